What follows belongs to an exercise in optimizing a design on an open flow for small area, a short achievable clock period and few clock cycles; a production flow would make more cautious choices.
At most, simulation tests tie the RTL to the original design; equivalence was not proved.
Runs are listed by start time; runs that overlapped did not see each other's results, and the first one shown may already differ from the original design.
Not every run is shown, and edits may drop behaviour that the tests do not exercise.
For runs 3 and 5, only the layout was checked, not whether the RTL still works.
Power and IR drop assume default switching activity.

==> flow/design.v <==
`timescale 1ns / 1ps
module Translate (
    input             CLK,
    input             RSTn,        
    output     [15:0] MADDR,       
    output            M_W,         
    output     [15:0] MDATAOUT,    
    input      [15:0] MDATAIN,     
    output reg        HALTED
);
    parameter word_size = 16;
    reg [1:0]            stage;    
    reg [word_size-1:0]  PC;
    reg [word_size-1:0]  I_IN;
    reg [word_size-1:0]  regdata1;
    reg                  equal;
    reg [word_size-1:0]  REG [15:0];
    wire [3:0] op      = I_IN[15:12];
    wire [3:0] regaddr1 = I_IN[11:8];
    wire [3:0] regaddr2 = I_IN[7:4];
    wire [3:0] regaddr3 = I_IN[3:0];
    wire [7:0] im      = I_IN[7:0];
    wire [3:0] offset  = I_IN[3:0];
    wire [7:0] target  = I_IN[11:4];
    wire [word_size-1:0] r1 = REG[regaddr1];
    wire [word_size-1:0] r2 = REG[regaddr2];
    wire [word_size-1:0] r3 = REG[regaddr3];
    wire mem_op = (op == 4'b0001) || (op == 4'b0011);
    assign MADDR    = (stage == 2'd2 && mem_op) ? {8'b0, im} : PC;
    assign M_W      = (stage == 2'd2 && op == 4'b0011);
    assign MDATAOUT = r1;
    wire [word_size-1:0] sum  = r2 + r3;
    wire [word_size-1:0] diff = r2 - r3;
    wire add_overflow = (r2[16-1] & r3[16-1] & ~sum[16-1]) |
                        (~r2[16-1] & ~r3[16-1] & sum[16-1]);
    wire sub_overflow = (r2[16-1] & ~r3[16-1] & ~diff[16-1]) |
                        (~r2[16-1] & r3[16-1] & diff[16-1]);
    always @(posedge CLK) begin
        if (!RSTn) begin
            stage  <= 2'd0;
            PC     <= 16'd0;
            HALTED <= 1'b0;
        end else if (!HALTED) begin
            stage <= stage + 2'd1;
            case (stage)
            2'd1: I_IN <= MDATAIN;
            2'd2: begin
                equal <= (r1 == r2);
                case (op)
                4'b0111: begin
                    regdata1 <= sum;
                    REG[4'b0111] <= {15'b0, add_overflow};
                end
                4'b1000: begin
                    regdata1 <= diff;
                    REG[4'b0111] <= {15'b0, sub_overflow};
                end
                4'b0110:   regdata1 <= r2 | r3;
                4'b0101:  regdata1 <= r2 & r3;
                4'b1001:  regdata1 <= (r2 < r3) ? 16'd1 : 16'd0;
                default: ;
                endcase
            end
            2'd3: begin
                case (op)
                4'b0001: begin
                    REG[regaddr1] <= MDATAIN;
                    PC <= PC + 16'd1;
                end
                4'b0011: PC <= PC + 16'd1;
                4'b0111, 4'b1000, 4'b0110, 4'b0101, 4'b1001: begin
                    REG[regaddr1] <= regdata1;
                    PC <= PC + 16'd1;
                end
                4'b1100: begin
                    REG[regaddr1] <= {8'b0, im};
                    PC <= PC + 16'd1;
                end
                4'b1010: PC <= equal ? PC + {12'b0, offset} : PC + 16'd1;
                4'b1011: PC <= {8'b0, target};
                default: HALTED <= 1'b1;
                endcase
            end
            default: ;
            endcase
        end
    end
endmodule
==> flow/run.sh <==
#!/bin/bash
# synth_recipe.tcl (not shown) runs the flow's synth.tcl, then flattens the netlist and writes it again
# the make line also repeats each setting of config.mk as NAME=value (left out here)
make -C /OpenROAD-flow-scripts/flow DESIGN_CONFIG=/design/flow/config.mk WORK_HOME=/design/flow/orfs CLKGATE_MAP_FILE= SYNTH_SCRIPT=/design/flow/synth_recipe.tcl finish
==> flow/config.mk <==
export PLATFORM = sky130hd
export DESIGN_NAME = Translate
export DESIGN_NICKNAME = Translate
export VERILOG_FILES = /design/flow/design.v
export SDC_FILE = /design/flow/constraint.sdc
export NUM_CORES = 4
export LEC_CHECK = 0
export CAP_MARGIN = 20
export CORE_MARGIN = 2
export CORE_UTILIZATION = 40
export SLEW_MARGIN = 20
==> flow/constraint.sdc <==
create_clock -name core_clock -period 6.0 [get_ports {CLK}]
set_input_delay 1.2000 -clock core_clock [delete_from_list [all_inputs] [get_ports {CLK}]]
set_output_delay 1.2000 -clock core_clock [all_outputs]
set_load 0.01 [all_outputs]
==> impl_metrics.ini, run 1 <==
[yosys]
seq_area_frac_synth = 0.480
synth-seq-cells = 320
synth.top_cell.area_share = 0.448
yosys.cell_types.count = 69
synth_top_area_cell = edfxtp_1
async_reset_ff_frac = 0
syn-num-nets = 1373
synthFlopType = edfxtp_1
yosys-top-cells-area = edfxtp_1 (45%), mux4_2 (28%), ha_1 (3.7%), dfxtp_1 (3.2%), nor2_1 (1.9%)
synth_edf_count = 289
yosys_warnings = 1
synth_area_sq_um = 19400
synth.avg_cell_area_sq_um = 15.0
syn_inst = 1294

[place]
dp_hpwl_mm = 37.7
gp_congestion = 0.934
detailedPlace.worstSlack_ns = 1.15
io_buffers = 51

[clock_network]
post_cts_resized = 0
clkSlewWorstSetupHoldPaths_ns = 0.06
cts_setup_buffers = 0
clkLatencyLatePin_ns = 0.56
cts_buffers = 38
cts_root_buffer = clkbuf_16
cts.path.max_buffers = 3
htree_num_levels = 2
hold_buffers = 0
clkSinkCount = 320
cts_tree = yes

[critical_path]
cp-start-kind = register
crit_family = compound AO/OA/AOI/OAI gates
cp-end-kind = register
cpMaxStageDelayCell = dfxtp_2
crit_chain = buf_4 -> mux4_2 -> mux4_2 -> inv_1 -> ha_1 -> inv_1 -> o221ai_1 -> a21oi_1 -> a221oi_1 -> nor4_1 -> a211o_1 -> a31oi_1 -> o21ai_0 -> buf_4
critPathBufInv = 4
cp_max_fo = 25
worst-setup-path-type = reg2reg
critPathRequiredTime_ns = 6.30
slowest_delay_ns = 0.85
arrival_ns = 5.17

[power]
power_density_nw_per_um2 = 247
seq_power_share = 0.465
switching_share = 0.256
peakVddDrop_uv = 156
p_leak_uw = 0.00653
power.total_uw = 5440
p_clk_frac = 0.412
power.switching_uw = 1390
p_comb_frac = 0.123
p_int_uw = 4050

[detailed_routing]
viasPerCell = 6.46
vias = 12800
post-route-drc-count = 0
routed_wl_mm = 58.2
first_pass_iters = 7
antenna_left = 0
drt_iter0_markers = 1529
wl_per_cell_um = 29.3

[floorplan]
initial_utilization = 0.406
ios = 52
die_height_um = 224
dieArea_sq_um = 50200
rows = 80
coreArea_sq_um = 47700
die_w_um = 224

[timing]
setup_slack_ns = 1.13
drv_slew = 0
setup_viol = 0
min_period_ns = 4.87
finalCritPeriodShare = 0.812
worst_pin_slew_ns = 1.07
rsz0062_at_grt = no
relSlewSlack = 0.283
skew_ns = 0.0254
hold_viol_final = 0
setup_tns_ns = 0
fmax_mhz = 205

[global_routing]
grt_pass1_vias = 12800
antenna_found_initial = 0
overflow = 0
grt_pass1_wl_mm = 85.6
grt_max_degree = 37
grt.total_usage = 0.235

[final_layout]
multi_input_area_sq_um = 9600
fin_util = 0.462
fin_nets = 1423
fill_cells = 4125
drive_gt1_frac = 0.296
insertedDiodeCount = 0
seqCellArea_sq_um = 9320
area_growth_pct = 13.7

[min_path]
hp-class = reg2reg

[run]
cap_violations = 0

[outcome]
outcome = complete, no violations
==> logic make-up after synthesis <==
logic type,share of synthesized area
and+or+nand+nor,0.0573
muxes,0.302
xor gates and xnor gates,0.0136
DFF,0.480
buffers and inverters,0.0318
adders and majority gates,0.0405
AOI/OAI and AO/OA,0.0754
==> layout make-up <==
cell class / count / area share
clock buffer: 48 / 0.0449
clock inverter: 19 / 0.00840
inverter: 58 / 0.00988
multi-input combinational: 823 / 0.436
sequential: 320 / 0.423
tap: 615 / 0.0349
timing repair buffer: 103 / 0.0437
==> metrics by stage <==
| stage | hold slack (ns) | instances | instance area, sq um |
|---|---|---|---|
| 6_report | 0.538 | 1986 | 22000 |
| 5_1_grt | 0.572 | 1986 | 22000 |
| 3_3_place_gp | 0.517 | 1918 | 20800 |
| 2_1_floorplan | 0.479 | 1294 | 19400 |
| 4_1_cts | 0.539 | 1985 | 22000 |
| 3_5_place_dp | 0.532 | 1918 | 20800 |
==> synth_stat cells (all sizes together), types with 27 or more instances <==
cell type  number
edfxtp        289
mux4          240
nor2           97
ha             58
inv            57
a21oi          53
clkbuf         53
o21ai          44
nand2          43
buf            40
dfxtp          31
xnor2          27
==> worst min-delay path, stage by stage, from the launching register on <==
cell,delay [ns]
dfxtp_1,0.36
nand2_1,0.08
a21oi_1,0.05
==> power groups by stage <==
stage | sequential (uW) | clock [uW] | combinational (uW)
floorplan | 2490 | 0 | 514
global placement | 2580 | 0 | 656
detailed placement | 2580 | 0 | 659
CTS | 2530 | 2270 | 662
global route | 2540 | 2360 | 708
finish | 2530 | 2240 | 666
==> state kept, by name, summed over array words and instances, names as in the netlist, named ones only <==
signal    cells
PC           16
I_IN         16
regdata1     16
stage         2
HALTED        1
REG         256
equal         1
==> path summary, 6_finish.rpt <==
| path | end | cells after the start | slack, ns | startpoint |
|---|---|---|---|---|
| setup / recovery | REG[1][0] | 14 | 1.13 | register |
| hold / removal | PC[10] | 2 | 0.54 | PC[10] |
| hold reg to reg | PC[10] | 2 | 0.54 | PC[10] |
| setup reg to reg | REG[1][0] | 14 | 1.13 | register |
==> layout by cell type, fill, tap and decap left out, types with 5 or more instances in the layout <==
cell,instances
a221o_1,16
clkbuf_1,10
nand4_1,7
o21ai_0,44
nand2_1,43
a21oi_1,52
clkinv_2,7
nor4_1,5
clkinv_1,6
dfxtp_1,24
buf_4,47
o21bai_1,6
a211o_1,6
clkbuf_16,38
a31oi_1,6
mux4_2,240
a211oi_1,10
ha_1,58
buf_12,5
nor3_2,5
inv_1,57
nand2b_1,12
a221oi_1,5
nor3_1,10
clkdlybuf4s50_1,51
o221ai_1,13
nor2_1,83
and2_1,5
mux2_2,20
edfxtp_1,289
nand3_1,18
xnor2_1,27
nor2b_1,12
a21o_1,6
nor2_2,14
mux2i_1,22
==> layer usage <==
metal | track usage | up-vias | routed length (um)
met1 | 0.317 | 6633 | 23100
met2 | 0.380 | 656 | 27600
met4 | 0.0991 | 0 | 2730
met5 | 0 | - | 0
met3 | 0.0359 | 122 | 4680
li1 | - | 5412 | -
==> inputs of run 2 (changes only) <==
==> flow/design.v (replaced) <==
`timescale 1ns / 1ps
module Translate (
    input             CLK,
    input             RSTn,        
    output     [15:0] MADDR,       
    output            M_W,         
    output     [15:0] MDATAOUT,    
    input      [15:0] MDATAIN,     
    output            HALTED
);
    localparam [3:0] OP_LW = 4'b0001, OP_SW = 4'b0011, OP_AND = 4'b0101,
                     OP_OR = 4'b0110, OP_ADD = 4'b0111, OP_SUB = 4'b1000,
                     OP_SLT = 4'b1001, OP_BEQ = 4'b1010, OP_J = 4'b1011,
                     OP_ADDI = 4'b1100;
    reg  [255:0] RF;       
    reg  [15:0]  NPC;      
    reg          AV;       
    reg  [15:0]  IR;       
    reg          IV;       
    reg  [3:0]   RB;       
    reg  [15:0]  BT;       
    reg          H;        
    reg          LWP;      
    reg  [3:0]   LWD;      
    wire [3:0] op = IR[15:12];
    wire [3:0] wa = IR[11:8];
    wire [3:0] ra = IR[7:4];
    wire [7:0] im = IR[7:0];
    wire is_lw   = (op == OP_LW);
    wire is_sw   = (op == OP_SW);
    wire is_and  = (op == OP_AND);
    wire is_or   = (op == OP_OR);
    wire is_add  = (op == OP_ADD);
    wire is_sub  = (op == OP_SUB);
    wire is_slt  = (op == OP_SLT);
    wire is_beq  = (op == OP_BEQ);
    wire is_addi = (op == OP_ADDI);
    wire is_halt = (op == 4'b0000) || (op == 4'b0010) || (op == 4'b0100) ||
                   (op == 4'b1101) || (op == 4'b1110) || (op == 4'b1111);
    wire ex = IV & ~LWP & ~H;
    wire [15:0] A = RF[{ra, 4'b0} +: 16];
    wire [15:0] B = RF[{RB, 4'b0} +: 16];
    wire        inv = is_sub | is_slt;
    wire [15:0] Bx  = inv ? ~B : B;
    wire [16:0] S   = {1'b0, A} + {1'b0, Bx} + {16'b0, inv};
    wire        ovf = (A[15] == Bx[15]) & (S[15] != A[15]);
    reg [15:0] res;
    always @(*) begin
        case (op)
        OP_AND:  res = A & B;
        OP_OR:   res = A | B;
        OP_SLT:  res = {15'b0, ~S[16]};
        OP_ADDI: res = {8'b0, im};
        default: res = S[15:0];
        endcase
    end
    wire eq    = (A == B);
    wire taken = ex & is_beq & eq;
    wire we    = ex & (is_and | is_or | is_add | is_sub | is_slt | is_addi);
    wire ovw   = ex & (is_add | is_sub);
    wire mem_e = ex & (is_lw | is_sw);
    wire hit   = ex & is_sw & AV & (({8'b0, im} + 16'd1) == NPC);
    wire in_j  = AV & (MDATAIN[15:12] == OP_J);
    wire [15:0] jt = {8'b0, MDATAIN[11:4]};
    wire [15:0] fa = in_j ? jt : NPC;
    wire jf    = in_j & ~taken & ~hit;     
    assign MADDR    = mem_e ? {8'b0, im} : fa;
    assign M_W      = ex & is_sw;
    assign MDATAOUT = B;
    assign HALTED   = H | (IV & ~LWP & is_halt);
    wire [15:0] wd = LWP ? MDATAIN : res;
    integer k;
    always @(posedge CLK) begin
        for (k = 0; k < 16; k = k + 1) begin
            if (LWP ? (LWD == k) : (we & (wa == k)))
                RF[16*k +: 16] <= wd;
            else if (k == 7 && ovw)
                RF[16*k +: 16] <= {15'b0, ovf};
        end
    end
    wire [3:0] in_op = MDATAIN[15:12];
    wire [4:0] zm1   = {1'b0, MDATAIN[3:0]} - 5'd1;
    always @(posedge CLK) begin
        if (AV) begin
            IR <= MDATAIN;
            RB <= (in_op == OP_SW || in_op == OP_BEQ) ? MDATAIN[11:8] : MDATAIN[3:0];
            BT <= NPC + {{11{zm1[4]}}, zm1};
        end
        LWD <= wa;
        if (!RSTn) begin
            NPC <= 16'd0;
            AV  <= 1'b0;
            IV  <= 1'b0;
            H   <= 1'b0;
            LWP <= 1'b0;
        end else begin
            LWP <= ex & is_lw;
            if (ex & is_halt) H <= 1'b1;
            AV  <= ~mem_e & ~taken;
            IV  <= (AV & ~in_j & ~taken & ~hit) | (IV & ~ex);
            if (taken)      NPC <= BT;
            else if (hit)   NPC <= {8'b0, im};
            else if (!mem_e) NPC <= fa + 16'd1;
            else if (jf)    NPC <= jt;
        end
    end
endmodule
==> run 2 against run 1 <==
- combinational power rose by 71%
- first-iteration DRC count fell by 18%
- clock skew down 0.0046 ns
- flip-flop and latch count down 4
- critical endpoint is now RF[112]
- core utilization is 0.20 points higher
- highest routed layer unchanged
==> impl_metrics.ini, run 2 <==
[detailed_routing]
post-route-drc-count = 0
viasPerCell = 6.08
wl_per_cell_um = 26.3
routed_wl_mm = 50.2
drt_iter0_markers = 1255
vias = 11600
antenna_left = 0
first_pass_iters = 5

[yosys]
synth.avg_cell_area_sq_um = 14.4
synth.top_cell.area_share = 0.495
synthFlopType = edfxtp_1
synth-seq-cells = 316
synthMostInstantiatedCell = edfxtp_1
synth_top_area_cell = edfxtp_1
syn-num-nets = 1311
seq_area_frac_synth = 0.522
yosys.cell_types.count = 72
syn_inst = 1226
yosys-top-cells-area = edfxtp_1 (50%), mux4_2 (20%), ha_1 (4.6%), dfxtp_1 (2.7%), nand2_1 (1.7%)
yosys_warnings = 1
async_reset_ff_frac = 0
ys_top_cells_by_count = edfxtp_1 (292), mux4_2 (158), nand2_1 (79), ha_1 (65), inv_1 (55)
synth_area_sq_um = 17700
synth_edf_count = 292

[critical_path]
critPathBufInv = 1
cp-end-kind = register
arrival_ns = 5.59
crit_top_cell = mux4_2
crit_family = compound AO/OA/AOI/OAI gates
cp_max_fo = 25
cp_num_cells = 13
cpMaxStageDelayCell = mux4_2
rr_worst_depth = 13
critPathRequiredTime_ns = 6.43
worst-setup-path-type = reg2reg
crit_chain = buf_4 -> mux4_2 -> mux4_2 -> fa_1 -> a21oi_1 -> o21bai_1 -> a211oi_1 -> o31a_1 -> o21ai_0 -> o311a_1 -> nor3_1 -> o21a_1 -> a221o_1
cp-start-kind = register
slowest_delay_ns = 0.57

[clock_network]
cts_tree = yes
cts_buffers = 36
clkSlewWorstSetupHoldPaths_ns = 0.06
htree_num_levels = 2
cts.path.max_buffers = 3
clkSinkCount = 316
hold_buffers = 0
cts_setup_buffers = 0
cts_root_buffer = clkbuf_16
post_cts_resized = 0
clkLatencyLatePin_ns = 0.56

[floorplan]
rows = 77
dieArea_sq_um = 46000
ios = 52
initial_utilization = 0.403
die_height_um = 214
coreArea_sq_um = 43900
die_w_um = 214

[timing]
rsz0062_at_grt = no
relSlewSlack = 0.265
fmax_mhz = 194
min_period_ns = 5.16
hold_viol_final = 0
drv_slew = 0
setup_viol = 0
setup_slack_ns = 0.839
worst_pin_slew_ns = 1.10
setup_tns_ns = 0
finalCritPeriodShare = 0.860
skew_ns = 0.0208

[outcome]
outcome = complete, no violations

[power]
p_comb_frac = 0.189
switching_share = 0.270
p_leak_uw = 0.00709
seq_power_share = 0.448
power_density_nw_per_um2 = 297
power.switching_uw = 1640
p_clk_frac = 0.363
p_int_uw = 4410
peakVddDrop_uv = 145

[place]
placed_area_sq_um = 19200
detailedPlace.worstSlack_ns = 0.857
gp_congestion = 0.885
dpl.cell_count = 1842
dp_hpwl_mm = 32.3
io_buffers = 51

[global_routing]
grt_pass1_wl_mm = 74.6
antenna_found_initial = 0
overflow = 0
grt.total_usage = 0.220
grt_max_degree = 48
grt_pass1_vias = 11400

[final_layout]
largest_reg_flops = 256
seqCellArea_sq_um = 9250
layout_commonest_cell = edfxtp_1
fill_cells = 3874
area_growth_pct = 15.0
insertedDiodeCount = 0
final_area_sq_um = 20400
fin_nets = 1374
drive_gt1_frac = 0.223
multi_input_area_sq_um = 8160
top_register = RF
final_cells = 1908
final_cell_mix = edfxtp_1 (292), mux4_2 (158), nand2_1 (79)

[min_path]
min_path_cells = 0
hp-class = reg2reg

[run]
cap_violations = 0
run 2: cell types whose count changed after synthesis, sizes merged, moves of 12 or more:
cell   previous run  this run
xor2              3        32
and3              4        16
mux4            240       159
and2              5        18
o22ai             2        17
nor2             97        50
mux2             20         5
nand2            43        79
a221o            16         3
buf              40        20
run 2: layer usage:
layer,wire [um],vias to the layer above,track usage
li1,-,5064,-
met1,21300,5969,0.306
met2,23800,479,0.355
met3,3650,81,0.0342
met4,1430,0,0.0757
met5,0,-,0
run 2: power by group through the flow:
| stage | clock, uW | sequential [uW] | combinational, uW |
|---|---|---|---|
| after floorplan | 0 | 2730 | 760 |
| after global placement | 0 | 2750 | 1110 |
| after detailed placement | 0 | 2760 | 1130 |
| after CTS | 2240 | 2710 | 1140 |
| after global routing | 2320 | 2710 | 1240 |
| final | 2200 | 2710 | 1140 |
run 2: final timing paths:
path          start  endpoint  slack, ns
min reg2reg  IR[11]    LWD[3]       0.45
max           IR[4]   RF[112]       0.84
min          IR[11]    LWD[3]       0.45
max reg2reg   IR[4]   RF[112]       0.84
run 2: cell type report:
type	instances	area share
clock inverter	23	0.0104
tap	592	0.0364
clock buffer	42	0.0464
sequential	316	0.454
multi-input combinational	785	0.401
timing repair buffer	95	0.0419
inverter	55	0.0101
run 2: stage by stage:
| step | hold slack [ns] | util | total power [uW] |
|---|---|---|---|
| 4_1_cts | 0.439 | 0.463 | 6080 |
| 5_1_grt | 0.473 | 0.464 | 6280 |
| 3_3_place_gp | 0.424 | 0.437 | 3860 |
| 2_1_floorplan | 0.398 | - | 3490 |
| 6_report | 0.447 | 0.464 | 6050 |
| 3_5_place_dp | 0.427 | 0.437 | 3890 |
run 2: worst register-to-register path: stages, from the launching register on:
cell      delay [ns]
edfxtp_1        0.52
buf_4           0.51
mux4_2          0.58
mux4_2          0.55
fa_1            0.49
a21oi_1         0.15
o21bai_1        0.13
a211oi_1        0.41
o31a_1          0.27
o21ai_0         0.19
o311a_1         0.35
nor3_1          0.15
o21a_1          0.48
a221o_1         0.24
run 2: logic make-up after synthesis:
group,synth area share
flip-flops,0.522
AND/OR/NAND/NOR,0.0781
multiplexers,0.215
AO/OA/AOI/OAI,0.0827
adder cells (fa/ha/maj),0.0482
buffers and inverters,0.0271
XOR/XNOR,0.0267
Testbench counts for the RTL of run 2, summed over its fixed seeds: cycles 191,203.
==> inputs of run 3 (changes only) <==
==> flow/design.v (replaced) <==
`timescale 1ns / 1ps
module Translate (
    input             CLK,
    input             RSTn,        
    output     [15:0] MADDR,       
    output            M_W,         
    output     [15:0] MDATAOUT,    
    input      [15:0] MDATAIN,     
    output            HALTED
);
    localparam [3:0] OP_LW = 4'b0001, OP_SW = 4'b0011, OP_AND = 4'b0101,
                     OP_OR = 4'b0110, OP_ADD = 4'b0111, OP_SUB = 4'b1000,
                     OP_SLT = 4'b1001, OP_BEQ = 4'b1010, OP_J = 4'b1011,
                     OP_ADDI = 4'b1100;
    function is_halt_op(input [3:0] o);
        is_halt_op = (o == 4'b0000) || (o == 4'b0010) || (o == 4'b0100) ||
                     (o == 4'b1101) || (o == 4'b1110) || (o == 4'b1111);
    endfunction
    reg  [255:0] RF;       
    reg  [15:0] MA;        
    reg         MF;        
    reg         MWR;       
    reg  [15:0] P;         
    reg         AV;        
    reg  [15:0] IR;
    reg         IV;
    reg  [15:0] IPC1;      
    reg  [3:0]  RB;        
    reg  [15:0] EI;
    reg         EV;
    reg  [15:0] OA, OB;    
    reg         PA, PB;    
    reg  [15:0] BTE;       
    reg         LWP;       
    reg  [3:0]  LWD;       
    reg         H;         
    wire [3:0] eop = EI[15:12];
    wire [3:0] ewa = EI[11:8];
    wire [7:0] eim = EI[7:0];
    wire e_lw   = (eop == OP_LW);
    wire e_sw   = (eop == OP_SW);
    wire e_sub  = (eop == OP_SUB);
    wire e_slt  = (eop == OP_SLT);
    wire e_add  = (eop == OP_ADD);
    wire e_beq  = (eop == OP_BEQ);
    wire e_halt = is_halt_op(eop);
    wire e_wr   = (eop == OP_AND) | (eop == OP_OR) | e_add | e_sub | e_slt | (eop == OP_ADDI);
    wire ex = EV & ~LWP & ~H;
    wire        inv = e_sub | e_slt;
    wire [15:0] Bx  = inv ? ~OB : OB;
    wire [16:0] S   = {1'b0, OA} + {1'b0, Bx} + {16'b0, inv};
    wire        ovf = (OA[15] == Bx[15]) & (S[15] != OA[15]);
    reg [15:0] res;
    always @(*) begin
        case (eop)
        OP_AND:  res = OA & OB;
        OP_OR:   res = OA | OB;
        OP_SLT:  res = {15'b0, ~S[16]};
        OP_ADDI: res = {8'b0, eim};
        default: res = S[15:0];
        endcase
    end
    wire we    = ex & e_wr;
    wire ovw   = ex & (e_add | e_sub);
    wire taken = ex & e_beq & (OA == OB);
    wire [8:0] eim1 = {1'b0, eim} + 9'd1;
    wire hitR  = IV & (IPC1 == {7'b0, eim1});
    wire hitA  = AV & (P == {7'b0, eim1});
    wire hit   = ex & e_sw & (hitR | hitA);
    wire [3:0] rop = IR[15:12];
    wire [3:0] ra  = IR[7:4];
    wire r_j  = (rop == OP_J);
    wire r_sw = (rop == OP_SW);
    wire radv = ~LWP;                         
    wire rsq  = taken | (hit & hitR);         
    wire rfold = IV & r_j & radv & ~rsq;
    wire [15:0] rfa = RF[{ra, 4'b0} +: 16];
    wire [15:0] rfb = RF[{RB, 4'b0} +: 16];
    wire [15:0] ovword = {15'b0, ovf};
    wire [15:0] fa = (we & (ewa == ra)) ? res : (ovw & (ra == 4'd7)) ? ovword : rfa;
    wire [15:0] fb = (we & (ewa == RB)) ? res : (ovw & (RB == 4'd7)) ? ovword : rfb;
    wire [3:0] aop = MDATAIN[15:12];
    wire asq   = taken | hit | rfold;
    wire afold = AV & (aop == OP_J) & ~(IV & r_sw) & ~asq;
    wire acap  = AV & ~asq & ~afold;
    wire ev_n   = radv ? (IV & ~rsq & ~r_j) : EV;
    wire [15:0] ni = radv ? IR : EI;
    wire lwp_n  = ex & e_lw;
    wire h_n    = H | (ex & e_halt);
    wire nex    = ev_n & ~lwp_n & ~h_n;
    wire nlw    = nex & (ni[15:12] == OP_LW);
    wire nsw    = nex & (ni[15:12] == OP_SW);
    wire dnext  = nlw | nsw;
    wire [15:0] seq  = MF ? MA + 16'd1 : P;
    wire [15:0] cand = taken ? BTE :
                       hit   ? {8'b0, eim} :
                       rfold ? {8'b0, IR[11:4]} :
                       afold ? {8'b0, MDATAIN[11:4]} : seq;
    assign MADDR    = MA;
    assign M_W      = MWR;
    assign MDATAOUT = OB;
    assign HALTED   = H | (EV & ~LWP & e_halt);
    wire [15:0] wd = LWP ? MDATAIN : res;
    integer k;
    always @(posedge CLK) begin
        for (k = 0; k < 16; k = k + 1) begin
            if (LWP ? (LWD == k) : (we & (ewa == k)))
                RF[16*k +: 16] <= wd;
            else if (k == 7 && ovw)
                RF[16*k +: 16] <= ovword;
        end
    end
    wire [4:0] zm1 = {1'b0, IR[3:0]} - 5'd1;
    always @(posedge CLK) begin
        LWD <= ewa;
        if (acap) begin
            IR   <= MDATAIN;
            IPC1 <= P;
            RB   <= (aop == OP_SW || aop == OP_BEQ) ? MDATAIN[11:8] : MDATAIN[3:0];
        end
        if (radv) begin
            EI  <= IR;
            OA  <= fa;
            OB  <= fb;
            PA  <= ex & e_lw & (ewa == ra);
            PB  <= ex & e_lw & (ewa == RB);
            BTE <= IPC1 + {{11{zm1[4]}}, zm1};
        end else begin
            if (PA) OA <= MDATAIN;
            if (PB) OB <= MDATAIN;
        end
        MA <= dnext ? {8'b0, ni[7:0]} : cand;
        P  <= dnext ? cand : seq;
        if (!RSTn) begin
            MA  <= 16'd0;
            MF  <= 1'b1;
            MWR <= 1'b0;
            AV  <= 1'b0;
            IV  <= 1'b0;
            EV  <= 1'b0;
            LWP <= 1'b0;
            H   <= 1'b0;
        end else begin
            MF  <= ~dnext;
            MWR <= nsw;
            AV  <= MF & ~asq & ~afold;
            IV  <= acap | (IV & ~radv & ~rsq);
            EV  <= ev_n;
            LWP <= lwp_n;
            H   <= h_n;
        end
    end
endmodule
==> run 3 against run 2 <==
- global-route usage down 0.18 points
- register-to-register slack better by 0.40 ns
- fmax up 8.4%
- largest power group unchanged
==> impl_metrics.ini, run 3 <==
[min_path]
min_to = IPC1[11]
hold_start = P[11]
hp-class = reg2reg
min_path_cells = 0

[power]
switching_share = 0.285
p_clk_frac = 0.338
power_density_nw_per_um2 = 316
peakVddDrop_uv = 161
power.switching_uw = 2160
p_leak_uw = 0.00829
seq_power_share = 0.466
p_comb_frac = 0.196
p_int_uw = 5420

[global_routing]
grt_max_degree = 65
overflow = 0
grt_pass1_wl_mm = 88.4
grt_pass1_vias = 13700
antenna_found_initial = 0
grt.total_usage = 0.219

[timing]
finalCritPeriodShare = 0.794
worst_pin_slew_ns = 1.14
setup_viol = 0
rsz0062_at_grt = no
min_period_ns = 4.76
relSlewSlack = 0.242
setup_tns_ns = 0
skew_ns = 0.0464
fmax_mhz = 210
hold_viol_final = 0
drv_slew = 0

[critical_path]
crit_top_cell = nor2_1
critPathRequiredTime_ns = 6.22
rr_worst_depth = 13
rrSetupSlack_ns = 1.24
arrival_ns = 4.98
cp-start-kind = register
r2r_end = RF[254]
slowest_delay_ns = 0.92
cp_max_fo = 16
cp-end-kind = register
crit_chain = nand2b_1 -> nor2_1 -> buf_4 -> xnor2_1 -> ha_1 -> o21ai_0 -> nor2_1 -> o311ai_0 -> nand3_1 -> and3_1 -> nor3_1 -> a211oi_1 -> a21oi_1
r2r-start = EI[14]
worst-setup-path-type = reg2reg
cpMaxStageDelayCell = a21oi_1

[floorplan]
die_w_um = 234
dieArea_sq_um = 54900
ios = 52
die_height_um = 234
coreArea_sq_um = 52600
initial_utilization = 0.404
rows = 84

[final_layout]
layout_commonest_cell = edfxtp_1
seqCellArea_sq_um = 11500
fin_nets = 1644
top_register = RF
multi_input_area_sq_um = 9260
insertedDiodeCount = 0
fill_cells = 4548
area_growth_pct = 13.2
drive_gt1_frac = 0.204
fin_util = 0.457
final_cell_mix = edfxtp_1 (346), mux4_2 (160), nor2_1 (93)
largest_reg_flops = 256

[clock_network]
cts_tree = yes
clkSlewWorstSetupHoldPaths_ns = 0.06
cts.path.max_buffers = 3
hold_buffers = 0
cts_root_buffer = clkbuf_16
htree_num_levels = 2
post_cts_resized = 0
cts_setup_buffers = 0
cts_buffers = 42
clkLatencyLatePin_ns = 0.59
clkSinkCount = 401

[yosys]
synthFlopType = edfxtp_1
synth-seq-cells = 401
synth_top_area_cell = edfxtp_1
yosys-top-cells-area = edfxtp_1 (49%), mux4_2 (17%), dfxtp_1 (5.2%), ha_1 (3.8%), xnor2_1 (2.1%)
synth.top_cell.area_share = 0.489
async_reset_ff_frac = 0
synthAdderAreaFrac = 0.0402
syn_inst = 1508
ys_top_cells_by_count = edfxtp_1 (346), mux4_2 (160), nor2_1 (94), inv_1 (76), nand2_1 (76)
synth_edf_count = 346
synth.mux.area_fraction = 0.183
synth-xor-area-share = 0.0333
synth_area_sq_um = 21200
synth_top_family_by_area = multiplexers
syn-num-nets = 1593
yosys.cell_types.count = 78
synth.avg_cell_area_sq_um = 14.1
synth_compound_area_frac = 0.0879
yosys_warnings = 1
synthMostInstantiatedCell = edfxtp_1
synthSimpleGateAreaFrac = 0.0846
seq_area_frac_synth = 0.541

[detailed_routing]
antenna_left = 0
vias = 14000
first_pass_iters = 5
drt_iter0_markers = 1499
wl_per_cell_um = 26.0
routed_wl_mm = 59.2
viasPerCell = 6.13
post-route-drc-count = 0

[place]
dp_hpwl_mm = 39.6
gp_congestion = 0.896
io_buffers = 51

[run]
cap_violations = 0

[outcome]
outcome = complete, no violations
run 3: through the flow:
step / setup WS, ns / hold slack (ns) / instances / instance area (sq um) / power, uW
after CTS: 1.35 / 0.456 / 2279 / 24000 / 7600
after global routing: 0.942 / 0.481 / 2279 / 24000 / 7880
after global placement: 1.48 / 0.447 / 2203 / 22700 / 5020
after detailed placement: 1.37 / 0.457 / 2203 / 22700 / 5050
after floorplan: 1.74 / 0.428 / 1508 / 21200 / 4500
final: 1.24 / 0.457 / 2279 / 24000 / 7580
run 3: area by class of cell:
cell class              count  area share
flip-flops and latches    401       0.478
multi-input cells         949       0.385
clock buffers              57      0.0465
well taps                 688      0.0358
repair buffers             87      0.0330
inverters                  78      0.0122
clock inverters            19     0.00885
run 3: worst max-delay path by stage:
stage,startpoint,end,slack [ns],depth (start not counted)
3_3_place_gp,EI[14],RF[126],1.48,14
4_1_cts,EI[14],RF[15],1.35,13
6_report,EI[14],RF[254],1.24,13
2_1_floorplan,EI[14],RF[125],1.74,14
3_5_place_dp,EI[14],RF[207],1.37,13
5_1_grt,EI[14],RF[126],0.94,14
run 3: power by group through the flow:
stage               Sequential [uW]  Combinational [uW]  Clock (uW)
finish                         3530                1490        2560
global route                   3550                1620        2710
CTS                            3530                1470        2600
detailed placement             3590                1460           0
global placement               3590                1430           0
floorplan                      3530                 968           0
run 3: cells by family after synthesis:
kind of cell,count (synthesis)
buf+inv,158
fa+ha+maj,67
mux,183
compound gates,263
flops,401
simple gates,357
xor+xnor,79
run 3: per-layer routing:
metal / part of all wire / GRT usage / up-vias
li1: - / - / 6096
met1: 0.41 / 0.304 / 7154
met2: 0.48 / 0.349 / 614
met3: 0.080 / 0.0407 / 101
met4: 0.030 / 0.0694 / 0
met5: 0 / 0 / -
run 3: worst max-delay path, delay by kind of cell, from the launching register on:
kind                       cells  cell delay [ns]
and+or+nand+nor                6             1.50
AOI/OAI and AO/OA              4             1.75
buffers and inverters          1             0.33
adders and majority gates      1             0.28
xor gates and xnor gates       1             0.14
DFF                            1             0.39
==> inputs of run 4 (changes only) <==
==> flow/design.v: back to that of run 2 <==
--- a/flow/config.mk
+++ b/flow/config.mk
@@ -8,4 +8,5 @@
 export CAP_MARGIN = 20
 export CORE_MARGIN = 2
 export CORE_UTILIZATION = 40
+export SETUP_SLACK_MARGIN = 2.5
 export SLEW_MARGIN = 20
==> run 4 against run 3 <==
- global-route usage rose by 1.6 points
- clock-buffer cell count down 13
- largest cell class unchanged
- non-clock buffer count up 175
- hold slack worse by 0.015 ns
- clock skew down 0.021 ns
- fmax rose by 8.2%
- still clean on timing, DRC and antenna
- setup slack better by 0.36 ns
- final area fell by 3.2%
- combinational power rose by 24%
- flip-flop and latch count decreased by 85
- power shrank 11%
- clock power decreased by 14%
==> impl_metrics.ini, run 4 <==
[outcome]
outcome = complete, no violations

[power]
peakVddDrop_uv = 194
power_density_nw_per_um2 = 291
power.total_uw = 6770
p_leak_uw = 0.00852

[final_layout]
top_register = RF
layout_commonest_cell = edfxtp_1
fin_nets = 1543
final_cells = 2078
final_cell_mix = edfxtp_1 (292), mux4_2 (158), buf_4 (120)
fin_util = 0.530
drive_gt1_frac = 0.420
fill_cells = 3628
largest_reg_flops = 256
area_growth_pct = 31.4

[floorplan]
die_height_um = 214
initial_utilization = 0.403
coreArea_sq_um = 43900
die_w_um = 214
rows = 77
ios = 52
dieArea_sq_um = 46000

[clock_network]
clkLatencyLatePin_ns = 0.56
clkSinkCount = 316
cts_root_buffer = clkbuf_16
cts_buffers = 37
hold_buffers = 0
cts_tree = yes
clkSlewWorstSetupHoldPaths_ns = 0.06
cts.path.max_buffers = 3
htree_num_levels = 2

[yosys]
synth.top_cell.area_share = 0.495
synth.avg_cell_area_sq_um = 14.4
synth-seq-cells = 316
synth_top_area_cell = edfxtp_1
yosys-top-cells-area = edfxtp_1 (50%), mux4_2 (20%), ha_1 (4.6%), dfxtp_1 (2.7%), nand2_1 (1.7%)
synth_edf_count = 292
ys_top_cells_by_count = edfxtp_1 (292), mux4_2 (158), nand2_1 (79), ha_1 (65), inv_1 (55)
seq_area_frac_synth = 0.522
yosys_warnings = 1
async_reset_ff_frac = 0
synthMostInstantiatedCell = edfxtp_1
syn_inst = 1226
yosys.cell_types.count = 72
synthFlopType = edfxtp_1
syn-num-nets = 1311
synth_area_sq_um = 17700

[place]
dpl.cell_count = 1835
io_buffers = 51
gp_congestion = 0.890
detailedPlace.worstSlack_ns = 1.07
dp_hpwl_mm = 32.3

[global_routing]
grt_max_degree = 64
grt_pass1_wl_mm = 79.3
antenna_found_initial = 2
grt.total_usage = 0.234
grt_pass1_vias = 12500
overflow = 0

[critical_path]
critPathRequiredTime_ns = 6.41
crit_family = compound AO/OA/AOI/OAI gates
slowest_delay_ns = 0.54
r2r-start = RB[0]
worst-setup-path-type = reg2reg
rr_worst_depth = 16
rrSetupSlack_ns = 1.60
cp-start-kind = register
r2r_end = RF[62]
crit_top_cell = buf_12
crit_chain = buf_12 -> buf_12 -> buf_16 -> mux4_2 -> mux4_2 -> xor2_2 -> fa_2 -> a21oi_4 -> o21bai_4 -> a211oi_2 -> o31a_1 -> o21ai_2 -> o311a_1 -> a211o_1 -> a2bb2oi_4 -> buf_12
cp-end-kind = register
critPathBufInv = 4
cp_max_fo = 14
arrival_ns = 4.81
cpMaxStageDelayCell = mux4_2

[timing]
fmax_mhz = 227
drv_slew = 0
setup_tns_ns = 0
hold_viol_final = 0
setup_slack_ns = 1.60
skew_ns = 0.0252
setup_viol = 0
rsz0062_at_grt = yes
finalCritPeriodShare = 0.734
relSlewSlack = 0.255
min_period_ns = 4.40
worst_pin_slew_ns = 1.12

[min_path]
min_to = LWD[1]
hp-class = reg2reg
min_path_cells = 0
hold_start = IR[9]

[detailed_routing]
post-route-drc-count = 0
vias = 12600
first_pass_iters = 7
viasPerCell = 6.06
drt_iter0_markers = 1447
routed_wl_mm = 54.8
antenna_left = 0
wl_per_cell_um = 26.3

[run]
cap_violations = 0
-- run 4: cell types whose count changed after synthesis, sizes merged, moves of 18 or more --
cell / before / now
edfxtp: 346 / 292
a22oi: 21 / 2
inv: 77 / 55
xnor2: 52 / 22
dfxtp: 55 / 24
a21oi: 65 / 42
nor2: 94 / 50
nand3: 38 / 20
-- run 4: routing by layer --
layer,share of wire,vias up,global-route usage
li1,-,5409,-
met1,0.41,6451,0.322
met2,0.47,590,0.373
met3,0.077,135,0.0423
met4,0.036,2,0.0919
met5,0.00018,-,0
-- run 4: report_power, final --
group          switching [uW]  internal, uW
logic                     924           926
clock network             914          1300
registers                43.6          2660
total                    1880          4890
-- run 4: cell type report --
type / instances / area (sq um) / share of cell area
sequential: 316 / 9250 / 0.398
multi-input combinational: 786 / 8960 / 0.385
timing repair buffer: 262 / 2920 / 0.125
clock buffer: 44 / 983 / 0.0423
tap: 592 / 741 / 0.0318
inverter: 55 / 213 / 0.00914
clock inverter: 22 / 193 / 0.00828
antenna: 1 / 2.50 / 0.000108
-- run 4: worst max-delay path by stage --
stage,startpoint,to,slack (ns),cells after the start
after global placement,MDATAIN[13],MADDR[5],1.13,6
after floorplan,RB[0],RF[126],1.91,15
after global routing,RB[0],RF[28],1.51,18
after CTS,RB[0],RF[62],1.67,16
final,RB[0],RF[62],1.60,16
after detailed placement,MDATAIN[14],MADDR[5],1.07,6
-- run 4: kinds of logic after synthesis --
logic type | Yosys count | synth area share
buffers and inverters | 125 | 0.0271
AO/OA/AOI/OAI | 213 | 0.0827
AND/OR/NAND/NOR | 272 | 0.0781
multiplexers | 179 | 0.215
flip-flops | 316 | 0.522
adder cells (fa/ha/maj) | 67 | 0.0482
XOR/XNOR | 54 | 0.0267
-- run 4: per-stage QoR --
| stage | hold slack, ns | cell area [sq um] |
|---|---|---|
| floorplan | 0.398 | 18200 |
| global route | 0.480 | 23300 |
| CTS | 0.440 | 22400 |
| finish | 0.442 | 23300 |
| global placement | 0.428 | 19300 |
| detailed placement | 0.427 | 19300 |
-- run 4: repair_timing --
action                                  CTS  global route
pin swaps                                27            47
buffers inserted                        111            48
endpoints found under the setup margin  315           311
gates cloned                             16             1
gates resized for setup                 270           119
Testbench counts for the RTL of run 4, summed over its fixed seeds: cycles 191,203.
==> inputs of run 5 (changes only) <==
==> flow/design.v: back to that of run 3 <==
--- a/flow/config.mk
+++ b/flow/config.mk
@@ -8,5 +8,5 @@
 export CAP_MARGIN = 20
 export CORE_MARGIN = 2
 export CORE_UTILIZATION = 40
-export SETUP_SLACK_MARGIN = 2.5
+export SETUP_SLACK_MARGIN = 3.0
 export SLEW_MARGIN = 20
==> run 5 against run 4 <==
- largest power group unchanged
- via count increased by 18%
- sequential power increased by 31%
- still clean on timing, DRC and antenna
- register-to-register slack improved by 1.1 ns
- largest cell class unchanged
- fmax increased by 33%
- highest routed layer is now met4
- final cell count increased by 16%
- sequential share of layout area increased by 3.2 points
- critical path type unchanged
- combinational power increased by 31%
- clock power increased by 16%
- non-clock buffer count decreased by 46
==> impl_metrics.ini, run 5 <==
[outcome]
outcome = complete, no violations

[yosys]
ys_top_cells_by_count = edfxtp_1 (346), mux4_2 (160), nor2_1 (94), inv_1 (76), nand2_1 (76)
seq_area_frac_synth = 0.541
synthFlopType = edfxtp_1
synth_area_sq_um = 21200
synth_top_area_cell = edfxtp_1
synth-seq-cells = 401
synth.top_cell.area_share = 0.489
async_reset_ff_frac = 0
syn_inst = 1508
synth_edf_count = 346
yosys.cell_types.count = 78
synth.avg_cell_area_sq_um = 14.1
yosys_warnings = 1
synthMostInstantiatedCell = edfxtp_1
yosys-top-cells-area = edfxtp_1 (49%), mux4_2 (17%), dfxtp_1 (5.2%), ha_1 (3.8%), xnor2_1 (2.1%)
syn-num-nets = 1593

[power]
p_leak_uw = 0.00934
p_comb_frac = 0.285
p_int_uw = 5990
switching_share = 0.298
seq_power_share = 0.414
peakVddDrop_uv = 191
power_density_nw_per_um2 = 318
power.switching_uw = 2540
p_clk_frac = 0.301

[clock_network]
hold_buffers = 0
clkSinkCount = 401
clkLatencyLatePin_ns = 0.59
cts_buffers = 43
cts_tree = yes
cts_root_buffer = clkbuf_16
htree_num_levels = 2
clkSlewWorstSetupHoldPaths_ns = 0.07
cts.path.max_buffers = 3

[final_layout]
fill_cells = 4306
area_growth_pct = 26.3
largest_reg_flops = 256
final_cells = 2415
top_register = RF
final_area_sq_um = 26800
insertedDiodeCount = 0
fin_nets = 1780
final_cell_mix = edfxtp_1 (346), mux4_2 (160), buf_4 (106)
layout_commonest_cell = edfxtp_1
seqCellArea_sq_um = 11500
multi_input_area_sq_um = 10500
drive_gt1_frac = 0.369

[place]
dpl.cell_count = 2192
dp_hpwl_mm = 40.4
detailedPlace.worstSlack_ns = 1.92
placed_area_sq_um = 22800
io_buffers = 51
gp_congestion = 0.935

[global_routing]
antenna_found_initial = 0
grt_max_degree = 65
grt_pass1_vias = 14700
grt_pass1_wl_mm = 93.3
overflow = 0
grt.total_usage = 0.232

[critical_path]
cpMaxStageDelayCell = or4b_4
arrival_ns = 3.66
cp_max_fo = 4
crit_top_cell = buf_4
worst-setup-path-type = reg2reg
cp-end-kind = register
critPathBufInv = 4
slowest_delay_ns = 0.54
crit_family = simple AND/OR/NAND/NOR gates
crit_chain = buf_4 -> buf_6 -> or4b_4 -> o21ai_4 -> fa_2 -> a211oi_4 -> buf_4 -> nor2_4 -> o311ai_4 -> nand3_2 -> and3_4 -> buf_4 -> o21ai_4 -> a21boi_4 -> a21oi_4 -> mux2_4
cp-start-kind = register
critPathRequiredTime_ns = 6.34

[timing]
setup_slack_ns = 2.68
relSlewSlack = 0.256
setup_viol = 0
setup_tns_ns = 0
worst_pin_slew_ns = 1.11
finalCritPeriodShare = 0.553
min_period_ns = 3.32
hold_viol_final = 0
skew_ns = 0.0234
drv_slew = 0
rsz0062_at_grt = yes
fmax_mhz = 301

[detailed_routing]
routed_wl_mm = 65.3
antenna_left = 0
first_pass_iters = 7
wl_per_cell_um = 27.0
post-route-drc-count = 0
viasPerCell = 6.16
vias = 14900
drt_iter0_markers = 1610

[floorplan]
rows = 84
initial_utilization = 0.404
die_w_um = 234
ios = 52
die_height_um = 234
coreArea_sq_um = 52600
dieArea_sq_um = 54900

[run]
cap_violations = 0

[min_path]
hp-class = reg2reg
[run 5: power groups by stage]
stage | registers (uW) | logic (uW) | clock network [uW]
floorplan | 3530 | 1010 | 0
finish | 3530 | 2430 | 2570
global placement | 3590 | 1460 | 0
detailed placement | 3590 | 1490 | 0
global route | 3540 | 2570 | 2700
CTS | 3530 | 1980 | 2600
[run 5: logic make-up (layout without fill, tap and decap cells)]
family	after synthesis	after routing	share of synthesized area
simple gates	357	362	0.0846
xor+xnor	79	79	0.0333
mux	183	183	0.183
buf+inv	158	372	0.0296
fa+ha+maj	67	67	0.0402
flops	401	401	0.541
compound gates	263	263	0.0879
[run 5: metrics by stage]
step / hold WS (ns) / utilization / power [uW]
after floorplan: 0.428 / - / 4540
after global placement: 0.462 / 0.433 / 5060
after detailed placement: 0.448 / 0.433 / 5090
after CTS: 0.458 / 0.487 / 8100
after global routing: 0.479 / 0.510 / 8810
final: 0.460 / 0.510 / 8530
[run 5: worst register-to-register path: stages (launching register included)]
cell	delay (ns)
dfxtp_4	0.35
buf_4	0.13
buf_6	0.11
or4b_4	0.54
o21ai_4	0.10
fa_2	0.26
a211oi_4	0.08
buf_4	0.15
nor2_4	0.14
o311ai_4	0.11
nand3_2	0.10
and3_4	0.21
buf_4	0.13
o21ai_4	0.06
a21boi_4	0.23
a21oi_4	0.10
mux2_4	0.29
[run 5: cell type report]
cell class | count | area share
inverter | 78 | 0.0114
timing repair buffer | 216 | 0.0841
sequential | 401 | 0.430
multi-input combinational | 954 | 0.393
clock buffer | 57 | 0.0426
clock inverter | 20 | 0.00704
timing repair inverter | 1 | 0.000280
tap | 688 | 0.0321
[run 5: timing repair]
item,4_1_cts,5_1_grt
setup buffers,85,51
setup endpoints to repair,424,380
gates cloned,6,4
pin swaps,74,62
resized for setup,161,121
[run 5: metal layers]
metal | part of all wire | track usage | vias up
li1 | - | - | 6378
met1 | 0.40 | 0.311 | 7631
met2 | 0.47 | 0.362 | 732
met3 | 0.094 | 0.0581 | 135
met4 | 0.036 | 0.0934 | 0
met5 | 0 | 0 | -
[run 5: final timing paths]
path	startpoint	endpoint	slack (ns)	cells past startpoint
worst max-delay path	EI[14]	RF[112]	2.68	16
worst min-delay path	IR[10]	EI[10]	0.46	0
worst max register to register	EI[14]	RF[112]	2.68	16
worst min register to register	IR[10]	EI[10]	0.46	0
==> inputs of run 6 (changes only) <==
==> flow/design.v (replaced) <==
`timescale 1ns / 1ps
module Translate (
    input             CLK,
    input             RSTn,        
    output     [15:0] MADDR,       
    output            M_W,         
    output     [15:0] MDATAOUT,    
    input      [15:0] MDATAIN,     
    output            HALTED
);
    localparam [3:0] OP_LW = 4'b0001, OP_SW = 4'b0011, OP_AND = 4'b0101,
                     OP_OR = 4'b0110, OP_ADD = 4'b0111, OP_SUB = 4'b1000,
                     OP_SLT = 4'b1001, OP_BEQ = 4'b1010, OP_J = 4'b1011,
                     OP_ADDI = 4'b1100;
    function is_halt_op(input [3:0] o);
        is_halt_op = (o == 4'b0000) || (o == 4'b0010) || (o == 4'b0100) ||
                     (o == 4'b1101) || (o == 4'b1110) || (o == 4'b1111);
    endfunction
    reg  [255:0] RF;       
    reg  [15:0] MA;        
    reg         MF;        
    reg         MWR;       
    reg  [15:0] P;         
    reg         AV;        
    reg  [15:0] IR;
    reg         IV;
    reg  [15:0] IPC1;      
    reg  [3:0]  RB;        
    reg  [11:0] EI;        
    reg         EV;
    reg         f_inv, f_and, f_or, f_sum, f_slt, f_addi, f_wr, f_as;
    reg         f_lw, f_sw, f_beq, f_halt;
    reg  [15:0] OA, OB;    
    reg         PA, PB;    
    reg  [15:0] BTE;       
    reg         LWP;       
    reg  [3:0]  LWD;       
    reg         H;         
    reg         MAA, MAB;  
    reg         SVA, SVB;  
    reg         HR;        
    wire [3:0] ewa = EI[11:8];
    wire [7:0] eim = EI[7:0];
    wire ex = EV & ~LWP & ~H;
    wire [15:0] Bx  = f_inv ? ~OB : OB;
    wire [16:0] S   = {1'b0, OA} + {1'b0, Bx} + {16'b0, f_inv};
    wire        ovf = (OA[15] == Bx[15]) & (S[15] != OA[15]);
    wire [15:0] res = ({16{f_and}} & (OA & OB)) |
                      ({16{f_or}}  & (OA | OB)) |
                      ({16{f_sum}} & S[15:0]) |
                      {15'b0, f_slt & ~S[16]} |
                      ({16{f_addi}} & {8'b0, eim});
    wire we    = ex & f_wr;
    wire ovw   = ex & f_as;
    wire taken = ex & f_beq & (OA == OB);
    wire [8:0] eim1 = {1'b0, eim} + 9'd1;
    wire hitR  = IV & HR;
    wire hitA  = AV & (P == {7'b0, eim1});
    wire hit   = ex & f_sw & (hitR | hitA);
    wire [3:0] rop = IR[15:12];
    wire [3:0] ra  = IR[7:4];
    wire r_j  = (rop == OP_J);
    wire r_sw = (rop == OP_SW);
    wire radv = ~LWP;                         
    wire rsq  = taken | (hit & hitR);         
    wire rfold = IV & r_j & radv & ~rsq;
    wire [15:0] rfa = RF[{ra, 4'b0} +: 16];
    wire [15:0] rfb = RF[{RB, 4'b0} +: 16];
    wire [15:0] ovword = {15'b0, ovf};
    wire [15:0] fa = (we & MAA) ? res : (ovw & SVA) ? ovword : rfa;
    wire [15:0] fb = (we & MAB) ? res : (ovw & SVB) ? ovword : rfb;
    wire r_wr = (rop == OP_AND) | (rop == OP_OR) | (rop == OP_ADD) | (rop == OP_SUB) |
                (rop == OP_SLT) | (rop == OP_ADDI);
    wire [3:0] aop = MDATAIN[15:12];
    wire asq   = taken | hit | rfold;
    wire aj    = AV & (aop == OP_J) & ~(IV & r_sw);
    wire afold = aj & ~asq;
    wire [3:0] axa = MDATAIN[7:4];
    wire [3:0] axb = (aop == OP_SW || aop == OP_BEQ) ? MDATAIN[11:8] : MDATAIN[3:0];
    wire acap  = AV & ~asq & ~afold;
    wire ev_n   = radv ? (IV & ~rsq & ~r_j) : EV;
    wire [3:0] niop = radv ? IR[15:12] : (f_lw ? OP_LW : f_sw ? OP_SW : 4'b0);
    wire [7:0] niim = radv ? IR[7:0] : eim;
    wire lwp_n  = ex & f_lw;
    wire h_n    = H | (ex & f_halt);
    wire nex    = ev_n & ~lwp_n & ~h_n;
    wire nlw    = nex & (niop == OP_LW);
    wire nsw    = nex & (niop == OP_SW);
    wire dnext  = nlw | nsw;
    wire [15:0] seq  = MF ? MA + 16'd1 : P;
    wire [15:0] cand = taken ? BTE :
                       hit   ? {8'b0, eim} :
                       rfold ? {8'b0, IR[11:4]} :
                       aj    ? {8'b0, MDATAIN[11:4]} : seq;
    assign MADDR    = MA;
    assign M_W      = MWR;
    assign MDATAOUT = OB;
    assign HALTED   = H | (EV & ~LWP & f_halt);
    wire [15:0] wd = LWP ? MDATAIN : res;
    integer k;
    always @(posedge CLK) begin
        for (k = 0; k < 16; k = k + 1) begin
            if (LWP ? (LWD == k) : (we & (ewa == k)))
                RF[16*k +: 16] <= wd;
            else if (k == 7 && ovw)
                RF[16*k +: 16] <= ovword;
        end
    end
    wire [4:0] zm1 = {1'b0, IR[3:0]} - 5'd1;
    always @(posedge CLK) begin
        LWD <= ewa;
        if (acap) begin
            IR   <= MDATAIN;
            IPC1 <= P;
            RB   <= axb;
            MAA  <= (IR[11:8] == axa);
            MAB  <= (IR[11:8] == axb);
            SVA  <= (axa == 4'd7);
            SVB  <= (axb == 4'd7);
            HR   <= r_sw & (P == {7'b0, {1'b0, IR[7:0]} + 9'd1});
        end
        if (radv) begin
            EI  <= IR[11:0];
            f_inv  <= (rop == OP_SUB) | (rop == OP_SLT);
            f_and  <= (rop == OP_AND);
            f_or   <= (rop == OP_OR);
            f_sum  <= (rop == OP_ADD) | (rop == OP_SUB);
            f_slt  <= (rop == OP_SLT);
            f_addi <= (rop == OP_ADDI);
            f_wr   <= r_wr;
            f_as   <= (rop == OP_ADD) | (rop == OP_SUB);
            f_lw   <= (rop == OP_LW);
            f_sw   <= (rop == OP_SW);
            f_beq  <= (rop == OP_BEQ);
            f_halt <= is_halt_op(rop);
            OA  <= fa;
            OB  <= fb;
            PA  <= ex & f_lw & MAA;
            PB  <= ex & f_lw & MAB;
            BTE <= IPC1 + {{11{zm1[4]}}, zm1};
        end else begin
            if (PA) OA <= MDATAIN;
            if (PB) OB <= MDATAIN;
        end
        MA <= dnext ? {8'b0, niim} : cand;
        P  <= dnext ? cand : seq;
        if (!RSTn) begin
            MA  <= 16'd0;
            MF  <= 1'b1;
            MWR <= 1'b0;
            AV  <= 1'b0;
            IV  <= 1'b0;
            EV  <= 1'b0;
            LWP <= 1'b0;
            H   <= 1'b0;
        end else begin
            MF  <= ~dnext;
            MWR <= nsw;
            AV  <= MF & ~asq & ~afold;
            IV  <= acap | (IV & ~radv & ~rsq);
            EV  <= ev_n;
            LWP <= lwp_n;
            H   <= h_n;
        end
    end
endmodule
==> run 6 against run 5 <==
- non-clock buffer count down 60
- first-iteration DRC count grew 9.6%
- fmax increased by 6.4%
- wire length is 2.4% lower
- final area fell by 2.7%
- area after synthesis rose by 2.5%
- via count is 1.5% lower
- global-route usage decreased by 0.96 points
- flip-flop and latch count is 12 higher
- sequential power decreased by 3%
==> impl_metrics.ini, run 6 <==
[timing]
min_period_ns = 3.12
fmax_mhz = 320
setup_tns_ns = 0
worst_pin_slew_ns = 1.03
relSlewSlack = 0.315
hold_viol_final = 0
setup_viol = 0
hold_ws_ns = 0.452
skew_ns = 0.0590
rsz0062_at_grt = yes
finalCritPeriodShare = 0.520
drv_slew = 0

[yosys]
synth_top_area_cell = edfxtp_1
synth_area_sq_um = 21800
synth.top_cell.area_share = 0.511
syn_inst = 1547
yosys_warnings = 1
synth.avg_cell_area_sq_um = 14.1
synth_edf_count = 370
synth-seq-cells = 413
ys_top_cells_by_count = edfxtp_1 (370), mux4_2 (144), nand2_1 (83), nor2_1 (81), a21oi_1 (73)
synthMostInstantiatedCell = edfxtp_1
seq_area_frac_synth = 0.550
yosys.cell_types.count = 83
async_reset_ff_frac = 0
syn-num-nets = 1633
synthFlopType = edfxtp_1
yosys-top-cells-area = edfxtp_1 (51%), mux4_2 (15%), dfxtp_1 (4.0%), ha_1 (3.8%), xor2_1 (1.9%)

[critical_path]
r2r-start = f_inv
cp_max_fo = 8
rr_worst_depth = 14
cp-start-kind = register
crit_chain = buf_6 -> buf_6 -> buf_8 -> buf_4 -> xor2_1 -> ha_2 -> nand2_1 -> nor2_2 -> nand2_1 -> o21ai_2 -> a21oi_2 -> nand4_1 -> or3b_4 -> o21a_4
r2r_end = RF[79]
critPathRequiredTime_ns = 6.35
critPathBufInv = 4
worst-setup-path-type = reg2reg
arrival_ns = 3.48
rrSetupSlack_ns = 2.88
crit_family = simple AND/OR/NAND/NOR gates
cpMaxStageDelayCell = or3b_4
cp-end-kind = register
slowest_delay_ns = 0.46

[min_path]
hold_start = EI[11]
min_to = LWD[3]
min_path_cells = 0
hp-class = reg2reg

[global_routing]
grt_pass1_wl_mm = 93.1
grt_max_degree = 71
grt_pass1_vias = 14500
overflow = 0
grt.total_usage = 0.223
antenna_found_initial = 0

[power]
p_leak_uw = 0.00926
peakVddDrop_uv = 227
power_density_nw_per_um2 = 289
power.total_uw = 7550

[final_layout]
top_register = RF
final_cell_mix = edfxtp_1 (370), mux4_2 (144), buf_4 (84)
area_growth_pct = 19.9
final_cells = 2402
insertedDiodeCount = 0
layout_commonest_cell = edfxtp_1
largest_reg_flops = 256
drive_gt1_frac = 0.274
fin_util = 0.485
fin_nets = 1757

[clock_network]
cts.path.max_buffers = 3
hold_buffers = 0
htree_num_levels = 2
cts_buffers = 45
cts_tree = yes
clkLatencyLatePin_ns = 0.62
clkSlewWorstSetupHoldPaths_ns = 0.07
clkSinkCount = 413
cts_root_buffer = clkbuf_16

[place]
gp_congestion = 0.868
io_buffers = 51
dpl.cell_count = 2232
dp_hpwl_mm = 39.6

[detailed_routing]
routed_wl_mm = 63.7
post-route-drc-count = 0
drt_iter0_markers = 1765
antenna_left = 0
viasPerCell = 6.10
first_pass_iters = 5
wl_per_cell_um = 26.5
vias = 14700

[outcome]
outcome = complete, no violations

[floorplan]
dieArea_sq_um = 56300
die_height_um = 237
die_w_um = 237
rows = 85
ios = 52
coreArea_sq_um = 53800
initial_utilization = 0.404

[run]
cap_violations = 0
run 6: changes by cell type after synthesis, sizes merged, moves of 13 or more:
cell / previous run / this run
o221ai: 20 / 7
inv: 77 / 58
mux2i: 3 / 34
xnor2: 52 / 36
xor2: 26 / 46
edfxtp: 346 / 370
mux4: 160 / 144
a22oi: 21 / 6
run 6: worst max path at each step:
stage / slack, ns / end / cells past startpoint / from
floorplan: 2.92 / RF[108] / 11 / f_inv
global placement: 1.59 / IPC1[1] / 8 / MDATAIN[13]
detailed placement: 1.49 / IPC1[1] / 8 / MDATAIN[13]
CTS: 2.91 / RF[15] / 11 / f_inv
global route: 2.79 / RF[44] / 11 / OB[0]
finish: 2.88 / RF[79] / 14 / f_inv
run 6: cells by family after synthesis:
logic type	share of synthesized area
multiplexers	0.173
buffers and inverters	0.0267
flip-flops	0.550
XOR/XNOR	0.0330
adder cells (fa/ha/maj)	0.0398
AND/OR/NAND/NOR	0.0849
AO/OA/AOI/OAI	0.0919
run 6: layout make-up:
class,count,area (sq um)
fillers,4552,27700
flip-flops and latches,413,12000
multi-input cells,993,10000
repair buffers,156,1560
clock buffers,61,1230
well taps,696,871
inverters,58,221
clock inverters,21,160
repair inverters,4,30.0
run 6: power breakdown:
group | switching [uW] | internal, uW
Combinational | 817 | 660
Clock | 1200 | 1450
Sequential | 109 | 3320
run 6: per-stage QoR:
stage	worst slack, ns	instance area [sq um]
floorplan	2.92	21800
global placement	1.59	23200
detailed placement	1.49	23200
CTS	2.91	25600
global route	2.79	26100
finish	2.88	26100
run 6: timing repair:
action / 4_1_cts / 5_1_grt
cloned: 9 / 2
pin swaps: 32 / 30
endpoints found under the setup margin: 345 / 282
buffers inserted: 48 / 29
gates resized for setup: 98 / 61
run 6: routing by layer:
metal / up-vias / GRT usage / routed length [um]
li1: 6369 / - / -
met1: 7470 / 0.301 / 26000
met2: 672 / 0.361 / 30300
met3: 139 / 0.0435 / 5250
met4: 0 / 0.0736 / 2190
met5: - / 0 / 0
Testbench counts for the RTL of run 6, summed over its fixed seeds: cycles 206,549.
==> inputs of run 7 (changes only) <==
--- a/flow/design.v
+++ b/flow/design.v
@@ -38,11 +38,13 @@
     reg         H;         
     reg         MAA, MAB;  
     reg         SVA, SVB;  
+    reg         FAR, FBR;  
+    reg         FAO, FBO;  
     reg         HR;        
     wire [3:0] ewa = EI[11:8];
     wire [7:0] eim = EI[7:0];
     wire ex = EV & ~LWP & ~H;
-    wire [15:0] Bx  = f_inv ? ~OB : OB;
+    wire [15:0] Bx  = OB;      
     wire [16:0] S   = {1'b0, OA} + {1'b0, Bx} + {16'b0, f_inv};
     wire        ovf = (OA[15] == Bx[15]) & (S[15] != OA[15]);
     wire [15:0] res = ({16{f_and}} & (OA & OB)) |
@@ -67,8 +69,9 @@
     wire [15:0] rfa = RF[{ra, 4'b0} +: 16];
     wire [15:0] rfb = RF[{RB, 4'b0} +: 16];
     wire [15:0] ovword = {15'b0, ovf};
-    wire [15:0] fa = (we & MAA) ? res : (ovw & SVA) ? ovword : rfa;
-    wire [15:0] fb = (we & MAB) ? res : (ovw & SVB) ? ovword : rfb;
+    wire [15:0] fa = FAR ? res : FAO ? ovword : rfa;
+    wire [15:0] fb = FBR ? res : FBO ? ovword : rfb;
+    wire r_inv = (rop == OP_SUB) | (rop == OP_SLT);
     wire r_wr = (rop == OP_AND) | (rop == OP_OR) | (rop == OP_ADD) | (rop == OP_SUB) |
                 (rop == OP_SLT) | (rop == OP_ADDI);
     wire [3:0] aop = MDATAIN[15:12];
@@ -87,6 +90,12 @@
     wire nlw    = nex & (niop == OP_LW);
     wire nsw    = nex & (niop == OP_SW);
     wire dnext  = nlw | nsw;
+    wire nwr    = nex & (radv ? r_wr : f_wr);
+    wire nas    = nex & (radv ? ((rop == OP_ADD) | (rop == OP_SUB)) : f_as);
+    wire maa_n  = acap ? (IR[11:8] == axa) : MAA;
+    wire mab_n  = acap ? (IR[11:8] == axb) : MAB;
+    wire sva_n  = acap ? (axa == 4'd7) : SVA;
+    wire svb_n  = acap ? (axb == 4'd7) : SVB;
     wire [15:0] seq  = MF ? MA + 16'd1 : P;
     wire [15:0] cand = taken ? BTE :
                        hit   ? {8'b0, eim} :
@@ -113,10 +122,6 @@
             IR   <= MDATAIN;
             IPC1 <= P;
             RB   <= axb;
-            MAA  <= (IR[11:8] == axa);
-            MAB  <= (IR[11:8] == axb);
-            SVA  <= (axa == 4'd7);
-            SVB  <= (axb == 4'd7);
             HR   <= r_sw & (P == {7'b0, {1'b0, IR[7:0]} + 9'd1});
         end
         if (radv) begin
@@ -134,14 +139,22 @@
             f_beq  <= (rop == OP_BEQ);
             f_halt <= is_halt_op(rop);
             OA  <= fa;
-            OB  <= fb;
+            OB  <= fb ^ {16{r_inv}};
             PA  <= ex & f_lw & MAA;
             PB  <= ex & f_lw & MAB;
             BTE <= IPC1 + {{11{zm1[4]}}, zm1};
         end else begin
             if (PA) OA <= MDATAIN;
-            if (PB) OB <= MDATAIN;
+            if (PB) OB <= MDATAIN ^ {16{f_inv}};
         end
+        MAA <= maa_n;
+        MAB <= mab_n;
+        SVA <= sva_n;
+        SVB <= svb_n;
+        FAR <= nwr & maa_n;
+        FBR <= nwr & mab_n;
+        FAO <= nas & sva_n;
+        FBO <= nas & svb_n;
         MA <= dnext ? {8'b0, niim} : cand;
         P  <= dnext ? cand : seq;
         if (!RSTn) begin
==> run 7 against run 6 <==
- flip-flop and latch count increased by 5
- critical path type unchanged
- clock power increased by 3%
- critical endpoint is now RF[124]
- sequential power about the same
- clock-buffer cell count decreased by 9
- wire length increased by 3.0%
- synthesized cell count increased by 0.78%
- largest cell class unchanged
==> impl_metrics.ini, run 7 <==
[outcome]
outcome = complete, no violations

[final_layout]
largest_reg_flops = 256
insertedDiodeCount = 0
fin_nets = 1778
seqCellArea_sq_um = 12000
final_area_sq_um = 26600
drive_gt1_frac = 0.306
fin_util = 0.493
fill_cells = 4580
area_growth_pct = 21.7
layout_commonest_cell = edfxtp_1
multi_input_area_sq_um = 10100
final_cells = 2439
final_cell_mix = edfxtp_1 (365), mux4_2 (159), buf_4 (105)
top_register = RF

[global_routing]
grt_pass1_wl_mm = 97.0
grt_max_degree = 66
grt.total_usage = 0.233
overflow = 0
antenna_found_initial = 2
grt_pass1_vias = 15000

[timing]
fmax_mhz = 326
setup_tns_ns = 0
skew_ns = 0.0379
hold_viol_final = 0
setup_slack_ns = 2.93
worst_pin_slew_ns = 1.05
setup_viol = 0
finalCritPeriodShare = 0.511
relSlewSlack = 0.297
drv_slew = 0
min_period_ns = 3.07
rsz0062_at_grt = yes

[yosys]
synthFlopType = edfxtp_1
synth.top_cell.area_share = 0.502
async_reset_ff_frac = 0
synth_top_area_cell = edfxtp_1
syn_inst = 1559
seq_area_frac_synth = 0.551
synth-seq-cells = 418
yosys.cell_types.count = 83
synth.avg_cell_area_sq_um = 14.0
yosys-top-cells-area = edfxtp_1 (50%), mux4_2 (16%), dfxtp_1 (4.9%), ha_1 (2.9%), xnor2_1 (2.0%)
synth_edf_count = 365
yosys_warnings = 1
syn-num-nets = 1631
synthMostInstantiatedCell = edfxtp_1
ys_top_cells_by_count = edfxtp_1 (365), mux4_2 (159), nor2_1 (94), nand2_1 (87), a21oi_1 (85)
synth_area_sq_um = 21800

[floorplan]
ios = 52
rows = 85
die_w_um = 238
coreArea_sq_um = 53900
dieArea_sq_um = 56500
die_height_um = 238
initial_utilization = 0.405

[detailed_routing]
post-route-drc-count = 0
vias = 14800
first_pass_iters = 5
viasPerCell = 6.07
wl_per_cell_um = 26.9
antenna_left = 0
routed_wl_mm = 65.6
drt_iter0_markers = 1518

[clock_network]
cts_tree = yes
cts_root_buffer = clkbuf_16
cts.path.max_buffers = 3
clkSinkCount = 418
hold_buffers = 0
htree_num_levels = 2
cts_buffers = 45
clkSlewWorstSetupHoldPaths_ns = 0.06
clkLatencyLatePin_ns = 0.60

[place]
dp_hpwl_mm = 40.2
io_buffers = 51
placed_area_sq_um = 23400
dpl.cell_count = 2251
detailedPlace.worstSlack_ns = 1.57
gp_congestion = 0.932

[power]
peakVddDrop_uv = 218
p_leak_uw = 0.00936
power_density_nw_per_um2 = 291

[min_path]
hp-class = reg2reg
hold_start = EI[9]

[run]
cap_violations = 0

[critical_path]
cp_max_fo = 8
critPathRequiredTime_ns = 6.34
r2r-start = f_inv
crit_chain = fa_2 -> inv_2 -> fa_2 -> nor2b_4 -> o31ai_4 -> buf_6 -> a211oi_4 -> nor2_1 -> xnor2_1 -> a21o_1 -> mux2_4 -> and2_4
slowest_delay_ns = 0.42
startpoint = f_inv
crit_top_cell = fa_2
cp-start-kind = register
worst-setup-path-type = reg2reg
cp-end-kind = register
arrival_ns = 3.41
cpMaxStageDelayCell = edfxtp_1
-- run 7: worst paths after layout --
| check | to | slack [ns] | depth (start not counted) |
|---|---|---|---|
| worst min-delay path | LWD[1] | 0.42 | 0 |
| worst max-delay path | RF[124] | 2.93 | 12 |
| worst min register to register | LWD[1] | 0.42 | 0 |
| worst max register to register | RF[124] | 2.93 | 12 |
-- run 7: final cells by class --
cell class              instances  area share
multi-input cells             977       0.381
inverters                      75      0.0109
clock inverters                32     0.00961
well taps                     696      0.0328
repair buffers                187      0.0683
clock buffers                  52      0.0437
flip-flops and latches        418       0.453
repair inverters                2    0.000565
-- run 7: report_power, final --
group | switching, uW | leakage, uW | internal (uW)
clock network | 1200 | 0.000686 | 1530
logic | 837 | 0.00473 | 732
registers | 106 | 0.00394 | 3340
total | 2140 | 0.00936 | 5600
-- run 7: repair_timing --
item,4_1_cts,5_1_grt
resized for setup,104,58
buffers inserted,55,44
gates cloned,2,2
pin swaps,29,28
endpoints found under the setup margin,315,248
-- run 7: kinds of logic after synthesis --
kind of cell | after synthesis | synth area share
compound gates | 291 | 0.0875
xor+xnor | 88 | 0.0353
fa+ha+maj | 54 | 0.0320
buf+inv | 164 | 0.0316
flops | 418 | 0.551
mux | 203 | 0.185
simple gates | 341 | 0.0778
-- run 7: metal layers --
metal,global-route usage,vias up,wire [um]
met3,0.0359,164,4590
met1,0.303,7557,26300
met2,0.387,685,31700
li1,-,6403,-
met4,0.101,2,2960
met5,0,-,14
-- run 7: per-stage QoR --
| stage | power, uW | hold slack, ns |
|---|---|---|
| CTS | 7620 | 0.433 |
| global route | 8010 | 0.451 |
| finish | 7740 | 0.424 |
| detailed placement | 4710 | 0.419 |
| floorplan | 4300 | 0.398 |
| global placement | 4700 | 0.412 |
-- run 7: critical path: cells and delay by family, from the launching register on --
family / cells / cell delay, ns
flip-flops: 1 / 0.42
XOR/XNOR: 1 / 0.15
AND/OR/NAND/NOR: 3 / 0.42
buffers and inverters: 2 / 0.19
adder cells (fa/ha/maj): 2 / 0.69
multiplexers: 1 / 0.37
AO/OA/AOI/OAI: 3 / 0.55
Testbench counts for the RTL of run 7, summed over its fixed seeds: cycles 206,549.
==> inputs of run 8 (changes only) <==
--- a/flow/config.mk
+++ b/flow/config.mk
@@ -8,5 +8,5 @@
 export CAP_MARGIN = 20
 export CORE_MARGIN = 2
 export CORE_UTILIZATION = 40
-export SETUP_SLACK_MARGIN = 3.0
+export SETUP_SLACK_MARGIN = 2.6
 export SLEW_MARGIN = 20
==> run 8 against run 7 <==
- setup slack got worse by 0.21 ns
- flip-flop and latch count did not move
- die area unchanged
- combinational power shrank about 20%
- clock power increased by 6%
- clock skew decreased by 0.0052 ns
- clock-buffer cell count rose by 5
- hold slack gained 0.028 ns
- non-clock buffer count is 82 lower
- core utilization down 2.6 points
- fmax fell by 6.4%
- largest cell class unchanged
- synthesized cell count stayed put
==> impl_metrics.ini, run 8 <==
[clock_network]
cts_buffers = 45
cts_root_buffer = clkbuf_16
cts_tree = yes
htree_num_levels = 2
clkSlewWorstSetupHoldPaths_ns = 0.06
cts.path.max_buffers = 3
hold_buffers = 0
clkSinkCount = 418
clkLatencyLatePin_ns = 0.60

[detailed_routing]
antenna_left = 0
first_pass_iters = 5
vias = 14200
post-route-drc-count = 0
wl_per_cell_um = 26.5
viasPerCell = 6.04
routed_wl_mm = 62.5
drt_iter0_markers = 1502

[yosys]
syn-num-nets = 1631
synthMostInstantiatedCell = edfxtp_1
async_reset_ff_frac = 0
yosys.cell_types.count = 83
syn_inst = 1559
synth_edf_count = 365
ys_top_cells_by_count = edfxtp_1 (365), mux4_2 (159), nor2_1 (94), nand2_1 (87), a21oi_1 (85)
synthFlopType = edfxtp_1
synth_area_sq_um = 21800
synth-seq-cells = 418
synth.top_cell.area_share = 0.502
yosys_warnings = 1
synth.avg_cell_area_sq_um = 14.0
yosys-top-cells-area = edfxtp_1 (50%), mux4_2 (16%), dfxtp_1 (4.9%), ha_1 (2.9%), xnor2_1 (2.0%)
synth_top_area_cell = edfxtp_1
seq_area_frac_synth = 0.551

[floorplan]
ios = 52
dieArea_sq_um = 56500
rows = 85
die_w_um = 238
die_height_um = 238
coreArea_sq_um = 53900
initial_utilization = 0.405

[place]
gp_congestion = 0.894
io_buffers = 51
dpl.cell_count = 2248
dp_hpwl_mm = 40.0

[critical_path]
r2r-start = OB[3]
arrival_ns = 2.08
r2r_end = MA[2]
critPathRequiredTime_ns = 4.80
rrSetupSlack_ns = 2.72
cp_max_fo = 74
rr_worst_depth = 11
startpoint = LWP
endpoint = HALTED
cp-end-kind = output pin
worst-setup-path-type = reg2out
cp-start-kind = register

[outcome]
outcome = complete, no violations

[power]
switching_share = 0.268
p_clk_frac = 0.380
p_int_uw = 5550
peakVddDrop_uv = 195
seq_power_share = 0.456
p_comb_frac = 0.164
p_leak_uw = 0.00883
power_density_nw_per_um2 = 301
power.switching_uw = 2040

[global_routing]
antenna_found_initial = 2
grt_max_degree = 75
grt.total_usage = 0.222
grt_pass1_vias = 14200
overflow = 0
grt_pass1_wl_mm = 93.0

[final_layout]
largest_reg_flops = 256
drive_gt1_frac = 0.214
top_register = RF
final_cell_mix = edfxtp_1 (365), mux4_2 (159), nor2_1 (93)
insertedDiodeCount = 0
layout_commonest_cell = edfxtp_1
fin_nets = 1696
area_growth_pct = 15.3
final_cells = 2357
fill_cells = 4652

[min_path]
hp-class = reg2reg

[timing]
setup_tns_ns = 0
hold_viol_final = 0
worst_pin_slew_ns = 1.08
finalCritPeriodShare = 0.546
min_period_ns = 3.28
relSlewSlack = 0.279
drv_slew = 0
rsz0062_at_grt = no
skew_ns = 0.0327
setup_viol = 0
fmax_mhz = 305

[run]
cap_violations = 0
-- run 8: changes by cell type in the layout (fill, tap and decap cells not counted), sizes merged, moves of 2 or more --
cell,delta
clkdlybuf4s50,+5
buf,-81
clkinv,-3
clkbuf,+5
clkinvlp,-2
dlygate4sd2,-2
dlymetal6s2s,-3
bufinv,+2
inv,-2
-- run 8: per-layer routing --
metal	track usage	share of wire
met5	0	0.00053
met4	0.0675	0.031
met3	0.0368	0.068
met2	0.365	0.48
met1	0.304	0.42
-- run 8: cell type report --
| type | instances | area (sq um) | share of cell area |
|---|---|---|---|
| inverter | 75 | 285 | 0.0113 |
| timing repair buffer | 105 | 1000 | 0.0398 |
| clock buffer | 57 | 1220 | 0.0485 |
| timing repair inverter | 2 | 15.0 | 0.000596 |
| tap | 696 | 871 | 0.0346 |
| clock inverter | 27 | 308 | 0.0122 |
| sequential | 418 | 12000 | 0.477 |
| multi-input combinational | 977 | 9460 | 0.375 |
-- run 8: worst max-delay path: stages (launching register included) --
cell	delay (ns)
dfxtp_2	0.37
buf_12	0.32
nor2b_1	0.12
a21o_1	0.20
clkdlybuf4s50_1	0.48
-- run 8: worst min-delay path by stage --
stage | startpoint | cells after the start | end | slack [ns]
after floorplan | EI[9] | 0 | LWD[1] | 0.40
after global placement | EI[9] | 0 | LWD[1] | 0.43
after detailed placement | EI[8] | 0 | LWD[0] | 0.43
after CTS | EI[8] | 0 | LWD[0] | 0.45
after global routing | EI[8] | 0 | LWD[0] | 0.49
final | EI[8] | 0 | LWD[0] | 0.45
-- run 8: power groups by stage --
stage | Clock (uW) | Combinational, uW | Sequential (uW)
floorplan | 0 | 796 | 3470
global placement | 0 | 1150 | 3520
finish | 2880 | 1250 | 3460
CTS | 2910 | 1190 | 3460
global route | 3030 | 1340 | 3470
detailed placement | 0 | 1160 | 3520
-- run 8: kinds of logic (layout without fill, tap and decap cells) --
kind of cell | after synthesis | count (layout) | share of synthesized area
adder cells (fa/ha/maj) | 54 | 54 | 0.0320
XOR/XNOR | 88 | 88 | 0.0353
AO/OA/AOI/OAI | 291 | 291 | 0.0875
buffers and inverters | 164 | 266 | 0.0316
AND/OR/NAND/NOR | 341 | 341 | 0.0778
flip-flops | 418 | 418 | 0.551
multiplexers | 203 | 203 | 0.185
-- run 8: per-stage QoR --
stage / cell area, sq um / utilization / hold WS [ns] / power, uW / setup WS, ns
3_5_place_dp: 23200 / 0.431 / 0.428 / 4680 / 1.65
6_report: 25200 / 0.467 / 0.453 / 7580 / 2.72
5_1_grt: 25200 / 0.467 / 0.488 / 7850 / 2.61
3_3_place_gp: 23200 / 0.431 / 0.425 / 4670 / 1.78
2_1_floorplan: 21800 / - / 0.398 / 4270 / 2.66
4_1_cts: 25000 / 0.463 / 0.453 / 7570 / 2.60
-- run 8: what timing repair did --
action / in CTS / in global routing
endpoints found under the setup margin: 180 / 155
pin swaps: 1 / 7
gates cloned: 1 / 1
buffers inserted: 9 / 14
gates resized for setup: 18 / 19
==> inputs of run 9 (changes only) <==
--- a/flow/config.mk
+++ b/flow/config.mk
@@ -8,5 +8,5 @@
 export CAP_MARGIN = 20
 export CORE_MARGIN = 2
 export CORE_UTILIZATION = 40
-export SETUP_SLACK_MARGIN = 2.6
+export SETUP_SLACK_MARGIN = 3.4
 export SLEW_MARGIN = 20
==> run 9 against run 8 <==
- global-route usage rose by 2.1 points
- critical path depth rose by 9
- final area rose by 15%
- clock power fell by 5%
- fmax is 2.2% higher
- area after synthesis unchanged
- setup slack gained 0.070 ns
- sequential power about the same
- largest power group unchanged
- highest routed layer is now met4
==> impl_metrics.ini, run 9 <==
[power]
peakVddDrop_uv = 212
seq_power_share = 0.426
p_leak_uw = 0.0103
p_int_uw = 5840
p_clk_frac = 0.339
p_comb_frac = 0.235
power_density_nw_per_um2 = 281
switching_share = 0.280
power.switching_uw = 2270

[place]
dpl.cell_count = 2242
dp_hpwl_mm = 40.2
io_buffers = 51
gp_congestion = 0.900

[detailed_routing]
vias = 15600
drt_iter0_markers = 1623
first_pass_iters = 6
post-route-drc-count = 0
viasPerCell = 6.17
antenna_left = 0
wl_per_cell_um = 28.0
routed_wl_mm = 70.5

[clock_network]
clkSlewWorstSetupHoldPaths_ns = 0.06
htree_num_levels = 2
clkSinkCount = 418
hold_buffers = 0
cts.path.max_buffers = 3
cts_buffers = 44
cts_tree = yes
cts_root_buffer = clkbuf_16
clkLatencyLatePin_ns = 0.60

[yosys]
synthMostInstantiatedCell = edfxtp_1
syn-num-nets = 1631
synth_area_sq_um = 21800
async_reset_ff_frac = 0
yosys-top-cells-area = edfxtp_1 (50%), mux4_2 (16%), dfxtp_1 (4.9%), ha_1 (2.9%), xnor2_1 (2.0%)
synth-seq-cells = 418
synth.top_cell.area_share = 0.502
seq_area_frac_synth = 0.551
synth.avg_cell_area_sq_um = 14.0
syn_inst = 1559
synthFlopType = edfxtp_1
synth_edf_count = 365
synth_top_area_cell = edfxtp_1
yosys.cell_types.count = 83
yosys_warnings = 1
ys_top_cells_by_count = edfxtp_1 (365), mux4_2 (159), nor2_1 (94), nand2_1 (87), a21oi_1 (85)

[global_routing]
antenna_found_initial = 0
overflow = 0
grt.total_usage = 0.243
grt_pass1_wl_mm = 101
grt_pass1_vias = 15300
grt_max_degree = 64

[timing]
setup_viol = 0
min_period_ns = 3.21
rsz0062_at_grt = yes
hold_viol_final = 0
finalCritPeriodShare = 0.535
relSlewSlack = 0.255
worst_pin_slew_ns = 1.12
drv_slew = 0
skew_ns = 0.0352
hold_ws_ns = 0.440
setup_tns_ns = 0
fmax_mhz = 312

[critical_path]
cp_max_fo = 4
cp-end-kind = register
crit_top_cell = fa_2
worst-setup-path-type = reg2reg
crit_chain = buf_12 -> fa_2 -> inv_2 -> fa_2 -> nor2b_4 -> o31ai_4 -> buf_4 -> a211oi_4 -> o21ai_2 -> nand2_2 -> a21oi_4 -> mux2i_1 -> and4b_1
arrival_ns = 3.55
critPathRequiredTime_ns = 6.34
slowest_delay_ns = 0.41
cp-start-kind = register
cpMaxStageDelayCell = edfxtp_1

[outcome]
outcome = complete, no violations

[final_layout]
top_register = RF
final_cells = 2519
fin_nets = 1864
insertedDiodeCount = 0
area_growth_pct = 32.2
final_cell_mix = edfxtp_1 (365), mux4_2 (159), buf_4 (97)
largest_reg_flops = 256
layout_commonest_cell = edfxtp_1
drive_gt1_frac = 0.399

[floorplan]
die_w_um = 238
ios = 52
dieArea_sq_um = 56500
rows = 85
die_height_um = 238
initial_utilization = 0.405
coreArea_sq_um = 53900

[run]
cap_violations = 0

[min_path]
hp-class = reg2reg
[run 9: cell counts after synthesis]
Identical to the previous run, type by type.
[run 9: logic make-up after synthesis]
kind of cell / count (synthesis) / share of synthesized area
adders and majority gates: 54 / 0.0320
DFF: 418 / 0.551
xor gates and xnor gates: 88 / 0.0353
buffers and inverters: 164 / 0.0316
AOI/OAI and AO/OA: 291 / 0.0875
and+or+nand+nor: 341 / 0.0778
muxes: 203 / 0.185
[run 9: what timing repair did]
item / in CTS / in global routing
gates cloned: 18 / 9
setup buffers: 103 / 70
gates resized for setup: 248 / 141
endpoints found under the setup margin: 493 / 426
pin swaps: 77 / 99
[run 9: final timing paths]
kind | startpoint | end | slack [ns] | cells past startpoint
worst max-delay path | f_inv | OB[0] | 2.79 | 13
worst min-delay path | P[14] | IPC1[14] | 0.44 | 0
worst max register to register | f_inv | OB[0] | 2.79 | 13
worst min register to register | P[14] | IPC1[14] | 0.44 | 0
[run 9: per-layer routing]
metal / GRT usage / vias up / routed length, um
met2: 0.398 / 810 / 33300
met4: 0.0983 / 0 / 3440
li1: - / 6582 / -
met1: 0.323 / 7961 / 27700
met3: 0.0423 / 198 / 6040
met5: 0 / - / 0
[run 9: layout make-up]
cell class / instances / area (sq um)
repair inverters: 3 / 26.3
inverters: 75 / 298
flip-flops and latches: 418 / 12000
clock buffers: 55 / 1160
multi-input cells: 980 / 10900
clock inverters: 22 / 260
fillers: 4238 / 25100
well taps: 696 / 871
repair buffers: 270 / 3340
[run 9: worst max-delay path, delay by kind of cell, from the launching register on]
| family | cells | cell delay (ns) |
|---|---|---|
| AOI/OAI and AO/OA | 4 | 0.87 |
| adders and majority gates | 2 | 0.64 |
| buffers and inverters | 3 | 0.41 |
| DFF | 1 | 0.41 |
| muxes | 1 | 0.19 |
| and+or+nand+nor | 3 | 0.43 |
[run 9: power groups by stage]
stage               Sequential [uW]  Clock (uW)  Combinational [uW]
floorplan                      3470           0                 877
global placement               3520           0                1230
detailed placement             3520           0                1240
CTS                            3450        2790                1590
global route                   3470        2900                2010
finish                         3450        2750                1910
[run 9: metrics by stage]
stage                     instance area, sq um  power (uW)  utilization  setup slack, ns
after floorplan                          22300        4350            -             2.92
after global placement                   23600        4750        0.437             1.82
after detailed placement                 23600        4760        0.437             1.75
after CTS                                27400        7840        0.508             2.86
after global routing                     28900        8380        0.535             2.74
final                                    28900        8110        0.535             2.79
==> inputs of run 10 (changes only) <==
--- a/flow/config.mk
+++ b/flow/config.mk
@@ -8,5 +8,6 @@
 export CAP_MARGIN = 20
 export CORE_MARGIN = 2
 export CORE_UTILIZATION = 40
-export SETUP_SLACK_MARGIN = 3.4
+export CTS_BUF_LIST = sky130_fd_sc_hd__clkbuf_4 sky130_fd_sc_hd__clkbuf_8
+export SETUP_SLACK_MARGIN = 3.0
 export SLEW_MARGIN = 20
==> run 10 against run 9 <==
- core utilization down 4.0 points
- area after synthesis unchanged
- flip-flop and latch count unchanged
- largest power group unchanged
- sequential power about the same
- still clean
- synthesized cell count unchanged
- critical endpoint unchanged
==> impl_metrics.ini, run 10 <==
[final_layout]
drive_gt1_frac = 0.331
fin_nets = 1812
layout_commonest_cell = edfxtp_1
fill_cells = 4562
area_growth_pct = 22.4
fin_util = 0.496
largest_reg_flops = 256
final_cell_mix = edfxtp_1 (365), mux4_2 (159), buf_4 (110)
insertedDiodeCount = 0
top_register = RF
final_cells = 2492

[power]
power_density_nw_per_um2 = 289
peakVddDrop_uv = 156
p_leak_uw = 0.00952

[clock_network]
cts_buffers = 72
cts_tree = yes
clkSlewWorstSetupHoldPaths_ns = 0.06
clkSinkCount = 418
clkLatencyLatePin_ns = 0.70
cts_root_buffer = clkbuf_8
htree_num_levels = 3
cts.path.max_buffers = 3
hold_buffers = 0

[place]
dpl.cell_count = 2251
detailedPlace.worstSlack_ns = 1.57
dp_hpwl_mm = 40.2
io_buffers = 51
gp_congestion = 0.932

[yosys]
synth.avg_cell_area_sq_um = 14.0
synth_area_sq_um = 21800
yosys-top-cells-area = edfxtp_1 (50%), mux4_2 (16%), dfxtp_1 (4.9%), ha_1 (2.9%), xnor2_1 (2.0%)
seq_area_frac_synth = 0.551
synth_top_area_cell = edfxtp_1
synthFlopType = edfxtp_1
synth.top_cell.area_share = 0.502
ys_top_cells_by_count = edfxtp_1 (365), mux4_2 (159), nor2_1 (94), nand2_1 (87), a21oi_1 (85)
async_reset_ff_frac = 0
synth_edf_count = 365
synthMostInstantiatedCell = edfxtp_1
syn_inst = 1559
synth-seq-cells = 418
yosys.cell_types.count = 83
yosys_warnings = 1
syn-num-nets = 1631

[critical_path]
cp-start-kind = register
cp-end-kind = register
cpMaxStageDelayCell = fa_2
critPathBufInv = 0
crit_family = simple AND/OR/NAND/NOR gates
critPathRequiredTime_ns = 6.41
r2r_end = OB[0]
crit_chain = fa_2 -> a211oi_2 -> o211a_1 -> or3_4 -> a41oi_4 -> xnor2_2 -> o31ai_1 -> or4_1 -> and4b_1
worst-setup-path-type = reg2reg
cp_max_fo = 4
r2r-start = f_inv
rrSetupSlack_ns = 2.97
arrival_ns = 3.43
rr_worst_depth = 9
slowest_delay_ns = 0.48

[detailed_routing]
vias = 15000
antenna_left = 0
routed_wl_mm = 66.2
first_pass_iters = 6
drt_iter0_markers = 1501
wl_per_cell_um = 26.6
viasPerCell = 6.03
post-route-drc-count = 0

[global_routing]
antenna_found_initial = 0
grt.total_usage = 0.234
grt_max_degree = 66
grt_pass1_vias = 15000
grt_pass1_wl_mm = 96.9
overflow = 0

[timing]
setup_viol = 0
setup_tns_ns = 0
rsz0062_at_grt = yes
finalCritPeriodShare = 0.505
relSlewSlack = 0.290
fmax_mhz = 330
skew_ns = 0.0760
hold_viol_final = 0
worst_pin_slew_ns = 1.07
setup_slack_ns = 2.97
drv_slew = 0
min_period_ns = 3.03

[run]
cap_violations = 0

[min_path]
hold_start = EI[9]
min_to = LWD[1]
min_path_cells = 0
hp-class = reg2reg

[floorplan]
die_w_um = 238
ios = 52
coreArea_sq_um = 53900
rows = 85
dieArea_sq_um = 56500
die_height_um = 238
initial_utilization = 0.405

[outcome]
outcome = complete, no violations
-- run 10: logic make-up after synthesis --
group,Yosys count,synth area share
DFF,418,0.551
and+or+nand+nor,341,0.0778
AOI/OAI and AO/OA,291,0.0875
xor gates and xnor gates,88,0.0353
buffers and inverters,164,0.0316
adders and majority gates,54,0.0320
muxes,203,0.185
-- run 10: layout make-up --
cell class              instances  area, sq um  share of cell area
clock buffers                 100         1220              0.0456
flip-flops and latches        418        12000               0.450
repair inverters                1         7.51            0.000281
repair buffers                194         1890              0.0707
multi-input cells             978        10200               0.380
inverters                      75          288              0.0108
clock inverters                30          280              0.0105
well taps                     696          871              0.0326
-- run 10: worst max path at each step --
stage	from	to	slack (ns)	cells past startpoint
2_1_floorplan	IR[0]	BTE[15]	2.92	11
3_3_place_gp	MDATAIN[13]	IPC1[0]	1.61	9
3_5_place_dp	MDATAIN[13]	IPC1[2]	1.57	9
4_1_cts	OB[2]	RF[125]	2.82	10
5_1_grt	IR[0]	BTE[15]	2.89	12
6_report	f_inv	OB[0]	2.97	9
-- run 10: metrics by stage --
stage / hold slack (ns) / total power [uW] / cell area [sq um]
after global placement: 0.412 / 4700 / 23400
after CTS: 0.414 / 7620 / 26000
after global routing: 0.451 / 8010 / 26700
after detailed placement: 0.419 / 4710 / 23400
final: 0.403 / 7740 / 26700
after floorplan: 0.398 / 4300 / 22100
-- run 10: per-layer routing --
| layer | part of all wire | GRT usage |
|---|---|---|
| met1 | 0.40 | 0.306 |
| met2 | 0.49 | 0.389 |
| met3 | 0.076 | 0.0387 |
| met4 | 0.036 | 0.0987 |
| met5 | 0 | 0 |
-- run 10: power by group --
part           switching [uW]  total [uW]  internal, uW  leakage [uW]
Clock                    1250        2750          1500      0.000788
Combinational             820        1530           711       0.00479
Sequential                106        3450          3340       0.00394
-- run 10: timing repair --
item / 4_1_cts / 5_1_grt
pin swaps: 28 / 33
buffers inserted: 55 / 49
setup endpoints to repair: 319 / 264
gates cloned: 3 / 3
gates resized for setup: 96 / 66
==> inputs of run 11 (changes only) <==
==> flow/config.mk (replaced) <==
export PLATFORM = sky130hd
export DESIGN_NAME = Translate
export DESIGN_NICKNAME = Translate
export VERILOG_FILES = /design/flow/design.v
export SDC_FILE = /design/flow/constraint.sdc
export NUM_CORES = 4
export LEC_CHECK = 0
export ABC_AREA = 1
export CAP_MARGIN = 20
export CORE_MARGIN = 2
export CORE_UTILIZATION = 40
export SETUP_SLACK_MARGIN = 3.0
export SLEW_MARGIN = 20
==> run 11 against run 10 <==
- global-route usage rose by 2.2 points
- synthesized cell count rose by 76%
- clock skew fell by 0.038 ns
- final cell count rose by 44%
- non-clock buffer count fell by 77
- area after synthesis rose by 6.1%
- die area rose by 6.0%
- clock power rose by 11%
- critical path depth did not move
- clock-buffer cell count fell by 35
- flip-flop and latch count did not move
- via count rose by 36%
==> impl_metrics.ini, run 11 <==
[outcome]
outcome = complete, no violations

[power]
p_leak_uw = 0.0106
p_int_uw = 5540
peakVddDrop_uv = 186
p_comb_frac = 0.174
power_density_nw_per_um2 = 296
power.switching_uw = 2310
seq_power_share = 0.439
p_clk_frac = 0.387
switching_share = 0.294

[final_layout]
fin_nets = 2848
top_register = RF
seqCellArea_sq_um = 12000
drive_gt1_frac = 0.0753
layout_commonest_cell = nand2_1
area_growth_pct = 14.4
largest_reg_flops = 256
final_cells = 3581
final_cell_mix = nand2_1 (540), o21ai_0 (366), edfxtp_1 (365)
insertedDiodeCount = 0
multi_input_area_sq_um = 9660
fill_cells = 5559

[critical_path]
critPathRequiredTime_ns = 6.32
cp-end-kind = register
cpMaxStageDelayCell = clkbuf_8
slowest_delay_ns = 0.55
cp_max_fo = 86
cp-start-kind = register
crit_chain = buf_6 -> clkbuf_8 -> a21oi_1 -> o21ai_0 -> o21ai_0 -> o21ai_0 -> a31oi_1 -> o21ai_0 -> o211ai_1
worst-setup-path-type = reg2reg
crit_top_cell = o21ai_0
arrival_ns = 3.24

[yosys]
yosys.cell_types.count = 45
yosys_warnings = 1
synth_area_sq_um = 23200
seq_area_frac_synth = 0.519
async_reset_ff_frac = 0
synthFlopType = edfxtp_1
yosys-top-cells-area = edfxtp_1 (47%), nand2_1 (8.8%), o21ai_0 (8.1%), nand3_1 (5.8%), a21oi_1 (5.3%)
syn_inst = 2750
ys_top_cells_by_count = nand2_1 (546), o21ai_0 (377), edfxtp_1 (365), inv_1 (292), nand3_1 (269)
synth-seq-cells = 418
synth_edf_count = 365
syn-num-nets = 2822
synth.avg_cell_area_sq_um = 8.42
synth_top_area_cell = edfxtp_1
synthMostInstantiatedCell = nand2_1
synth.top_cell.area_share = 0.473

[clock_network]
htree_num_levels = 2
clkLatencyLatePin_ns = 0.61
clkSinkCount = 418
cts_root_buffer = clkbuf_16
hold_buffers = 0
cts_buffers = 48
cts_tree = yes
cts.path.max_buffers = 3
clkSlewWorstSetupHoldPaths_ns = 0.06

[place]
gp_congestion = 0.900
dp_hpwl_mm = 50.7
dpl.cell_count = 3460
detailedPlace.worstSlack_ns = 1.27
io_buffers = 51

[min_path]
hp-class = reg2reg

[floorplan]
dieArea_sq_um = 59800
initial_utilization = 0.403
die_height_um = 245
rows = 88
die_w_um = 245
coreArea_sq_um = 57500
ios = 52

[detailed_routing]
post-route-drc-count = 0
vias = 20400
antenna_left = 0
drt_iter0_markers = 2435
routed_wl_mm = 78.3
first_pass_iters = 6
viasPerCell = 5.70
wl_per_cell_um = 21.9

[global_routing]
overflow = 0
grt_use_met1 = 0.355
antenna_found_initial = 1
grt_pass1_wl_mm = 117
use_met2 = 0.399
busiest_layer = met2
grt_use_met3 = 0.0446
grt_pass1_vias = 19100
grt.total_usage = 0.256
grt_max_degree = 205

[timing]
min_period_ns = 2.92
finalCritPeriodShare = 0.487
skew_ns = 0.0380
rsz0062_at_grt = yes
setup_tns_ns = 0
worst_pin_slew_ns = 1.10
drv_slew = 0
setup_slack_ns = 3.08
hold_viol_final = 0
relSlewSlack = 0.264
setup_viol = 0
fmax_mhz = 343

[run]
cap_violations = 0
-- run 11: changes by cell type in the layout (fill, tap and decap cells not counted), sizes merged, moves of 50 or more --
cell / delta
a21oi: +159
buf: -75
inv: +215
mux4: -159
nand2: +461
nand3: +242
nor2: +92
o211ai: +50
o21ai: +334
-- run 11: logic make-up (layout without fill, tap and decap cells) --
logic type      after synthesis  after routing  share of synthesized area
compound gates              728            728                      0.168
xor+xnor                     37             37                     0.0140
buf+inv                     446            512                     0.0736
simple gates               1067           1067                      0.195
flops                       418            418                      0.519
fa+ha+maj                    54             54                     0.0301
-- run 11: critical path: cells and delay by family, from the launching register on --
| family | cells | cell delay [ns] |
|---|---|---|
| buf+inv | 2 | 0.95 |
| compound gates | 7 | 1.31 |
| flops | 1 | 0.33 |
-- run 11: final cells by class --
cell class / count / area share
timing repair inverter: 2 / 0.000519
multi-input combinational: 1886 / 0.365
timing repair buffer: 117 / 0.0398
sequential: 418 / 0.454
clock buffer: 65 / 0.0489
tap: 765 / 0.0361
clock inverter: 25 / 0.0120
inverter: 303 / 0.0442
-- run 11: per-layer routing --
| layer | vias up | routed length (um) |
|---|---|---|
| met3 | 166 | 7240 |
| met5 | - | 10 |
| met1 | 9683 | 33200 |
| li1 | 9535 | - |
| met4 | 2 | 2990 |
| met2 | 1016 | 34900 |
-- run 11: worst paths after layout --
kind / cells past startpoint / endpoint / start / slack (ns)
setup reg to reg: 9 / OA[11] / IR[4] / 3.08
hold / removal: 0 / IPC1[9] / P[9] / 0.43
setup / recovery: 9 / OA[11] / IR[4] / 3.08
hold reg to reg: 0 / IPC1[9] / P[9] / 0.43
-- run 11: power by group through the flow --
stage / clock [uW] / sequential, uW / combinational [uW]
2_1_floorplan: 0 / 3470 / 846
3_3_place_gp: 0 / 3510 / 1280
3_5_place_dp: 0 / 3510 / 1300
4_1_cts: 3080 / 3450 / 1320
5_1_grt: 3190 / 3460 / 1500
6_report: 3040 / 3440 / 1370
-- run 11: timing repair --
| action | in CTS | in global routing |
|---|---|---|
| pin swaps | 1 | 3 |
| cloned | 2 | 0 |
| endpoints found under the setup margin | 357 | 223 |
| endpoints found under the hold margin | 0 | 0 |
| setup buffers | 9 | 20 |
| resized for setup | 29 | 33 |
-- run 11: stage by stage --
stage | util | power, uW | hold WS, ns | area (sq um)
6_report | 0.461 | 7850 | 0.431 | 26500
5_1_grt | 0.461 | 8150 | 0.443 | 26500
4_1_cts | 0.457 | 7850 | 0.433 | 26200
3_5_place_dp | 0.425 | 4810 | 0.418 | 24400
3_3_place_gp | 0.425 | 4790 | 0.412 | 24400
2_1_floorplan | - | 4320 | 0.393 | 23200
==> inputs of run 12 (changes only) <==
--- a/flow/config.mk
+++ b/flow/config.mk
@@ -9,5 +9,7 @@
 export CAP_MARGIN = 20
 export CORE_MARGIN = 2
 export CORE_UTILIZATION = 40
+export CTS_CLUSTER_DIAMETER = 100
+export CTS_CLUSTER_SIZE = 30
 export SETUP_SLACK_MARGIN = 3.0
 export SLEW_MARGIN = 20
==> run 12 against run 11 <==
- hold slack improved by 0.014 ns
- die area did not move
- sequential share of layout area is 1.6 points higher
- final area is 3.5% lower
- critical endpoint is now OA[9]
- sequential power about the same
- flip-flop and latch count unchanged
- global-route usage fell by 0.37 points
- setup slack got worse by 0.098 ns
- final cell count down 1.5%
- largest cell class unchanged
- fmax decreased by 3.3%
- clock-buffer cell count fell by 43
==> impl_metrics.ini, run 12 <==
[floorplan]
die_w_um = 245
dieArea_sq_um = 59800
rows = 88
coreArea_sq_um = 57500
initial_utilization = 0.403
die_height_um = 245
ios = 52

[timing]
rsz0062_at_grt = yes
setup_tns_ns = 0
hold_viol_final = 0
relSlewSlack = 0.279
min_period_ns = 3.02
setup_viol = 0
drv_slew = 0
worst_pin_slew_ns = 1.08
skew_ns = 0.0465
finalCritPeriodShare = 0.503
fmax_mhz = 331

[critical_path]
cp-end-kind = register
startpoint = IR[4]
cp-start-kind = register
critPathRequiredTime_ns = 6.29
worst-setup-path-type = reg2reg
r2r-start = IR[4]
arrival_ns = 3.31
cp_max_fo = 63

[clock_network]
htree_num_levels = 1
cts_tree = yes
cts.path.max_buffers = 3
clkLatencyLatePin_ns = 0.60
cts_root_buffer = clkbuf_16
clkSlewWorstSetupHoldPaths_ns = 0.12
cts_buffers = 21
clkSinkCount = 418

[global_routing]
grt.total_usage = 0.252
overflow = 0
grt_pass1_vias = 18800
antenna_found_initial = 1
grt_pass1_wl_mm = 115
grt_max_degree = 205

[final_layout]
final_cell_mix = nand2_1 (540), o21ai_0 (366), edfxtp_1 (365)
area_growth_pct = 10.4
layout_commonest_cell = nand2_1
final_area_sq_um = 25600
drive_gt1_frac = 0.0619
final_cells = 3526
insertedDiodeCount = 0
top_register = RF
fin_nets = 2821
largest_reg_flops = 256

[yosys]
synth-seq-cells = 418
syn_inst = 2750
yosys.cell_types.count = 45
synth.avg_cell_area_sq_um = 8.42
ys_top_cells_by_count = nand2_1 (546), o21ai_0 (377), edfxtp_1 (365), inv_1 (292), nand3_1 (269)
async_reset_ff_frac = 0
syn-num-nets = 2822
synthMostInstantiatedCell = nand2_1
synth_top_area_cell = edfxtp_1
seq_area_frac_synth = 0.519
yosys_warnings = 1
synth_area_sq_um = 23200
synth.top_cell.area_share = 0.473
yosys-top-cells-area = edfxtp_1 (47%), nand2_1 (8.8%), o21ai_0 (8.1%), nand3_1 (5.8%), a21oi_1 (5.3%)
synthFlopType = edfxtp_1
synth_edf_count = 365

[detailed_routing]
wl_per_cell_um = 22.0
vias = 20200
antenna_left = 0
viasPerCell = 5.73
routed_wl_mm = 77.4
drt_iter0_markers = 2451
post-route-drc-count = 0
first_pass_iters = 7

[place]
dp_hpwl_mm = 50.7
dpl.cell_count = 3460
io_buffers = 51
gp_congestion = 0.900
placed_area_sq_um = 24400

[power]
peakVddDrop_uv = 211
power_density_nw_per_um2 = 257
p_leak_uw = 0.0101

[outcome]
outcome = complete, no violations

[min_path]
hp-class = reg2reg
hold_start = P[9]

[run]
cap_violations = 0
run 12: cell counts after synthesis:
No cell type changed its count.
run 12: layer usage:
metal,track usage,routed length (um),vias up
li1,-,-,9452
met1,0.354,33100,9624
met2,0.400,35000,992
met3,0.0337,6730,148
met4,0.0898,2690,2
met5,0,13,-
run 12: power by group:
| group | internal, uW | total, uW | switching (uW) |
|---|---|---|---|
| logic | 419 | 1380 | 956 |
| clock network | 697 | 1750 | 1050 |
| registers | 3340 | 3440 | 101 |
| total | 4450 | 6560 | 2110 |
run 12: logic make-up after synthesis:
logic type               synth area share
AND/OR/NAND/NOR                     0.195
AO/OA/AOI/OAI                       0.168
buffers and inverters              0.0736
flip-flops                          0.519
adder cells (fa/ha/maj)            0.0301
XOR/XNOR                           0.0140
run 12: cell type report:
cell class                      count  area [sq um]
Timing Repair Buffer              117          1070
Clock inverter                     13           158
Inverter                          303          1170
Clock buffer                       22           529
Sequential cell                   418         12000
Timing Repair inverter              2          13.8
Multi-Input combinational cell   1886          9650
Tap cell                          765           957
Fill cell                        5622         31900
run 12: worst max-delay path, stage by stage (launching register included):
cell and delay (ns):
edfxtp_1 0.35, buf_6 0.41, clkbuf_8 0.46, a21oi_1 0.11, o21ai_0 0.10, o21ai_0 0.11, o21ai_0 0.30, nor2_1 0.06
o21ai_0 0.46, o221ai_1 0.27
run 12: final timing paths:
check | endpoint | slack [ns] | depth (start not counted)
worst max register to register | OA[9] | 2.98 | 9
worst min register to register | IPC1[9] | 0.45 | 0
worst min-delay path | IPC1[9] | 0.45 | 0
worst max-delay path | OA[9] | 2.98 | 9
run 12: metrics by stage:
step | hold WS [ns] | power (uW) | util | worst slack [ns]
after floorplan | 0.393 | 4320 | - | 3.13
final | 0.445 | 6560 | 0.445 | 2.98
after global routing | 0.455 | 6830 | 0.445 | 2.90
after global placement | 0.412 | 4790 | 0.425 | 1.37
after CTS | 0.448 | 6550 | 0.441 | 2.57
after detailed placement | 0.418 | 4810 | 0.425 | 1.27
run 12: repair_timing:
item,4_1_cts,5_1_grt
setup buffers,9,20
pin swaps,1,1
setup endpoints to repair,365,236
cloned,2,0
hold buffers,0,0
resized for setup,29,31
==> inputs of run 13 (changes only) <==
--- a/flow/config.mk
+++ b/flow/config.mk
@@ -9,7 +9,5 @@
 export CAP_MARGIN = 20
 export CORE_MARGIN = 2
 export CORE_UTILIZATION = 40
-export CTS_CLUSTER_DIAMETER = 100
-export CTS_CLUSTER_SIZE = 30
-export SETUP_SLACK_MARGIN = 3.0
+export SETUP_SLACK_MARGIN = 3.2
 export SLEW_MARGIN = 20
==> run 13 against run 12 <==
- via count increased by 2.1%
- combinational power about the same
- final area increased by 5.0%
- largest cell class unchanged
- highest routed layer is now met4
- clock-buffer cell count increased by 42
- critical path depth decreased by 5
- hold slack got worse by 0.0060 ns
- largest power group unchanged
- fmax increased by 3.3%
- critical endpoint is now HALTED
- power increased by 21%
- first-iteration DRC count decreased by 7.0%
- final cell count increased by 2.0%
- critical path type is now reg2out
==> impl_metrics.ini, run 13 <==
[yosys]
syn_inst = 2750
seq_area_frac_synth = 0.519
synthMostInstantiatedCell = nand2_1
synth-seq-cells = 418
yosys_warnings = 1
synthFlopType = edfxtp_1
syn-num-nets = 2822
ys_top_cells_by_count = nand2_1 (546), o21ai_0 (377), edfxtp_1 (365), inv_1 (292), nand3_1 (269)
synthSimpleGateAreaFrac = 0.195
synth_edf_count = 365
synth_area_sq_um = 23200
yosys.cell_types.count = 45
synth_compound_area_frac = 0.168
async_reset_ff_frac = 0
synth.avg_cell_area_sq_um = 8.42
synth.top_cell.area_share = 0.473
yosys-top-cells-area = edfxtp_1 (47%), nand2_1 (8.8%), o21ai_0 (8.1%), nand3_1 (5.8%), a21oi_1 (5.3%)
synthAdderAreaFrac = 0.0301
synth_top_family_by_area = simple AND/OR/NAND/NOR gates
synth.mux.area_fraction = 0
synth-xor-area-share = 0.0140
synth_top_area_cell = edfxtp_1

[critical_path]
cp_max_fo = 6
cp_num_cells = 4
rrSetupSlack_ns = 3.24
arrival_ns = 1.72
cp-start-kind = register
cp-end-kind = output pin
r2r_end = RF[33]
crit_family = flip-flops
startpoint = LWP
critPathBufInv = 2
slowest_delay_ns = 0.41
rr_worst_depth = 9
critPathRequiredTime_ns = 4.80
worst-setup-path-type = reg2out
r2r-start = OA[0]
crit_chain = inv_8 -> nand3_4 -> o21ai_4 -> clkdlybuf4s15_2
cpMaxStageDelayCell = dfxtp_2

[final_layout]
fin_nets = 2862
final_cell_mix = nand2_1 (531), edfxtp_1 (365), o21ai_0 (357)
layout_commonest_cell = nand2_1
top_register = RF
area_growth_pct = 15.9
fill_cells = 5509
drive_gt1_frac = 0.0911
final_cells = 3596
insertedDiodeCount = 0
largest_reg_flops = 256

[place]
gp_congestion = 0.899
dp_hpwl_mm = 50.2
dpl.cell_count = 3461
io_buffers = 51

[global_routing]
overflow = 0
grt_max_degree = 204
grt_pass1_wl_mm = 117
antenna_found_initial = 0
grt.total_usage = 0.257
grt_pass1_vias = 19400

[clock_network]
clkLatencyLatePin_ns = 0.64
clkSinkCount = 418
cts_buffers = 49
htree_num_levels = 2
hold_buffers = 0
cts_tree = yes
cts_root_buffer = clkbuf_16
cts.path.max_buffers = 3
clkSlewWorstSetupHoldPaths_ns = 0.06

[run]
cap_violations = 0

[floorplan]
coreArea_sq_um = 57500
ios = 52
die_w_um = 245
die_height_um = 245
initial_utilization = 0.403
rows = 88
dieArea_sq_um = 59800

[timing]
worst_pin_slew_ns = 1.06
min_period_ns = 2.92
setup_tns_ns = 0
setup_viol = 0
drv_slew = 0
finalCritPeriodShare = 0.487
relSlewSlack = 0.288
hold_ws_ns = 0.439
fmax_mhz = 342
rsz0062_at_grt = yes
hold_viol_final = 0
skew_ns = 0.0658

[min_path]
min_path_cells = 0
hp-class = reg2reg
min_to = IPC1[9]
hold_start = P[9]

[detailed_routing]
drt_iter0_markers = 2279
post-route-drc-count = 0
viasPerCell = 5.74
wl_per_cell_um = 21.9
antenna_left = 0
vias = 20600
routed_wl_mm = 78.8
first_pass_iters = 5

[power]
power_density_nw_per_um2 = 296
p_leak_uw = 0.0108
peakVddDrop_uv = 186

[outcome]
outcome = complete, no violations
-- run 13: logic make-up after synthesis --
family,count (synthesis)
XOR/XNOR,37
flip-flops,418
AO/OA/AOI/OAI,728
buffers and inverters,446
adder cells (fa/ha/maj),54
AND/OR/NAND/NOR,1067
-- run 13: worst reg2reg max path, stage by stage (launching register included) --
cell	delay [ns]
edfxtp_1	0.46
fa_2	0.25
inv_1	0.05
fa_1	0.47
o21ai_0	0.10
a21oi_1	0.31
nor2_1	0.09
a21oi_2	0.37
clkinvlp_4	0.14
buf_4	0.20
-- run 13: timing repair --
item,CTS,global route
cloned,2,2
setup endpoints to repair,590,290
buffers inserted,24,15
pin swaps,2,4
resized for setup,67,67
-- run 13: worst max path at each step --
stage                    end  slack, ns
global route          HALTED       3.03
finish                HALTED       3.08
floorplan                 HR       3.22
global placement    IPC1[14]       1.40
CTS                   HALTED       3.05
detailed placement  IPC1[14]       1.37
-- run 13: per-layer routing --
layer	share of wire	GRT usage
met1	0.43	0.357
met3	0.085	0.0403
met4	0.030	0.0843
met2	0.46	0.409
met5	0	0
-- run 13: layout make-up --
class	count	area (sq um)	area share
multi-input cells	1886	9770	0.364
well taps	765	957	0.0357
clock buffers	64	1310	0.0489
clock inverters	28	353	0.0131
flip-flops and latches	418	12000	0.448
inverters	303	1180	0.0439
repair buffers	129	1230	0.0460
repair inverters	3	21.3	0.000792
-- run 13: where the power goes --
part	leakage [uW]	switching, uW	internal [uW]
Combinational	0.00604	959	432
Sequential	0.00395	102	3340
Clock	0.000808	1290	1820
Total	0.0108	2350	5590
-- run 13: through the flow --
stage / worst slack (ns) / utilization / power (uW) / area [sq um]
detailed placement: 1.37 / 0.426 / 4800 / 24500
floorplan: 3.22 / - / 4320 / 23200
global route: 3.03 / 0.467 / 8260 / 26800
CTS: 3.05 / 0.461 / 7920 / 26500
global placement: 1.40 / 0.426 / 4780 / 24500
finish: 3.08 / 0.467 / 7940 / 26800
==> inputs of run 14 (changes only) <==
--- a/flow/design.v
+++ b/flow/design.v
@@ -25,7 +25,8 @@
     reg  [15:0] IR;
     reg         IV;
     reg  [15:0] IPC1;      
-    reg  [3:0]  RB;        
+    reg  [15:0] OHA;       
+    reg  [15:0] OHB;       
     reg  [11:0] EI;        
     reg         EV;
     reg         f_inv, f_and, f_or, f_sum, f_slt, f_addi, f_wr, f_as;
@@ -66,8 +67,16 @@
     wire radv = ~LWP;                         
     wire rsq  = taken | (hit & hitR);         
     wire rfold = IV & r_j & radv & ~rsq;
-    wire [15:0] rfa = RF[{ra, 4'b0} +: 16];
-    wire [15:0] rfb = RF[{RB, 4'b0} +: 16];
+    reg  [15:0] rfa, rfb;
+    integer j;
+    always @(*) begin
+        rfa = 16'b0;
+        rfb = 16'b0;
+        for (j = 0; j < 16; j = j + 1) begin
+            rfa = rfa | ({16{OHA[j]}} & RF[16*j +: 16]);
+            rfb = rfb | ({16{OHB[j]}} & RF[16*j +: 16]);
+        end
+    end
     wire [15:0] ovword = {15'b0, ovf};
     wire [15:0] fa = FAR ? res : FAO ? ovword : rfa;
     wire [15:0] fb = FBR ? res : FBO ? ovword : rfb;
@@ -121,7 +130,8 @@
         if (acap) begin
             IR   <= MDATAIN;
             IPC1 <= P;
-            RB   <= axb;
+            OHA  <= 16'b1 << axa;
+            OHB  <= 16'b1 << axb;
             HR   <= r_sw & (P == {7'b0, {1'b0, IR[7:0]} + 9'd1});
         end
         if (radv) begin
--- a/flow/config.mk
+++ b/flow/config.mk
@@ -9,5 +9,5 @@
 export CAP_MARGIN = 20
 export CORE_MARGIN = 2
 export CORE_UTILIZATION = 40
-export SETUP_SLACK_MARGIN = 3.2
+export SETUP_SLACK_MARGIN = 3.0
 export SLEW_MARGIN = 20
==> run 14 against run 13 <==
- register-to-register slack lost 0.30 ns
- via count shrank 6.5%
- clock skew shrank 0.014 ns
- clock-buffer cell count shrank 6
- largest power group unchanged
- core utilization shrank 0.13 points
- final cell count shrank 9.2%
- hold slack lost 0.027 ns
- fmax shrank 4.5%
==> impl_metrics.ini, run 14 <==
[outcome]
outcome = complete, no violations

[clock_network]
clkLatencyLatePin_ns = 0.64
cts_root_buffer = clkbuf_16
clkSlewWorstSetupHoldPaths_ns = 0.06
cts_tree = yes
cts_buffers = 48
htree_num_levels = 2
clkSinkCount = 446
cts.path.max_buffers = 3

[critical_path]
cp-start-kind = register
worst-setup-path-type = reg2reg
cp-end-kind = register
critPathRequiredTime_ns = 6.39
arrival_ns = 3.45
cp_max_fo = 58

[final_layout]
fill_cells = 5261
seqCellArea_sq_um = 12900
top_register = RF
multi_input_area_sq_um = 9000
area_growth_pct = 15.5
layout_commonest_cell = nand2_1
drive_gt1_frac = 0.0897
largest_reg_flops = 256
final_cell_mix = nand2_1 (780), edfxtp_1 (393), inv_1 (188)
fin_nets = 2540

[detailed_routing]
drt_iter0_markers = 2914
wl_per_cell_um = 25.4
vias = 19300
first_pass_iters = 7
viasPerCell = 5.91
routed_wl_mm = 82.8
post-route-drc-count = 0
antenna_left = 0

[yosys]
synth_edf_count = 393
yosys-top-cells-area = edfxtp_1 (52%), nand2_1 (13%), dfxtp_1 (4.7%), inv_1 (3.2%), nand3_1 (2.9%)
synth_top_area_cell = edfxtp_1
synth_area_sq_um = 22700
async_reset_ff_frac = 0
yosys.cell_types.count = 60
synth.avg_cell_area_sq_um = 9.38
synth.top_cell.area_share = 0.521
syn_inst = 2416
seq_area_frac_synth = 0.568
syn-num-nets = 2488
yosys_warnings = 1
ys_top_cells_by_count = nand2_1 (789), edfxtp_1 (393), inv_1 (192), nand3_1 (131), nor2_1 (131)
synthMostInstantiatedCell = nand2_1
synth-seq-cells = 446
synthFlopType = edfxtp_1

[floorplan]
rows = 87
die_height_um = 242
dieArea_sq_um = 58600
die_w_um = 242
coreArea_sq_um = 56200
initial_utilization = 0.403
ios = 52

[timing]
finalCritPeriodShare = 0.510
worst_pin_slew_ns = 1.26
skew_ns = 0.0520
relSlewSlack = 0.162
drv_slew = 0
setup_tns_ns = 0
setup_viol = 0
fmax_mhz = 327
hold_ws_ns = 0.412
rsz0062_at_grt = yes
min_period_ns = 3.06
hold_viol_final = 0

[global_routing]
grt.total_usage = 0.275
grt_pass1_vias = 17900
overflow = 0
grt_max_degree = 59
grt_pass1_wl_mm = 119
antenna_found_initial = 1

[place]
io_buffers = 51
gp_congestion = 0.960
dp_hpwl_mm = 52.4

[power]
p_leak_uw = 0.0104
power_density_nw_per_um2 = 295
peakVddDrop_uv = 235

[min_path]
hp-class = reg2reg

[run]
cap_violations = 0
[run 14: cell families (layout without fill, tap and decap cells)]
kind of cell,count (synthesis),after routing,synth area share
XOR/XNOR,43,43,0.0172
other,0,1,0
buffers and inverters,306,398,0.0522
flip-flops,446,446,0.568
AO/OA/AOI/OAI,366,366,0.105
adder cells (fa/ha/maj),54,54,0.0308
AND/OR/NAND/NOR,1201,1201,0.227
[run 14: layout make-up]
class                   count  share of cell area
flip-flops and latches    446               0.492
multi-input cells        1664               0.344
clock buffers              58              0.0485
well taps                 756              0.0361
repair buffers             96              0.0332
inverters                 208              0.0314
clock inverters            32              0.0134
repair inverters            4             0.00134
diodes                      1           0.0000956
[run 14: power breakdown]
group | total, uW | internal, uW | leakage [uW] | switching, uW
Combinational | 925 | 291 | 0.00545 | 633
Sequential | 3690 | 3530 | 0.00416 | 160
Clock | 3090 | 1740 | 0.000789 | 1350
Total | 7710 | 5570 | 0.0104 | 2140
[run 14: worst paths after layout]
check | start | to | slack (ns) | cells after the start
worst min register to register | P[13] | IPC1[13] | 0.41 | 0
worst max-delay path | LWP | OA[9] | 2.94 | 6
worst min-delay path | P[13] | IPC1[13] | 0.41 | 0
worst max register to register | LWP | OA[9] | 2.94 | 6
[run 14: what timing repair did]
item | in CTS | in global routing
resized for setup | 24 | 29
setup endpoints to repair | 491 | 249
cloned | 4 | 0
pin swaps | 0 | 3
setup buffers | 3 | 12
hold buffers | 0 | 0
[run 14: per-layer routing]
layer	global-route usage	wire length (um)	part of all wire
met5	0	0	0
met4	0.0955	3240	0.039
met3	0.0772	10500	0.13
met2	0.418	35700	0.43
met1	0.377	33300	0.40
[run 14: per-stage QoR]
stage | utilization | setup slack [ns] | power (uW) | cell area [sq um] | cells
finish | 0.466 | 2.94 | 7710 | 26200 | 3265
global route | 0.466 | 2.98 | 7920 | 26200 | 3264
CTS | 0.462 | 3.00 | 7650 | 25900 | 3252
detailed placement | 0.430 | 1.73 | 4610 | 24200 | 3155
global placement | 0.430 | 1.72 | 4600 | 24200 | 3155
floorplan | - | 3.00 | 4220 | 22700 | 2416
[run 14: critical path, stage by stage, from the launching register on]
cell,delay (ns)
dfxtp_4,0.42
buf_4,0.37
nor2_1,0.55
nand2_1,0.72
a41oi_1,0.44
a21oi_1,0.07
o21ai_1,0.23
Testbench counts for the RTL of run 14, summed over its fixed seeds: cycles 206,549.
==> inputs of run 15 (changes only) <==
--- a/flow/design.v
+++ b/flow/design.v
@@ -25,8 +25,7 @@
     reg  [15:0] IR;
     reg         IV;
     reg  [15:0] IPC1;      
-    reg  [15:0] OHA;       
-    reg  [15:0] OHB;       
+    reg  [3:0]  RB;        
     reg  [11:0] EI;        
     reg         EV;
     reg         f_inv, f_and, f_or, f_sum, f_slt, f_addi, f_wr, f_as;
@@ -67,16 +66,8 @@
     wire radv = ~LWP;                         
     wire rsq  = taken | (hit & hitR);         
     wire rfold = IV & r_j & radv & ~rsq;
-    reg  [15:0] rfa, rfb;
-    integer j;
-    always @(*) begin
-        rfa = 16'b0;
-        rfb = 16'b0;
-        for (j = 0; j < 16; j = j + 1) begin
-            rfa = rfa | ({16{OHA[j]}} & RF[16*j +: 16]);
-            rfb = rfb | ({16{OHB[j]}} & RF[16*j +: 16]);
-        end
-    end
+    wire [15:0] rfa = RF[{ra, 4'b0} +: 16];
+    wire [15:0] rfb = RF[{RB, 4'b0} +: 16];
     wire [15:0] ovword = {15'b0, ovf};
     wire [15:0] fa = FAR ? res : FAO ? ovword : rfa;
     wire [15:0] fb = FBR ? res : FBO ? ovword : rfb;
@@ -130,8 +121,7 @@
         if (acap) begin
             IR   <= MDATAIN;
             IPC1 <= P;
-            OHA  <= 16'b1 << axa;
-            OHB  <= 16'b1 << axb;
+            RB   <= axb;
             HR   <= r_sw & (P == {7'b0, {1'b0, IR[7:0]} + 9'd1});
         end
         if (radv) begin
--- a/flow/config.mk
+++ b/flow/config.mk
@@ -9,5 +9,5 @@
 export CAP_MARGIN = 20
 export CORE_MARGIN = 2
 export CORE_UTILIZATION = 40
-export SETUP_SLACK_MARGIN = 3.0
+export SETUP_SLACK_MARGIN = 3.4
 export SLEW_MARGIN = 20
==> run 15 against run 14 <==
- register-to-register slack better by 0.39 ns
- fmax grew 14%
- synthesized cell count is 14% higher
- hold slack better by 0.023 ns
- core utilization grew 2.2 points
- power increased by 4.8%
- clock-buffer cell count unchanged
- critical path depth is 4 lower
- first-iteration DRC count shrank 16%
- combinational power is 75% higher
- final area up 7.1%
- die area is 2.2% higher
- critical endpoint is now MDATAOUT[1]
- largest cell class unchanged
==> impl_metrics.ini, run 15 <==
[clock_network]
htree_num_levels = 2
clkSinkCount = 418
hold_buffers = 0
clkLatencyLatePin_ns = 0.64
cts_buffers = 47
cts_root_buffer = clkbuf_16
clkSlewWorstSetupHoldPaths_ns = 0.06
cts_tree = yes
cts.path.max_buffers = 3

[place]
dp_hpwl_mm = 50.1
gp_congestion = 0.912
io_buffers = 51
detailedPlace.worstSlack_ns = 1.55

[detailed_routing]
wl_met1_mm = 34.1
dr_wl_met2_mm = 37.8
drt_iter0_markers = 2451
wl_per_cell_um = 22.5
routed_wl_mm = 82.0
highest_layer = met4
antenna_left = 0
viasPerCell = 5.74
vias = 20900
dr_wl_met3_mm = 7.34
post-route-drc-count = 0
first_pass_iters = 6

[critical_path]
arrival_ns = 1.49
cp-end-kind = output pin
cp_max_fo = 2
worst-setup-path-type = reg2out
cp-start-kind = register
critPathRequiredTime_ns = 4.80

[final_layout]
largest_reg_flops = 256
final_cell_mix = nand2_1 (499), edfxtp_1 (365), o21ai_0 (342)
fin_nets = 2918
top_register = RF
insertedDiodeCount = 0
drive_gt1_frac = 0.154
layout_commonest_cell = nand2_1
area_growth_pct = 21.0
fill_cells = 5356

[power]
seq_power_share = 0.426
p_int_uw = 5630
p_clk_frac = 0.373
power_density_nw_per_um2 = 288
power.total_uw = 8080
switching_share = 0.303
p_leak_uw = 0.0112
power.switching_uw = 2450
p_comb_frac = 0.201
peakVddDrop_uv = 233

[global_routing]
grt_pass1_vias = 19700
grt_max_degree = 103
grt_pass1_wl_mm = 120
overflow = 0
antenna_found_initial = 0
grt.total_usage = 0.263

[outcome]
outcome = complete, no violations

[yosys]
async_reset_ff_frac = 0
ys_top_cells_by_count = nand2_1 (546), o21ai_0 (377), edfxtp_1 (365), inv_1 (292), nand3_1 (269)
synth.top_cell.area_share = 0.473
seq_area_frac_synth = 0.519
syn-num-nets = 2822
synthMostInstantiatedCell = nand2_1
synth-seq-cells = 418
synth.avg_cell_area_sq_um = 8.42
syn_inst = 2750
synth_area_sq_um = 23200
yosys-top-cells-area = edfxtp_1 (47%), nand2_1 (8.8%), o21ai_0 (8.1%), nand3_1 (5.8%), a21oi_1 (5.3%)
yosys.cell_types.count = 45
yosys_warnings = 1
synth_edf_count = 365
synth_top_area_cell = edfxtp_1
synthFlopType = edfxtp_1

[timing]
setup_slack_ns = 3.31
rsz0062_at_grt = yes
setup_viol = 0
finalCritPeriodShare = 0.448
skew_ns = 0.0625
setup_tns_ns = 0
min_period_ns = 2.69
hold_viol_final = 0
drv_slew = 0
fmax_mhz = 372
worst_pin_slew_ns = 1.18
relSlewSlack = 0.213

[floorplan]
die_w_um = 245
dieArea_sq_um = 59800
coreArea_sq_um = 57500
ios = 52
initial_utilization = 0.403
die_height_um = 245
rows = 88

[run]
cap_violations = 0

[min_path]
hp-class = reg2reg
[run 15: cell types whose count changed after synthesis, sizes merged, moves of 49 or more]
cell	delta
o21ai	+275
a21oi	+148
inv	+89
nand3	+133
a221oi	-70
nand4	-61
nand2	-245
nor2	+50
o211ai	+49
[run 15: path summary, 6_finish.rpt]
check,start,to,slack (ns),cells after the start
setup / recovery,OB[1],MDATAOUT[1],3.31,2
hold / removal,P[9],IPC1[9],0.44,0
hold reg to reg,P[9],IPC1[9],0.44,0
setup reg to reg,OB[0],RF[54],3.33,15
[run 15: stage by stage]
step           cell area [sq um]  cells  hold WS [ns]   util
2_1_floorplan              23200   2750         0.393      -
3_3_place_gp               24500   3461         0.417  0.426
3_5_place_dp               24500   3461         0.418  0.426
4_1_cts                    27000   3608         0.439  0.471
5_1_grt                    28000   3650         0.454  0.488
6_report                   28000   3650         0.436  0.488
[run 15: what timing repair did]
action                     4_1_cts  5_1_grt
setup endpoints to repair      670      375
buffers inserted                52       38
gates cloned                     7        4
resized for setup              171      187
pin swaps                       12       32
[run 15: cell type report]
class	instances	area [sq um]	area share
clock buffer	58	1230	0.0438
clock inverter	30	359	0.0128
inverter	303	1220	0.0434
multi-input combinational	1886	10400	0.369
sequential	418	12000	0.430
tap	765	957	0.0342
timing repair buffer	186	1840	0.0658
timing repair inverter	4	28.8	0.00103
[run 15: kinds of logic (layout without fill, tap and decap cells)]
kind of cell,count (synthesis),in the layout,share of synthesized area
simple gates,1067,1067,0.195
compound gates,728,728,0.168
fa+ha+maj,54,54,0.0301
xor+xnor,37,37,0.0140
buf+inv,446,581,0.0736
flops,418,418,0.519
[run 15: layer usage]
layer / GRT usage / vias up
met4: 0.0924 / 0
li1: - / 9681
met3: 0.0409 / 175
met5: 0 / -
met1: 0.361 / 10000
met2: 0.422 / 1031
[run 15: worst max-delay path, cell delays in order, from the launching register on]
cell	delay [ns]
edfxtp_1	0.44
buf_4	0.16
dlygate4sd2_1	0.27
[run 15: power groups by stage]
stage               Combinational (uW)  Clock [uW]  Sequential, uW
global placement                  1270           0            3510
CTS                               1420        3050            3440
floorplan                          848           0            3470
global route                      1760        3150            3450
detailed placement                1280           0            3510
finish                            1620        3020            3440
Testbench counts for the RTL of run 15, summed over its fixed seeds: cycles 206,549.
==> inputs of run 16 (changes only) <==
--- a/flow/design.v
+++ b/flow/design.v
@@ -25,7 +25,8 @@
     reg  [15:0] IR;
     reg         IV;
     reg  [15:0] IPC1;      
-    reg  [3:0]  RB;        
+    reg  [15:0] OHA;       
+    reg  [15:0] OHB;       
     reg  [11:0] EI;        
     reg         EV;
     reg         f_inv, f_and, f_or, f_sum, f_slt, f_addi, f_wr, f_as;
@@ -66,8 +67,16 @@
     wire radv = ~LWP;                         
     wire rsq  = taken | (hit & hitR);         
     wire rfold = IV & r_j & radv & ~rsq;
-    wire [15:0] rfa = RF[{ra, 4'b0} +: 16];
-    wire [15:0] rfb = RF[{RB, 4'b0} +: 16];
+    reg  [15:0] rfa, rfb;
+    integer j;
+    always @(*) begin
+        rfa = 16'b0;
+        rfb = 16'b0;
+        for (j = 0; j < 16; j = j + 1) begin
+            rfa = rfa | ({16{OHA[j]}} & RF[16*j +: 16]);
+            rfb = rfb | ({16{OHB[j]}} & RF[16*j +: 16]);
+        end
+    end
     wire [15:0] ovword = {15'b0, ovf};
     wire [15:0] fa = FAR ? res : FAO ? ovword : rfa;
     wire [15:0] fb = FBR ? res : FBO ? ovword : rfb;
@@ -121,7 +130,8 @@
         if (acap) begin
             IR   <= MDATAIN;
             IPC1 <= P;
-            RB   <= axb;
+            OHA  <= 16'b1 << axa;
+            OHB  <= 16'b1 << axb;
             HR   <= r_sw & (P == {7'b0, {1'b0, IR[7:0]} + 9'd1});
         end
         if (radv) begin
--- a/flow/config.mk
+++ b/flow/config.mk
@@ -9,5 +9,5 @@
 export CAP_MARGIN = 20
 export CORE_MARGIN = 2
 export CORE_UTILIZATION = 40
-export SETUP_SLACK_MARGIN = 3.4
+export SETUP_SLACK_MARGIN = 3.3
 export SLEW_MARGIN = 20
==> run 16 against run 15 <==
- still clean
- register-to-register slack lost 0.11 ns
- synthesized cell count shrank 12%
- first-iteration DRC count grew 7.5%
- flip-flop and latch count grew 28
- final cell count shrank 8.5%
- final area shrank 2.9%
- power shrank 1.9%
- via count shrank 6.1%
- critical endpoint is now BTE[15]
- largest cell class unchanged
==> impl_metrics.ini, run 16 <==
[outcome]
outcome = complete, no violations

[floorplan]
ios = 52
dieArea_sq_um = 58600
initial_utilization = 0.403
coreArea_sq_um = 56200
die_w_um = 242
die_height_um = 242
rows = 87

[yosys]
ys_top_cells_by_count = nand2_1 (789), edfxtp_1 (393), inv_1 (192), nand3_1 (131), nor2_1 (131)
yosys_warnings = 1
synth_edf_count = 393
yosys.cell_types.count = 60
synth_area_sq_um = 22700
synth_top_area_cell = edfxtp_1
synthMostInstantiatedCell = nand2_1
yosys-top-cells-area = edfxtp_1 (52%), nand2_1 (13%), dfxtp_1 (4.7%), inv_1 (3.2%), nand3_1 (2.9%)
syn_inst = 2416
synth.avg_cell_area_sq_um = 9.38
synthFlopType = edfxtp_1
syn-num-nets = 2488
seq_area_frac_synth = 0.568
synth.top_cell.area_share = 0.521
async_reset_ff_frac = 0
synth-seq-cells = 446

[place]
dpl.cell_count = 3157
gp_congestion = 0.949
dp_hpwl_mm = 52.1
io_buffers = 51

[timing]
skew_ns = 0.0549
setup_tns_ns = 0
setup_viol = 0
worst_pin_slew_ns = 1.28
fmax_mhz = 359
min_period_ns = 2.78
rsz0062_at_grt = yes
hold_viol_final = 0
finalCritPeriodShare = 0.464
drv_slew = 0
relSlewSlack = 0.144

[clock_network]
cts_tree = yes
cts_root_buffer = clkbuf_16
clkLatencyLatePin_ns = 0.64
hold_buffers = 0
cts_buffers = 48
clkSlewWorstSetupHoldPaths_ns = 0.06
cts.path.max_buffers = 3
htree_num_levels = 2
clkSinkCount = 446

[critical_path]
cp-end-kind = register
critPathRequiredTime_ns = 6.34
arrival_ns = 3.12
cp-start-kind = register
worst-setup-path-type = reg2reg
cp_max_fo = 6

[final_layout]
final_cell_mix = nand2_1 (763), edfxtp_1 (393), inv_1 (176)
area_growth_pct = 20.1
top_register = RF
layout_commonest_cell = nand2_1
drive_gt1_frac = 0.144
fin_nets = 2612
final_cells = 3339
largest_reg_flops = 256

[global_routing]
grt.total_usage = 0.276
overflow = 0
antenna_found_initial = 3
grt_pass1_vias = 18300
grt_pass1_wl_mm = 120
grt_max_degree = 59

[detailed_routing]
viasPerCell = 5.89
antenna_left = 0
wl_per_cell_um = 25.1
vias = 19700
routed_wl_mm = 83.7
post-route-drc-count = 0
first_pass_iters = 8
drt_iter0_markers = 2636

[power]
power_density_nw_per_um2 = 291
power.total_uw = 7920
p_leak_uw = 0.0109
peakVddDrop_uv = 225

[min_path]
hp-class = reg2reg

[run]
cap_violations = 0
run 16: cells by family (layout without fill, tap and decap cells):
family	after synthesis	count (layout)	synth area share
and+or+nand+nor	1201	1201	0.227
adders and majority gates	54	54	0.0308
xor gates and xnor gates	43	43	0.0172
other	0	4	0
AOI/OAI and AO/OA	366	366	0.105
buffers and inverters	306	469	0.0522
DFF	446	446	0.568
run 16: worst paths after layout:
kind,slack [ns],cells after the start,start,endpoint
worst min-delay path,0.44,0,P[15],IPC1[15]
worst min register to register,0.44,0,P[15],IPC1[15]
worst max register to register,3.22,16,IR[1],BTE[15]
worst max-delay path,3.22,16,IR[1],BTE[15]
run 16: stage by stage:
stage               worst slack (ns)  utilization  cell area, sq um  hold WS (ns)
floorplan                       3.31            -             22700         0.393
global placement                2.16        0.430             24200         0.420
detailed placement              2.14        0.430             24200         0.426
CTS                             3.15        0.472             26500         0.446
global route                    3.04        0.484             27200         0.470
finish                          3.22        0.485             27200         0.440
run 16: area by class of cell:
type	instances	area (sq um)
antenna	4	10.0
clock buffer	67	1370
clock inverter	22	333
fill	5187	29000
inverter	208	833
multi-input combinational	1664	9340
sequential	446	12900
tap	756	946
timing repair buffer	168	1450
timing repair inverter	4	45.0
run 16: timing repair:
| action | in CTS | in global routing |
|---|---|---|
| setup endpoints to repair | 703 | 412 |
| gates resized for setup | 130 | 82 |
| cloned | 4 | 1 |
| pin swaps | 11 | 29 |
| buffers inserted | 32 | 52 |
| endpoints found under the hold margin | 0 | 0 |
run 16: routing by layer:
metal,wire length (um),GRT usage,vias to the layer above
li1,-,-,8692
met2,36300,0.425,1299
met3,9920,0.0658,311
met4,4570,0.129,2
met1,32800,0.370,9353
met5,11,0,-
run 16: power by group:
part	total (uW)	internal, uW	switching, uW
sequential	3680	3540	148
clock	3210	1910	1300
combinational	1030	343	683
run 16: worst max-delay path: stages (launching register included):
cell	delay (ns)
edfxtp_1	0.41
inv_2	0.08
ha_4	0.18
nand3_4	0.12
clkinvlp_4	0.16
buf_6	0.15
buf_4	0.13
buf_8	0.13
ha_4	0.24
a21oi_4	0.14
nor2_2	0.05
a211oi_2	0.25
o31ai_4	0.14
a21oi_2	0.16
inv_1	0.05
nand2_1	0.05
nand2_1	0.05
Testbench counts for the RTL of run 16, summed over its fixed seeds: cycles 206,549.
==> inputs of run 17 (changes only) <==
--- a/flow/design.v
+++ b/flow/design.v
@@ -24,7 +24,7 @@
     reg         AV;        
     reg  [15:0] IR;
     reg         IV;
-    reg  [15:0] IPC1;      
+    reg  [15:0] IPC;       
     reg  [15:0] OHA;       
     reg  [15:0] OHB;       
     reg  [11:0] EI;        
@@ -33,7 +33,6 @@
     reg         f_lw, f_sw, f_beq, f_halt;
     reg  [15:0] OA, OB;    
     reg         PA, PB;    
-    reg  [15:0] BTE;       
     reg         LWP;       
     reg  [3:0]  LWD;       
     reg         H;         
@@ -63,6 +62,7 @@
     wire [3:0] rop = IR[15:12];
     wire [3:0] ra  = IR[7:4];
     wire r_j  = (rop == OP_J);
+    wire r_beq = (rop == OP_BEQ);
     wire r_sw = (rop == OP_SW);
     wire radv = ~LWP;                         
     wire rsq  = taken | (hit & hitR);         
@@ -89,7 +89,10 @@
     wire afold = aj & ~asq;
     wire [3:0] axa = MDATAIN[7:4];
     wire [3:0] axb = (aop == OP_SW || aop == OP_BEQ) ? MDATAIN[11:8] : MDATAIN[3:0];
-    wire acap  = AV & ~asq & ~afold;
+    wire abq   = AV & (aop == OP_BEQ) & IV & r_beq;
+    wire abnc  = abq & ~asq;
+    wire acap  = AV & ~asq & ~afold & ~abnc;
+    wire [15:0] pm1 = P - 16'd1;          
     wire ev_n   = radv ? (IV & ~rsq & ~r_j) : EV;
     wire [3:0] niop = radv ? IR[15:12] : (f_lw ? OP_LW : f_sw ? OP_SW : 4'b0);
     wire [7:0] niim = radv ? IR[7:0] : eim;
@@ -106,10 +109,12 @@
     wire sva_n  = acap ? (axa == 4'd7) : SVA;
     wire svb_n  = acap ? (axb == 4'd7) : SVB;
     wire [15:0] seq  = MF ? MA + 16'd1 : P;
-    wire [15:0] cand = taken ? BTE :
+    wire [15:0] bt   = IPC + {12'b0, eim[3:0]};
+    wire [15:0] cand = taken ? bt :
                        hit   ? {8'b0, eim} :
                        rfold ? {8'b0, IR[11:4]} :
-                       aj    ? {8'b0, MDATAIN[11:4]} : seq;
+                       aj    ? {8'b0, MDATAIN[11:4]} :
+                       abq   ? pm1 : seq;
     assign MADDR    = MA;
     assign M_W      = MWR;
     assign MDATAOUT = OB;
@@ -124,12 +129,11 @@
                 RF[16*k +: 16] <= ovword;
         end
     end
-    wire [4:0] zm1 = {1'b0, IR[3:0]} - 5'd1;
     always @(posedge CLK) begin
         LWD <= ewa;
         if (acap) begin
             IR   <= MDATAIN;
-            IPC1 <= P;
+            if (aop == OP_BEQ) IPC <= pm1;
             OHA  <= 16'b1 << axa;
             OHB  <= 16'b1 << axb;
             HR   <= r_sw & (P == {7'b0, {1'b0, IR[7:0]} + 9'd1});
@@ -152,7 +156,6 @@
             OB  <= fb ^ {16{r_inv}};
             PA  <= ex & f_lw & MAA;
             PB  <= ex & f_lw & MAB;
-            BTE <= IPC1 + {{11{zm1[4]}}, zm1};
         end else begin
             if (PA) OA <= MDATAIN;
             if (PB) OB <= MDATAIN ^ {16{f_inv}};
@@ -179,7 +182,7 @@
         end else begin
             MF  <= ~dnext;
             MWR <= nsw;
-            AV  <= MF & ~asq & ~afold;
+            AV  <= MF & ~asq & ~afold & ~abnc;
             IV  <= acap | (IV & ~radv & ~rsq);
             EV  <= ev_n;
             LWP <= lwp_n;
--- a/flow/config.mk
+++ b/flow/config.mk
@@ -9,5 +9,5 @@
 export CAP_MARGIN = 20
 export CORE_MARGIN = 2
 export CORE_UTILIZATION = 40
-export SETUP_SLACK_MARGIN = 3.3
+export SETUP_SLACK_MARGIN = 3.5
 export SLEW_MARGIN = 20
==> run 17 against run 16 <==
- power decreased by 3.7%
- flip-flop and latch count decreased by 16
- non-clock buffer count grew 64
- final cell count is 4.7% higher
- synthesized cell count rose by 4.4%
- sequential share of layout area decreased by 3.7 points
- setup slack improved by 0.082 ns
- highest routed layer unchanged
==> impl_metrics.ini, run 17 <==
[outcome]
outcome = complete, no violations

[yosys]
syn-num-nets = 2584
synth.avg_cell_area_sq_um = 8.91
synth-xor-area-share = 0.0125
synthSimpleGateAreaFrac = 0.243
synth.mux.area_fraction = 0
yosys_warnings = 1
synth_compound_area_frac = 0.114
synth-seq-cells = 430
ys_top_cells_by_count = nand2_1 (825), edfxtp_1 (377), inv_1 (213), nand3_1 (182), nor2_1 (169)
synth.top_cell.area_share = 0.504
yosys-top-cells-area = edfxtp_1 (50%), nand2_1 (14%), dfxtp_1 (4.7%), nand3_1 (4.1%), inv_1 (3.6%)
synthMostInstantiatedCell = nand2_1
seq_area_frac_synth = 0.551
synthAdderAreaFrac = 0.0249
yosys.cell_types.count = 52
synth_top_family_by_area = simple AND/OR/NAND/NOR gates
synth_edf_count = 377
syn_inst = 2523
async_reset_ff_frac = 0
synthFlopType = edfxtp_1
synth_top_area_cell = edfxtp_1
synth_area_sq_um = 22500

[critical_path]
cpMaxStageDelayCell = edfxtp_1
crit_chain = fa_2 -> inv_2 -> fa_2 -> o21ai_2 -> buf_4 -> nand2_1 -> nand2_1 -> o21ai_4 -> nand2_2 -> o211ai_1
rrSetupSlack_ns = 3.30
cp-end-kind = register
slowest_delay_ns = 0.49
startpoint = f_inv
cp-start-kind = register
cp_max_fo = 3
endpoint = OA[4]
arrival_ns = 3.08
rr_worst_depth = 10
r2r_end = OA[4]
cp_num_cells = 10
worst-setup-path-type = reg2reg
critPathBufInv = 2
crit_family = compound AO/OA/AOI/OAI gates
r2r-start = f_inv
critPathRequiredTime_ns = 6.38

[clock_network]
clkLatencyLatePin_ns = 0.61
cts_buffers = 48
clkSlewWorstSetupHoldPaths_ns = 0.06
clkSinkCount = 430
cts_root_buffer = clkbuf_16
cts.path.max_buffers = 3
htree_num_levels = 2
cts_tree = yes

[run]
cap_violations = 0

[global_routing]
grt_pass1_wl_mm = 125
overflow = 0
antenna_found_initial = 6
grt.total_usage = 0.296
grt_max_degree = 69
grt_pass1_vias = 19000

[timing]
min_period_ns = 2.70
hold_viol_final = 0
rsz0062_at_grt = yes
relSlewSlack = 0.228
drv_slew = 0
setup_tns_ns = 0
fmax_mhz = 370
setup_viol = 0
worst_pin_slew_ns = 1.16
skew_ns = 0.0376
finalCritPeriodShare = 0.450

[floorplan]
rows = 86
ios = 52
dieArea_sq_um = 58100
initial_utilization = 0.406
die_w_um = 241
die_height_um = 241
coreArea_sq_um = 55300

[final_layout]
final_area_sq_um = 28400
fin_nets = 2772
area_growth_pct = 26.6
drive_gt1_frac = 0.204
layout_commonest_cell = nand2_1
largest_reg_flops = 256
final_cell_mix = nand2_1 (758), edfxtp_1 (377), inv_1 (191)
top_register = RF

[min_path]
hp-class = reg2reg

[power]
p_comb_frac = 0.161
power_density_nw_per_um2 = 268
seq_power_share = 0.459
power.switching_uw = 2180
switching_share = 0.286
p_leak_uw = 0.0115
peakVddDrop_uv = 227
p_int_uw = 5450
p_clk_frac = 0.381

[detailed_routing]
routed_wl_mm = 88.9
post-route-drc-count = 0
viasPerCell = 5.93
wl_per_cell_um = 25.4
drt_iter0_markers = 2557
antenna_left = 0
vias = 20700
first_pass_iters = 6

[place]
io_buffers = 51
dp_hpwl_mm = 56.3
gp_congestion = 0.961
placed_area_sq_um = 24100
run 17: changes by cell type after synthesis, moves of 16 or more:
cell	previous run	this run
nand3_1	131	182
nor2_1	131	169
nand2_1	789	825
inv_1	192	213
edfxtp_1	393	377
nand4_1	75	59
run 17: cell families (layout without fill, tap and decap cells):
kind of cell,count (synthesis),after routing
buf+inv,322,540
xor+xnor,32,32
fa+ha+maj,43,43
flops,430,430
other cells,0,1
compound gates,394,394
simple gates,1302,1308
run 17: worst min path at each step:
stage                 from      to  slack, ns  depth (start not counted)
detailed placement  EI[10]  LWD[2]       0.43                          0
global route        EI[10]  LWD[2]       0.49                          0
finish              EI[10]  LWD[2]       0.46                          0
floorplan           EI[10]  LWD[2]       0.39                          0
global placement    EI[10]  LWD[2]       0.42                          0
CTS                 EI[10]  LWD[2]       0.46                          0
run 17: stage by stage:
step                hold WS, ns  power [uW]  cells   util  worst slack [ns]
finish                    0.459        7630   3496  0.514              3.30
global route              0.489        7840   3495  0.514              3.22
CTS                       0.458        7440   3414  0.486              3.28
detailed placement        0.428        4460   3256  0.435              1.84
global placement          0.420        4450   3256  0.435              1.87
floorplan                 0.393        4070   2523      -              3.05
run 17: power groups by stage:
stage	sequential, uW	combinational, uW	clock, uW
CTS	3510	1010	2920
floorplan	3500	568	0
global route	3500	1300	3040
detailed placement	3580	881	0
finish	3500	1220	2900
global placement	3580	873	0
run 17: final cells by class:
type | instances | area [sq um]
fill | 5039 | 26900
multi-input combinational | 1777 | 10300
clock inverter | 23 | 218
inverter | 220 | 891
tap | 748 | 936
timing repair buffer | 232 | 2300
antenna | 1 | 2.50
timing repair inverter | 2 | 22.5
sequential | 430 | 12400
clock buffer | 63 | 1310
run 17: layer usage:
| metal | GRT usage | share of wire | vias up |
|---|---|---|---|
| met3 | 0.0700 | 0.12 | 276 |
| met4 | 0.112 | 0.044 | 10 |
| li1 | - | - | 9157 |
| met1 | 0.407 | 0.40 | 9919 |
| met2 | 0.453 | 0.44 | 1361 |
| met5 | 0 | 0.00079 | - |
run 17: repair_timing:
item,CTS,global route
buffers inserted,68,69
gates resized for setup,255,241
hold buffers,0,0
gates cloned,4,12
endpoints found under the setup margin,640,506
pin swaps,31,83
Testbench counts for the RTL of run 17, summed over its fixed seeds: cycles 206,583.
==> inputs of run 18 (changes only) <==
--- a/flow/config.mk
+++ b/flow/config.mk
@@ -9,5 +9,5 @@
 export CAP_MARGIN = 20
 export CORE_MARGIN = 2
 export CORE_UTILIZATION = 40
-export SETUP_SLACK_MARGIN = 3.5
+export SETUP_SLACK_MARGIN = 3.8
 export SLEW_MARGIN = 20
==> run 18 against run 17 <==
- global-route usage grew 0.94 points
- critical endpoint is now RF[226]
- via count up 3.5%
- first-iteration DRC count rose by 13%
- still clean on timing, DRC and antenna
==> impl_metrics.ini, run 18 <==
[outcome]
outcome = complete, no violations

[yosys]
synth_top_area_cell = edfxtp_1
syn-num-nets = 2584
synth_edf_count = 377
synthFlopType = edfxtp_1
synth.avg_cell_area_sq_um = 8.91
yosys_warnings = 1
ys_top_cells_by_count = nand2_1 (825), edfxtp_1 (377), inv_1 (213), nand3_1 (182), nor2_1 (169)
synth-seq-cells = 430
yosys-top-cells-area = edfxtp_1 (50%), nand2_1 (14%), dfxtp_1 (4.7%), nand3_1 (4.1%), inv_1 (3.6%)
async_reset_ff_frac = 0
seq_area_frac_synth = 0.551
synth.top_cell.area_share = 0.504
syn_inst = 2523
synth_area_sq_um = 22500
yosys.cell_types.count = 52
synthMostInstantiatedCell = nand2_1

[detailed_routing]
viasPerCell = 6.00
drt_iter0_markers = 2896
wl_per_cell_um = 25.6
post-route-drc-count = 0
first_pass_iters = 6
routed_wl_mm = 91.5
antenna_left = 0
vias = 21500

[timing]
worst_pin_slew_ns = 1.24
hold_viol_final = 0
drv_slew = 0
finalCritPeriodShare = 0.438
setup_tns_ns = 0
relSlewSlack = 0.175
skew_ns = 0.0627
fmax_mhz = 381
setup_viol = 0
rsz0062_at_grt = yes
min_period_ns = 2.63

[power]
p_leak_uw = 0.0122
peakVddDrop_uv = 222
power_density_nw_per_um2 = 270
power.total_uw = 8160

[floorplan]
ios = 52
die_height_um = 241
dieArea_sq_um = 58100
rows = 86
coreArea_sq_um = 55300
initial_utilization = 0.406
die_w_um = 241

[critical_path]
crit_chain = fa_2 -> inv_2 -> fa_2 -> buf_4 -> buf_6 -> a21oi_2 -> nor3_4 -> or2_4 -> buf_6 -> buf_12 -> nand2_8
r2r_end = RF[226]
startpoint = OA[0]
rr_worst_depth = 11
critPathRequiredTime_ns = 6.30
slowest_delay_ns = 0.46
cp_max_fo = 8
r2r-start = OA[0]
rrSetupSlack_ns = 3.37
worst-setup-path-type = reg2reg
cpMaxStageDelayCell = edfxtp_1
cp-end-kind = register
cp-start-kind = register
arrival_ns = 2.93

[final_layout]
final_cell_mix = nand2_1 (713), edfxtp_1 (377), inv_1 (173)
multi_input_area_sq_um = 11100
fill_cells = 4794
final_cells = 3574
drive_gt1_frac = 0.278
layout_commonest_cell = nand2_1
top_register = RF
fin_nets = 2846
seqCellArea_sq_um = 12400
largest_reg_flops = 256
area_growth_pct = 34.7

[place]
dpl.cell_count = 3261
gp_congestion = 0.963
io_buffers = 51
dp_hpwl_mm = 55.7

[min_path]
hp-class = reg2reg
min_path_cells = 0
min_to = LWD[2]
hold_start = EI[10]

[global_routing]
grt_pass1_wl_mm = 129
grt_max_degree = 67
overflow = 0
grt.total_usage = 0.305
antenna_found_initial = 1
grt_pass1_vias = 19800

[clock_network]
clkLatencyLatePin_ns = 0.63
clkSinkCount = 430
htree_num_levels = 2
clkSlewWorstSetupHoldPaths_ns = 0.06
cts_tree = yes
cts_root_buffer = clkbuf_16
cts.path.max_buffers = 3
cts_buffers = 47

[run]
cap_violations = 0
[run 18: final cells by class]
| type | count | share of cell area |
|---|---|---|
| timing repair inverter | 1 | 0.000289 |
| antenna | 2 | 0.000165 |
| inverter | 220 | 0.0300 |
| clock inverter | 36 | 0.0175 |
| tap | 748 | 0.0309 |
| multi-input combinational | 1782 | 0.367 |
| sequential | 430 | 0.411 |
| timing repair buffer | 303 | 0.104 |
| clock buffer | 52 | 0.0395 |
[run 18: metrics by stage]
step           hold WS (ns)  area (sq um)  utilization  setup WS (ns)
3_3_place_gp          0.433         24100        0.437           2.03
4_1_cts               0.452         28500        0.516           3.40
3_5_place_dp          0.419         24200        0.437           1.96
6_report              0.454         30300        0.547           3.37
2_1_floorplan         0.393         22700            -           3.05
5_1_grt               0.503         30300        0.547           3.30
[run 18: repair_timing]
action,4_1_cts,5_1_grt
buffers inserted,130,74
gates cloned,12,7
resized for setup,536,270
endpoints found under the setup margin,751,474
pin swaps,84,123
hold buffers,0,0
[run 18: routing by layer]
layer	vias to the layer above	track usage	wire length, um
li1	9297	-	-
met1	10200	0.417	35300
met2	1582	0.462	39400
met3	359	0.0732	11800
met4	0	0.132	5040
met5	-	0	0
[run 18: cell families (layout without fill, tap and decap cells)]
family                     count (synthesis)  count (layout)  share of synthesized area
adders and majority gates                 43              43                     0.0249
buffers and inverters                    322             612                     0.0542
xor gates and xnor gates                  32              32                     0.0125
other                                      0               2                          0
and+or+nand+nor                         1302            1313                      0.243
DFF                                      430             430                      0.551
AOI/OAI and AO/OA                        394             394                      0.114
[run 18: worst max-delay path by stage]
stage	endpoint	depth (start not counted)
after floorplan	HR	10
after global placement	OHB[4]	10
after detailed placement	OHB[5]	10
after CTS	HALTED	4
after global routing	OA[2]	9
final	RF[226]	11
[run 18: worst max-delay path: cells and delay by family (launching register included)]
kind                     cells  cell delay (ns)
AO/OA/AOI/OAI                1             0.05
adder cells (fa/ha/maj)      2             0.73
flip-flops                   1             0.46
buffers and inverters        5             0.50
AND/OR/NAND/NOR              3             0.57
[run 18: power by group]
part / internal (uW) / switching [uW] / total [uW] / leakage [uW]
registers: 3380 / 105 / 3480 / 0.00398
logic: 551 / 896 / 1450 / 0.00738
clock network: 1900 / 1330 / 3230 / 0.000820
==> inputs of run 19 (changes only) <==
==> flow/design.v: back to that of run 7 <==
==> run 19 against run 18 <==
- area after synthesis grew 3.1%
- global-route usage down 1.4 points
- final area rose by 2.4%
- synthesized cell count rose by 9.0%
- setup slack better by 0.074 ns
- critical path type is now reg2out
- largest cell class unchanged
- highest routed layer unchanged
==> impl_metrics.ini, run 19 <==
[clock_network]
clkSinkCount = 418
htree_num_levels = 2
cts_root_buffer = clkbuf_16
cts_tree = yes
clkSlewWorstSetupHoldPaths_ns = 0.06
cts_buffers = 48
cts.path.max_buffers = 3
clkLatencyLatePin_ns = 0.64

[final_layout]
fill_cells = 5051
top_register = RF
area_growth_pct = 33.9
final_cell_mix = nand2_1 (436), edfxtp_1 (365), o21ai_0 (317)
drive_gt1_frac = 0.266
fin_nets = 3034
layout_commonest_cell = nand2_1
largest_reg_flops = 256
fin_util = 0.540
insertedDiodeCount = 0

[power]
p_leak_uw = 0.0123
power_density_nw_per_um2 = 278
peakVddDrop_uv = 238

[timing]
relSlewSlack = 0.140
rsz0062_at_grt = yes
setup_slack_ns = 3.45
finalCritPeriodShare = 0.426
skew_ns = 0.0683
worst_pin_slew_ns = 1.28
hold_viol_final = 0
drv_slew = 0
fmax_mhz = 392
setup_tns_ns = 0
setup_viol = 0
min_period_ns = 2.55

[critical_path]
rrSetupSlack_ns = 3.45
worst-setup-path-type = reg2out
crit_chain = inv_8 -> nand3_4 -> o21ai_4 -> buf_6
arrival_ns = 1.35
r2r_end = OA[14]
rr_worst_depth = 14
r2r-start = OA[0]
crit_family = flip-flops
cp-end-kind = output pin
startpoint = LWP
cpMaxStageDelayCell = dfxtp_4
critPathRequiredTime_ns = 4.80
endpoint = HALTED
slowest_delay_ns = 0.37
cp-start-kind = register
critPathBufInv = 2
cp_max_fo = 3
cp_num_cells = 4

[detailed_routing]
vias = 22200
post-route-drc-count = 0
viasPerCell = 5.90
drt_iter0_markers = 2590
wl_per_cell_um = 23.6
routed_wl_mm = 89.0
antenna_left = 0
first_pass_iters = 6

[global_routing]
antenna_found_initial = 0
grt_use_met1 = 0.386
busiest_layer = met2
grt_use_met3 = 0.0608
grt.total_usage = 0.292
grt_pass1_wl_mm = 132
use_met2 = 0.461
grt_pass1_vias = 21400
grt_max_degree = 102
overflow = 0

[floorplan]
dieArea_sq_um = 59800
die_w_um = 245
die_height_um = 245
rows = 88
ios = 52
coreArea_sq_um = 57500
initial_utilization = 0.403

[yosys]
synth.top_cell.area_share = 0.473
yosys-top-cells-area = edfxtp_1 (47%), nand2_1 (8.8%), o21ai_0 (8.1%), nand3_1 (5.8%), a21oi_1 (5.3%)
yosys_warnings = 1
synthFlopType = edfxtp_1
syn_inst = 2750
syn-num-nets = 2822
synth-seq-cells = 418
synth_edf_count = 365
synth.avg_cell_area_sq_um = 8.42
synthMostInstantiatedCell = nand2_1
yosys.cell_types.count = 45
seq_area_frac_synth = 0.519
synth_top_area_cell = edfxtp_1
synth_area_sq_um = 23200
async_reset_ff_frac = 0
ys_top_cells_by_count = nand2_1 (546), o21ai_0 (377), edfxtp_1 (365), inv_1 (292), nand3_1 (269)

[place]
gp_congestion = 0.893
dp_hpwl_mm = 50.3
io_buffers = 51
detailedPlace.worstSlack_ns = 1.57

[run]
cap_violations = 0

[outcome]
outcome = complete, no violations

[min_path]
hp-class = reg2reg
run 19: changes by cell type after synthesis, moves of 13 or more:
cell      change
a21oi_1     +143
clkbuf_1     +17
a221oi_1     -69
a22o_1       -27
nand2_1     -279
o211ai_1     +35
buf_1        +13
inv_1        +79
nand4_1      -42
o21ai_0     +285
nand3_1      +87
nor2_1       +14
run 19: final cells by class:
cell class	count	area, sq um	area share
timing repair inverter	2	16.3	0.000524
inverter	303	1270	0.0411
tap	765	957	0.0309
multi-input combinational	1895	11800	0.381
sequential	418	12100	0.389
clock buffer	50	1220	0.0393
clock inverter	39	394	0.0127
timing repair buffer	294	3280	0.106
run 19: repair_timing:
item                                    in CTS  in global routing
resized for setup                          652                190
setup buffers                              148                 39
endpoints found under the setup margin     674                467
hold buffers                                 0                  0
cloned                                      29                  1
pin swaps                                  117                 76
run 19: stage by stage:
| step | area, sq um | power (uW) | hold slack, ns | instances |
|---|---|---|---|---|
| finish | 31000 | 8620 | 0.431 | 3766 |
| global placement | 24700 | 4810 | 0.417 | 3460 |
| detailed placement | 24700 | 4830 | 0.420 | 3460 |
| floorplan | 23500 | 4340 | 0.393 | 2750 |
| global route | 31000 | 8900 | 0.439 | 3766 |
| CTS | 29900 | 8350 | 0.435 | 3726 |
run 19: worst min-delay path by stage:
stage,start,end,cells past startpoint
after floorplan,EI[10],LWD[2],0
after global placement,P[9],IPC1[9],0
after detailed placement,P[15],IPC1[15],0
after CTS,P[15],IPC1[15],0
after global routing,P[15],IPC1[15],0
final,P[15],IPC1[15],0
run 19: where the power goes:
group          switching, uW  internal [uW]  total, uW  leakage, uW
sequential              99.6           3340       3440      0.00395
clock                   1310           1710       3020     0.000785
combinational           1320            830       2150      0.00752
total                   2740           5880       8620       0.0123
run 19: per-layer routing:
metal | up-vias | part of all wire | routed length (um)
li1 | 9969 | - | -
met1 | 10700 | 0.40 | 35400
met2 | 1281 | 0.45 | 40300
met3 | 283 | 0.10 | 9210
met4 | 0 | 0.047 | 4180
met5 | - | 0 | 0
run 19: cells by family after synthesis:
logic type                 synth area share
adders and majority gates            0.0301
AOI/OAI and AO/OA                     0.168
buffers and inverters                0.0736
DFF                                   0.519
xor gates and xnor gates             0.0140
and+or+nand+nor                       0.195
Testbench counts for the RTL of run 19, summed over its fixed seeds: cycles 206,549.
==> inputs of run 20 (changes only) <==
--- a/flow/config.mk
+++ b/flow/config.mk
@@ -8,6 +8,6 @@
 export ABC_AREA = 1
 export CAP_MARGIN = 20
 export CORE_MARGIN = 2
-export CORE_UTILIZATION = 40
-export SETUP_SLACK_MARGIN = 3.8
+export CORE_UTILIZATION = 50
+export SETUP_SLACK_MARGIN = 3.4
 export SLEW_MARGIN = 20
==> run 20 against run 19 <==
- clock-buffer cell count is 15 higher
- via count is 4.2% lower
- global-route usage is 4.7 points higher
- largest cell class unchanged
- sequential power hardly changed
- setup slack worse by 0.11 ns
- flip-flop and latch count stayed put
==> impl_metrics.ini, run 20 <==
[outcome]
outcome = complete, no violations

[critical_path]
cp-start-kind = register
arrival_ns = 2.99
cp-end-kind = register
rr_worst_depth = 15
crit_chain = buf_12 -> fa_2 -> inv_2 -> fa_2 -> o21ai_4 -> nand2_2 -> nand2_4 -> nand2_1 -> nand3_2 -> nand2_2 -> inv_2 -> nor2_2 -> a21oi_4 -> buf_12 -> clkinvlp_4
slowest_delay_ns = 0.40
rrSetupSlack_ns = 3.34
r2r-start = f_inv
r2r_end = RF[22]
worst-setup-path-type = reg2reg
critPathRequiredTime_ns = 6.33
critPathBufInv = 5
cpMaxStageDelayCell = edfxtp_1
cp_max_fo = 7
crit_family = adder cells

[clock_network]
clkSlewWorstSetupHoldPaths_ns = 0.06
clkLatencyLatePin_ns = 0.61
hold_buffers = 0
cts_buffers = 46
cts.path.max_buffers = 3
cts_tree = yes
htree_num_levels = 2
clkSinkCount = 418
cts_root_buffer = clkbuf_16

[yosys]
synth_compound_area_frac = 0.168
seq_area_frac_synth = 0.519
async_reset_ff_frac = 0
syn-num-nets = 2822
synth.avg_cell_area_sq_um = 8.42
ys_top_cells_by_count = nand2_1 (546), o21ai_0 (377), edfxtp_1 (365), inv_1 (292), nand3_1 (269)
synthMostInstantiatedCell = nand2_1
synth_area_sq_um = 23200
synth_top_family_by_area = simple AND/OR/NAND/NOR gates
yosys-top-cells-area = edfxtp_1 (47%), nand2_1 (8.8%), o21ai_0 (8.1%), nand3_1 (5.8%), a21oi_1 (5.3%)
synth.mux.area_fraction = 0
synth_edf_count = 365
synthFlopType = edfxtp_1
synth.top_cell.area_share = 0.473
synthSimpleGateAreaFrac = 0.195
yosys_warnings = 1
syn_inst = 2750
synth-xor-area-share = 0.0140
synthAdderAreaFrac = 0.0301
synth-seq-cells = 418
yosys.cell_types.count = 45
synth_top_area_cell = edfxtp_1

[final_layout]
top_register = RF
layout_commonest_cell = nand2_1
area_growth_pct = 19.5
fin_nets = 2904
largest_reg_flops = 256
final_cell_mix = nand2_1 (506), edfxtp_1 (365), o21ai_0 (340)
insertedDiodeCount = 0
drive_gt1_frac = 0.137

[timing]
worst_pin_slew_ns = 1.17
skew_ns = 0.0289
finalCritPeriodShare = 0.444
setup_tns_ns = 0
rsz0062_at_grt = yes
relSlewSlack = 0.221
min_period_ns = 2.66
fmax_mhz = 375
drv_slew = 0
setup_slack_ns = 3.34
hold_ws_ns = 0.434
setup_viol = 0
hold_viol_final = 0

[place]
gp_congestion = 0.953
dp_hpwl_mm = 50.3
io_buffers = 51
detailedPlace.worstSlack_ns = 1.74

[floorplan]
dieArea_sq_um = 48100
ios = 52
rows = 78
die_w_um = 219
die_height_um = 219
initial_utilization = 0.508
coreArea_sq_um = 45600

[min_path]
min_to = IPC1[15]
min_path_cells = 0
hold_start = P[15]
hp-class = reg2reg

[global_routing]
grt_pass1_vias = 19400
grt_max_degree = 103
grt_pass1_wl_mm = 121
grt.total_usage = 0.339
overflow = 0
antenna_found_initial = 0

[detailed_routing]
drt_iter0_markers = 2714
post-route-drc-count = 0
antenna_left = 0
wl_per_cell_um = 24.1
first_pass_iters = 5
viasPerCell = 6.14
routed_wl_mm = 83.5
vias = 21300

[power]
switching_share = 0.304
power_density_nw_per_um2 = 286
peakVddDrop_uv = 222
p_clk_frac = 0.357
p_int_uw = 5520
seq_power_share = 0.435
p_comb_frac = 0.208
power.switching_uw = 2410
p_leak_uw = 0.0111

[run]
cap_violations = 0
run 20: cell counts after synthesis:
No cell type changed its count.
run 20: worst max-delay path by stage:
| stage | depth (start not counted) | startpoint | slack [ns] | endpoint |
|---|---|---|---|---|
| after detailed placement | 9 | MDATAIN[14] | 1.74 | IPC1[10] |
| final | 15 | f_inv | 3.34 | RF[22] |
| after floorplan | 8 | MDATAIN[14] | 3.33 | HR |
| after global routing | 15 | f_inv | 3.25 | RF[102] |
| after CTS | 4 | LWP | 3.27 | HALTED |
| after global placement | 9 | MDATAIN[14] | 1.82 | IPC1[14] |
run 20: what timing repair did:
item                                   4_1_cts  5_1_grt
gates resized for setup                    173      149
pin swaps                                   14       39
gates cloned                                 9        3
endpoints found under the hold margin        0        0
setup endpoints to repair                  651      443
setup buffers                               42       44
run 20: layout make-up:
cell class              count  area [sq um]
fillers                  3943         17900
repair inverters            4          28.8
repair buffers            173          1810
inverters                 303          1200
flip-flops and latches    418         12000
clock inverters            17           201
clock buffers              65          1270
multi-input cells        1886         10400
well taps                 600           751
run 20: kinds of logic after synthesis:
family          after synthesis
compound gates              728
xor+xnor                     37
fa+ha+maj                    54
buf+inv                     446
flops                       418
simple gates               1067
run 20: worst reg2reg max path, delay by kind of cell, from the launching register on:
family          cells  cell delay, ns
compound gates      2            0.40
simple gates        6            0.47
buf+inv             5            0.56
flops               1            0.40
fa+ha+maj           2            0.56
run 20: metal layers:
layer	GRT usage	routed length, um	up-vias
li1	-	-	9657
met1	0.469	34400	10200
met2	0.540	38100	1202
met3	0.0549	7870	214
met4	0.119	3120	0
met5	0	0	-
run 20: power by group through the flow:
stage               sequential (uW)  clock, uW  combinational (uW)
floorplan                      3470          0                 848
global placement               3510          0                1290
detailed placement             3510          0                1310
CTS                            3450       2850                1440
global route                   3460       2950                1780
finish                         3450       2830                1650
run 20: stage by stage:
| stage | power (uW) | instance area, sq um | std cells | util |
|---|---|---|---|---|
| final | 7920 | 27700 | 3466 | 0.607 |
| after global placement | 4800 | 24300 | 3286 | 0.533 |
| after detailed placement | 4820 | 24300 | 3286 | 0.533 |
| after floorplan | 4320 | 23200 | 2750 | - |
| after global routing | 8190 | 27700 | 3466 | 0.607 |
| after CTS | 7730 | 26700 | 3419 | 0.586 |
==> inputs of run 21 (changes only) <==
==> flow/design.v: back to that of run 17 <==
--- a/flow/config.mk
+++ b/flow/config.mk
@@ -8,6 +8,6 @@
 export ABC_AREA = 1
 export CAP_MARGIN = 20
 export CORE_MARGIN = 2
-export CORE_UTILIZATION = 50
+export CORE_UTILIZATION = 40
 export SETUP_SLACK_MARGIN = 3.4
 export SLEW_MARGIN = 20
==> run 21 against run 20 <==
- setup slack improved by 0.030 ns
- via count fell by 5.7%
- first-iteration DRC count fell by 0.59%
- clock skew rose by 0.020 ns
- critical endpoint is now OA[8]
==> impl_metrics.ini, run 21 <==
[detailed_routing]
viasPerCell = 5.87
post-route-drc-count = 0
routed_wl_mm = 85.4
drt_iter0_markers = 2698
first_pass_iters = 7
vias = 20100
wl_per_cell_um = 25.0
antenna_left = 0

[yosys]
synth_edf_count = 377
synth_area_sq_um = 22500
async_reset_ff_frac = 0
synthFlopType = edfxtp_1
syn_inst = 2523
synth.avg_cell_area_sq_um = 8.91
yosys.cell_types.count = 52
ys_top_cells_by_count = nand2_1 (825), edfxtp_1 (377), inv_1 (213), nand3_1 (182), nor2_1 (169)
synth.top_cell.area_share = 0.504
yosys_warnings = 1
synthMostInstantiatedCell = nand2_1
syn-num-nets = 2584
synth-seq-cells = 430
yosys-top-cells-area = edfxtp_1 (50%), nand2_1 (14%), dfxtp_1 (4.7%), nand3_1 (4.1%), inv_1 (3.6%)
synth_top_area_cell = edfxtp_1
seq_area_frac_synth = 0.551

[clock_network]
clkSlewWorstSetupHoldPaths_ns = 0.06
cts_buffers = 47
htree_num_levels = 2
hold_buffers = 0
clkSinkCount = 430
cts_tree = yes
cts.path.max_buffers = 3
clkLatencyLatePin_ns = 0.61
cts_root_buffer = clkbuf_16

[final_layout]
fin_nets = 2694
drive_gt1_frac = 0.148
fill_cells = 5193
final_cells = 3421
final_area_sq_um = 27100
final_cell_mix = nand2_1 (781), edfxtp_1 (377), inv_1 (200)
fin_util = 0.489
area_growth_pct = 20.5
largest_reg_flops = 256
top_register = RF
layout_commonest_cell = nand2_1

[place]
dp_hpwl_mm = 55.1
io_buffers = 51
placed_area_sq_um = 24100
dpl.cell_count = 3259
gp_congestion = 0.938

[power]
power.switching_uw = 2110
p_leak_uw = 0.0110
p_int_uw = 5410
p_clk_frac = 0.391
power_density_nw_per_um2 = 278
peakVddDrop_uv = 210
p_comb_frac = 0.143
seq_power_share = 0.466
switching_share = 0.281

[timing]
finalCritPeriodShare = 0.439
skew_ns = 0.0494
hold_viol_final = 0
drv_slew = 0
rsz0062_at_grt = yes
fmax_mhz = 380
relSlewSlack = 0.233
setup_viol = 0
worst_pin_slew_ns = 1.15
min_period_ns = 2.63
setup_tns_ns = 0

[global_routing]
grt_pass1_wl_mm = 122
grt_pass1_vias = 18400
grt_max_degree = 63
grt.total_usage = 0.288
antenna_found_initial = 1
overflow = 0

[critical_path]
r2r-start = OA[0]
cp-end-kind = register
rr_worst_depth = 13
rrSetupSlack_ns = 3.37
critPathRequiredTime_ns = 6.31
endpoint = OA[8]
cpMaxStageDelayCell = edfxtp_1
crit_chain = fa_2 -> inv_2 -> fa_2 -> o21ai_2 -> nand2_1 -> nand2_2 -> nand2_2 -> nand2_4 -> a21oi_2 -> o21ai_1 -> nand2_1 -> nand2_4 -> o211ai_1
startpoint = OA[0]
worst-setup-path-type = reg2reg
slowest_delay_ns = 0.45
cp_max_fo = 4
cp-start-kind = register
arrival_ns = 2.95
r2r_end = OA[8]

[floorplan]
initial_utilization = 0.406
ios = 52
die_height_um = 241
dieArea_sq_um = 58100
die_w_um = 241
rows = 86
coreArea_sq_um = 55300

[min_path]
hp-class = reg2reg

[outcome]
outcome = complete, no violations

[run]
cap_violations = 0
run 21: cell types whose count changed after synthesis, moves of 27 or more:
| cell | delta |
|---|---|
| a21oi_1 | -143 |
| a221oi_1 | +69 |
| a22o_1 | +27 |
| inv_1 | -79 |
| nand2_1 | +279 |
| nand3_1 | -87 |
| nand4_1 | +42 |
| o211ai_1 | -35 |
| o21ai_0 | -285 |
run 21: what timing repair did:
item / 4_1_cts / 5_1_grt
setup endpoints to repair: 559 / 397
hold endpoints to repair: 0 / 0
cloned: 2 / 6
pin swaps: 14 / 49
resized for setup: 149 / 144
buffers inserted: 31 / 34
run 21: cells by family (layout without fill, tap and decap cells):
| group | Yosys count | count (layout) | synth area share |
|---|---|---|---|
| compound gates | 394 | 394 | 0.114 |
| xor+xnor | 32 | 32 | 0.0125 |
| fa+ha+maj | 43 | 43 | 0.0249 |
| buf+inv | 322 | 465 | 0.0542 |
| flops | 430 | 430 | 0.551 |
| other cells | 0 | 1 | 0 |
| simple gates | 1302 | 1308 | 0.243 |
run 21: through the flow:
step	hold WS, ns	worst slack (ns)	total power, uW
global route	0.473	3.28	7740
detailed placement	0.432	1.84	4460
floorplan	0.393	3.05	4060
finish	0.452	3.37	7520
CTS	0.450	3.29	7390
global placement	0.422	1.92	4450
run 21: layer usage:
metal | part of all wire | vias up | track usage
met1 | 0.40 | 9472 | 0.399
met3 | 0.12 | 270 | 0.0611
met2 | 0.43 | 1349 | 0.444
met5 | 0 | - | 0
li1 | - | 8989 | -
met4 | 0.043 | 0 | 0.106
run 21: worst min path at each step:
stage	startpoint	endpoint	slack, ns	depth (start not counted)
6_report	EI[10]	LWD[2]	0.45	0
5_1_grt	EI[10]	LWD[2]	0.47	0
4_1_cts	EI[10]	LWD[2]	0.45	0
3_5_place_dp	EI[10]	LWD[2]	0.43	0
3_3_place_gp	EI[10]	LWD[2]	0.42	0
2_1_floorplan	EI[10]	LWD[2]	0.39	0
run 21: worst max-delay path: cells and delay by family, from the launching register on:
family                     cells  cell delay (ns)
buffers and inverters          1             0.05
and+or+nand+nor                6             0.66
adders and majority gates      2             0.69
DFF                            1             0.45
AOI/OAI and AO/OA              4             0.48
run 21: power by group through the flow:
stage	logic, uW	registers (uW)	clock network, uW
detailed placement	888	3570	0
CTS	934	3500	2960
global placement	876	3570	0
floorplan	567	3500	0
finish	1070	3500	2940
global route	1150	3510	3080
run 21: layout make-up:
cell class                      instances  area, sq um  share of cell area
Antenna cell                            1         2.50           0.0000925
Clock buffer                           64         1280              0.0473
Clock inverter                         24          259             0.00957
Inverter                              220          866              0.0320
Multi-Input combinational cell       1777         9950               0.367
Sequential cell                       430        12400               0.458
Tap cell                              748          936              0.0346
Timing Repair Buffer                  157         1370              0.0506
Testbench counts for the RTL of run 21, summed over its fixed seeds: cycles 206,583.
==> inputs of run 22 (changes only) <==
--- a/flow/config.mk
+++ b/flow/config.mk
@@ -9,5 +9,7 @@
 export CAP_MARGIN = 20
 export CORE_MARGIN = 2
 export CORE_UTILIZATION = 40
+export CTS_CLUSTER_DIAMETER = 80
+export CTS_CLUSTER_SIZE = 20
 export SETUP_SLACK_MARGIN = 3.4
 export SLEW_MARGIN = 20
==> run 22 against run 21 <==
- critical endpoint is now MDATAOUT[15]
- flip-flop and latch count is the same
- final area is 2.4% lower
- via count shrank 0.58%
- clock power down 36%
- area after synthesis is the same
- still clean on timing, DRC and antenna
- non-clock buffer count rose by 9
- first-iteration DRC count up 3.8%
- die area stayed put
- critical path type is now reg2out
- setup slack worse by 0.0058 ns
- hold slack gained 0.0052 ns
==> impl_metrics.ini, run 22 <==
[outcome]
outcome = complete, no violations

[clock_network]
clkSlewWorstSetupHoldPaths_ns = 0.09
clkSinkCount = 430
cts_tree = yes
htree_num_levels = 1
cts_buffers = 27
cts_root_buffer = clkbuf_16
cts.path.max_buffers = 3
clkLatencyLatePin_ns = 0.61

[place]
dp_hpwl_mm = 55.1
placed_area_sq_um = 24100
detailedPlace.worstSlack_ns = 1.84
io_buffers = 51
gp_congestion = 0.938

[yosys]
synth.avg_cell_area_sq_um = 8.91
seq_area_frac_synth = 0.551
yosys-top-cells-area = edfxtp_1 (50%), nand2_1 (14%), dfxtp_1 (4.7%), nand3_1 (4.1%), inv_1 (3.6%)
synthFlopType = edfxtp_1
yosys_warnings = 1
synth.mux.area_fraction = 0
ys_top_cells_by_count = nand2_1 (825), edfxtp_1 (377), inv_1 (213), nand3_1 (182), nor2_1 (169)
synth-xor-area-share = 0.0125
synth_top_family_by_area = simple AND/OR/NAND/NOR gates
yosys.cell_types.count = 52
synth_edf_count = 377
synth_top_area_cell = edfxtp_1
syn-num-nets = 2584
synth-seq-cells = 430
synthAdderAreaFrac = 0.0249
synthSimpleGateAreaFrac = 0.243
syn_inst = 2523
synthMostInstantiatedCell = nand2_1
synth_compound_area_frac = 0.114
synth_area_sq_um = 22500
synth.top_cell.area_share = 0.504
async_reset_ff_frac = 0

[floorplan]
die_height_um = 241
dieArea_sq_um = 58100
initial_utilization = 0.406
ios = 52
die_w_um = 241
coreArea_sq_um = 55300
rows = 86

[final_layout]
final_cell_mix = nand2_1 (776), edfxtp_1 (377), inv_1 (201)
area_growth_pct = 17.6
drive_gt1_frac = 0.144
final_area_sq_um = 26400
largest_reg_flops = 256
fin_util = 0.478
fill_cells = 5261
insertedDiodeCount = 0
fin_nets = 2682
layout_commonest_cell = nand2_1
top_register = RF

[global_routing]
overflow = 0
grt_pass1_wl_mm = 120
grt_pass1_vias = 18200
antenna_found_initial = 1
grt_max_degree = 63
grt.total_usage = 0.284

[timing]
fmax_mhz = 379
setup_slack_ns = 3.36
min_period_ns = 2.64
rsz0062_at_grt = yes
relSlewSlack = 0.237
skew_ns = 0.0312
hold_viol_final = 0
finalCritPeriodShare = 0.440
hold_ws_ns = 0.458
worst_pin_slew_ns = 1.14
drv_slew = 0
setup_tns_ns = 0
setup_viol = 0

[critical_path]
crit_chain = buf_4 -> dlygate4sd2_1
critPathRequiredTime_ns = 4.80
arrival_ns = 1.44
cp-start-kind = register
cpMaxStageDelayCell = edfxtp_1
slowest_delay_ns = 0.41
worst-setup-path-type = reg2out
rrSetupSlack_ns = 3.36
cp-end-kind = output pin
cp_max_fo = 2

[run]
cap_violations = 0

[power]
p_comb_frac = 0.170
p_int_uw = 4580
seq_power_share = 0.539
p_leak_uw = 0.0106
p_clk_frac = 0.291
switching_share = 0.293
power_density_nw_per_um2 = 245
power.switching_uw = 1900
peakVddDrop_uv = 195

[detailed_routing]
post-route-drc-count = 0
first_pass_iters = 6
drt_iter0_markers = 2801
routed_wl_mm = 85.1
wl_per_cell_um = 25.2
antenna_left = 0
vias = 20000
viasPerCell = 5.90

[min_path]
hp-class = reg2reg
-- run 22: cell families (layout without fill, tap and decap cells) --
family          Yosys count  count (layout)
simple gates           1302            1307
flops                   430             430
buf+inv                 322             429
compound gates          394             394
fa+ha+maj                43              43
xor+xnor                 32              32
-- run 22: timing repair --
| action | CTS | global route |
|---|---|---|
| hold endpoints to repair | 0 | 0 |
| hold buffers | 0 | 0 |
| gates cloned | 1 | 7 |
| pin swaps | 13 | 39 |
| resized for setup | 142 | 154 |
| buffers inserted | 34 | 39 |
| setup endpoints to repair | 559 | 397 |
-- run 22: path summary, 6_finish.rpt --
path              depth (start not counted)           end    from
hold reg to reg                           0        LWD[2]  EI[10]
setup / recovery                          2  MDATAOUT[15]  OB[15]
setup reg to reg                         14        OA[15]   OB[0]
hold / removal                            0        LWD[2]  EI[10]
-- run 22: critical path, delay by kind of cell, from the launching register on --
family / cells / cell delay [ns]
buffers and inverters: 2 / 0.43
DFF: 1 / 0.41
-- run 22: per-layer routing --
metal,global-route usage,vias to the layer above,part of all wire
met1,0.399,9513,0.41
met2,0.434,1288,0.44
li1,-,8927,-
met4,0.109,2,0.042
met3,0.0542,233,0.11
met5,0,-,0.00021
-- run 22: power by group through the flow --
stage	Sequential, uW	Combinational (uW)	Clock [uW]
floorplan	3500	567	0
global placement	3570	876	0
detailed placement	3570	888	0
CTS	3490	938	1890
global route	3500	1180	2010
finish	3490	1100	1890
-- run 22: stage by stage --
step | power [uW] | std cells
2_1_floorplan | 4060 | 2523
3_3_place_gp | 4450 | 3259
3_5_place_dp | 4460 | 3259
4_1_cts | 6330 | 3337
5_1_grt | 6680 | 3383
6_report | 6480 | 3383
-- run 22: area by class of cell --
cell class | instances | area, sq um | area share
inverters | 220 | 866 | 0.0328
flip-flops and latches | 430 | 12400 | 0.470
clock buffers | 33 | 708 | 0.0268
repair buffers | 166 | 1470 | 0.0555
multi-input cells | 1776 | 9960 | 0.377
clock inverters | 10 | 72.6 | 0.00275
well taps | 748 | 936 | 0.0354
==> inputs of run 23 (changes only) <==
--- a/flow/config.mk
+++ b/flow/config.mk
@@ -8,7 +8,7 @@
 export ABC_AREA = 1
 export CAP_MARGIN = 20
 export CORE_MARGIN = 2
-export CORE_UTILIZATION = 40
+export CORE_UTILIZATION = 50
 export CTS_CLUSTER_DIAMETER = 80
 export CTS_CLUSTER_SIZE = 20
 export SETUP_SLACK_MARGIN = 3.4
==> run 23 against run 22 <==
- still clean
- register-to-register slack worse by 0.08 ns
- core utilization grew 13 points
- flip-flop and latch count unchanged
- global-route usage grew 8.0 points
- clock power is 8% higher
- sequential share of layout area fell by 0.68 points
- fmax decreased by 3.1%
- area after synthesis stayed put
- clock skew is 0.00085 ns higher
- clock-buffer cell count unchanged
- power rose by 3.4%
- setup slack lost 0.085 ns
- largest power group unchanged
==> impl_metrics.ini, run 23 <==
[outcome]
outcome = complete, no violations

[final_layout]
seqCellArea_sq_um = 12400
fill_cells = 3860
drive_gt1_frac = 0.156
final_cell_mix = nand2_1 (776), edfxtp_1 (377), inv_1 (198)
fin_nets = 2710
layout_commonest_cell = nand2_1
multi_input_area_sq_um = 10100
fin_util = 0.605
largest_reg_flops = 256
area_growth_pct = 19.3
top_register = RF

[global_routing]
grt_pass1_vias = 18700
overflow = 0
grt_max_degree = 52
grt.total_usage = 0.364
antenna_found_initial = 2
grt_pass1_wl_mm = 124

[clock_network]
cts_buffers = 29
htree_num_levels = 1
cts.path.max_buffers = 3
clkSlewWorstSetupHoldPaths_ns = 0.09
clkLatencyLatePin_ns = 0.64
cts_tree = yes
hold_buffers = 0
clkSinkCount = 430
cts_root_buffer = clkbuf_16

[yosys]
yosys_warnings = 1
synth_top_area_cell = edfxtp_1
synth_edf_count = 377
synth-seq-cells = 430
synth_area_sq_um = 22500
syn-num-nets = 2584
syn_inst = 2523
synthFlopType = edfxtp_1
synth.top_cell.area_share = 0.504
yosys.cell_types.count = 52
seq_area_frac_synth = 0.551
yosys-top-cells-area = edfxtp_1 (50%), nand2_1 (14%), dfxtp_1 (4.7%), nand3_1 (4.1%), inv_1 (3.6%)
async_reset_ff_frac = 0
synthMostInstantiatedCell = nand2_1
ys_top_cells_by_count = nand2_1 (825), edfxtp_1 (377), inv_1 (213), nand3_1 (182), nor2_1 (169)
synth.avg_cell_area_sq_um = 8.91

[timing]
hold_viol_final = 0
min_period_ns = 2.72
worst_pin_slew_ns = 1.20
skew_ns = 0.0320
setup_viol = 0
setup_slack_ns = 3.28
setup_tns_ns = 0
rsz0062_at_grt = yes
finalCritPeriodShare = 0.454
hold_ws_ns = 0.468
fmax_mhz = 367
relSlewSlack = 0.202
drv_slew = 0

[critical_path]
slowest_delay_ns = 0.51
cpMaxStageDelayCell = o211ai_1
cp-end-kind = register
cp-start-kind = register
crit_top_cell = nand2_2
rrSetupSlack_ns = 3.28
critPathRequiredTime_ns = 6.34
arrival_ns = 3.06
crit_chain = fa_2 -> inv_2 -> fa_2 -> o21ai_4 -> nand2_2 -> nand2_4 -> a21oi_2 -> o21ai_2 -> nand2_2 -> nand2_2 -> o211ai_1
r2r_end = OA[6]
cp_max_fo = 4
crit_family = compound AO/OA/AOI/OAI gates
worst-setup-path-type = reg2reg
rr_worst_depth = 11
critPathBufInv = 1
r2r-start = OB[0]

[power]
power.total_uw = 6700
seq_power_share = 0.522
peakVddDrop_uv = 284
power.switching_uw = 2020
p_int_uw = 4680
switching_share = 0.302
p_clk_frac = 0.305
p_comb_frac = 0.173
power_density_nw_per_um2 = 250
p_leak_uw = 0.0108

[floorplan]
initial_utilization = 0.507
die_w_um = 216
ios = 52
dieArea_sq_um = 46600
die_height_um = 216
rows = 77
coreArea_sq_um = 44300

[min_path]
min_path_cells = 0
hp-class = reg2reg
min_to = LWD[2]
hold_start = EI[10]

[detailed_routing]
routed_wl_mm = 87.5
drt_iter0_markers = 2938
first_pass_iters = 8
viasPerCell = 6.25
antenna_left = 0
wl_per_cell_um = 26.9
vias = 20400
post-route-drc-count = 0

[run]
cap_violations = 0

[place]
detailedPlace.worstSlack_ns = 1.76
dp_hpwl_mm = 56.5
gp_congestion = 0.970
io_buffers = 51
run 23: cell counts after synthesis:
No cell type changed its count.
run 23: worst max-delay path by stage:
stage                startpoint      end  slack (ns)  cells past startpoint
CTS                       OB[3]    OA[6]        3.26                     12
finish                    OB[0]    OA[6]        3.28                     11
global route              OB[0]    OA[6]        3.28                     11
global placement    MDATAIN[12]   OHA[5]        1.80                      9
detailed placement  MDATAIN[12]  OHA[13]        1.76                      9
floorplan           MDATAIN[14]       HR        3.05                     10
run 23: worst register-to-register path, delay by kind of cell (launching register included):
family | cells | cell delay, ns
and+or+nand+nor | 4 | 0.42
AOI/OAI and AO/OA | 4 | 0.81
adders and majority gates | 2 | 0.70
DFF | 1 | 0.45
buffers and inverters | 1 | 0.07
run 23: cell families after synthesis:
logic type,count (synthesis),synth area share
AO/OA/AOI/OAI,394,0.114
flip-flops,430,0.551
adder cells (fa/ha/maj),43,0.0249
XOR/XNOR,32,0.0125
buffers and inverters,322,0.0542
AND/OR/NAND/NOR,1302,0.243
run 23: per-layer routing:
| metal | track usage | wire length [um] | vias up | share of wire |
|---|---|---|---|---|
| met3 | 0.0706 | 9940 | 314 | 0.11 |
| li1 | - | - | 8991 | - |
| met2 | 0.576 | 39400 | 1335 | 0.45 |
| met5 | 0 | 13 | - | 0.00015 |
| met1 | 0.486 | 33300 | 9726 | 0.38 |
| met4 | 0.166 | 4860 | 2 | 0.056 |
run 23: power by group through the flow:
stage          combinational (uW)  sequential (uW)  clock (uW)
4_1_cts                       971             3500        2050
2_1_floorplan                 567             3500           0
3_5_place_dp                  894             3580           0
6_report                     1160             3500        2040
5_1_grt                      1230             3500        2150
3_3_place_gp                  887             3580           0
run 23: cell type report:
class                   count  share of cell area
repair inverters            1            0.000327
diodes                      1           0.0000934
repair buffers            194              0.0665
multi-input cells        1773               0.377
flip-flops and latches    430               0.463
inverters                 220              0.0331
well taps                 592              0.0276
clock buffers              33              0.0276
clock inverters            13             0.00490
run 23: metrics by stage:
stage | std cells | cell area, sq um
finish | 3257 | 26800
global route | 3256 | 26800
CTS | 3200 | 25600
detailed placement | 3104 | 23900
global placement | 3104 | 23900
floorplan | 2523 | 22500
run 23: what timing repair did:
item,CTS,global route
pin swaps,23,50
resized for setup,160,167
gates cloned,1,3
buffers inserted,49,52
endpoints found under the setup margin,599,487

==> what the ideal ports hide <==
Ports are ideal in the flow. The routed layouts listed here were re-timed in OpenROAD.
Step 1: set_driving_cell puts a clkbuf_16 on CLK and a buf_2 on each other input, an assumption about the parent block.
Step 2 moves the port delays by t, midway between the first and last clock arrival at a register: inputs arrive t later, outputs are due t later. That takes back most of the time a late clock gives input paths.
Three values: ideal, step 1, step 2; two values: the first two.
run	shift t [ns]	slack for setup (ns)	hold slack, ns	worst data-port slew with drivers (ns)	pins driven straight from the clock port
run 1	0.603	1.131 / 1.131 / 1.131	0.538 / 0.538 / 0.538	0.04	1
run 2	0.605	0.839 / 0.839 / 0.839	0.447 / 0.447 / 0.447	0.09	1
run 3	0.629	1.238 / 1.238 / 1.238	0.457 / 0.457 / 0.457	0.05	1
run 4	0.601	1.598 / 1.598 / 1.598	0.442 / 0.442 / 0.442	0.09	1
run 5	0.632	2.679 / 2.679 / 2.438	0.460 / 0.460 / 0.460	0.07	1
run 6	0.645	2.878 / 2.878 / 2.512	0.452 / 0.452 / 0.452	0.03	1
run 7	0.641	2.931 / 2.931 / 2.594	0.424 / 0.424 / 0.424	0.05	1
run 8	0.643	2.722 / 2.661 / 2.120	0.453 / 0.453 / 0.453	0.04	1
run 9	0.648	2.792 / 2.792 / 2.501	0.440 / 0.440 / 0.440	0.04	1
run 10	0.716	2.972 / 2.972 / 2.418	0.403 / 0.403 / 0.403	0.05	1
run 11	0.643	3.080 / 3.074 / 2.479	0.431 / 0.431 / 0.431	0.04	1
run 12	0.634	2.982 / 2.982 / 2.498	0.445 / 0.445 / 0.445	0.04	1
run 13	0.666	3.079 / 3.020 / 2.690	0.439 / 0.439 / 0.439	0.04	1
run 14	0.669	2.941 / 2.941 / 2.514	0.412 / 0.412 / 0.412	0.07	1
run 15	0.656	3.311 / 3.257 / 2.883	0.436 / 0.436 / 0.436	0.04	1
run 16	0.672	3.215 / 3.215 / 2.790	0.440 / 0.440 / 0.440	0.08	1
run 17	0.649	3.297 / 3.266 / 2.856	0.459 / 0.459 / 0.459	0.08	1
run 18	0.658	3.373 / 3.345 / 2.890	0.454 / 0.454 / 0.454	0.09	1
run 19	0.668	3.447 / 3.386 / 2.950	0.431 / 0.431 / 0.431	0.04	1
run 20	0.655	3.336 / 3.280 / 2.901	0.434 / 0.434 / 0.434	0.04	1
run 21	0.644	3.366 / 3.330 / 2.864	0.452 / 0.452 / 0.452	0.08	1
run 22	0.653	3.360 / 3.301 / 2.798	0.458 / 0.458 / 0.458	0.06	1
run 23	0.678	3.276 / 3.276 / 2.767	0.468 / 0.468 / 0.468	0.07	1
After both steps setup and hold are still met in every run listed. The setup slack of run 8, which loses most, moves by -0.061 ns with the drivers and by -0.602 ns with both steps.
